This design comes from an exercise in tuning for small area on the open sky130 flow, not from production work. RTL that was checked went through simulation tests only; none was proved equivalent to the original. Runs are listed by start time; runs that overlapped did not see each other's results, and the first one shown may already differ from the original design. Some runs may be left out. An edit can pass the tests and still lose a function that they never use. No functional check of the RTL was part of runs 1 to 5, 11, 15 and 18 to 20.

### flow/design.v
module gray_converter(
    input [23:0] rgb_in,
    output [7:0] rgb_out 
);
assign rgb_out = (rgb_in[7:0] >> 4) + (rgb_in[15:8] >> 1) + (rgb_in[23:16] >> 2);
endmodule
module line_buffer #(parameter WIDTH = 100, parameter DATA_WIDTH = 24) (
    input clk,
    input rst_n,
    input shift_en,
    input [DATA_WIDTH-1:0] data_in,
    output [DATA_WIDTH-1:0] data_out
);
logic [DATA_WIDTH-1:0] arr [WIDTH-1:0];
always_ff @(posedge clk or negedge rst_n) begin
    if(!rst_n) begin
        for(int i = 0; i < WIDTH; i = i+1) begin
            arr[i] <= {DATA_WIDTH{1'b0}};
        end
    end
    else if (shift_en) begin
        arr[0] <= data_in;
        for(int i = 1; i < WIDTH; i = i+1) begin
            arr[i] <= arr[i-1];
        end 
    end
end
assign data_out = arr[WIDTH-1];
endmodule
module row_fifo_manager #(parameter WIDTH = 100, parameter DATA_WIDTH = 8) (
    input clk,
    input rst_n,
    input shift_en,
    input [DATA_WIDTH-1:0] data_in,
    output [DATA_WIDTH-1:0] row0,
    output [DATA_WIDTH-1:0] row1,
    output [DATA_WIDTH-1:0] row2
);
logic [DATA_WIDTH-1:0] lb1_out;
logic [DATA_WIDTH-1:0] lb2_out;
line_buffer #(.WIDTH(WIDTH+1), .DATA_WIDTH(DATA_WIDTH))lb1 (.clk(clk), .rst_n(rst_n), .shift_en(shift_en),
                .data_in(data_in), .data_out(lb1_out));
line_buffer #(.WIDTH(WIDTH), .DATA_WIDTH(DATA_WIDTH)) lb2 (.clk(clk), .rst_n(rst_n), .shift_en(shift_en),
                .data_in(lb1_out), .data_out(lb2_out));
assign row2 = data_in;
assign row1 = lb1_out;
assign row0 = lb2_out;
endmodule
module pixel_matrix_3x3 #(parameter WIDTH = 100, parameter DATA_WIDTH = 24) (
    input clk,
    input rst_n,
    input shift_en,
    input [DATA_WIDTH-1:0] row0,
    input [DATA_WIDTH-1:0] row1, 
    input [DATA_WIDTH-1:0] row2,
    output logic [DATA_WIDTH-1:0] p11,
    output logic [DATA_WIDTH-1:0] p12,
    output logic [DATA_WIDTH-1:0] p13,
    output logic [DATA_WIDTH-1:0] p21,
    output logic [DATA_WIDTH-1:0] p22,
    output logic [DATA_WIDTH-1:0] p23,
    output logic [DATA_WIDTH-1:0] p31,
    output logic [DATA_WIDTH-1:0] p32,
    output logic [DATA_WIDTH-1:0] p33
);
always_ff @(posedge clk or negedge rst_n) begin
    if(!rst_n) begin
        p11 <= '0;
        p12 <= '0;
        p13 <= '0;
    end
    else if(shift_en) begin
        p11 <= row0;
        p12 <= p11;
        p13 <= p12;
    end
end
always_ff @(posedge clk or negedge rst_n) begin
    if(!rst_n) begin
        p21 <= '0;
        p22 <= '0;
        p23 <= '0;
    end
    else if(shift_en) begin
        p21 <= row1;
        p22 <= p21;
        p23 <= p22;
    end
end
always_ff @(posedge clk or negedge rst_n) begin
    if(!rst_n) begin
        p31 <= '0;
        p32 <= '0;
        p33 <= '0;
    end
    else if(shift_en) begin
        p31 <= row2;
        p32 <= p31;
        p33 <= p32;
    end
end
endmodule
module sobel_kernel #(
    parameter THRESHOLD = 350   
)(
    input  logic clk,
    input  logic rst_n,
    input  logic [7:0] p11, p12, p13,
    input  logic [7:0] p21, p22, p23,
    input  logic [7:0] p31, p32, p33,
    output logic [7:0] out_pixel  
);
    logic signed [10:0] Gx, Gy;
    logic [10:0] abs_gx, abs_gy, sum_final;
    always_ff @(posedge clk or negedge rst_n) begin
        if(!rst_n) begin
            out_pixel <= 8'h0;
            Gx <= '0; Gy <= '0;
            abs_gx <= '0; abs_gy <= '0;
            sum_final <= '0;
        end else begin
            Gx <= (p13 + (p23 << 1) + p33) - (p11 + (p21 << 1) + p31);
            Gy <= (p11 + (p12 << 1) + p13) - (p31 + (p32 << 1) + p33);
            abs_gx <= (Gx < 0) ? -Gx : Gx;
            abs_gy <= (Gy < 0) ? -Gy : Gy;
            sum_final <= abs_gx + abs_gy;
            if (sum_final > THRESHOLD)
                out_pixel <= 8'hFF; 
            else
                out_pixel <= 8'h00; 
        end
    end
endmodule
module image_processor #(parameter WIDTH = 100, parameter DATA_WIDTH = 8) (
    input clk,
    input rst_n,
    input shift_en,
    input [3*DATA_WIDTH-1:0] data_in,
    output logic [3*DATA_WIDTH-1:0] out_pixel
);
logic [DATA_WIDTH-1:0] row_sync0;
logic [DATA_WIDTH-1:0] row_sync1;
logic [DATA_WIDTH-1:0] row_sync2;
logic [DATA_WIDTH-1:0] gray_px;
logic [DATA_WIDTH-1:0] sobel_result;
logic [DATA_WIDTH-1:0] p11, p12, p13, p21, p22, p23, p31, p32, p33;
gray_converter gc(.rgb_in(data_in), .rgb_out(gray_px));
row_fifo_manager #(.WIDTH(100), .DATA_WIDTH(8)) rfm (.clk(clk), .rst_n(rst_n), .shift_en(shift_en),
                      .data_in(gray_px), .row0(row_sync0), .row1(row_sync1), .row2(row_sync2));
pixel_matrix_3x3 #(.WIDTH(100), .DATA_WIDTH(8)) pm3x3 (.clk(clk), .rst_n(rst_n), .shift_en(shift_en), 
                        .row0(row_sync0), .row1(row_sync1), .row2(row_sync2),
                        .p11(p11), .p12(p12), .p13(p13),
                        .p21(p21), .p22(p22), .p23(p23),
                        .p31(p31), .p32(p32), .p33(p33));
sobel_kernel #(.THRESHOLD(350)) kernel (
        .clk, .rst_n,
        .p11, .p12, .p13, .p21, .p22, .p23, .p31, .p32, .p33,
        .out_pixel(sobel_result)
    );
assign out_pixel = {sobel_result, sobel_result, sobel_result};
endmodule
### flow/run.sh
#!/bin/bash
# synth_recipe.tcl (not shown) runs the flow's synth.tcl, then flattens the netlist and writes it again
# the make line also repeats each setting of config.mk as NAME=value (left out here)
make -C /OpenROAD-flow-scripts/flow DESIGN_CONFIG=/design/flow/config.mk WORK_HOME=/design/flow/orfs CLKGATE_MAP_FILE= SYNTH_SCRIPT=/design/flow/synth_recipe.tcl finish
### flow/config.mk
export PLATFORM = sky130hd
export DESIGN_NAME = image_processor
export DESIGN_NICKNAME = image_processor
export VERILOG_FILES = /design/flow/design.v
export SDC_FILE = /design/flow/constraint.sdc
export NUM_CORES = 4
export LEC_CHECK = 0
export CAP_MARGIN = 20
export CORE_MARGIN = 2
export CORE_UTILIZATION = 40
export SLEW_MARGIN = 20
### flow/constraint.sdc
create_clock -name core_clock -period 6.0 [get_ports {clk}]
set_input_delay 1.2000 -clock core_clock [delete_from_list [all_inputs] [get_ports {clk}]]
set_output_delay 1.2000 -clock core_clock [all_outputs]
set_load 0.01 [all_outputs]
==> results of run 1 <==
[synthesized netlist by cell type (3+ instances only)]
cell / n
ha_1: 76
nand2_1: 38
buf_4: 23
nor2b_1: 6
o21ai_1: 16
o31ai_1: 4
o211ai_1: 3
o21a_1: 7
xnor2_1: 51
nor3_1: 9
mux2_2: 1612
a211oi_1: 10
inv_1: 96
a21oi_1: 30
dfrtp_1: 1688
or3_1: 6
clkbuf_1: 12
nand3_1: 8
xor2_1: 22
mux2i_1: 4
o21bai_1: 8
fa_1: 42
o21ai_0: 32
nand2b_1: 8
nor2_1: 30
a21o_1: 13
buf_2: 173
[stage by stage]
step | instance area (um^2) | util, % | hold WS [ps] | worst slack [ps] | instances
final | 74100 | 45.5 | 414 | 1300 | 6416
after global routing | 74100 | 45.5 | 433 | 1100 | 6416
after CTS | 74100 | 45.5 | 417 | 1320 | 6416
after detailed placement | 68500 | 42.0 | 401 | 1350 | 6110
after global placement | 68500 | 42.0 | 410 | 1350 | 6110
after floorplan | 65800 | - | 376 | 1770 | 4056
[layer usage]
metal	vias to the layer above	global-route usage, %	part of all wire [%]
met1	15700	15.6	50
li1	14300	-	-
met3	193	2.34	3.2
met2	261	16.4	44
met5	-	0	0
met4	0	3.89	2.7
[registers in the layout, summed over array words and instances (netlist names)]
register,count
kernel.out_pixel,1
kernel.Gx,11
pm3x3.p31,8
rfm.lb2.arr,776
rfm.lb1.arr,784
pm3x3.p11,8
kernel.abs_gy,11
pm3x3.p23,8
kernel.Gy,11
pm3x3.p22,8
pm3x3.p33,8
pm3x3.p32,8
kernel.abs_gx,11
pm3x3.p12,8
pm3x3.p13,8
kernel.sum_final,11
pm3x3.p21,8
[cell type report]
cell class | count | area (um^2)
Timing Repair Buffer | 87 | 1080
Sequential cell | 1688 | 42200
Tap cell | 2175 | 2720
Fill cell | 14500 | 88800
Clock buffer | 264 | 5050
Multi-Input combinational cell | 2062 | 22100
Inverter | 98 | 368
Clock inverter | 42 | 601
[cell families (layout without fill, tap and decap cells)]
family | Yosys count | in the layout | share of synthesized area [%]
AOI/OAI and AO/OA | 139 | 139 | 1.36
adders and majority gates | 118 | 118 | 2.72
DFF | 1688 | 1688 | 64.2
buffers and inverters | 306 | 491 | 2.21
xor gates and xnor gates | 73 | 73 | 0.972
and+or+nand+nor | 116 | 116 | 0.852
muxes | 1616 | 1616 | 27.7
[worst min path at each step]
stage / start / to / slack (ps) / cells after the start
after global routing: kernel.Gx[0]$_DFF_PN0_ / kernel.abs_gx[0]$_DFF_PN0_ / 430 / 0
after CTS: rst_n / rfm.lb1.arr[45][4]$_DFFE_PN0P_ / 420 / 1
after detailed placement: kernel.Gx[0]$_DFF_PN0_ / kernel.abs_gx[0]$_DFF_PN0_ / 400 / 0
final: kernel.Gx[0]$_DFF_PN0_ / kernel.abs_gx[0]$_DFF_PN0_ / 410 / 0
after floorplan: kernel.Gx[0]$_DFF_PN0_ / kernel.abs_gx[0]$_DFF_PN0_ / 380 / 0
after global placement: kernel.Gy[0]$_DFF_PN0_ / kernel.abs_gy[0]$_DFF_PN0_ / 410 / 0
[worst max-delay path: cells and delay by family, from the launching register on]
| kind | cells | cell delay, ps |
|---|---|---|
| xor+xnor | 1 | 110 |
| buf+inv | 2 | 110 |
| flops | 1 | 410 |
| fa+ha+maj | 5 | 2120 |
| simple gates | 2 | 310 |
| compound gates | 7 | 1600 |
==> run summary, run 1 <==
status complete, no violations; sequential element share of the synthesized area 64.2%; startpoint types register; syn avg cell area 16.2 um^2; crit-path cells ha_1 > fa_1 > a21o_1 > a21oi_1 > o21bai_1 > a211oi_1 > nor2_1 > fa_1 > inv_1 > fa_1 > inv_1 > ha_1 > and4_1 > a2bb2o_1 > a211oi_1 > o21ba_1 > xnor2_1; Slew @ Worst Pin between 900 and 1000 ps; Synth Instances 4056; num rows 148; total gr overflow 0; Slew headroom 37.9%; arrival time at the worst endpoint 5400 ps; largest net degree at the start of global routing 164; post-DR vias/cell 4.74; Post-CTS Resized 0; post-route setup TNS 0 ps; root buf cell clkbuf_16; Synth-to-Final Area Change 12.7%; DRT iter0 DRCs 1290; number of antenna violations at the first check in global routing 0; IO Pins 51; critical path's most frequent cell fa_1; WL per Instance 13.9 um; CTS Hold Bufs 0; Initial Utilization about two fifths; Detailed Place HPWL 51.2 mm; most used cells in the layout excluding fill and tap cells 1688 x dfrtp_1, 1612 x mux2_2, 174 x clkbuf_16; worst-skew pair later-pin latency 780 ps; Critical R2R Launch pm3x3.p11[1]$_DFFE_PN0P_; Core ar. around 160000 um^2; Worst Setup EP kernel.Gy[10]$_DFF_PN0_; slowest CP cell fa_1; Setup crit start pm3x3.p11[1]$_DFFE_PN0P_; ANT cells 0; Yosys reg bits between 1500 and 2000; 1st-pass router iterations 4; critical path's largest stage delay 530 ps; Main synth FF type dfrtp_1; Worst EP required about 6700 ps; CTS Buf Count 174; cell taking the most area after synthesis dfrtp_1; Port-buffer cells 43; MaxCap Viol Count 0; commonest non-fill, non-tap cell in the layout dfrtp_1; critical path type register to register; hold violation count in the final report 0; Synth Cell Area roughly 66000 um^2; clk sink count ~1700; Crit. End Element register; first-pass GRT wire length around 160 mm; flop2flop setup slack around 1300 ps; Clock Skew 38.7 ps; Max Slew Vio Count 0; Yosys cell types 49; GPL Wtd Cong between 0.7 and 0.8; Antenna Nets Post-Route 0; post-synth top area share 64.2%; Nets 4256; DRC Markers 0; Worst Hold Class register to register; RSZ-0062 raised after global routing no; GRT Total Usage 10.9%; vias in the first global route 31700; R2R Path End kernel.Gy[10]$_DFF_PN0_; Vert. Die Dim 409 um; Final Setup Violations 0; Register-to-Register Path Depth 17; Tmin final between 4000 and 5000 ps; CTS tree yes; H-tree Lvls 4; number of synthesized flops with an enable pin 0; Post CTS Setup Buffer Count 0; Chip Width 409 um; Die Area 168000 um^2; Clk pin slew, worst setup/hold paths about 60 ps; worst-path maximum fanout 5; clock buffer depth 3; vias post-DR around 30000; synth warn 6; Syn Nets between 4000 and 5000; Post-synth ARST share 100%; share of cells above drive strength 1 45.2%; Total Wirelength 89.4 mm; top cells by area, synth dfrtp_1 64%, mux2_2 28%, ha_1 1.4%; period utilization 78.4%; Max Clk Rate around 210 MHz
Power of run 1 is not shown: the default activity estimate is doubtful for this run.
==> run 2: changes to the inputs <==
==> flow/design.v (replaced) <==
module gray_converter(
    input [23:0] rgb_in,
    output [7:0] rgb_out 
);
assign rgb_out = (rgb_in[7:0] >> 4) + (rgb_in[15:8] >> 1) + (rgb_in[23:16] >> 2);
endmodule
module line_buffer #(parameter DEPTH = 204, parameter DATA_WIDTH = 8) (
    input clk,
    input shift_en,
    input [DATA_WIDTH-1:0] data_in,
    output logic [DEPTH*DATA_WIDTH-1:0] taps
);
always_ff @(posedge clk) begin
    if (shift_en)
        taps <= {taps[(DEPTH-1)*DATA_WIDTH-1:0], data_in};
end
endmodule
module row_fifo_manager #(parameter WIDTH = 100, parameter DATA_WIDTH = 8) (
    input clk,
    input rst_n,
    input shift_en,
    input [DATA_WIDTH-1:0] data_in,
    output logic [DATA_WIDTH-1:0] p11, p12, p13,
    output logic [DATA_WIDTH-1:0] p21, p22, p23,
    output logic [DATA_WIDTH-1:0] p31, p32, p33
);
localparam DEPTH = 2*WIDTH + 4;
logic [DEPTH*DATA_WIDTH-1:0] taps;
logic [7:0] cnt;
line_buffer #(.DEPTH(DEPTH), .DATA_WIDTH(DATA_WIDTH)) lb (.clk(clk), .shift_en(shift_en),
                .data_in(data_in), .taps(taps));
always_ff @(posedge clk or negedge rst_n) begin
    if (!rst_n)
        cnt <= '0;
    else if (shift_en && cnt != DEPTH)
        cnt <= cnt + 8'd1;
end
function automatic [DATA_WIDTH-1:0] tap(input integer k);
    tap = taps[k*DATA_WIDTH +: DATA_WIDTH] & {DATA_WIDTH{cnt > k}};
endfunction
assign p31 = tap(0);
assign p32 = tap(1);
assign p33 = tap(2);
assign p21 = tap(WIDTH+1);
assign p22 = tap(WIDTH+2);
assign p23 = tap(WIDTH+3);
assign p11 = tap(2*WIDTH+1);
assign p12 = tap(2*WIDTH+2);
assign p13 = tap(2*WIDTH+3);
endmodule
module pixel_matrix_3x3;
endmodule
module sobel_kernel #(
    parameter THRESHOLD = 350
)(
    input  logic clk,
    input  logic rst_n,
    input  logic [7:0] p11, p12, p13,
    input  logic [7:0] p21, p22, p23,
    input  logic [7:0] p31, p32, p33,
    output logic edge_out
);
    logic signed [10:0] Gx, Gy;
    logic [10:0] abs_gx, abs_gy;
    logic [11:0] sum;
    logic e1, e2, e3;
    always_comb begin
        Gx = (p13 + (p23 << 1) + p33) - (p11 + (p21 << 1) + p31);
        Gy = (p11 + (p12 << 1) + p13) - (p31 + (p32 << 1) + p33);
        abs_gx = (Gx < 0) ? -Gx : Gx;
        abs_gy = (Gy < 0) ? -Gy : Gy;
        sum = abs_gx + abs_gy;
    end
    always_ff @(posedge clk or negedge rst_n) begin
        if (!rst_n) begin
            e1 <= 1'b0; e2 <= 1'b0; e3 <= 1'b0; edge_out <= 1'b0;
        end else begin
            e1 <= (sum > THRESHOLD);
            e2 <= e1;
            e3 <= e2;
            edge_out <= e3;
        end
    end
endmodule
module image_processor #(parameter WIDTH = 100, parameter DATA_WIDTH = 8) (
    input clk,
    input rst_n,
    input shift_en,
    input [3*DATA_WIDTH-1:0] data_in,
    output logic [3*DATA_WIDTH-1:0] out_pixel
);
logic [DATA_WIDTH-1:0] gray_px;
logic [DATA_WIDTH-1:0] p11, p12, p13, p21, p22, p23, p31, p32, p33;
logic edge_px;
gray_converter gc(.rgb_in(data_in), .rgb_out(gray_px));
row_fifo_manager #(.WIDTH(100), .DATA_WIDTH(8)) rfm (.clk(clk), .rst_n(rst_n), .shift_en(shift_en),
                      .data_in(gray_px),
                      .p11(p11), .p12(p12), .p13(p13),
                      .p21(p21), .p22(p22), .p23(p23),
                      .p31(p31), .p32(p32), .p33(p33));
sobel_kernel #(.THRESHOLD(350)) kernel (
        .clk, .rst_n,
        .p11, .p12, .p13, .p21, .p22, .p23, .p31, .p32, .p33,
        .edge_out(edge_px)
    );
assign out_pixel = {3*DATA_WIDTH{edge_px}};
endmodule
==> run 2 against run 1 <==
Now fails the layout checks on setup timing. Setup slack worse by 2100 ps. Sequential share of layout area is 20 points higher. Synthesized area fell by 17%. Routed wire length decreased by 18%. Core utilization is 1.9 points higher. Via count decreased by 31%. Clock skew down 12 ps. Fmax down 31%. Clock-buffer cell count shrank 89. Global-route usage shrank 0.49 points. Final cell count fell by 28%.
==> run summary, run 2 <==
Clk pin slew, worst setup/hold paths 60 ps; Post-synth ARST share 0.730%; CTS Buf Count 149; worst-path maximum fanout 5; worst-skew pair later-pin latency 750 ps; Max Clk Rate 146 MHz; flop2flop setup slack -840 ps; MaxCap Viol Count 0; root buf cell clkbuf_16; vias in the first global route 21100; top cells by count, synth 1632 x edfxtp_1, 105 x inv_1, 82 x ha_1, 64 x nand2_1, 49 x xnor2_1; hold violation count in the final report 0; Slew @ Worst Pin 1120 ps; Tmin final 6840 ps; R2R Path End kernel.e1$_DFF_PN0_; Yosys cell types between 60 and 70; Detailed Place HPWL 38.6 mm; number of antenna violations at the first check in global routing 3; 1st-pass router iterations 5; CTS Hold Bufs 0; Port-buffer cells 43; num rows 135; Vert. Die Dim 373 um; Total Wirelength 73.6 mm; H-tree Lvls 4; Slew headroom between 20% and 30%; Nets between 2000 and 3000; Synth Instances 2320; RSZ-0062 raised after global routing yes; Max Slew Vio Count 0; Clock Skew 26.4 ps; number of synthesized flops with an enable pin 1632; Largest register FFs 1632; WL per Instance 16.0 um; Die Area roughly 140000 um^2; post-DR vias/cell roughly 4.6; Critical R2R Launch rfm.cnt[0]$_DFFE_PN0P_; Main synth FF type edfxtp_1; Final Setup Violations 1; share of cells above drive strength 1 between 10% and 20%; cell count after placement 4319; critical path type register to register; Reg with most FFs rfm.lb.taps; post-synth top area share 90.1%; Final Non-Filler Cells 4601; GPL Wtd Cong 0.792; syn avg cell area 23.5 um^2; vias post-DR 21000; DRC Markers 0; synth warn 3; DRT iter0 DRCs between 1500 and 2000; Setup crit start rfm.cnt[0]$_DFFE_PN0P_; top-count cell post-synth edfxtp_1; clock buffer depth 3; status finished with violations; Layout Check Fails setup timing; IO Pins 51; GRT Total Usage about a tenth; commonest non-fill, non-tap cell in the layout edfxtp_1; first-pass GRT wire length about 120 mm; Largest regs rfm.lb.taps (1632), rfm.cnt (8); largest net degree at the start of global routing between 200 and 250; period utilization 114%; Yosys reg bits 1644; clk sink count 1644; most used cells in the layout excluding fill and tap cells 1632 x edfxtp_1, 209 x buf_4, 150 x clkbuf_16; top cells by area, synth edfxtp_1 90%, ha_1 1.9%, fa_1 1.5%; Chip Width between 300 and 400 um; cell taking the most area after synthesis edfxtp_1; Antenna Nets Post-Route 0; ANT cells 0; setup ws final -837 ps; arrival time at the worst endpoint 7490 ps; Synth Cell Area ~54000 um^2; critical path's most frequent cell ha_4; Syn Nets about 2500; Worst EP required 6650 ps; total gr overflow 0; slowest CP cell fa_1; Worst Setup EP kernel.e1$_DFF_PN0_; Core ar. 135000 um^2; Synth-to-Final Area Change 17.8%; sequential element share of the synthesized area 90.6%; Worst Hold Class register to register; Fillers 10900; Register-to-Register Path Depth 31; Initial Utilization 40.2%; Crit. End Element register; critical path's largest stage delay between 500 and 600 ps; CTS tree yes; startpoint types register
==> run 2: cell families after synthesis <==
group	Yosys count	synth area share (%)
buffers and inverters	135	1.11
XOR/XNOR	74	1.20
flip-flops	1644	90.6
AO/OA/AOI/OAI	153	1.89
adder cells (fa/ha/maj)	122	3.36
AND/OR/NAND/NOR	192	1.82
==> run 2: final cells by class <==
| type | instances | area [um^2] | share of cell area, % |
|---|---|---|---|
| Sequential cell | 1644 | 49300 | 76.9 |
| Multi-Input combinational cell | 541 | 5190 | 8.09 |
| Clock buffer | 175 | 3850 | 6.00 |
| Tap cell | 1781 | 2230 | 3.48 |
| Timing Repair Buffer | 265 | 2220 | 3.47 |
| Clock inverter | 90 | 913 | 1.42 |
| Inverter | 105 | 394 | 0.615 |
==> run 2: metal layers <==
layer	wire length [um]	track usage, %
met1	38200	16.2
met2	30500	14.0
met3	3370	2.77
met4	1610	3.94
met5	0	0
==> run 2: repair_timing <==
item / CTS / global route
resized for setup: 16 / 86
gates cloned: 1 / 0
setup endpoints to repair: 1 / 1
pin swaps: 14 / 78
hold endpoints to repair: 0 / 0
buffers inserted: 5 / 12
==> run 2: metrics by stage <==
| stage | util [%] | hold slack (ps) | setup slack (ps) | area (um^2) | TNS, ps |
|---|---|---|---|---|---|
| 2_1_floorplan | - | 331 | -460 | 54700 | -460 |
| 3_3_place_gp | 43.4 | 347 | -1100 | 58700 | -1100 |
| 3_5_place_dp | 43.4 | 337 | -1210 | 58700 | -1210 |
| 4_1_cts | 47.0 | 352 | -956 | 63600 | -956 |
| 5_1_grt | 47.4 | 371 | -1180 | 64100 | -1180 |
| 6_report | 47.4 | 349 | -837 | 64100 | -837 |
==> run 2: critical path: cells and delay by family, from the launching register on <==
kind / cells / cell delay (ps)
AO/OA/AOI/OAI: 10 / 1780
buffers and inverters: 3 / 240
flip-flops: 1 / 420
AND/OR/NAND/NOR: 8 / 1670
adder cells (fa/ha/maj): 7 / 1980
XOR/XNOR: 3 / 670
==> run 2: worst min-delay path by stage <==
stage	depth (start not counted)	end	start	slack, ps
floorplan	0	kernel.e2$_DFF_PN0_	kernel.e1$_DFF_PN0_	330
global placement	0	kernel.e3$_DFF_PN0_	kernel.e2$_DFF_PN0_	350
detailed placement	0	kernel.edge_out$_DFF_PN0_	kernel.e3$_DFF_PN0_	340
CTS	0	kernel.edge_out$_DFF_PN0_	kernel.e3$_DFF_PN0_	350
global route	0	kernel.edge_out$_DFF_PN0_	kernel.e3$_DFF_PN0_	370
finish	0	kernel.edge_out$_DFF_PN0_	kernel.e3$_DFF_PN0_	350
Power of run 2 is not shown: the default activity estimate is doubtful for this run.
==> run 3: changes to the inputs <==
--- a/flow/design.v
+++ b/flow/design.v
@@ -62,12 +62,10 @@
 );
-    logic signed [10:0] Gx, Gy;
-    logic [10:0] abs_gx, abs_gy;
-    logic [11:0] sum;
+    localparam logic [9:0] T = THRESHOLD / 2;
+    logic [9:0] a_pos, a_neg, b_pos, b_neg;
     logic e1, e2, e3;
     always_comb begin
-        Gx = (p13 + (p23 << 1) + p33) - (p11 + (p21 << 1) + p31);
-        Gy = (p11 + (p12 << 1) + p13) - (p31 + (p32 << 1) + p33);
-        abs_gx = (Gx < 0) ? -Gx : Gx;
-        abs_gy = (Gy < 0) ? -Gy : Gy;
-        sum = abs_gx + abs_gy;
+        a_pos = p12 + p13 + p23;
+        a_neg = p21 + p31 + p32;
+        b_pos = p23 + p32 + p33;
+        b_neg = p11 + p12 + p21;
     end
@@ -77,3 +75,4 @@
         end else begin
-            e1 <= (sum > THRESHOLD);
+            e1 <= ({1'b0, a_pos} > a_neg + T) || ({1'b0, a_neg} > a_pos + T) ||
+                  ({1'b0, b_pos} > b_neg + T) || ({1'b0, b_neg} > b_pos + T);
             e2 <= e1;
--- a/flow/config.mk
+++ b/flow/config.mk
@@ -7,5 +7,6 @@
 export LEC_CHECK = 0
-export CAP_MARGIN = 20
+export CAP_MARGIN = 0
 export CORE_MARGIN = 2
 export CORE_UTILIZATION = 40
-export SLEW_MARGIN = 20
+export CTS_BUF_LIST = sky130_fd_sc_hd__clkbuf_4 sky130_fd_sc_hd__clkbuf_8
+export SLEW_MARGIN = 0
==> run 3 against run 2 <==
Now clean on timing, DRC and antenna. Hold slack better by 10 ps. Critical path depth decreased by 1. Highest routed layer unchanged. Routed wire length up 9.0%. Global-route usage rose by 0.80 points.
==> run summary, run 3 <==
H-tree Lvls 5; Synth Instances around 2400; Post-synth ARST share 0.730%; status complete, no violations; share of cells above drive strength 1 19.6%; Hold Crit Depth 0; Register-to-Register Path Depth 30; Final Setup Violations 0; Largest register FFs 1632; Die Area 141000 um^2; DRT iter0 DRCs 1726; Register Area 49300 um^2; Fillers 11200; sequential element share of the synthesized area 89.3%; GRT Total Usage 11.2%; Antenna Nets Post-Route 0; Worst EP required a little under 7000 ps; Initial Utilization 40.2%; Yosys cell types 79; Critical R2R Launch rfm.cnt[1]$_DFFE_PN0P_; Slew headroom 31.9%; 1st-pass router iterations 5; Total Wirelength 80.2 mm; Max Slew Vio Count 0; Syn Nets approximately 2600; worst-path maximum fanout 4; period utilization a little over nine tenths; GPL Wtd Cong 0.801; Synth Cell Area 55200 um^2; number of antenna violations at the first check in global routing 5; vias in the first global route 23000; startpoint types register; IO Pins 51; total gr overflow 0; Yosys reg bits 1644; DRC Markers 0; critical path's largest stage delay 420 ps; top cells by count, synth 1632 x edfxtp_1, 108 x ha_1, 64 x xnor2_1, 60 x inv_1, 45 x a21oi_1; post-DR vias/cell between 4 and 5; worst-skew pair later-pin latency 920 ps; R2R Path End kernel.e1$_DFF_PN0_; Largest regs rfm.lb.taps (1632), rfm.cnt (8); slowest CP cell or4_1; commonest non-fill, non-tap cell in the layout edfxtp_1; setup ws final between 200 and 300 ps; Worst Hold Endpoint kernel.e3$_DFF_PN0_; first-pass GRT wire length 125 mm; top-count cell post-synth edfxtp_1; start point of the worst hold path kernel.e2$_DFF_PN0_; Slew @ Worst Pin 1020 ps; Chip Width 375 um; Nets between 2000 and 3000; critical path's most frequent cell ha_1; Vert. Die Dim 375 um; CTS Buf Count roughly 280; Main synth FF type edfxtp_1; WL per Instance 16.6 um; clk sink count 1644; CTS Hold Bufs 0; Reg with most FFs rfm.lb.taps; pre-CTS setup slack -16.1 ps; Detailed Place HPWL roughly 40 mm; Max Clk Rate 175 MHz; Tmin final 5710 ps; post-synth top area share 88.8%; Synth-to-Final Area Change 15.9%; Multi-input gate area 5560 um^2; clock buffer depth 4; cell taking the most area after synthesis edfxtp_1; Crit. End Element register; MaxCap Viol Count 0; Clk pin slew, worst setup/hold paths ~70 ps; Core ar. 137000 um^2; largest net degree at the start of global routing 190; syn avg cell area 22.7 um^2; flop2flop setup slack roughly 290 ps; Clock Skew slightly above 80 ps; most used cells in the layout excluding fill and tap cells 1632 x edfxtp_1, 287 x clkbuf_8, 124 x buf_4; hold violation count in the final report 0; critical path type register to register; number of synthesized flops with an enable pin 1632; num rows 136; Port-buffer cells 43; top cells by area, synth edfxtp_1 89%, ha_1 2.4%, xnor2_1 1.0%; synth warn 3; vias post-DR roughly 23000; Setup crit start rfm.cnt[1]$_DFFE_PN0P_; root buf cell clkbuf_8; CTS tree yes; Worst Hold Class register to register; arrival time at the worst endpoint 6510 ps
run 3: worst max-delay path by stage:
stage	to	slack (ps)	depth (start not counted)
2_1_floorplan	kernel.e1$_DFF_PN0_	370	28
3_3_place_gp	kernel.e1$_DFF_PN0_	40	27
3_5_place_dp	kernel.e1$_DFF_PN0_	-20	28
4_1_cts	kernel.e1$_DFF_PN0_	40	28
5_1_grt	kernel.e1$_DFF_PN0_	-20	26
6_report	kernel.e1$_DFF_PN0_	290	30
run 3: worst max-delay path, delay by kind of cell (launching register included):
| kind | cells | cell delay, ps |
|---|---|---|
| XOR/XNOR | 2 | 360 |
| buffers and inverters | 4 | 610 |
| flip-flops | 1 | 380 |
| AO/OA/AOI/OAI | 10 | 1770 |
| AND/OR/NAND/NOR | 8 | 1190 |
| multiplexers | 1 | 150 |
| adder cells (fa/ha/maj) | 5 | 1220 |
run 3: logic make-up after synthesis:
family                   count (synthesis)  synth area share (%)
AO/OA/AOI/OAI                          236                  2.95
XOR/XNOR                                96                  1.57
adder cells (fa/ha/maj)                120                  2.83
buffers and inverters                  100                 0.877
flip-flops                            1644                  89.3
multiplexers                             7                 0.152
AND/OR/NAND/NOR                        227                  2.27
run 3: layer usage:
metal | track usage (%) | share of wire [%] | vias to the layer above
li1 | - | - | 10400
met1 | 16.7 | 51 | 11500
met2 | 15.3 | 42 | 458
met3 | 3.00 | 4.2 | 202
met4 | 5.31 | 2.9 | 0
met5 | 0 | 0 | -
run 3: metrics by stage:
step	hold slack (ps)	cells	cell area [um^2]	util, %	TNS [ps]
after CTS	359	4818	63800	46.5	0
after global placement	349	4361	58700	42.8	0
after floorplan	331	2430	55200	-	0
final	359	4820	63900	46.6	0
after global routing	372	4820	63900	46.6	-24.3
after detailed placement	346	4361	58700	42.8	-16.1
run 3: timing repair:
item | CTS | global route
gates resized for setup | 0 | 36
buffers inserted | 0 | 0
endpoints found under the hold margin | 0 | 0
setup endpoints to repair | 0 | 1
run 3: cell type report:
class / instances / area share, %
sequential: 1644 / 77.1
multi-input combinational: 686 / 8.70
clock buffer: 368 / 7.13
tap: 1794 / 3.51
timing repair buffer: 174 / 2.38
clock inverter: 89 / 0.787
inverter: 63 / 0.370
antenna: 2 / 0.00783
Power of run 3 is not shown: the default activity estimate is doubtful for this run.
==> run 4: changes to the inputs <==
--- a/flow/config.mk
+++ b/flow/config.mk
@@ -7,6 +7,5 @@
 export LEC_CHECK = 0
-export CAP_MARGIN = 0
+export CAP_MARGIN = 20
 export CORE_MARGIN = 2
 export CORE_UTILIZATION = 40
-export CTS_BUF_LIST = sky130_fd_sc_hd__clkbuf_4 sky130_fd_sc_hd__clkbuf_8
-export SLEW_MARGIN = 0
+export SLEW_MARGIN = 20
==> run 4 against run 3 <==
Fmax decreased by 0.12%. Die area did not move. Clock skew fell by 54 ps. Non-clock buffer count is 1 higher. First-iteration DRC count up 2.4%. Cell area is 0.14% higher. Global-route usage decreased by 0.30 points. Synthesized area unchanged. Core utilization grew 0.063 points. Register-to-register slack is essentially flat. Synthesized cell count unchanged. Routed wire length shrank 2.7%. Critical path type unchanged.
==> run summary, run 4 <==
Slew @ Worst Pin 1010 ps; top cells by count, synth 1632 x edfxtp_1, 108 x ha_1, 64 x xnor2_1, 60 x inv_1, 45 x a21oi_1; flop2flop setup slack 280 ps; number of synthesized flops with an enable pin between 1500 and 2000; top-count cell post-synth edfxtp_1; CTS Hold Bufs 0; vias post-DR 21800; post-DR vias/cell 4.70; CTS Buf Count 159; WL per Instance 16.8 um; DRT iter0 DRCs approximately 1800; Yosys reg bits between 1500 and 2000; number of antenna violations at the first check in global routing 2; Syn Nets 2574; synth warn 3; Die Area 141000 um^2; H-tree Lvls 4; Detailed Place HPWL 40.8 mm; top cells by area, synth edfxtp_1 89%, ha_1 2.4%, xnor2_1 1.0%; Max Slew Vio Count 0; post-synth top area share 88.8%; vias in the first global route 21800; CTS tree yes; GPL Wtd Cong 0.801; Core ar. about 140000 um^2; largest net degree at the start of global routing 190; sequential element share of the synthesized area 89.3%; Chip Width 375 um; MaxCap Viol Count 0; Final Non-Filler Cells 4646; IO Pins between 50 and 60; Clk pin slew, worst setup/hold paths approximately 60 ps; total gr overflow 0; Post-synth ARST share less than 1%; Worst Hold Class register to register; Max Clk Rate 175 MHz; hold violation count in the final report 0; Nets 2873; Main synth FF type edfxtp_1; share of cells above drive strength 1 between 10 and 15%; Final Setup Violations 0; Total Wirelength a little under 80 mm; final hold slack 360 ps; Largest regs rfm.lb.taps (1632), rfm.cnt (8); Initial Utilization 40.2%; first-pass GRT wire length 122 mm; DRC Markers 0; Clock Skew roughly 27 ps; clock buffer depth 3; Synth Cell Area 55200 um^2; Tmin final 5720 ps; worst-skew pair later-pin latency 760 ps; Worst EP required about 6600 ps; commonest non-fill, non-tap cell in the layout edfxtp_1; startpoint types register; most used cells in the layout excluding fill and tap cells 1632 x edfxtp_1, 160 x clkbuf_16, 124 x buf_4; critical path's largest stage delay 440 ps; clk sink count around 1600; arrival time at the worst endpoint 6350 ps; cell count after placement 4361; root buf cell clkbuf_16; cell taking the most area after synthesis edfxtp_1; syn avg cell area 22.7 um^2; Port-buffer cells 43; period utilization 95.3%; worst-path maximum fanout 9; Slew headroom 32.7%; GRT Total Usage a little over a tenth; slowest CP cell dfrtp_2; 1st-pass router iterations 7; Synth-to-Final Area Change 16.0%; Largest register FFs between 1500 and 2000; Vert. Die Dim approximately 380 um; Antenna Nets Post-Route 0; Fillers 11200; Synth Instances roughly 2400; Yosys cell types 79; Crit. End Element register; num rows 136; Reg with most FFs rfm.lb.taps; status complete, no violations; critical path type register to register; ANT cells 0
[run 4: metrics by stage]
step	cell area, um^2	TNS [ps]	util, %	worst slack, ps
floorplan	55200	0	-	373
global placement	58700	0	42.8	35.4
detailed placement	58700	-16.1	42.8	-16.1
CTS	63800	0	46.5	31.7
global route	64000	-12.9	46.7	-12.9
finish	64000	0	46.7	283
[run 4: timing repair]
item                       4_1_cts  5_1_grt
buffers inserted                 0        1
pin swaps                        0        8
setup endpoints to repair        1        1
resized for setup                2       48
[run 4: logic make-up (layout without fill, tap and decap cells)]
| group | after synthesis | after routing | synth area share, % |
|---|---|---|---|
| and+or+nand+nor | 227 | 227 | 2.27 |
| DFF | 1644 | 1644 | 89.3 |
| AOI/OAI and AO/OA | 236 | 236 | 2.95 |
| xor gates and xnor gates | 96 | 96 | 1.57 |
| muxes | 7 | 7 | 0.152 |
| buffers and inverters | 100 | 522 | 0.877 |
| adders and majority gates | 120 | 120 | 2.83 |
[run 4: layout make-up]
type	instances	area [um^2]	area share (%)
flip-flops and latches	1644	49300	77.0
multi-input cells	686	5600	8.75
repair buffers	175	1530	2.39
clock buffers	204	4200	6.56
clock inverters	80	902	1.41
well taps	1794	2240	3.51
inverters	63	236	0.369
[run 4: final timing paths]
check / depth (start not counted) / to / start
setup / recovery: 29 / kernel.e1$_DFF_PN0_ / rfm.cnt[7]$_DFFE_PN0P_
hold / removal: 0 / kernel.edge_out$_DFF_PN0_ / kernel.e3$_DFF_PN0_
max in group asynchronous: 1 / rfm.cnt[7]$_DFFE_PN0P_ / rst_n
setup reg to reg: 29 / kernel.e1$_DFF_PN0_ / rfm.cnt[7]$_DFFE_PN0P_
min in group asynchronous: 1 / kernel.edge_out$_DFF_PN0_ / rst_n
hold reg to reg: 0 / kernel.edge_out$_DFF_PN0_ / kernel.e3$_DFF_PN0_
[run 4: metal layers]
layer | global-route usage, % | share of wire [%]
met1 | 16.7 | 51
met2 | 15.1 | 42
met3 | 2.90 | 4.1
met4 | 3.71 | 2.2
met5 | 0 | 0
[run 4: worst max-delay path: cells and delay by family (launching register included)]
family	cells	cell delay (ps)
and+or+nand+nor	9	1530
muxes	1	150
xor gates and xnor gates	2	350
DFF	1	440
adders and majority gates	4	990
buffers and inverters	4	590
AOI/OAI and AO/OA	9	1550
Power of run 4 is not shown: the default activity estimate is doubtful for this run.
==> run 5: changes to the inputs <==
--- a/flow/design.v
+++ b/flow/design.v
@@ -6,4 +6,5 @@
 endmodule
-module line_buffer #(parameter DEPTH = 204, parameter DATA_WIDTH = 8) (
+module line_buffer #(parameter DEPTH = 100, parameter DATA_WIDTH = 8, parameter RESET = 0) (
     input clk,
+    input rst_n,
     input shift_en,
@@ -12,5 +13,14 @@
 );
-always_ff @(posedge clk) begin
-    if (shift_en)
-        taps <= {taps[(DEPTH-1)*DATA_WIDTH-1:0], data_in};
+if (RESET) begin : g_rst
+    always_ff @(posedge clk or negedge rst_n) begin
+        if (!rst_n)
+            taps <= '0;
+        else if (shift_en)
+            taps <= {taps[(DEPTH-1)*DATA_WIDTH-1:0], data_in};
+    end
+end else begin : g_norst
+    always_ff @(posedge clk) begin
+        if (shift_en)
+            taps <= {taps[(DEPTH-1)*DATA_WIDTH-1:0], data_in};
+    end
 end
@@ -26,7 +36,8 @@
 );
-localparam DEPTH = 2*WIDTH + 4;
-logic [DEPTH*DATA_WIDTH-1:0] taps;
+localparam N = DATA_WIDTH;
+logic [3*N-1:0] row3, row2, row1;
+logic [(WIDTH-2)*N-1:0] gap1;
+logic [(WIDTH-3)*N-1:0] gap2;
 logic [7:0] cnt;
-line_buffer #(.DEPTH(DEPTH), .DATA_WIDTH(DATA_WIDTH)) lb (.clk(clk), .shift_en(shift_en),
-                .data_in(data_in), .taps(taps));
+logic [N-1:0] to_row2, to_row1;
 always_ff @(posedge clk or negedge rst_n) begin
@@ -34,17 +45,20 @@
         cnt <= '0;
-    else if (shift_en && cnt != DEPTH)
+    else if (shift_en && cnt != 8'(2*WIDTH+1))
         cnt <= cnt + 8'd1;
 end
-function automatic [DATA_WIDTH-1:0] tap(input integer k);
-    tap = taps[k*DATA_WIDTH +: DATA_WIDTH] & {DATA_WIDTH{cnt > k}};
-endfunction
-assign p31 = tap(0);
-assign p32 = tap(1);
-assign p33 = tap(2);
-assign p21 = tap(WIDTH+1);
-assign p22 = tap(WIDTH+2);
-assign p23 = tap(WIDTH+3);
-assign p11 = tap(2*WIDTH+1);
-assign p12 = tap(2*WIDTH+2);
-assign p13 = tap(2*WIDTH+3);
+assign to_row2 = gap1[(WIDTH-2)*N-1 -: N] & {N{cnt > 8'(WIDTH)}};
+assign to_row1 = gap2[(WIDTH-3)*N-1 -: N] & {N{cnt > 8'(2*WIDTH)}};
+line_buffer #(.DEPTH(3), .DATA_WIDTH(N), .RESET(1)) lb_r3 (.clk, .rst_n, .shift_en,
+    .data_in(data_in), .taps(row3));
+line_buffer #(.DEPTH(WIDTH-2), .DATA_WIDTH(N), .RESET(0)) lb_g1 (.clk, .rst_n, .shift_en,
+    .data_in(row3[3*N-1 -: N]), .taps(gap1));
+line_buffer #(.DEPTH(3), .DATA_WIDTH(N), .RESET(1)) lb_r2 (.clk, .rst_n, .shift_en,
+    .data_in(to_row2), .taps(row2));
+line_buffer #(.DEPTH(WIDTH-3), .DATA_WIDTH(N), .RESET(0)) lb_g2 (.clk, .rst_n, .shift_en,
+    .data_in(row2[3*N-1 -: N]), .taps(gap2));
+line_buffer #(.DEPTH(3), .DATA_WIDTH(N), .RESET(1)) lb_r1 (.clk, .rst_n, .shift_en,
+    .data_in(to_row1), .taps(row1));
+assign {p33, p32, p31} = row3;
+assign {p23, p22, p21} = row2;
+assign {p13, p12, p11} = row1;
 endmodule
@@ -62,10 +76,9 @@
 );
-    localparam logic [9:0] T = THRESHOLD / 2;
-    logic [9:0] a_pos, a_neg, b_pos, b_neg;
+    localparam int T = THRESHOLD / 2;
+    logic signed [10:0] d, a, b;
     logic e1, e2, e3;
     always_comb begin
-        a_pos = p12 + p13 + p23;
-        a_neg = p21 + p31 + p32;
-        b_pos = p23 + p32 + p33;
-        b_neg = p11 + p12 + p21;
+        d = $signed({3'b0, p23}) - $signed({3'b0, p21});
+        a = d + $signed({2'b0, {1'b0, p12} + {1'b0, p13}}) - $signed({2'b0, {1'b0, p31} + {1'b0, p32}});
+        b = d + $signed({2'b0, {1'b0, p32} + {1'b0, p33}}) - $signed({2'b0, {1'b0, p11} + {1'b0, p12}});
     end
@@ -75,4 +88,3 @@
         end else begin
-            e1 <= ({1'b0, a_pos} > a_neg + T) || ({1'b0, a_neg} > a_pos + T) ||
-                  ({1'b0, b_pos} > b_neg + T) || ({1'b0, b_neg} > b_pos + T);
+            e1 <= (a > T) || (a < -T) || (b > T) || (b < -T);
             e2 <= e1;
==> run 5 against run 4 <==
Fmax up 32%. Clock-buffer cell count down 12. Register-to-register slack better by 1400 ps. Flip-flop and latch count unchanged. Hold slack better by 3.2 ps. Critical endpoint unchanged. Sequential share of layout area up 3.3 points. Cell area down 4.8%. Final cell count down 7.7%. Setup slack better by 1400 ps.
==> run summary, run 5 <==
Critical R2R Launch rfm.lb_r3.taps[8]$_DFFE_PN0P_; Initial Utilization 40.2%; cell taking the most area after synthesis edfxtp_1; flop2flop setup slack 1680 ps; Most Used Layer, Global Route met1; Worst Hold Endpoint kernel.edge_out$_DFF_PN0_; Register-to-Register Path Depth 18; Reg with most FFs rfm.lb_g1.taps; H-tree Lvls 4; Max Slew Vio Count 0; most used cells in the layout excluding fill and tap cells 1560 x edfxtp_1, 154 x clkbuf_16, 108 x inv_1; Crit. End Element register; Clock Skew around 20 ps; largest net degree at the start of global routing between 200 and 250; Yosys cell types 49; critical path type register to register; worst-skew pair later-pin latency about 750 ps; Slew @ Worst Pin 1020 ps; Largest regs rfm.lb_g1.taps (784), rfm.lb_g2.taps (776); Core ar. 133000 um^2; post-synth top area share 87.7%; grt met2 use approximately an eighth; Hold Crit Depth 0; post-DR vias/cell 4.54; start point of the worst hold path kernel.e3$_DFF_PN0_; syn avg cell area between 20 and 25 um^2; Post-synth ARST share 5.11%; CTS tree yes; Synth-to-Final Area Change 14.1%; total gr overflow 0; arrival time at the worst endpoint 4920 ps; top cells by area, synth edfxtp_1 88%, dfrtp_1 3.9%, ha_1 1.7%; Synth Cell Area 53400 um^2; top-count cell post-synth edfxtp_1; first-pass GRT wire length 106 mm; Tmin final ~4300 ps; met3 Use GR 2.47%; Post CTS Setup Buffer Count 0; Slew headroom 31.7%; WL per Instance 15.5 um; met1 usage 15.1%; sequential element share of the synthesized area 91.6%; top cells by count, synth 1560 x edfxtp_1, 108 x inv_1, 84 x dfrtp_1, 73 x ha_1, 49 x mux2_2; vias post-DR 19500; Chip Width between 300 and 400 um; 1st-pass router iterations 5; Clk pin slew, worst setup/hold paths 60 ps; Yosys reg bits 1644; Antenna Nets Post-Route 0; GPL Wtd Cong ~0.77; num rows about 130; Syn Nets approximately 2300; DRT iter0 DRCs 1860; hold violation count in the final report 0; DRC Markers 0; commonest non-fill, non-tap cell in the layout edfxtp_1; Fillers 10800; share of cells above drive strength 1 a little under an eighth; Max Clk Rate 231 MHz; Final Setup Violations 0; vias in the first global route around 19000; startpoint types register; Vert. Die Dim between 300 and 400 um; period utilization between 70 and 80%; clock buffer depth 3; post-route setup TNS 0 ps; ANT cells 0; Post-CTS Resized 0; synth warn 5; Total Wirelength 66.5 mm; Port-buffer cells 43; MaxCap Viol Count 0; clk sink count roughly 1600; Worst EP required approximately 6600 ps; R2R Path End kernel.e1$_DFF_PN0_; GRT Total Usage 9.72%; root buf cell clkbuf_16; status complete, no violations; number of antenna violations at the first check in global routing 0; Die Area 136000 um^2; Detailed Place HPWL roughly 32 mm; Synth Instances 2217; CTS Hold Bufs 0; IO Pins 51; Main synth FF type edfxtp_1; Worst Hold Class register to register; number of synthesized flops with an enable pin 1560; worst-path maximum fanout 4; Nets roughly 2500; CTS Buf Count 153; RSZ-0062 raised after global routing no; Largest register FFs around 780
## run 5: changes by cell type after synthesis, sizes merged, moves of 28 or more
| cell | change |
|---|---|
| dfrtp | +72 |
| edfxtp | -72 |
| mux2 | +48 |
| inv | +45 |
| ha | -35 |
| xnor2 | -33 |
| and2 | -28 |
| nor2b | -28 |
## run 5: area by class of cell
| class | instances | area, um^2 | share of cell area, % |
|---|---|---|---|
| multi-input combinational | 431 | 3840 | 6.30 |
| inverter | 108 | 405 | 0.665 |
| tap | 1768 | 2210 | 3.63 |
| sequential | 1644 | 48900 | 80.3 |
| clock buffer | 192 | 4000 | 6.56 |
| timing repair buffer | 60 | 677 | 1.11 |
| clock inverter | 87 | 843 | 1.38 |
## run 5: critical path, stage by stage (launching register included)
cell and delay, ps:
dfrtp_1 410, ha_1 240, fa_1 400, a21oi_1 190
nor2_1 60, nor2_1 150, o21bai_1 90, a21oi_1 260
xnor2_1 160, fa_1 550, inv_1 40, ha_1 340
o21a_1 150, a211oi_1 350, o21bai_1 130, a22oi_1 240
nand2_1 90, nor3_1 170, o22ai_1 140
## run 5: metal layers
metal  wire, um  up-vias
met4       1870        0
met1      34500     9987
met5          0        -
met3       2980      134
met2      27200      353
li1           -     8990
## run 5: logic make-up (layout without fill, tap and decap cells)
family,count (synthesis),in the layout,synth area share (%)
muxes,51,51,1.07
DFF,1644,1644,91.6
buffers and inverters,142,447,1.17
AOI/OAI and AO/OA,151,151,1.83
xor gates and xnor gates,50,50,0.848
and+or+nand+nor,78,78,0.675
adders and majority gates,101,101,2.76
## run 5: metrics by stage
stage	std cells	hold WS [ps]	area (um^2)	setup WS, ps	util [%]
finish	4290	364	60900	1680	45.8
global route	4290	379	60900	1310	45.8
CTS	4290	365	60900	1680	45.8
detailed placement	4011	352	56100	1720	42.2
global placement	4011	347	56100	1800	42.2
floorplan	2217	331	53400	2300	-
## run 5: worst max path at each step
stage | slack, ps | startpoint | to | cells after the start
final | 1680 | rfm.lb_r3.taps[8]$_DFFE_PN0P_ | kernel.e1$_DFF_PN0_ | 18
after global routing | 1310 | rfm.lb_r2.taps[16]$_DFFE_PN0P_ | kernel.e1$_DFF_PN0_ | 18
after CTS | 1680 | rfm.lb_r2.taps[16]$_DFFE_PN0P_ | kernel.e1$_DFF_PN0_ | 18
after detailed placement | 1720 | rfm.lb_r2.taps[16]$_DFFE_PN0P_ | kernel.e1$_DFF_PN0_ | 18
after global placement | 1800 | rfm.lb_r2.taps[16]$_DFFE_PN0P_ | kernel.e1$_DFF_PN0_ | 18
after floorplan | 2300 | rfm.lb_r2.taps[16]$_DFFE_PN0P_ | kernel.e1$_DFF_PN0_ | 19
Power of run 5 is not shown: the default activity estimate is doubtful for this run.
==> run 6: changes to the inputs <==
--- a/flow/design.v
+++ b/flow/design.v
@@ -78,7 +78,11 @@
     logic signed [10:0] d, a, b;
+    logic signed [10:0] s12, s13, s21, s23, s11, s31, s32, s33;
     logic e1, e2, e3;
     always_comb begin
-        d = $signed({3'b0, p23}) - $signed({3'b0, p21});
-        a = d + $signed({2'b0, {1'b0, p12} + {1'b0, p13}}) - $signed({2'b0, {1'b0, p31} + {1'b0, p32}});
-        b = d + $signed({2'b0, {1'b0, p32} + {1'b0, p33}}) - $signed({2'b0, {1'b0, p11} + {1'b0, p12}});
+        s11 = {3'b0, p11}; s12 = {3'b0, p12}; s13 = {3'b0, p13};
+        s21 = {3'b0, p21}; s23 = {3'b0, p23};
+        s31 = {3'b0, p31}; s32 = {3'b0, p32}; s33 = {3'b0, p33};
+        d = s23 - s21;
+        a = d + (s12 + s13) - (s31 + s32);
+        b = d + (s32 + s33) - (s11 + s12);
     end
--- a/flow/config.mk
+++ b/flow/config.mk
@@ -10,2 +10,4 @@
 export CORE_UTILIZATION = 40
+export CTS_CLUSTER_DIAMETER = 40
+export CTS_CLUSTER_SIZE = 40
 export SLEW_MARGIN = 20
==> run 6 against run 5 <==
Still clean. Synthesized area about the same. Cell area rose by 1.7%. First-iteration DRC count is 6.8% lower. Critical path type unchanged. Largest cell class unchanged. Highest routed layer unchanged.
==> run summary, run 6 <==
status complete, no violations; Main synth FF type edfxtp_1; Post CTS Setup Buffer Count 0; worst-skew pair later-pin latency around 760 ps; Nets 2533; Worst Setup EP kernel.e1$_DFF_PN0_; vias in the first global route 19700; Worst Hold Class input pin to asynchronous set/reset pin; H-tree Lvls 4; top-count cell post-synth edfxtp_1; Worst EP required 6620 ps; critical path's top delay family compound AO/OA/AOI/OAI gates; 1st-pass router iterations 5; Crit. End Element register; post-route setup TNS 0 ps; sequential element share of the synthesized area 91.6%; period utilization 71.9%; R2R Path End kernel.e1$_DFF_PN0_; vias post-DR 19600; Clock Skew 33.7 ps; GPL Wtd Cong 0.731; most used cells in the layout excluding fill and tap cells 1560 x edfxtp_1, 168 x clkbuf_16, 108 x inv_1; commonest non-fill, non-tap cell in the layout edfxtp_1; CTS Buf Count 162; simple-gate portion of the synthesized area 0.696%; total gr overflow 0; number of synthesized flops with an enable pin roughly 1600; syn avg cell area between 20 and 25 um^2; top cells by count, synth 1560 x edfxtp_1, 108 x inv_1, 84 x dfrtp_1, 73 x ha_1, 49 x mux2_2; clk sink count 1644; flop2flop setup slack 1690 ps; Initial Utilization 40.2%; Synth-to-Final Area Change 16.0%; critical path type register to register; IO Pins between 50 and 60; MaxCap Viol Count 0; number of antenna violations at the first check in global routing 2; Synth Cell Area 53400 um^2; top cells by area, synth edfxtp_1 88%, dfrtp_1 3.9%, ha_1 1.7%; worst-path maximum fanout 4; ANT cells 0; Chip Width 369 um; largest net degree at the start of global routing 200; post-synthesis mux area share 1.07%; Register-to-Register Path Depth 18; post-synth top area share 87.7%; Yosys cell types 50; Fillers ~11000; Slew @ Worst Pin 1100 ps; Slew headroom approximately a quarter; Critical R2R Launch rfm.lb_r2.taps[17]$_DFFE_PN0P_; Total Wirelength 67.0 mm; Detailed Place HPWL 31.4 mm; first-pass GRT wire length 107 mm; RSZ-0062 raised after global routing no; CP Depth 18; share of cells above drive strength 1 14.1%; WL per Instance 15.6 um; Yosys reg bits about 1600; clock buffer depth 3; main combinational cell family by area after synthesis adder cells; Port-buffer cells 43; DRT iter0 DRCs 1733; hold violation count in the final report 0; final core utilization 46.6%; cell taking the most area after synthesis edfxtp_1; num rows 134; synth warn 5; Core ar. about 130000 um^2; Reg with most FFs rfm.lb_g1.taps; CTS tree yes; Vert. Die Dim 369 um; startpoint types register; Synth Instances between 2000 and 2500; Largest regs rfm.lb_g1.taps (784), rfm.lb_g2.taps (776); Tmin final around 4300 ps; Antenna Nets Post-Route 0; WP buf/inv 1; GRT Total Usage 9.79%; DRC Markers 0; Syn Nets 2346; compound-cell area share of the yosys netlist 1.83%; Final Setup Violations 0; crit-path cells ha_1 > nor2b_1 > o21ai_0 > a21oi_1 > o21ai_0 > nand2b_1 > a21o_2 > a21oi_1 > xor2_1 > fa_1 > inv_1 > ha_1 > o21a_1 > o31a_1 > nor2_1 > a2bb2oi_1 > and4_1 > o22ai_1; CTS Hold Bufs 0; slowest CP cell fa_1; arrival time at the worst endpoint 4930 ps; Post-synth ARST share 5.11%; Max Slew Vio Count 0; Clk pin slew, worst setup/hold paths about 80 ps; post-DR vias/cell 4.54; Die Area between 100000 and 150000 um^2; critical path's largest stage delay between 400 and 500 ps; xor and xnor fraction of the mapped netlist area 0.832%; Largest register FFs 784; root buf cell clkbuf_16; Synth Area in Adders 2.76%; Max Clk Rate 232 MHz; Post-CTS Resized 0; Setup crit start rfm.lb_r2.taps[17]$_DFFE_PN0P_
## run 6: metrics by stage
step | cell area (um^2) | hold WS, ps | setup WS (ps) | cells
final | 61900 | 214 | 1690 | 4307
after global routing | 61900 | 156 | 1330 | 4307
after CTS | 61900 | 139 | 1680 | 4307
after detailed placement | 56100 | 336 | 1700 | 4009
after global placement | 56100 | 337 | 1720 | 4009
after floorplan | 53400 | 331 | 2310 | 2218
## run 6: how the worst min path moves through the flow
stage | cells past startpoint | slack [ps] | to | from
4_1_cts | 1 | 140 | kernel.e3$_DFF_PN0_ | rst_n
2_1_floorplan | 0 | 330 | kernel.e2$_DFF_PN0_ | kernel.e1$_DFF_PN0_
6_report | 1 | 210 | kernel.e3$_DFF_PN0_ | rst_n
3_3_place_gp | 0 | 340 | kernel.edge_out$_DFF_PN0_ | kernel.e3$_DFF_PN0_
5_1_grt | 1 | 160 | kernel.edge_out$_DFF_PN0_ | rst_n
3_5_place_dp | 0 | 340 | kernel.edge_out$_DFF_PN0_ | kernel.e3$_DFF_PN0_
## run 6: cells by family after synthesis
group | count (synthesis)
buf+inv | 142
xor+xnor | 49
flops | 1644
simple gates | 80
fa+ha+maj | 101
compound gates | 151
mux | 51
## run 6: final cells by class
| class | instances | area, um^2 | share of cell area [%] |
|---|---|---|---|
| tap | 1768 | 2210 | 3.57 |
| multi-input combinational | 432 | 3840 | 6.20 |
| sequential | 1644 | 48900 | 79.0 |
| clock inverter | 124 | 1600 | 2.59 |
| clock buffer | 174 | 4240 | 6.84 |
| inverter | 108 | 405 | 0.655 |
| timing repair buffer | 57 | 692 | 1.12 |
## run 6: routing by layer
metal | track usage, % | routed length [um] | vias to the layer above
li1 | - | - | 9009
met1 | 15.1 | 34500 | 10100
met2 | 13.0 | 27800 | 286
met3 | 2.84 | 3000 | 145
met4 | 3.88 | 1720 | 0
met5 | 0 | 0 | -
Power of run 6 is not shown: the default activity estimate is doubtful for this run.
==> run 7: changes to the inputs <==
--- a/flow/config.mk
+++ b/flow/config.mk
@@ -10,4 +10,4 @@
 export CORE_UTILIZATION = 40
-export CTS_CLUSTER_DIAMETER = 40
-export CTS_CLUSTER_SIZE = 40
+export CTS_CLUSTER_DIAMETER = 60
+export CTS_CLUSTER_SIZE = 30
 export SLEW_MARGIN = 20
==> run 7 against run 6 <==
Routed wire length down 2.1%. Synthesized cell count is the same. Sequential share of layout area rose by 2.7 points. Register-to-register slack about the same. Fmax fell by 0.26%. Core utilization decreased by 1.5 points. Hold slack better by 56 ps. Cell area shrank 3.3%. Critical path depth is the same. First-iteration DRC count increased by 2.4%. Largest cell class unchanged. Highest routed layer unchanged.
==> run summary, run 7 <==
Total Wirelength about 66 mm; Slew @ Worst Pin 1120 ps; Yosys cell types 50; Final Setup Violations 0; Clk pin slew, worst setup/hold paths 90 ps; hold violation count in the final report 0; CTS tree yes; routed wl met3 approximately 2.2 mm; vias post-DR ~19000; post-route setup TNS 0 ps; Worst EP required 6570 ps; Crit. End Element register; startpoint types register; Synth Instances 2218; top cells by count, synth 1560 x edfxtp_1, 108 x inv_1, 84 x dfrtp_1, 73 x ha_1, 49 x mux2_2; R2R Path End kernel.e1$_DFF_PN0_; Tmin final 4320 ps; Die Area 136000 um^2; CTS Hold Bufs 0; clk sink count between 1500 and 2000; post-route cell area 59900 um^2; Max Slew Vio Count 0; Core ar. 133000 um^2; worst-skew pair later-pin latency 730 ps; Port-buffer cells 43; crit-path cells ha_1 > nor2b_1 > o21ai_0 > a21oi_1 > o21ai_0 > nand2b_1 > a21o_2 > a21oi_1 > xor2_1 > fa_1 > inv_1 > ha_1 > o21a_1 > o31a_1 > nor2_1 > a2bb2oi_1 > and4_1 > o22ai_1; final hold slack 270 ps; Largest register FFs approximately 800; Synth-to-Final Area Change 12.1%; Post CTS Setup Buffer Count 0; Critical R2R Launch rfm.lb_r2.taps[17]$_DFFE_PN0P_; 1st-pass router iterations 5; IO Pins 51; Nets 2472; met1 wire length 34.6 mm; Post-CTS Resized 0; post-DR vias/cell 4.55; num rows between 100 and 150; DRC Markers 0; Highest Signal Layer met4; Reg with most FFs rfm.lb_g1.taps; Largest regs rfm.lb_g1.taps (784), rfm.lb_g2.taps (776); placed inst area 56100 um^2; root buf cell clkbuf_16; arrival time at the worst endpoint slightly below 5000 ps; Antenna Nets Post-Route 0; worst-path maximum fanout 4; DRT iter0 DRCs 1775; GPL Wtd Cong 0.731; first-pass GRT wire length 104 mm; GRT Total Usage a little under a tenth; Detailed Place HPWL 31.4 mm; critical path's largest stage delay 470 ps; Max Clk Rate 231 MHz; Initial Utilization 40.2%; status complete, no violations; Post-synth ARST share 5.11%; Vert. Die Dim 369 um; sequential element share of the synthesized area 91.6%; clock buffer depth 3; cell taking the most area after synthesis edfxtp_1; H-tree Lvls 3; share of cells above drive strength 1 10.7%; Syn Nets 2346; ANT cells 0; MaxCap Viol Count 0; Yosys reg bits 1644; CTS Buf Count 101; period utilization 72.1%; total gr overflow 0; syn avg cell area around 24 um^2; flop2flop setup slack 1680 ps; vias in the first global route 18900; WL per Instance 15.6 um; RSZ-0062 raised after global routing no; routed wire length on met2 27.2 mm; critical path type register to register; Chip Width 369 um; post-synth top area share just under 90%; synth warn 5; Synth Cell Area 53400 um^2; Slew headroom 25.6%; number of antenna violations at the first check in global routing 2; commonest non-fill, non-tap cell in the layout edfxtp_1; largest net degree at the start of global routing 200; Clock Skew around 43 ps; top-count cell post-synth edfxtp_1; top cells by area, synth edfxtp_1 88%, dfrtp_1 3.9%, ha_1 1.7%; slowest CP cell fa_1; number of synthesized flops with an enable pin 1560; Register-to-Register Path Depth 18; Main synth FF type edfxtp_1; Worst Hold Class input pin to asynchronous set/reset pin; most used cells in the layout excluding fill and tap cells 1560 x edfxtp_1, 108 x inv_1, 103 x clkbuf_16
run 7: cell counts after synthesis:
No cell type changed its count.
run 7: critical path, delay by kind of cell, from the launching register on:
kind / cells / cell delay (ps)
compound gates: 9 / 1660
fa+ha+maj: 3 / 1040
simple gates: 4 / 590
flops: 1 / 440
xor+xnor: 1 / 390
buf+inv: 1 / 70
run 7: cell families after synthesis:
logic type               synth area share [%]
adder cells (fa/ha/maj)                  2.76
AO/OA/AOI/OAI                            1.83
AND/OR/NAND/NOR                         0.696
flip-flops                               91.6
XOR/XNOR                                0.832
buffers and inverters                    1.17
multiplexers                             1.07
run 7: worst max-delay path by stage:
stage | end | start
floorplan | kernel.e1$_DFF_PN0_ | rfm.lb_r2.taps[16]$_DFFE_PN0P_
global placement | kernel.e1$_DFF_PN0_ | rfm.lb_r1.taps[8]$_DFFE_PN0P_
detailed placement | kernel.e1$_DFF_PN0_ | rfm.lb_r2.taps[17]$_DFFE_PN0P_
CTS | kernel.e1$_DFF_PN0_ | rfm.lb_r2.taps[17]$_DFFE_PN0P_
global route | kernel.e1$_DFF_PN0_ | rfm.lb_r2.taps[16]$_DFFE_PN0P_
finish | kernel.e1$_DFF_PN0_ | rfm.lb_r2.taps[17]$_DFFE_PN0P_
run 7: cell type report:
type	count	area [um^2]
flip-flops and latches	1644	48900
repair buffers	57	692
fillers	10900	73100
inverters	108	405
clock buffers	105	2580
multi-input cells	432	3840
well taps	1768	2210
clock inverters	85	1200
run 7: routing by layer:
metal	global-route usage, %	up-vias
met5	0	-
met1	15.1	9975
met2	12.7	215
met3	2.09	110
met4	3.15	0
li1	-	8825
run 7: per-stage QoR:
stage / util, % / instances / setup slack [ps]
6_report: 45.0 / 4199 / 1680
5_1_grt: 45.0 / 4199 / 1320
4_1_cts: 45.0 / 4199 / 1640
3_5_place_dp: 42.2 / 4009 / 1700
3_3_place_gp: 42.2 / 4009 / 1720
2_1_floorplan: - / 2218 / 2310
Power of run 7 is not shown: the default activity estimate is doubtful for this run.
==> run 8: changes to the inputs <==
==> flow/flow/run.sh (new file) <==
#!/bin/bash
# Own flow: the standard layout (standard.sh, standard synthesis and
# floorplan/power grid unchanged), with the clock tree built from larger
# sink clusters and without dummy loads, and the ports buffered with the
# smallest buffer. Each step's full log stays in orfs/logs/; make's own
# output goes to standard.log.
set -euo pipefail
cd "$(dirname "$0")/.."
export CTS_ARGS="-sink_clustering_enable -repair_clock_nets -sink_clustering_size ${CTS_SIZE:-30} -sink_clustering_max_diameter ${CTS_DIAM:-60} -dont_use_dummy_load"
export BUFFER_PORTS_ARGS="-buffer_cell sky130_fd_sc_hd__buf_1"
bash standard.sh > standard.log 2>&1
cp -r orfs/logs flow_logs 2>/dev/null || true
==> flow/standard.sh (new file) <==
#!/bin/bash
# synth_recipe.tcl (not shown) runs the flow's synth.tcl, then flattens the netlist and writes it again
# the make line also repeats each setting of config.mk as NAME=value (left out here)
make -C /OpenROAD-flow-scripts/flow DESIGN_CONFIG=/design/flow/config.mk WORK_HOME=/design/flow/orfs CLKGATE_MAP_FILE= SYNTH_SCRIPT=/design/flow/synth_recipe.tcl "${@:-finish}"
--- a/flow/config.mk
+++ b/flow/config.mk
@@ -10,4 +10,2 @@
 export CORE_UTILIZATION = 40
-export CTS_CLUSTER_DIAMETER = 60
-export CTS_CLUSTER_SIZE = 30
 export SLEW_MARGIN = 20
removed: flow/run.sh
==> run 8 against run 7 <==
Clock skew grew 9.8 ps. First-iteration DRC count shrank 4.5%. Synthesized area is the same. Register-to-register slack better by 50 ps. Fmax grew 1.2%. Non-clock buffer count is 18 higher. Final cell count down 1.9%. Via count down 0.62%. Critical path type unchanged. Highest routed layer unchanged.
==> run summary, run 8 <==
WL per Instance ~16 um; hold violation count in the final report 0; slowest CP cell fa_1; clock buffer depth 3; critical path type register to register; Setup crit start rfm.lb_r2.taps[16]$_DFFE_PN0P_; sequential element share of the synthesized area 91.6%; ANT cells 0; CTS Buf Count 94; largest net degree at the start of global routing 157; Crit. End Element register; Post-synth ARST share 5.11%; Main synth FF type edfxtp_1; Worst Hold Class input pin to asynchronous set/reset pin; routed wire length on met2 26.4 mm; post-route setup TNS 0 ps; CTS tree yes; post-synth top area share between 80 and 90%; vias in the first global route 18700; IO Pins 51; Slew @ Worst Pin 989 ps; first-pass GRT wire length 102 mm; number of synthesized flops with an enable pin 1560; Tmin final between 4000 and 5000 ps; CTS Hold Bufs 0; number of antenna violations at the first check in global routing 3; Highest Signal Layer met4; 1st-pass router iterations 5; Slew headroom 34.1%; total gr overflow 0; Port-buffer cells 43; DRC Markers 0; arrival time at the worst endpoint 4780 ps; Initial Utilization 40.2%; Vert. Die Dim 369 um; Yosys reg bits 1644; Total Wirelength 64.0 mm; Reg with most FFs rfm.lb_g1.taps; Post CTS Setup Buffer Count 0; H-tree Lvls 3; Synth Instances approximately 2200; worst-skew pair later-pin latency 670 ps; Yosys cell types 50; syn avg cell area between 20 and 25 um^2; clk sink count 1644; share of cells above drive strength 1 7.99%; Critical R2R Launch rfm.lb_r2.taps[16]$_DFFE_PN0P_; Detailed Place HPWL between 30 and 40 mm; MaxCap Viol Count 0; commonest non-fill, non-tap cell in the layout edfxtp_1; Synth-to-Final Area Change 9.35%; top-count cell post-synth edfxtp_1; GPL Wtd Cong about 0.79; top cells by area, synth edfxtp_1 88%, dfrtp_1 3.9%, ha_1 1.7%; Largest regs rfm.lb_g1.taps (784), rfm.lb_g2.taps (776); Clock Skew 53.1 ps; status complete, no violations; worst-path maximum fanout 8; crit-path cells inv_1 > ha_1 > inv_1 > fa_1 > a21o_1 > a21oi_1 > xor2_1 > fa_1 > inv_1 > ha_1 > o21ai_0 > o21ai_0 > a211oi_1 > o21bai_1 > a22oi_1 > nand2_1 > nor3_1 > o22ai_1; Final Setup Violations 0; critical path's most frequent cell inv_1; Chip Width 369 um; num rows 134; critical path's largest stage delay 490 ps; Max Slew Vio Count 0; top cells by count, synth 1560 x edfxtp_1, 108 x inv_1, 84 x dfrtp_1, 73 x ha_1, 49 x mux2_2; vias post-DR 19000; Post-CTS Resized 0; Max Clk Rate 234 MHz; Synth Cell Area 53400 um^2; Nets approximately 2500; Clk pin slew, worst setup/hold paths 80 ps; synth warn 5; period utilization 71.2%; cell taking the most area after synthesis edfxtp_1; most used cells in the layout excluding fill and tap cells 1560 x edfxtp_1, 108 x inv_1, 94 x clkbuf_16; DRT iter0 DRCs 1695; Largest register FFs approximately 800; startpoint types register; Syn Nets ~2300; met1 wire length ~33 mm; RSZ-0062 raised after global routing no; root buf cell clkbuf_16; GRT Total Usage ~9%; post-DR vias/cell around 4.6; routed wl met3 around 2.7 mm; Core ar. 133000 um^2; Die Area 136000 um^2; Worst EP required 6510 ps; Antenna Nets Post-Route 0
run 8: cell counts after synthesis:
No cell type changed its count.
run 8: layout make-up:
cell class | instances | area, um^2
Clock buffer | 94 | 2350
Fill cell | 11000 | 74500
Inverter | 108 | 405
Multi-Input combinational cell | 432 | 3840
Sequential cell | 1644 | 48900
Tap cell | 1768 | 2210
Timing Repair Buffer | 75 | 651
run 8: per-layer routing:
metal  vias up  track usage (%)
li1       8742                -
met1      9844             14.6
met2       293             12.6
met3       127             2.03
met4         0             3.12
met5         -                0
run 8: worst paths after layout:
path | depth (start not counted) | to | slack [ps]
max in group asynchronous | 2 | rfm.lb_r3.taps[7]$_DFFE_PN0P_ | 4650
min in group core_clock | 0 | kernel.edge_out$_DFF_PN0_ | 360
min reg2reg | 0 | kernel.edge_out$_DFF_PN0_ | 360
max | 18 | kernel.e1$_DFF_PN0_ | 1730
max reg2reg | 18 | kernel.e1$_DFF_PN0_ | 1730
min | 1 | kernel.edge_out$_DFF_PN0_ | 340
run 8: logic make-up after synthesis:
logic type,after synthesis,synth area share (%)
AND/OR/NAND/NOR,80,0.696
multiplexers,51,1.07
flip-flops,1644,91.6
adder cells (fa/ha/maj),101,2.76
buffers and inverters,142,1.17
AO/OA/AOI/OAI,151,1.83
XOR/XNOR,49,0.832
run 8: worst max-delay path: cells and delay by family, from the launching register on:
family	cells	cell delay, ps
compound gates	8	1530
fa+ha+maj	4	1360
xor+xnor	1	420
flops	1	380
simple gates	2	220
buf+inv	3	200
run 8: metrics by stage:
stage	hold slack [ps]	area (um^2)	util [%]	cells	worst slack, ps
after floorplan	331	53400	-	2218	2310
after global placement	341	56100	42.2	4027	1760
after detailed placement	345	56100	42.2	4027	1820
after CTS	268	58400	43.9	4121	1760
after global routing	279	58400	43.9	4121	1350
final	338	58400	43.9	4121	1730
Power of run 8 is not shown: the default activity estimate is doubtful for this run.
==> run 9: changes to the inputs <==
--- a/flow/config.mk
+++ b/flow/config.mk
@@ -9,3 +9,4 @@
 export CORE_MARGIN = 2
-export CORE_UTILIZATION = 40
+export CORE_UTILIZATION = 65
+export PLACE_DENSITY = 0.75
 export SLEW_MARGIN = 20
==> run 9 against run 8 <==
Register-to-register slack hardly changed. Flip-flop and latch count stayed put. Clock-buffer cell count is 7 lower. Still clean. Routed wire length is 8.5% higher. Via count is 0.78% higher. Synthesized cell count stayed put. First-iteration DRC count is 14% higher.
==> run summary, run 9 <==
number of antenna violations at the first check in global routing 1; Worst EP required 6460 ps; Vert. Die Dim 291 um; number of synthesized flops with an enable pin 1560; Yosys cell types 50; num rows 105; post-DR vias/cell 5.63; clock buffer depth 3; MaxCap Viol Count 0; placed inst area 55000 um^2; period utilization 71.2%; most used cells in the layout excluding fill and tap cells 1560 x edfxtp_1, 108 x inv_1, 87 x clkbuf_16; Synth-to-Final Area Change 7.08%; Post CTS Setup Buffer Count 0; CTS tree yes; Max Slew Vio Count 0; Main synth FF type edfxtp_1; DRT iter0 DRCs just under 2000; total gr overflow 0; Max Clk Rate around 230 MHz; arrival time at the worst endpoint 4730 ps; post-route cell area about 57000 um^2; cell taking the most area after synthesis edfxtp_1; ANT cells 0; GRT Total Usage between 10% and 20%; Post-CTS Resized 0; final core utilization a little over two thirds; Initial Utilization 65.4%; Synth Instances 2218; commonest non-fill, non-tap cell in the layout edfxtp_1; Crit. End Element register; Reg with most FFs rfm.lb_g1.taps; status complete, no violations; largest net degree at the start of global routing about 200; RSZ-0062 raised after global routing no; Yosys reg bits 1644; first-pass GRT wire length 107 mm; Clk pin slew, worst setup/hold paths 100 ps; DRC Markers 0; Worst Hold Class register to register; Core ar. 81700 um^2; H-tree Lvls 3; pre-CTS setup slack 1790 ps; Slew headroom between 20% and 30%; vias in the first global route 18900; top cells by count, synth 1560 x edfxtp_1, 108 x inv_1, 84 x dfrtp_1, 73 x ha_1, 49 x mux2_2; 1st-pass router iterations 5; top cells by area, synth edfxtp_1 88%, dfrtp_1 3.9%, ha_1 1.7%; post-route setup TNS 0 ps; root buf cell clkbuf_16; post-synth top area share between 80% and 90%; hold violation count in the final report 0; sequential element share of the synthesized area 91.6%; worst-skew pair later-pin latency 660 ps; Largest register FFs between 700 and 800; CTS Hold Bufs 0; synth warn 5; Clock Skew 85.3 ps; vias post-DR 19200; critical path type register to register; setup ws final 1730 ps; Largest regs rfm.lb_g1.taps (784), rfm.lb_g2.taps (776); Detailed Place HPWL 32.8 mm; top-count cell post-synth edfxtp_1; CTS Buf Count 87; IO Pins 51; Tmin final 4270 ps; worst-path maximum fanout 8; Synth Cell Area 53400 um^2; Slew @ Worst Pin 1140 ps; share of cells above drive strength 1 a little over 7%; clk sink count 1644; syn avg cell area 24.1 um^2; Port-buffer cells 43; Final Setup Violations 0; Post-synth ARST share about 5.1%; Die Area 84500 um^2; startpoint types register; Chip Width 291 um; Nets 2464; WL per Instance 20.4 um; Total Wirelength 69.5 mm; Syn Nets 2346; Antenna Nets Post-Route 0; GPL Wtd Cong 0.801
-- run 9: worst max-delay path, cell delays in order (launching register included) --
cell and delay [ps]:
dfrtp_1 390, inv_1 70, ha_1 160, inv_1 50, fa_1 410, a21o_1 250, a21oi_1 180, xor2_1 400
fa_1 500, inv_1 70, ha_1 300, o21ai_0 160, o21ai_0 160, a211oi_1 330, o21bai_1 120, a22oi_1 210
nand2_1 70, nor3_1 140, o22ai_1 110
-- run 9: routing by layer --
metal	track usage [%]	wire, um	part of all wire [%]
met5	0	0	0
met4	4.04	1370	2.0
met3	2.55	2760	4.0
met2	25.1	32200	46
met1	25.7	33100	48
-- run 9: path summary, 6_finish.rpt --
path                                                 from                        endpoint  slack [ps]  depth (start not counted)
max                        rfm.lb_r2.taps[16]$_DFFE_PN0P_             kernel.e1$_DFF_PN0_        1730                         18
min                          rfm.lb_g1.taps[42]$_DFFE_PP_    rfm.lb_g1.taps[50]$_DFFE_PP_         350                          0
max reg2reg                rfm.lb_r2.taps[16]$_DFFE_PN0P_             kernel.e1$_DFF_PN0_        1730                         18
min reg2reg                  rfm.lb_g1.taps[42]$_DFFE_PP_    rfm.lb_g1.taps[50]$_DFFE_PP_         350                          0
max in group asynchronous                           rst_n  rfm.lb_r1.taps[17]$_DFFE_PN0P_        4630                          2
min in group asynchronous                           rst_n  rfm.lb_r3.taps[23]$_DFFE_PN0P_         680                          2
-- run 9: through the flow --
stage               instances  hold WS (ps)
floorplan                2218           331
global placement         3317           339
detailed placement       3317           343
CTS                      3404           344
global route             3404           352
finish                   3404           346
-- run 9: final cells by class --
class / instances / area [um^2]
multi-input combinational: 432 / 3840
inverter: 108 / 405
tap: 1070 / 1340
clock buffer: 87 / 2180
sequential: 1644 / 48900
timing repair buffer: 63 / 485
fill: 4680 / 24500
-- run 9: cells by family after synthesis --
kind of cell	count (synthesis)	share of synthesized area [%]
fa+ha+maj	101	2.76
flops	1644	91.6
xor+xnor	49	0.832
buf+inv	142	1.17
mux	51	1.07
compound gates	151	1.83
simple gates	80	0.696
Power of run 9 is not shown: the default activity estimate is doubtful for this run.
==> run 10: changes to the inputs <==
--- a/flow/flow/run.sh
+++ b/flow/flow/run.sh
@@ -11,2 +11 @@
 bash standard.sh > standard.log 2>&1
-cp -r orfs/logs flow_logs 2>/dev/null || true
==> run 10 against run 9 <==
Non-clock buffer count unchanged. Setup slack is the same. Still clean. Via count unchanged. Final cell count stayed put. Largest cell class unchanged. Fmax unchanged.
==> run summary, run 10 <==
status complete, no violations; Initial Utilization between 60 and 70%; Post-CTS Resized 0; critical path's largest stage delay 500 ps; R2R Path End kernel.e1$_DFF_PN0_; Yosys cell types 50; post-route cell area 57200 um^2; Post-synth ARST share between 5 and 6%; Synth-to-Final Area Change 7.08%; IO Pins 51; 1st-pass router iterations 5; clk sink count 1644; sequential element share of the synthesized area 91.6%; start point of the worst hold path rfm.lb_g1.taps[42]$_DFFE_PP_; clock buffer depth 3; RSZ-0062 raised after global routing no; first-pass GRT wire length between 100 and 150 mm; Port-buffer cells 43; flop2flop setup slack roughly 1700 ps; Worst Hold Endpoint rfm.lb_g1.taps[50]$_DFFE_PP_; WL per Instance around 20 um; Clk pin slew, worst setup/hold paths 100 ps; Clock Skew roughly 85 ps; Die Area about 84000 um^2; hold violation count in the final report 0; Synth Instances 2218; worst-skew pair later-pin latency 660 ps; top cells by area, synth edfxtp_1 88%, dfrtp_1 3.9%, ha_1 1.7%; GPL Wtd Cong 0.801; Tmin final between 4000 and 5000 ps; ANT cells 0; most used cells in the layout excluding fill and tap cells 1560 x edfxtp_1, 108 x inv_1, 87 x clkbuf_16; number of synthesized flops with an enable pin between 1500 and 2000; num rows 105; Slew headroom 24.2%; vias in the first global route 18900; vias post-DR 19200; startpoint types register; Worst Hold Class register to register; Chip Width roughly 290 um; Vert. Die Dim approximately 290 um; syn avg cell area between 20 and 25 um^2; WP buf/inv 3; CTS tree yes; slowest CP cell fa_1; share of cells above drive strength 1 under 10%; Hold Crit Depth 0; CTS Hold Bufs 0; Yosys reg bits 1644; Max Slew Vio Count 0; Syn Nets 2346; root buf cell clkbuf_16; Post CTS Setup Buffer Count 0; largest net degree at the start of global routing 195; worst-path maximum fanout 8; Synth Cell Area approximately 53000 um^2; GRT Total Usage 16.4%; CTS Buf Count 87; Reg with most FFs rfm.lb_g1.taps; number of antenna violations at the first check in global routing 1; Critical R2R Launch rfm.lb_r2.taps[16]$_DFFE_PN0P_; post-route setup TNS 0 ps; Register-to-Register Path Depth 18; post-DR vias/cell 5.63; period utilization 71.2%; Crit. End Element register; critical path's most frequent cell inv_1; final core utilization between 60% and 70%; arrival time at the worst endpoint 4730 ps; DRC Markers 0; Largest register FFs 784; Core ar. slightly above 80000 um^2; cell taking the most area after synthesis edfxtp_1; Main synth FF type edfxtp_1; synth warn 5; Largest regs rfm.lb_g1.taps (784), rfm.lb_g2.taps (776); critical path's top delay family compound AO/OA/AOI/OAI gates; Total Wirelength 69.5 mm; top-count cell post-synth edfxtp_1; Slew @ Worst Pin 1140 ps; Max Clk Rate around 230 MHz; Final Setup Violations 0; Worst EP required 6460 ps; placed inst area 55000 um^2; critical path type register to register; post-synth top area share just under 90%; Antenna Nets Post-Route 0; Detailed Place HPWL 32.8 mm; MaxCap Viol Count 0; DRT iter0 DRCs about 1900; Nets roughly 2500; top cells by count, synth 1560 x edfxtp_1, 108 x inv_1, 84 x dfrtp_1, 73 x ha_1, 49 x mux2_2; H-tree Lvls 3; crit-path cells inv_1 > ha_1 > inv_1 > fa_1 > a21o_1 > a21oi_1 > xor2_1 > fa_1 > inv_1 > ha_1 > o21ai_0 > o21ai_0 > a211oi_1 > o21bai_1 > a22oi_1 > nand2_1 > nor3_1 > o22ai_1; commonest non-fill, non-tap cell in the layout edfxtp_1; total gr overflow 0
## run 10: cell counts after synthesis
No cell type changed its count.
## run 10: worst reg2reg max path, stage by stage, from the launching register on
cell and delay [ps]:
dfrtp_1 390, inv_1 70, ha_1 160, inv_1 50, fa_1 410, a21o_1 250
a21oi_1 180, xor2_1 400, fa_1 500, inv_1 70, ha_1 300, o21ai_0 160
o21ai_0 160, a211oi_1 330, o21bai_1 120, a22oi_1 210, nand2_1 70, nor3_1 140
o22ai_1 110
## run 10: how the worst max path moves through the flow
stage                                        start                  end  slack [ps]  depth (start not counted)
floorplan           rfm.lb_r2.taps[16]$_DFFE_PN0P_  kernel.e1$_DFF_PN0_        2310                         17
global placement     rfm.lb_r1.taps[8]$_DFFE_PN0P_  kernel.e1$_DFF_PN0_        1830                         19
detailed placement  rfm.lb_r2.taps[16]$_DFFE_PN0P_  kernel.e1$_DFF_PN0_        1790                         18
CTS                 rfm.lb_r2.taps[16]$_DFFE_PN0P_  kernel.e1$_DFF_PN0_        1720                         18
global route         rfm.lb_r2.taps[1]$_DFFE_PN0P_  kernel.e1$_DFF_PN0_        1390                         19
finish              rfm.lb_r2.taps[16]$_DFFE_PN0P_  kernel.e1$_DFF_PN0_        1730                         18
## run 10: layer usage
layer	vias to the layer above	track usage [%]	wire length [um]
met2	392	25.1	32200
met1	9966	25.7	33100
met4	0	4.04	1370
met5	-	0	0
li1	8703	-	-
met3	94	2.55	2760
## run 10: per-stage QoR
step / std cells / setup WS [ps] / hold WS, ps
floorplan: 2218 / 2310 / 331
global placement: 3317 / 1830 / 339
detailed placement: 3317 / 1790 / 343
CTS: 3404 / 1720 / 344
global route: 3404 / 1390 / 352
finish: 3404 / 1730 / 346
## run 10: area by class of cell
| cell class | count | area (um^2) |
|---|---|---|
| sequential | 1644 | 48900 |
| fill | 4680 | 24500 |
| multi-input combinational | 432 | 3840 |
| clock buffer | 87 | 2180 |
| tap | 1070 | 1340 |
| timing repair buffer | 63 | 485 |
| inverter | 108 | 405 |
## run 10: cell families after synthesis
group / after synthesis / synth area share (%)
buf+inv: 142 / 1.17
flops: 1644 / 91.6
xor+xnor: 49 / 0.832
fa+ha+maj: 101 / 2.76
compound gates: 151 / 1.83
simple gates: 80 / 0.696
mux: 51 / 1.07
Power of run 10 is not shown: the default activity estimate is doubtful for this run.
==> run 11: changes to the inputs <==
==> flow/design.v (replaced) <==
module gray_converter(
    input [23:0] rgb_in,
    output [7:0] rgb_out 
);
assign rgb_out = (rgb_in[7:0] >> 4) + (rgb_in[15:8] >> 1) + (rgb_in[23:16] >> 2);
endmodule
module line_buffer #(parameter DEPTH = 204, parameter DATA_WIDTH = 8) (
    input clk,
    input shift_en,
    input [DATA_WIDTH-1:0] data_in,
    output logic [DEPTH*DATA_WIDTH-1:0] taps
);
always_ff @(posedge clk) begin
    if (shift_en)
        taps <= {taps[(DEPTH-1)*DATA_WIDTH-1:0], data_in};
end
endmodule
module row_fifo_manager #(parameter WIDTH = 100, parameter DATA_WIDTH = 8) (
    input clk,
    input rst_n,
    input shift_en,
    input [DATA_WIDTH-1:0] data_in,
    output logic [DATA_WIDTH-1:0] p11, p12, p13,
    output logic [DATA_WIDTH-1:0] p21, p22, p23,
    output logic [DATA_WIDTH-1:0] p31, p32, p33
);
localparam DEPTH = 2*WIDTH + 4;
logic [DEPTH*DATA_WIDTH-1:0] taps;
logic [7:0] cnt;
line_buffer #(.DEPTH(DEPTH), .DATA_WIDTH(DATA_WIDTH)) lb (.clk(clk), .shift_en(shift_en),
                .data_in(data_in), .taps(taps));
always_ff @(posedge clk or negedge rst_n) begin
    if (!rst_n)
        cnt <= '0;
    else if (shift_en && cnt != DEPTH)
        cnt <= cnt + 8'd1;
end
function automatic [DATA_WIDTH-1:0] tap(input integer k);
    tap = taps[k*DATA_WIDTH +: DATA_WIDTH] & {DATA_WIDTH{cnt > k}};
endfunction
assign p31 = tap(0);
assign p32 = tap(1);
assign p33 = tap(2);
assign p21 = tap(WIDTH+1);
assign p22 = tap(WIDTH+2);
assign p23 = tap(WIDTH+3);
assign p11 = tap(2*WIDTH+1);
assign p12 = tap(2*WIDTH+2);
assign p13 = tap(2*WIDTH+3);
endmodule
module pixel_matrix_3x3;
endmodule
module sobel_kernel #(
    parameter THRESHOLD = 350
)(
    input  logic clk,
    input  logic rst_n,
    input  logic [7:0] p11, p12, p13,
    input  logic [7:0] p21, p22, p23,
    input  logic [7:0] p31, p32, p33,
    output logic edge_out
);
    localparam int T = THRESHOLD / 2;
    function automatic [8:0] sub8(input [7:0] u, input [7:0] v);
        logic c;
        c = 1'b1;
        for (int i = 0; i < 8; i++) begin
            sub8[i] = u[i] ^ ~v[i] ^ c;
            c = (u[i] & ~v[i]) | (c & (u[i] ^ ~v[i]));
        end
        sub8[8] = ~c;
    endfunction
    function automatic [10:0] add3(input [8:0] u, input [8:0] v, input [8:0] w, input ci);
        logic [10:0] su, cy, uu, vv, ww;
        logic c;
        uu = {{2{u[8]}}, u}; vv = {{2{v[8]}}, v}; ww = {{2{w[8]}}, w};
        su = uu ^ vv ^ ww;
        cy = {(uu & vv) | (uu & ww) | (vv & ww), ci};
        c = 1'b0;
        for (int i = 0; i < 11; i++) begin
            add3[i] = su[i] ^ cy[i] ^ c;
            c = (su[i] & cy[i]) | (c & (su[i] ^ cy[i]));
        end
    endfunction
    logic [8:0] d, x, y, z;
    logic [10:0] a, b;
    logic big_a, big_b;
    logic e1, e2, e3;
    always_comb begin
        d = sub8(p23, p21);
        x = sub8(p12, p32);
        y = sub8(p13, p31);
        z = sub8(p33, p11);
        a = add3(d, x, y, 1'b0);
        b = add3(d, ~x, z, 1'b1);    
        big_a = a[10] ? (a[9:0] < 10'(1024 - T)) : (a[9:0] > 10'(T));
        big_b = b[10] ? (b[9:0] < 10'(1024 - T)) : (b[9:0] > 10'(T));
    end
    always_ff @(posedge clk or negedge rst_n) begin
        if (!rst_n) begin
            e1 <= 1'b0; e2 <= 1'b0; e3 <= 1'b0; edge_out <= 1'b0;
        end else begin
            e1 <= big_a | big_b;
            e2 <= e1;
            e3 <= e2;
            edge_out <= e3;
        end
    end
endmodule
module image_processor #(parameter WIDTH = 100, parameter DATA_WIDTH = 8) (
    input clk,
    input rst_n,
    input shift_en,
    input [3*DATA_WIDTH-1:0] data_in,
    output logic [3*DATA_WIDTH-1:0] out_pixel
);
logic [DATA_WIDTH-1:0] gray_px;
logic [DATA_WIDTH-1:0] p11, p12, p13, p21, p22, p23, p31, p32, p33;
logic edge_px;
gray_converter gc(.rgb_in(data_in), .rgb_out(gray_px));
row_fifo_manager #(.WIDTH(100), .DATA_WIDTH(8)) rfm (.clk(clk), .rst_n(rst_n), .shift_en(shift_en),
                      .data_in(gray_px),
                      .p11(p11), .p12(p12), .p13(p13),
                      .p21(p21), .p22(p22), .p23(p23),
                      .p31(p31), .p32(p32), .p33(p33));
sobel_kernel #(.THRESHOLD(350)) kernel (
        .clk, .rst_n,
        .p11, .p12, .p13, .p21, .p22, .p23, .p31, .p32, .p33,
        .edge_out(edge_px)
    );
assign out_pixel = {3*DATA_WIDTH{edge_px}};
endmodule
==> run 11 against run 10 <==
The layout now fails its checks (setup timing). Highest routed layer unchanged. Register-to-register slack lost 2100 ps. Via count down 8.4%. Clock-buffer cell count decreased by 5. Sequential share of layout area is 2.1 points higher. Cell area down 1.7%. Core utilization is 0.97 points higher. Fmax is 33% lower. Die area decreased by 2.3%. Setup slack got worse by 2100 ps. Global-route usage up 0.37 points. Clock skew is 21 ps lower.
==> run summary, run 11 <==
arrival time at the worst endpoint 6830 ps; WL per Instance around 22 um; GPL Wtd Cong roughly 0.80; Port-buffer cells 43; clock buffer depth 3; syn avg cell area 26.5 um^2; num rows around 100; DRC Markers 0; critical path's most frequent cell fa_2; CTS Buf Count a little over 80; GRT Total Usage 16.8%; Core ar. 79300 um^2; post-synth top area share 94.0%; Multi-input gate area ~2700 um^2; Die Area 82500 um^2; MaxCap Viol Count 0; CTS tree yes; Synth-to-Final Area Change 7.82%; Synth Instances 1971; status finished with violations; largest net degree at the start of global routing 195; start point of the worst hold path rfm.lb.taps[823]$_DFFE_PP_; Crit. End Element register; total gr overflow 0; sequential element share of the synthesized area 94.5%; first-pass GRT wire length 103 mm; top cells by count, synth 1632 x edfxtp_1, 49 x fa_1, 41 x nand2_1, 35 x inv_1, 30 x xnor2_1; Total Wirelength between 60 and 70 mm; Clock Skew about 65 ps; Reg with most FFs rfm.lb.taps; hold violation count in the final report 0; vias in the first global route 17400; RSZ-0062 raised after global routing yes; Slew @ Worst Pin 1020 ps; slowest CP cell fa_1; top-count cell post-synth edfxtp_1; critical path's largest stage delay 490 ps; cell taking the most area after synthesis edfxtp_1; Syn Nets ~2100; Detailed Place HPWL 32.4 mm; Worst Hold Class register to register; 1st-pass router iterations 5; number of synthesized flops with an enable pin 1632; worst-skew pair later-pin latency 650 ps; startpoint types register; Register Area 49300 um^2; period utilization 106%; root buf cell clkbuf_16; Register-to-Register Path Depth 27; Main synth FF type edfxtp_1; Largest regs rfm.lb.taps (1632), rfm.cnt (8); Worst EP required 6460 ps; most used cells in the layout excluding fill and tap cells 1632 x edfxtp_1, 82 x clkbuf_16, 53 x buf_4; post-DR vias/cell 5.51; Tmin final 6360 ps; Max Clk Rate 157 MHz; number of antenna violations at the first check in global routing 2; Post-synth ARST share 0.730%; clk sink count 1644; vias post-DR between 15000 and 20000; critical path type register to register; share of cells above drive strength 1 8.86%; Largest register FFs 1632; Vert. Die Dim 287 um; final core utilization 71.0%; IO Pins 51; Setup crit start rfm.cnt[0]$_DFFE_PN0P_; CTS Hold Bufs 0; Chip Width 287 um; Clk pin slew, worst setup/hold paths around 90 ps; Layout Check Fails setup timing; H-tree Lvls 3; Slew headroom 31.7%; setup ws final -364 ps; Yosys reg bits roughly 1600; Final Setup Violations 1; Nets 2240; worst-path maximum fanout 3; Hold Crit Depth 0; top cells by area, synth edfxtp_1 94%, fa_1 1.9%, ha_1 0.67%; Critical R2R Launch rfm.cnt[0]$_DFFE_PN0P_; synth warn 3; Yosys cell types 37; commonest non-fill, non-tap cell in the layout edfxtp_1; Max Slew Vio Count 0; Synth Cell Area around 52000 um^2; Antenna Nets Post-Route 0; Initial Utilization 65.8%; DRT iter0 DRCs 1884; Fillers 4427
==> run 11: cell count changes in the layout (fill, tap and decap cells not counted), sizes merged, moves of 28 or more <==
| cell | change |
|---|---|
| ha | -45 |
| dfrtp | -72 |
| mux2 | -49 |
| buf | +44 |
| edfxtp | +72 |
| inv | -73 |
| a21oi | -28 |
| o21ai | -35 |
==> run 11: layer usage <==
| metal | up-vias | GRT usage [%] | share of wire, % |
|---|---|---|---|
| li1 | 7949 | - | - |
| met1 | 9202 | 25.2 | 46 |
| met2 | 288 | 26.7 | 48 |
| met3 | 101 | 2.72 | 3.5 |
| met4 | 0 | 4.23 | 2.0 |
| met5 | - | 0 | 0 |
==> run 11: final timing paths <==
path	to	slack, ps
setup / recovery	kernel.e1$_DFF_PN0_	-360
hold / removal	rfm.lb.taps[831]$_DFFE_PP_	350
setup reg to reg	kernel.e1$_DFF_PN0_	-360
hold reg to reg	rfm.lb.taps[831]$_DFFE_PP_	350
max in group asynchronous	kernel.e1$_DFF_PN0_	4600
min in group asynchronous	kernel.e3$_DFF_PN0_	700
==> run 11: final cells by class <==
cell class | instances | share of cell area [%]
flip-flops and latches | 1644 | 87.7
inverters | 35 | 0.234
multi-input cells | 267 | 4.77
well taps | 1050 | 2.34
repair buffers | 106 | 1.34
diodes | 1 | 0.00445
clock buffers | 82 | 3.65
==> run 11: critical path: cells and delay by family, from the launching register on <==
kind	cells	cell delay, ps
adder cells (fa/ha/maj)	13	4190
AO/OA/AOI/OAI	5	660
AND/OR/NAND/NOR	3	420
XOR/XNOR	1	190
flip-flops	1	420
buffers and inverters	5	320
==> run 11: stage by stage <==
step | area [um^2] | instances | worst slack (ps) | hold slack [ps] | TNS [ps]
finish | 56200 | 3185 | -364 | 351 | -364
global route | 56200 | 3184 | -720 | 341 | -720
CTS | 56200 | 3184 | -382 | 348 | -382
detailed placement | 54100 | 3097 | -644 | 336 | -644
global placement | 54100 | 3097 | -619 | 346 | -619
floorplan | 52200 | 1971 | -446 | 331 | -446
==> run 11: cell families (layout without fill, tap and decap cells) <==
| kind of cell | count (synthesis) | count (layout) | synth area share (%) |
|---|---|---|---|
| other | 0 | 1 | 0 |
| flip-flops | 1644 | 1644 | 94.5 |
| AO/OA/AOI/OAI | 39 | 39 | 0.461 |
| AND/OR/NAND/NOR | 108 | 108 | 1.07 |
| XOR/XNOR | 36 | 36 | 0.633 |
| adder cells (fa/ha/maj) | 84 | 84 | 2.69 |
| buffers and inverters | 60 | 223 | 0.619 |
==> run 11: repair_timing <==
action,4_1_cts,5_1_grt
setup buffers,5,0
gates cloned,0,0
setup endpoints to repair,1,1
pin swaps,17,0
resized for setup,27,0
Power of run 11 is not shown: the default activity estimate is doubtful for this run.
==> run 12: changes to the inputs <==
--- a/flow/design.v
+++ b/flow/design.v
@@ -27,24 +27,32 @@
 localparam DEPTH = 2*WIDTH + 4;
-logic [DEPTH*DATA_WIDTH-1:0] taps;
-logic [7:0] cnt;
-line_buffer #(.DEPTH(DEPTH), .DATA_WIDTH(DATA_WIDTH)) lb (.clk(clk), .shift_en(shift_en),
+localparam N = DATA_WIDTH;
+logic [DEPTH*N-1:0] taps;
+logic [7:0] cnt;             
+logic [2:0] v3, v2, v1;      
+line_buffer #(.DEPTH(DEPTH), .DATA_WIDTH(N)) lb (.clk(clk), .shift_en(shift_en),
                 .data_in(data_in), .taps(taps));
 always_ff @(posedge clk or negedge rst_n) begin
-    if (!rst_n)
+    if (!rst_n) begin
         cnt <= '0;
-    else if (shift_en && cnt != DEPTH)
-        cnt <= cnt + 8'd1;
+        v3 <= '0; v2 <= '0; v1 <= '0;
+    end else if (shift_en) begin
+        if (cnt != 8'(2*WIDTH+1))
+            cnt <= cnt + 8'd1;
+        v3 <= {v3[1:0], 1'b1};
+        v2 <= {v2[1:0], v2[0] | (cnt == 8'(WIDTH+1))};
+        v1 <= {v1[1:0], v1[0] | (cnt == 8'(2*WIDTH+1))};
+    end
 end
-function automatic [DATA_WIDTH-1:0] tap(input integer k);
-    tap = taps[k*DATA_WIDTH +: DATA_WIDTH] & {DATA_WIDTH{cnt > k}};
+function automatic [N-1:0] tap(input integer k, input logic valid);
+    tap = taps[k*N +: N] & {N{valid}};
 endfunction
-assign p31 = tap(0);
-assign p32 = tap(1);
-assign p33 = tap(2);
-assign p21 = tap(WIDTH+1);
-assign p22 = tap(WIDTH+2);
-assign p23 = tap(WIDTH+3);
-assign p11 = tap(2*WIDTH+1);
-assign p12 = tap(2*WIDTH+2);
-assign p13 = tap(2*WIDTH+3);
+assign p31 = tap(0, v3[0]);
+assign p32 = tap(1, v3[1]);
+assign p33 = tap(2, v3[2]);
+assign p21 = tap(WIDTH+1, v2[0]);
+assign p22 = tap(WIDTH+2, v2[1]);
+assign p23 = tap(WIDTH+3, v2[2]);
+assign p11 = tap(2*WIDTH+1, v1[0]);
+assign p12 = tap(2*WIDTH+2, v1[1]);
+assign p13 = tap(2*WIDTH+3, v1[2]);
 endmodule
==> run 12 against run 11 <==
Now clean on timing, DRC and antenna. Die area increased by 0.40%. Critical path depth shrank 7. Core utilization fell by 0.56 points. Register-to-register slack improved by 450 ps. Synthesized area up 0.41%. First-iteration DRC count up 8.2%. Synthesized cell count is 0.36% higher. Hold slack got worse by 4.4 ps. Critical endpoint unchanged. Largest cell class unchanged.
==> run summary, run 12 <==
period utilization 98.6%; Slew @ Worst Pin between 1000 and 1500 ps; top-count cell post-synth edfxtp_1; worst-skew pair later-pin latency 650 ps; crit-path cells nand2_1 > ha_1 > inv_1 > fa_1 > fa_1 > fa_1 > fa_1 > fa_1 > fa_1 > fa_1 > xnor2_1 > xnor2_1 > fa_2 > inv_1 > fa_1 > inv_1 > fa_1 > nand3b_1 > nor2b_1 > a221o_1; startpoint types register; Largest regs rfm.lb.taps (1632), rfm.cnt (8); Worst Hold Class register to register; post-synthesis mux area share 0.129%; Synth Instances 1978; largest net degree at the start of global routing 182; syn avg cell area 26.5 um^2; Detailed Place HPWL 37.9 mm; Max Clk Rate roughly 170 MHz; share of cells above drive strength 1 8.11%; GRT Total Usage between 10% and 20%; Antenna Nets Post-Route 0; Vert. Die Dim about 290 um; WL per Instance 24.5 um; clock buffer depth 3; synth warn 3; Core ar. about 80000 um^2; critical path's top delay family adder cells; Port-buffer cells 43; top cells by count, synth 1632 x edfxtp_1, 49 x fa_1, 38 x nand2_1, 36 x inv_1, 32 x and2_1; num rows around 100; IO Pins 51; Synth-to-Final Area Change 7.75%; first-pass GRT wire length 114 mm; vias in the first global route 17700; critical path's most frequent cell fa_1; most used cells in the layout excluding fill and tap cells 1632 x edfxtp_1, 87 x clkbuf_16, 42 x buf_1, 42 x buf_4, 38 x nand2_1; xor and xnor fraction of the mapped netlist area less than 1%; Clock Skew 78.7 ps; total gr overflow 0; CTS Buf Count 87; DRC Markers 0; Tmin final 5910 ps; GPL Wtd Cong 0.769; Yosys cell types 37; critical path's largest stage delay about 560 ps; WP buf/inv 3; number of synthesized flops with an enable pin 1632; CTS tree yes; MaxCap Viol Count 0; Main synth FF type edfxtp_1; Yosys reg bits between 1500 and 2000; Worst EP required 6450 ps; RSZ-0062 raised after global routing yes; clk sink count approximately 1700; arrival time at the worst endpoint roughly 6400 ps; hold violation count in the final report 0; Nets 2236; critical path type register to register; post-route setup TNS 0 ps; Post-synth ARST share 1.27%; final core utilization 70.4%; Crit. End Element register; commonest non-fill, non-tap cell in the layout edfxtp_1; vias post-DR 18000; slowest CP cell fa_1; DRT iter0 DRCs 2039; H-tree Lvls 3; root buf cell clkbuf_16; Reg with most FFs rfm.lb.taps; compound-cell area share of the yosys netlist 0.409%; Total Wirelength 78.1 mm; Final Setup Violations 0; ANT cells 0; Slew headroom 31.2%; post-synth top area share 93.6%; sequential element share of the synthesized area 94.6%; simple-gate portion of the synthesized area 1.00%; Max Slew Vio Count 0; worst-path maximum fanout 2; Synth Area in Adders 2.63%; Initial Utilization between 60% and 70%; post-DR vias/cell approximately 5.6; top cells by area, synth edfxtp_1 94%, fa_1 1.9%, dfrtp_1 1.0%; cell taking the most area after synthesis edfxtp_1; Syn Nets roughly 2100; placed inst area 54200 um^2; number of antenna violations at the first check in global routing 7; Synth Cell Area 52400 um^2; Clk pin slew, worst setup/hold paths 110 ps; status complete, no violations; 1st-pass router iterations 5; main combinational cell family by area after synthesis adder cells; Largest register FFs 1632; post-route cell area between 50000 and 60000 um^2; Chip Width ~290 um; Die Area 82900 um^2
-- run 12: routing by layer --
layer	GRT usage, %	vias up	share of wire [%]
met5	0	-	0
met3	2.76	107	4.8
met4	4.75	0	2.2
met1	29.5	9450	44
met2	29.5	467	49
li1	-	7952	-
-- run 12: final cells by class --
type | count | area [um^2]
sequential | 1653 | 49500
fill | 4476 | 23700
multi-input combinational | 260 | 2560
clock buffer | 87 | 2180
tap | 1060 | 1330
timing repair buffer | 96 | 701
inverter | 36 | 135
-- run 12: repair_timing --
item,4_1_cts,5_1_grt
buffers inserted,2,1
hold buffers,0,0
gates resized for setup,11,11
setup endpoints to repair,1,1
cloned,0,0
pin swaps,4,11
-- run 12: final timing paths --
check | slack (ps) | start | to | cells after the start
max | 90 | rfm.lb.taps[1624]$_DFFE_PP_ | kernel.e1$_DFF_PN0_ | 20
min | 350 | kernel.e1$_DFF_PN0_ | kernel.e2$_DFF_PN0_ | 0
max reg2reg | 90 | rfm.lb.taps[1624]$_DFFE_PP_ | kernel.e1$_DFF_PN0_ | 20
min reg2reg | 350 | kernel.e1$_DFF_PN0_ | kernel.e2$_DFF_PN0_ | 0
max in group asynchronous | 5080 | rst_n | kernel.e1$_DFF_PN0_ | 2
min in group asynchronous | 520 | rst_n | kernel.edge_out$_DFF_PN0_ | 2
-- run 12: through the flow --
step / instances / worst slack, ps / hold WS, ps
6_report: 3192 / 86.3 / 346
5_1_grt: 3192 / -154 / 369
4_1_cts: 3191 / 8.79 / 356
3_5_place_dp: 3102 / -96.3 / 373
3_3_place_gp: 3102 / -70.8 / 348
2_1_floorplan: 1978 / 86.6 / 331
-- run 12: kinds of logic (layout without fill, tap and decap cells) --
family,count (synthesis),in the layout
muxes,6,6
xor gates and xnor gates,37,37
and+or+nand+nor,102,102
buffers and inverters,65,219
adders and majority gates,82,82
DFF,1653,1653
AOI/OAI and AO/OA,33,33
-- run 12: worst register-to-register path: cells and delay by family, from the launching register on --
kind,cells,cell delay (ps)
xor+xnor,2,310
simple gates,3,420
compound gates,1,350
flops,1,430
buf+inv,3,170
fa+ha+maj,11,4030
Power of run 12 is not shown: the default activity estimate is doubtful for this run.
==> run 13: changes to the inputs <==
==> flow/flow/run.sh (replaced) <==
#!/bin/bash
# Own flow: the standard layout (standard.sh: standard synthesis,
# floorplan, power grid, placement, routing), with the clock tree built
# from small clock buffers on larger sink clusters and without dummy
# loads, and the ports buffered with the smallest buffer. Each step's full
# log stays in orfs/logs/; make's output goes to standard.log.
set -euo pipefail
cd "$(dirname "$0")/.."
export CTS_ARGS="-sink_clustering_enable -repair_clock_nets -dont_use_dummy_load -sink_clustering_size 20 -sink_clustering_max_diameter 42 -buf_list sky130_fd_sc_hd__clkbuf_8"
export BUFFER_PORTS_ARGS="-buffer_cell sky130_fd_sc_hd__buf_1"
bash standard.sh > standard.log 2>&1
--- a/flow/config.mk
+++ b/flow/config.mk
@@ -9,4 +9,4 @@
 export CORE_MARGIN = 2
-export CORE_UTILIZATION = 65
-export PLACE_DENSITY = 0.75
+export CORE_UTILIZATION = 75
+export PLACE_DENSITY = 0.9
 export SLEW_MARGIN = 20
==> run 13 against run 12 <==
Core utilization is 11 points higher. Still clean on timing, DRC and antenna. Clock skew hardly changed. Non-clock buffer count is 9 lower. Register-to-register slack better by 80 ps. Critical endpoint unchanged. Clock-buffer cell count is 51 higher. Critical path depth is 2 higher. Setup slack better by 84 ps.
==> run summary, run 13 <==
Detailed Place HPWL 41.3 mm; synth warn 3; total gr overflow 0; CTS Buf Count 138; commonest non-fill, non-tap cell in the layout edfxtp_1; num rows 96; Initial Utilization roughly three quarters; Post-synth ARST share 1.27%; number of synthesized flops with an enable pin 1632; Total Wirelength 74.1 mm; syn avg cell area between 20 and 30 um^2; Nets 2278; post-DR vias/cell 5.82; DRC Markers 0; share of cells above drive strength 1 a little over a tenth; Synth Area in Adders 2.63%; Crit. End Element register; Slew headroom 25.5%; GPL Wtd Cong 0.769; Final Setup Violations 0; Tmin final between 5000 and 6000 ps; Synth Cell Area 52400 um^2; status complete, no violations; most used cells in the layout excluding fill and tap cells 1632 x edfxtp_1, 138 x clkbuf_8, 42 x buf_1; largest net degree at the start of global routing 209; Max Clk Rate around 170 MHz; Vert. Die Dim 268 um; Reg with most FFs rfm.lb.taps; IO Pins 51; Yosys cell types 37; arrival time at the worst endpoint 6430 ps; first-pass GRT wire length 107 mm; number of antenna violations at the first check in global routing 2; Max Slew Vio Count 0; Yosys reg bits 1653; cell taking the most area after synthesis edfxtp_1; 1st-pass router iterations 6; Clock Skew 78.4 ps; top cells by area, synth edfxtp_1 94%, fa_1 1.9%, dfrtp_1 1.0%; vias in the first global route approximately 18000; CTS Hold Bufs 0; top-count cell post-synth edfxtp_1; Syn Nets 2080; Largest register FFs 1632; crit-path cells and2_4 > ha_1 > inv_1 > fa_2 > fa_2 > fa_2 > fa_2 > fa_2 > fa_2 > inv_2 > fa_2 > buf_6 > xnor2_4 > xnor2_2 > fa_1 > inv_1 > fa_1 > inv_1 > fa_1 > nand3b_1 > nor2b_1 > a221o_1; clock buffer depth 3; simple-gate portion of the synthesized area about 1.0%; critical path type register to register; Slew @ Worst Pin 1120 ps; Worst Hold Class register to register; Port-buffer cells 43; GRT Total Usage 20.9%; critical path's largest stage delay roughly 460 ps; Die Area just over 70000 um^2; main combinational cell family by area after synthesis adder cells; post-synth top area share 93.6%; Final Non-Filler Cells slightly above 3000; CTS tree yes; vias post-DR 18100; hold violation count in the final report 0; worst-skew pair later-pin latency ~800 ps; xor and xnor fraction of the mapped netlist area 0.619%; Synth Instances 1978; Largest regs rfm.lb.taps (1632), rfm.cnt (8); cell count after placement around 3000; critical path's most frequent cell fa_2; startpoint types register; post-route setup TNS 0 ps; period utilization slightly below 100%; sequential element share of the synthesized area 94.6%; top cells by count, synth 1632 x edfxtp_1, 49 x fa_1, 38 x nand2_1, 36 x inv_1, 32 x and2_1; Chip Width 268 um; worst-path maximum fanout 3; post-synthesis mux area share 0.129%; Core ar. 68800 um^2; clk sink count 1653; flop2flop setup slack 170 ps; DRT iter0 DRCs approximately 1800; Antenna Nets Post-Route 0; Synth-to-Final Area Change 6.96%; Main synth FF type edfxtp_1; H-tree Lvls 4; MaxCap Viol Count 0; Clk pin slew, worst setup/hold paths roughly 90 ps; compound-cell area share of the yosys netlist less than 1%; Worst EP required 6600 ps; root buf cell clkbuf_8; WL per Instance 23.9 um; slowest CP cell fa_2
-- run 13: what timing repair did --
item | 4_1_cts | 5_1_grt
setup buffers | 2 | 2
resized for setup | 13 | 27
pin swaps | 5 | 10
endpoints found under the setup margin | 1 | 1
-- run 13: path summary, 6_finish.rpt --
path                                             from                          to  cells after the start
min in group asynchronous                       rst_n         kernel.e2$_DFF_PN0_                      2
min reg2reg                rfm.lb.taps[822]$_DFFE_PP_  rfm.lb.taps[830]$_DFFE_PP_                      0
max                        rfm.lb.taps[808]$_DFFE_PP_         kernel.e1$_DFF_PN0_                     22
min                        rfm.lb.taps[822]$_DFFE_PP_  rfm.lb.taps[830]$_DFFE_PP_                      0
max reg2reg                rfm.lb.taps[808]$_DFFE_PP_         kernel.e1$_DFF_PN0_                     22
max in group asynchronous                       rst_n         kernel.e1$_DFF_PN0_                      2
-- run 13: layer usage --
metal  routed length, um  vias to the layer above  global-route usage [%]
li1                    -                     8018                       -
met1               31600                     9390                    30.1
met2               36600                      519                    33.3
met3                3950                      140                    4.03
met4                1880                        2                    7.29
met5                  12                        -                       0
-- run 13: logic make-up (layout without fill, tap and decap cells) --
group	Yosys count	in the layout
fa+ha+maj	82	82
flops	1653	1653
compound gates	33	33
xor+xnor	37	37
simple gates	102	102
other cells	0	1
buf+inv	65	261
mux	6	6
-- run 13: layout make-up --
cell class | instances | area [um^2]
sequential | 1653 | 49500
fill | 2804 | 12800
multi-input combinational | 260 | 2640
clock buffer | 138 | 1900
tap | 931 | 1160
timing repair buffer | 87 | 649
inverter | 36 | 135
antenna | 1 | 2.50
-- run 13: worst max-delay path: cells and delay by family (launching register included) --
kind / cells / cell delay (ps)
xor gates and xnor gates: 2 / 280
buffers and inverters: 5 / 410
DFF: 1 / 380
adders and majority gates: 11 / 3760
AOI/OAI and AO/OA: 1 / 330
and+or+nand+nor: 3 / 500
-- run 13: stage by stage --
| step | cell area, um^2 | utilization [%] | hold slack (ps) | worst slack [ps] |
|---|---|---|---|---|
| 2_1_floorplan | 52400 | - | 331 | 86.6 |
| 3_3_place_gp | 54000 | 78.4 | 346 | -3.83 |
| 3_5_place_dp | 54000 | 78.4 | 348 | -89.1 |
| 4_1_cts | 55900 | 81.2 | 362 | 2.21 |
| 5_1_grt | 56000 | 81.4 | 378 | -26.8 |
| 6_report | 56000 | 81.4 | 363 | 170 |
Power of run 13 is not shown: the default activity estimate is doubtful for this run.
==> run 14: changes to the inputs <==
==> flow/flow/run.sh (replaced) <==
#!/bin/bash
# Own flow: the standard layout (standard.sh: standard synthesis,
# floorplan, power grid, placement, routing, all unchanged), except that
#  - the clock tree is built from small clock buffers on larger sink
#    clusters and without dummy loads (CTS_ARGS), and
set -uo pipefail
cd "$(dirname "$0")/.."
export BUFFER_PORTS_ARGS="-buffer_cell sky130_fd_sc_hd__buf_1"
base="-sink_clustering_enable -repair_clock_nets -dont_use_dummy_load"
trees=(
  "-sink_clustering_size 20 -sink_clustering_max_diameter 42 -buf_list sky130_fd_sc_hd__clkbuf_8"
  "-sink_clustering_size 20 -sink_clustering_max_diameter 42 -buf_list sky130_fd_sc_hd__clkbuf_8"
  "-sink_clustering_size 30 -sink_clustering_max_diameter 60"
)
RESULTS=$(pwd)/orfs/results/sky130hd/image_processor/base
export RESULTS
n=0
for t in "${trees[@]}"; do
  n=$((n+1))
  export CTS_ARGS="$base $t"
  if [[ $n -gt 1 ]]; then
    bash standard.sh clean_cts clean_route clean_finish > clean_$n.log 2>&1
  fi
  if ! bash standard.sh > standard_$n.log 2>&1; then
    continue
  fi
  openroad -no_init -exit flow/check.tcl > check_$n.log 2>&1 || continue
  slew=$(awk '/^CHECK clk_pin_slew_ps/{print $3}' check_$n.log)
  setup=$(awk '/^CHECK setup_slack/{print $3}' check_$n.log)
  if awk -v s="$slew" -v t="$setup" 'BEGIN{exit !(s != "" && s < 122 && t != "" && t >= 0.06)}'; then
    exit 0
  fi
done
[[ -f out/final.def ]]
==> flow/flow/check.tcl (new file) <==
set P $::env(FLOW_HOME)/platforms/sky130hd
set R $::env(RESULTS)
read_lef $P/lef/sky130_fd_sc_hd.tlef
read_lef $P/lef/sky130_fd_sc_hd_merged.lef
read_liberty $P/lib/sky130_fd_sc_hd__tt_025C_1v80.lib
read_db $R/6_final.odb
read_sdc $R/6_final.sdc
read_spef $R/6_final.spef
set_propagated_clock [all_clocks]
set worst 0
foreach pin [all_registers -clock_pins -edge_triggered] {
  foreach edge {rise fall} {
    foreach analysis {min max} {
      set s [expr {[sta::time_ui_sta [get_property $pin slew_${analysis}_$edge]] * 1e12}]
      if {$s > $worst} { set worst $s }
    }
  }
}
puts "CHECK clk_pin_slew_ps $worst"
puts "CHECK setup_slack [sta::worst_slack -max]"
puts "CHECK hold_slack [sta::worst_slack -min]"
--- a/flow/config.mk
+++ b/flow/config.mk
@@ -7,3 +7,3 @@
 export LEC_CHECK = 0
-export CAP_MARGIN = 20
+export CAP_MARGIN = 0
 export CORE_MARGIN = 2
@@ -11,2 +11,2 @@
 export PLACE_DENSITY = 0.9
-export SLEW_MARGIN = 20
+export SLEW_MARGIN = 0
==> run 14 against run 13 <==
Final cell count stayed put. Highest routed layer unchanged. Sequential share of layout area stayed put. Via count is the same. Synthesized area unchanged. Critical path type unchanged. Flip-flop and latch count stayed put. First-iteration DRC count unchanged. Synthesized cell count unchanged.
==> run summary, run 14 <==
status complete, no violations; Antenna Nets Post-Route 0; worst-path maximum fanout 3; Tmin final ~5800 ps; Vert. Die Dim 268 um; num rows 96; Syn Nets 2080; H-tree Lvls 4; most used cells in the layout excluding fill and tap cells 1632 x edfxtp_1, 138 x clkbuf_8, 42 x buf_1; WL per Instance 23.9 um; Max Clk Rate 172 MHz; Detailed Place HPWL roughly 41 mm; Clk pin slew, worst setup/hold paths 90 ps; Main synth FF type edfxtp_1; Slew @ Worst Pin 1120 ps; CTS Buf Count 138; simple-gate portion of the synthesized area about 1%; Register-to-Register Path Depth 22; clock buffer depth 3; Die Area just over 70000 um^2; critical path type register to register; cell count after placement between 2000 and 3000; Final Non-Filler Cells 3106; number of synthesized flops with an enable pin roughly 1600; Initial Utilization 76.1%; Synth-to-Final Area Change 6.96%; CTS Hold Bufs 0; compound-cell area share of the yosys netlist less than 1%; arrival time at the worst endpoint around 6400 ps; DRT iter0 DRCs 1791; GPL Wtd Cong 0.769; root buf cell clkbuf_8; post-DR vias/cell 5.82; period utilization 97.2%; xor and xnor fraction of the mapped netlist area 0.619%; first-pass GRT wire length ~110 mm; Worst EP required 6600 ps; Yosys cell types 37; Core ar. 68800 um^2; GRT Total Usage 20.9%; largest net degree at the start of global routing 209; Largest register FFs 1632; Total Wirelength 74.1 mm; Hold Crit Depth 0; grt met2 use 33.3%; Port-buffer cells 43; worst-skew pair later-pin latency 800 ps; vias in the first global route 18100; Largest regs rfm.lb.taps (1632), rfm.cnt (8); Chip Width around 270 um; Slew headroom between 20 and 30%; vias post-DR approximately 18000; top cells by count, synth 1632 x edfxtp_1, 49 x fa_1, 38 x nand2_1, 36 x inv_1, 32 x and2_1; Crit. End Element register; met3 Use GR 4.03%; syn avg cell area 26.5 um^2; Nets 2278; startpoint types register; sequential element share of the synthesized area 94.6%; share of cells above drive strength 1 10.6%; Max Slew Vio Count 0; post-route setup TNS 0 ps; clk sink count between 1500 and 2000; total gr overflow 0; post-synth top area share between 90 and 100%; Synth Cell Area 52400 um^2; Most Used Layer, Global Route met2; MaxCap Viol Count 0; cell taking the most area after synthesis edfxtp_1; synth warn 3; DRC Markers 0; Yosys reg bits roughly 1700; Synth Instances a little under 2000; top cells by area, synth edfxtp_1 94%, fa_1 1.9%, dfrtp_1 1.0%; Final Setup Violations 0; CTS tree yes; main combinational cell family by area after synthesis adder cells; Worst Hold Class register to register; hold violation count in the final report 0; post-synthesis mux area share 0.129%; commonest non-fill, non-tap cell in the layout edfxtp_1; met1 usage a little under a third; 1st-pass router iterations 6; IO Pins between 50 and 60; final core utilization 81.4%; top-count cell post-synth edfxtp_1; Synth Area in Adders 2.63%; Clock Skew 78.4 ps; number of antenna violations at the first check in global routing 2; Reg with most FFs rfm.lb.taps; Post-synth ARST share 1.27%
-- run 14: cell counts after synthesis --
Identical to the previous run, type by type.
-- run 14: timing repair --
action	in CTS	in global routing
pin swaps	5	10
setup buffers	2	2
resized for setup	13	27
endpoints found under the setup margin	1	1
-- run 14: layout make-up --
cell class	instances	area, um^2
Antenna cell	1	2.50
Clock buffer	138	1900
Fill cell	2804	12800
Inverter	36	135
Multi-Input combinational cell	260	2640
Sequential cell	1653	49500
Tap cell	931	1160
Timing Repair Buffer	87	649
-- run 14: per-stage QoR --
stage                     setup WS, ps  hold WS, ps  area, um^2
after floorplan                   86.6          331       52400
after global placement           -3.83          346       54000
after detailed placement         -89.1          348       54000
after CTS                         2.21          362       55900
after global routing             -26.8          378       56000
final                              170          363       56000
-- run 14: path summary, 6_finish.rpt --
path | startpoint | slack, ps | end
max | rfm.lb.taps[808]$_DFFE_PP_ | 170 | kernel.e1$_DFF_PN0_
max reg2reg | rfm.lb.taps[808]$_DFFE_PP_ | 170 | kernel.e1$_DFF_PN0_
min in group asynchronous | rst_n | 420 | kernel.e2$_DFF_PN0_
min reg2reg | rfm.lb.taps[822]$_DFFE_PP_ | 360 | rfm.lb.taps[830]$_DFFE_PP_
min | rfm.lb.taps[822]$_DFFE_PP_ | 360 | rfm.lb.taps[830]$_DFFE_PP_
max in group asynchronous | rst_n | 5220 | kernel.e1$_DFF_PN0_
-- run 14: cell families after synthesis --
logic type | Yosys count
compound gates | 33
xor+xnor | 37
buf+inv | 65
flops | 1653
mux | 6
simple gates | 102
fa+ha+maj | 82
-- run 14: metal layers --
layer  up-vias  part of all wire (%)
met5         -                 0.016
met4         2                   2.5
met3       140                   5.3
met2       519                    49
met1      9390                    43
li1       8018                     -
-- run 14: worst max-delay path, stage by stage, from the launching register on --
cell,delay [ps]
edfxtp_1,380
and2_4,160
ha_1,140
inv_1,60
fa_2,370
fa_2,380
fa_2,350
fa_2,350
fa_2,360
fa_2,350
inv_2,70
fa_2,460
buf_6,160
xnor2_4,140
xnor2_2,140
fa_1,410
inv_1,70
fa_1,150
inv_1,50
fa_1,440
nand3b_1,190
nor2b_1,150
a221o_1,330
Power of run 14 is not shown: the default activity estimate is doubtful for this run.
==> run 15: changes to the inputs <==
--- a/flow/design.v
+++ b/flow/design.v
@@ -8,3 +8,4 @@
     input clk,
-    input shift_en,
+    input load,
+    input hold,
     input [DATA_WIDTH-1:0] data_in,
@@ -12,6 +13,6 @@
 );
-always_ff @(posedge clk) begin
-    if (shift_en)
-        taps <= {taps[(DEPTH-1)*DATA_WIDTH-1:0], data_in};
-end
+logic [DEPTH*DATA_WIDTH-1:0] shifted;
+assign shifted = {taps[(DEPTH-1)*DATA_WIDTH-1:0], data_in};
+always_ff @(posedge clk)
+    taps <= (shifted & {DEPTH*DATA_WIDTH{load}}) | (taps & {DEPTH*DATA_WIDTH{hold}});
 endmodule
@@ -31,3 +32,3 @@
 logic [2:0] v3, v2, v1;      
-line_buffer #(.DEPTH(DEPTH), .DATA_WIDTH(N)) lb (.clk(clk), .shift_en(shift_en),
+line_buffer #(.DEPTH(DEPTH), .DATA_WIDTH(N)) lb (.clk(clk), .load(shift_en), .hold(~shift_en),
                 .data_in(data_in), .taps(taps));
--- a/flow/config.mk
+++ b/flow/config.mk
@@ -7,3 +7,3 @@
 export LEC_CHECK = 0
-export CAP_MARGIN = 0
+export CAP_MARGIN = 20
 export CORE_MARGIN = 2
@@ -11,2 +11,3 @@
 export PLACE_DENSITY = 0.9
-export SLEW_MARGIN = 0
+export SLEW_MARGIN = 20
+export SYNTH_HIERARCHICAL = 1
==> run 15 against run 14 <==
The layout now fails its checks (setup timing). Flip-flop and latch count did not move. Fmax fell by 5.6%. First-iteration DRC count increased by 25%. Setup slack got worse by 350 ps. Final cell count increased by 53%. Global-route usage rose by 1.1 points. Clock skew decreased by 13 ps. Synthesized cell count increased by 100%. Via count rose by 65%. Core utilization is 3.9 points lower.
==> run summary, run 15 <==
Max Clk Rate roughly 160 MHz; post-DR vias/cell 6.28; flop2flop setup slack -180 ps; startpoint types register; Total Wirelength slightly above 80 mm; WL per Instance 17.4 um; Die Area 73500 um^2; Setup crit start rfm.v3[1]$_DFFE_PN0P_; H-tree Lvls 3; critical path type register to register; pre-CTS setup slack -285 ps; setup ws final -176 ps; share of cells above drive strength 1 5.11%; root buf cell clkbuf_16; Post CTS Setup Buffer Count 0; start point of the worst hold path kernel.e1$_DFF_PN0_; CTS tree yes; Nets 3903; num rows 97; Synth Cell Area roughly 53000 um^2; Largest regs rfm.lb.taps (1632), rfm.cnt (8); Fillers a little over 4000; vias post-DR 29800; Vert. Die Dim between 200 and 300 um; first-pass GRT wire length 141 mm; clk sink count 1653; Critical R2R Launch rfm.v3[1]$_DFFE_PN0P_; GPL Wtd Cong 0.796; CTS Buf Count 75; Port-buffer cells 43; synth warn 9; Antenna Nets Post-Route 0; Max Slew Vio Count 0; Synth-to-Final Area Change 1.84%; DRC Markers 0; Clock Skew 65.7 ps; Worst EP required 6460 ps; Final Setup Violations 1; total gr overflow 0; Worst Hold Class register to register; Layout Check Fails setup timing; largest net degree at the start of global routing 255; Tmin final between 6000 and 7000 ps; number of antenna violations at the first check in global routing 0; Slew @ Worst Pin about 1100 ps; Reg with most FFs rfm.lb.taps; GRT Total Usage 22.0%; arrival time at the worst endpoint 6640 ps; status finished with violations; placed inst area 52500 um^2; hold violation count in the final report 0; most used cells in the layout excluding fill and tap cells 1633 x a22o_1, 1632 x dfxtp_1, 75 x clkbuf_16; critical path's most frequent cell fa_2; worst-path maximum fanout 9; critical path's largest stage delay 610 ps; Detailed Place HPWL between 40 and 50 mm; Syn Nets 4107; worst-skew pair later-pin latency around 640 ps; IO Pins between 50 and 60; ANT cells 0; post-route cell area 54500 um^2; MaxCap Viol Count 0; Chip Width 271 um; Synth Instances 4006; Initial Utilization 76.1%; cell count after placement 4665; clock buffer depth 3; Slew headroom 25.7%; vias in the first global route 28400; syn avg cell area roughly 13 um^2; crit-path cells buf_4 > and2_1 > inv_1 > fa_2 > ha_4 > xnor2_1 > ha_1 > nand2b_1 > mux2_4 > nand2b_4 > fa_2 > fa_2 > fa_2 > fa_2 > fa_2 > fa_2 > inv_2 > fa_1 > inv_1 > fa_1 > a211o_1 > a22o_1 > a221o_1; DRT iter0 DRCs around 2200; final core utilization 77.5%; 1st-pass router iterations 5; CTS Hold Bufs 0; Final Non-Filler Cells 4740; Clk pin slew, worst setup/hold paths 80 ps; commonest non-fill, non-tap cell in the layout a22o_1; period utilization 103%; RSZ-0062 raised after global routing yes; Crit. End Element register; slowest CP cell fa_2; Largest register FFs 1632; Core ar. 70300 um^2
## run 15: changes by cell type in the layout (fill, tap and decap cells not counted), moves of 4 or more
| cell | delta |
|---|---|
| a22o_1 | +1633 |
| edfxtp_1 | -1632 |
| inv_1 | +30 |
| nand2_1 | -27 |
| buf_12 | +6 |
| clkbuf_16 | +75 |
| and2_1 | +35 |
| nor2_1 | -4 |
| dfxtp_1 | +1632 |
| buf_4 | +17 |
| clkbuf_8 | -138 |
## run 15: final cells by class
| cell class | count | area (um^2) | area share, % |
|---|---|---|---|
| inverters | 67 | 259 | 0.476 |
| well taps | 940 | 1180 | 2.16 |
| repair buffers | 109 | 886 | 1.63 |
| flip-flops and latches | 1653 | 33200 | 60.9 |
| multi-input cells | 1896 | 17100 | 31.3 |
| clock buffers | 75 | 1880 | 3.45 |
## run 15: final timing paths
check | to | depth (start not counted)
max in group asynchronous | rfm.v2[1]$_DFFE_PN0P_ | 2
worst min register to register | kernel.e2$_DFF_PN0_ | 0
worst min-delay path | kernel.e2$_DFF_PN0_ | 0
worst max-delay path | kernel.e1$_DFF_PN0_ | 23
min in group asynchronous | rfm.cnt[2]$_DFFE_PN0P_ | 2
worst max register to register | kernel.e1$_DFF_PN0_ | 23
## run 15: what timing repair did
item / in CTS / in global routing
resized for setup: 10 / 3
setup endpoints to repair: 1 / 1
pin swaps: 4 / 3
## run 15: per-stage QoR
stage,hold WS (ps),TNS [ps]
floorplan,331,-68.1
global placement,335,-245
detailed placement,335,-285
CTS,351,-241
global route,364,-462
finish,349,-176
## run 15: critical path: cells and delay by family (launching register included)
| kind | cells | cell delay (ps) |
|---|---|---|
| adders and majority gates | 11 | 4100 |
| AOI/OAI and AO/OA | 3 | 680 |
| DFF | 1 | 360 |
| buffers and inverters | 4 | 330 |
| and+or+nand+nor | 3 | 280 |
| muxes | 1 | 160 |
| xor gates and xnor gates | 1 | 120 |
## run 15: routing by layer
metal  global-route usage (%)  share of wire, %
met1                     32.5                50
met2                     34.8                47
met3                     2.79               2.2
met4                     4.70               1.8
met5                        0                 0
Power of run 15 is not shown: the default activity estimate is doubtful for this run.
==> run 16: changes to the inputs <==
--- a/flow/design.v
+++ b/flow/design.v
@@ -25,3 +25,4 @@
     output logic [DATA_WIDTH-1:0] p21, p22, p23,
-    output logic [DATA_WIDTH-1:0] p31, p32, p33
+    output logic [DATA_WIDTH-1:0] p31, p32, p33,
+    output logic [2:0] v1, v2, v3    
 );
@@ -31,3 +32,2 @@
 logic [7:0] cnt;             
-logic [2:0] v3, v2, v1;      
 line_buffer #(.DEPTH(DEPTH), .DATA_WIDTH(N)) lb (.clk(clk), .load(shift_en), .hold(~shift_en),
@@ -46,14 +46,11 @@
 end
-function automatic [N-1:0] tap(input integer k, input logic valid);
-    tap = taps[k*N +: N] & {N{valid}};
-endfunction
-assign p31 = tap(0, v3[0]);
-assign p32 = tap(1, v3[1]);
-assign p33 = tap(2, v3[2]);
-assign p21 = tap(WIDTH+1, v2[0]);
-assign p22 = tap(WIDTH+2, v2[1]);
-assign p23 = tap(WIDTH+3, v2[2]);
-assign p11 = tap(2*WIDTH+1, v1[0]);
-assign p12 = tap(2*WIDTH+2, v1[1]);
-assign p13 = tap(2*WIDTH+3, v1[2]);
+assign p31 = taps[0 +: N];
+assign p32 = taps[N +: N];
+assign p33 = taps[2*N +: N];
+assign p21 = taps[(WIDTH+1)*N +: N];
+assign p22 = taps[(WIDTH+2)*N +: N];
+assign p23 = taps[(WIDTH+3)*N +: N];
+assign p11 = taps[(2*WIDTH+1)*N +: N];
+assign p12 = taps[(2*WIDTH+2)*N +: N];
+assign p13 = taps[(2*WIDTH+3)*N +: N];
 endmodule
@@ -69,2 +66,3 @@
     input  logic [7:0] p31, p32, p33,
+    input  logic [2:0] v1, v2, v3,    
     output logic edge_out
@@ -72,37 +70,16 @@
     localparam int T = THRESHOLD / 2;
-    function automatic [8:0] sub8(input [7:0] u, input [7:0] v);
-        logic c;
-        c = 1'b1;
-        for (int i = 0; i < 8; i++) begin
-            sub8[i] = u[i] ^ ~v[i] ^ c;
-            c = (u[i] & ~v[i]) | (c & (u[i] ^ ~v[i]));
-        end
-        sub8[8] = ~c;
-    endfunction
-    function automatic [10:0] add3(input [8:0] u, input [8:0] v, input [8:0] w, input ci);
-        logic [10:0] su, cy, uu, vv, ww;
-        logic c;
-        uu = {{2{u[8]}}, u}; vv = {{2{v[8]}}, v}; ww = {{2{w[8]}}, w};
-        su = uu ^ vv ^ ww;
-        cy = {(uu & vv) | (uu & ww) | (vv & ww), ci};
-        c = 1'b0;
-        for (int i = 0; i < 11; i++) begin
-            add3[i] = su[i] ^ cy[i] ^ c;
-            c = (su[i] & cy[i]) | (c & (su[i] ^ cy[i]));
-        end
-    endfunction
-    logic [8:0] d, x, y, z;
-    logic [10:0] a, b;
-    logic big_a, big_b;
+    localparam int BIAS = 3 * 255;
+    logic [10:0] sa, sb;
     logic e1, e2, e3;
-    always_comb begin
-        d = sub8(p23, p21);
-        x = sub8(p12, p32);
-        y = sub8(p13, p31);
-        z = sub8(p33, p11);
-        a = add3(d, x, y, 1'b0);
-        b = add3(d, ~x, z, 1'b1);    
-        big_a = a[10] ? (a[9:0] < 10'(1024 - T)) : (a[9:0] > 10'(T));
-        big_b = b[10] ? (b[9:0] < 10'(1024 - T)) : (b[9:0] > 10'(T));
-    end
+    logic [7:0] m11, m12, m13, m21, m23, m31, m32, m33;
+    assign m11 = p11 & {8{v1[0]}};
+    assign m12 = p12 & {8{v1[1]}};
+    assign m13 = p13 & {8{v1[2]}};
+    assign m21 = p21 & {8{v2[0]}};
+    assign m23 = p23 & {8{v2[2]}};
+    assign m31 = p31 & {8{v3[0]}};
+    assign m32 = p32 & {8{v3[1]}};
+    assign m33 = p33 & {8{v3[2]}};
+    assign sa = {3'b0, m12} + {3'b0, m13} + {3'b0, m23} + {3'b0, ~m21} + {3'b0, ~m31} + {3'b0, ~m32};
+    assign sb = {3'b0, m23} + {3'b0, m32} + {3'b0, m33} + {3'b0, ~m21} + {3'b0, ~m12} + {3'b0, ~m11};
     always_ff @(posedge clk or negedge rst_n) begin
@@ -111,3 +88,3 @@
         end else begin
-            e1 <= big_a | big_b;
+            e1 <= (sa > 11'(BIAS + T)) | (sa < 11'(BIAS - T)) | (sb > 11'(BIAS + T)) | (sb < 11'(BIAS - T));
             e2 <= e1;
@@ -128,2 +105,3 @@
 logic edge_px;
+logic [2:0] v1, v2, v3;
 gray_converter gc(.rgb_in(data_in), .rgb_out(gray_px));
@@ -133,6 +111,7 @@
                       .p21(p21), .p22(p22), .p23(p23),
-                      .p31(p31), .p32(p32), .p33(p33));
+                      .p31(p31), .p32(p32), .p33(p33),
+                      .v1(v1), .v2(v2), .v3(v3));
 sobel_kernel #(.THRESHOLD(350)) kernel (
         .clk, .rst_n,
-        .p11, .p12, .p13, .p21, .p22, .p23, .p31, .p32, .p33,
+        .p11, .p12, .p13, .p21, .p22, .p23, .p31, .p32, .p33, .v1, .v2, .v3,
         .edge_out(edge_px)
--- a/flow/flow/run.sh
+++ b/flow/flow/run.sh
@@ -11,3 +11,3 @@
   "-sink_clustering_size 20 -sink_clustering_max_diameter 42 -buf_list sky130_fd_sc_hd__clkbuf_8"
-  "-sink_clustering_size 20 -sink_clustering_max_diameter 42 -buf_list sky130_fd_sc_hd__clkbuf_8"
+  "-sink_clustering_size 16 -sink_clustering_max_diameter 40 -buf_list sky130_fd_sc_hd__clkbuf_8"
   "-sink_clustering_size 30 -sink_clustering_max_diameter 60"
@@ -27,2 +27,4 @@
   openroad -no_init -exit flow/check.tcl > check_$n.log 2>&1 || continue
+  cp orfs/reports/sky130hd/image_processor/base/6_finish.rpt finish_$n.rpt 2>/dev/null || true
+  cp orfs/logs/sky130hd/image_processor/base/6_report.log report_$n.log 2>/dev/null || true
   slew=$(awk '/^CHECK clk_pin_slew_ps/{print $3}' check_$n.log)
--- a/flow/config.mk
+++ b/flow/config.mk
@@ -9,4 +9,4 @@
 export CORE_MARGIN = 2
-export CORE_UTILIZATION = 75
-export PLACE_DENSITY = 0.9
+export CORE_UTILIZATION = 65
+export PLACE_DENSITY = 0.75
 export SLEW_MARGIN = 20
==> run 16 against run 15 <==
Largest cell class unchanged. Via count up 0.80%. Global-route usage down 4.2 points. Clock-buffer cell count up 68. Register-to-register slack better by 1700 ps. Critical path depth down 10. Core utilization down 11 points. Final cell count up 4.7%. Critical endpoint unchanged. Now clean on timing, DRC and antenna. First-iteration DRC count down 17%. Routed wire length down 7.8%.
==> run summary, run 16 <==
Vert. Die Dim 292 um; Largest regs rfm.lb.taps (1632), rfm.cnt (8); number of antenna violations at the first check in global routing 2; Core ar. approximately 80000 um^2; vias post-DR around 30000; GRT Total Usage 17.8%; slowest CP cell fa_1; Port-buffer cells 43; critical path type register to register; synth warn 9; Reg with most FFs rfm.lb.taps; sequential element share of the synthesized area between 60% and 70%; syn avg cell area 13.2 um^2; Worst EP required 6660 ps; Nets between 4000 and 5000; most used cells in the layout excluding fill and tap cells 1632 x a22o_1, 1632 x dfxtp_1, 143 x clkbuf_8; first-pass GRT wire length between 100 and 150 mm; Die Area about 85000 um^2; Final Setup Violations 0; RSZ-0062 raised after global routing no; DRT iter0 DRCs 1871; Crit. End Element register; Yosys cell types between 50 and 60; top cells by count, synth 1632 x a22o_1, 1632 x dfxtp_1, 181 x buf_2, 161 x buf_6, 107 x inv_1; Max Clk Rate 221 MHz; GPL Wtd Cong around 0.77; post-synth top area share approximately three fifths; worst-skew pair later-pin latency ~800 ps; Max Slew Vio Count 0; Clk pin slew, worst setup/hold paths 110 ps; Antenna Nets Post-Route 0; critical path's most frequent cell fa_1; period utilization 75.3%; DRC Markers 0; Main synth FF type dfxtp_1; Worst Hold Class register to register; post-route setup TNS 0 ps; crit-path cells and2_1 > fa_1 > inv_1 > fa_1 > fa_1 > ha_1 > fa_1 > a211oi_1 > nor2_1 > o31ai_1 > a22oi_1 > mux2i_1 > nand4_1; Slew headroom 26.6%; Slew @ Worst Pin 1100 ps; number of synthesized flops with an enable pin 0; WL per Instance roughly 15 um; Detailed Place HPWL 40.5 mm; arrival time at the worst endpoint a little over 5000 ps; Fillers 6050; startpoint types register; CTS Hold Bufs 0; Largest register FFs 1632; Yosys reg bits 1653; cell taking the most area after synthesis dfxtp_1; status complete, no violations; hold violation count in the final report 0; 1st-pass router iterations 5; Synth Cell Area 53900 um^2; vias in the first global route between 20000 and 30000; Post-CTS Resized 0; Tmin final 4520 ps; share of cells above drive strength 1 4.57%; post-DR vias/cell 6.05; root buf cell clkbuf_8; Total Wirelength 76.0 mm; largest net degree at the start of global routing 285; num rows 105; Post CTS Setup Buffer Count 0; CTS Buf Count 143; Chip Width 292 um; Synth Instances 4070; H-tree Lvls 4; clk sink count ~1700; Syn Nets 4192; IO Pins 51; Clock Skew 88.2 ps; Post-synth ARST share about 1.3%; CTS tree yes; critical path's largest stage delay 560 ps; MaxCap Viol Count 0; Initial Utilization 65.6%; clock buffer depth 3; total gr overflow 0; Synth-to-Final Area Change 1.48%; worst-path maximum fanout 10; top cells by area, synth dfxtp_1 61%, a22o_1 27%, buf_6 3.4%
## run 16: cell types whose count changed in the layout (fill, tap and decap cells not counted), moves of 33 or more
cell	change
and2_1	-33
buf_4	-38
clkbuf_16	-75
clkbuf_8	+143
fa_1	+41
inv_1	+43
## run 16: worst max-delay path, delay by kind of cell, from the launching register on
| kind | cells | cell delay, ps |
|---|---|---|
| adders and majority gates | 5 | 2260 |
| AOI/OAI and AO/OA | 3 | 920 |
| DFF | 1 | 520 |
| and+or+nand+nor | 3 | 450 |
| muxes | 1 | 180 |
| buffers and inverters | 1 | 50 |
## run 16: metal layers
layer	up-vias	routed length, um	global-route usage [%]
met5	-	0	0
met4	0	1630	6.16
met3	125	1870	2.94
met1	14700	39700	24.8
met2	225	32800	28.1
li1	14900	-	-
## run 16: cell families after synthesis
group	count (synthesis)	synth area share, %
AOI/OAI and AO/OA	1691	27.3
xor gates and xnor gates	18	0.293
adders and majority gates	95	3.11
buffers and inverters	496	6.44
DFF	1653	61.6
muxes	10	0.200
and+or+nand+nor	107	1.06
## run 16: worst paths after layout
kind                                       start                     to  slack, ps  cells after the start
setup reg to reg           rfm.v3[1]$_DFFE_PN0P_    kernel.e1$_DFF_PN0_       1480                     13
hold / removal               kernel.e2$_DFF_PN0_    kernel.e3$_DFF_PN0_        350                      0
max in group asynchronous                  rst_n  rfm.v1[1]$_DFFE_PN0P_       5290                      2
hold reg to reg              kernel.e2$_DFF_PN0_    kernel.e3$_DFF_PN0_        350                      0
setup / recovery           rfm.v3[1]$_DFFE_PN0P_    kernel.e1$_DFF_PN0_       1480                     13
min in group asynchronous                  rst_n    kernel.e1$_DFF_PN0_        370                      2
## run 16: area by class of cell
type	count	area, um^2	area share (%)
Sequential cell	1653	33200	60.7
Multi-Input combinational cell	1921	17200	31.5
Clock buffer	143	1970	3.60
Tap cell	1070	1340	2.45
Timing Repair Buffer	68	548	1.00
Inverter	107	409	0.748
Antenna cell	2	5.00	0.00915
## run 16: Yosys stat by module, one instance, submodules excluded, a selection
module,flops+latches,cells inside
image_processor,0,24
gray_converter,0,39
## run 16: per-stage QoR
| stage | setup WS, ps | cell area [um^2] | utilization [%] | instances | hold WS (ps) |
|---|---|---|---|---|---|
| 6_report | 1480 | 54700 | 66.6 | 4964 | 353 |
| 5_1_grt | 1170 | 54700 | 66.6 | 4964 | 337 |
| 4_1_cts | 1490 | 54700 | 66.6 | 4961 | 286 |
| 3_5_place_dp | 1520 | 52700 | 64.2 | 4818 | 338 |
| 3_3_place_gp | 1560 | 52700 | 64.2 | 4818 | 336 |
| 2_1_floorplan | 2020 | 53900 | - | 4070 | 331 |
Power of run 16 is not shown: the default activity estimate is doubtful for this run.
==> run 17: changes to the inputs <==
--- a/flow/flow/run.sh
+++ b/flow/flow/run.sh
@@ -10,4 +10,4 @@
 trees=(
+  "-sink_clustering_size 20 -sink_clustering_max_diameter 50 -buf_list sky130_fd_sc_hd__clkbuf_8"
   "-sink_clustering_size 20 -sink_clustering_max_diameter 42 -buf_list sky130_fd_sc_hd__clkbuf_8"
-  "-sink_clustering_size 16 -sink_clustering_max_diameter 40 -buf_list sky130_fd_sc_hd__clkbuf_8"
   "-sink_clustering_size 30 -sink_clustering_max_diameter 60"
--- a/flow/config.mk
+++ b/flow/config.mk
@@ -9,4 +9,4 @@
 export CORE_MARGIN = 2
-export CORE_UTILIZATION = 65
-export PLACE_DENSITY = 0.75
+export CORE_UTILIZATION = 75
+export PLACE_DENSITY = 0.9
 export SLEW_MARGIN = 20
==> run 17 against run 16 <==
Global-route usage increased by 3.5 points. Critical path depth is the same. Clock skew grew 33 ps. Register-to-register slack got worse by 20 ps. Sequential share of layout area is 0.72 points higher. Fmax decreased by 0.38%. Critical path type unchanged.
==> run summary, run 17 <==
status complete, no violations; Setup crit start rfm.v3[1]$_DFFE_PN0P_; Final Setup Violations 0; hold violation count in the final report 0; Core ar. 71400 um^2; Vert. Die Dim 272 um; Nets between 3000 and 4000; CTS tree yes; post-synthesis mux area share 0.200%; num rows between 90 and 100; Reg with most FFs rfm.lb.taps; arrival time at the worst endpoint about 5000 ps; DRT iter0 DRCs 2284; Slew headroom between 20 and 30%; xor and xnor fraction of the mapped netlist area 0.293%; Tmin final 4530 ps; Post-synth ARST share 1.27%; cell taking the most area after synthesis dfxtp_1; Critical R2R Launch rfm.v3[1]$_DFFE_PN0P_; clock buffer depth 3; start point of the worst hold path kernel.e3$_DFF_PN0_; root buf cell clkbuf_8; post-route setup TNS 0 ps; first-pass GRT wire length between 100 and 150 mm; Synth-to-Final Area Change 0.299%; WL per Instance 16.7 um; worst-skew pair later-pin latency 760 ps; Slew @ Worst Pin 1070 ps; Clock Skew between 100 and 150 ps; post-DR vias/cell 6.28; IO Pins 51; Yosys cell types between 50 and 60; synth warn 9; CTS Buf Count approximately 110; clk sink count 1653; GRT Total Usage between 20% and 30%; pre-CTS setup slack 1610 ps; period utilization 75.6%; worst-path maximum fanout 10; top cells by area, synth dfxtp_1 61%, a22o_1 27%, buf_6 3.4%; CTS Hold Bufs 0; total gr overflow 0; Clk pin slew, worst setup/hold paths 110 ps; Chip Width 272 um; main combinational cell family by area after synthesis compound AO/OA/AOI/OAI gates; Antenna Nets Post-Route 0; DRC Markers 0; Yosys reg bits around 1700; Synth Area in Adders ~3.1%; Main synth FF type dfxtp_1; vias post-DR around 30000; Post-CTS Resized 0; MaxCap Viol Count 0; top cells by count, synth 1632 x a22o_1, 1632 x dfxtp_1, 181 x buf_2, 161 x buf_6, 107 x inv_1; number of synthesized flops with an enable pin 0; Synth Cell Area 53900 um^2; Largest regs rfm.lb.taps (1632), rfm.cnt (8); Largest register FFs 1632; startpoint types register; largest net degree at the start of global routing 236; final hold slack roughly 340 ps; Worst EP required 6510 ps; RSZ-0062 raised after global routing no; syn avg cell area between 10 and 15 um^2; Syn Nets approximately 4200; Synth Instances 4070; GPL Wtd Cong 0.813; number of antenna violations at the first check in global routing 1; critical path type register to register; Initial Utilization 75.5%; sequential element share of the synthesized area 61.6%; Crit. End Element register; Port-buffer cells 43; Die Area approximately 74000 um^2; share of cells above drive strength 1 3.81%; Detailed Place HPWL 45.9 mm; most used cells in the layout excluding fill and tap cells 1632 x a22o_1, 1632 x dfxtp_1, 106 x inv_1, 106 x clkbuf_8, 65 x fa_1; Worst Hold Class register to register; Total Wirelength 80.5 mm; post-synth top area share 60.6%; vias in the first global route 28700; flop2flop setup slack 1470 ps; 1st-pass router iterations 5; Max Slew Vio Count 0; setup ws final roughly 1500 ps; H-tree Lvls 3; Max Clk Rate 221 MHz; compound-cell area share of the yosys netlist a little over a quarter; simple-gate portion of the synthesized area under 10%; Post CTS Setup Buffer Count 0
==> run 17: cell count changes in the layout (fill, tap and decap cells not counted), sizes merged <==
cell	change
clkbuf	-37
buf	+6
diode	-1
==> run 17: area by class of cell <==
type / count / area, um^2
timing repair buffer: 74 / 573
sequential: 1653 / 33200
fill: 4469 / 17300
clock buffer: 106 / 1460
tap: 950 / 1190
inverter: 107 / 409
antenna: 1 / 2.50
multi-input combinational: 1921 / 17200
==> run 17: path summary, 6_finish.rpt <==
check	cells after the start	to
max	13	kernel.e1$_DFF_PN0_
min reg2reg	0	kernel.edge_out$_DFF_PN0_
max reg2reg	13	kernel.e1$_DFF_PN0_
min	0	kernel.edge_out$_DFF_PN0_
min in group asynchronous	2	rfm.v3[0]$_DFFE_PN0P_
max in group asynchronous	2	rfm.v1[2]$_DFFE_PN0P_
==> run 17: routing by layer <==
layer	up-vias	track usage [%]	wire (um)
li1	14800	-	-
met1	15000	31.2	40000
met2	261	33.6	37100
met3	112	2.97	1900
met4	0	5.42	1500
met5	-	0	0
==> run 17: critical path, cell delays in order (launching register included) <==
cell      delay [ps]
dfrtp_1          530
and2_1           250
fa_1             540
inv_1             60
fa_1             550
fa_1             420
ha_1             240
fa_1             490
a211oi_1         310
nor2_1           110
o31ai_1          350
a22oi_1          150
mux2i_1          170
nand4_1          110
==> run 17: through the flow <==
| stage | util [%] | instances | cell area [um^2] |
|---|---|---|---|
| global placement | 73.7 | 4705 | 52600 |
| detailed placement | 73.7 | 4705 | 52600 |
| finish | 75.7 | 4812 | 54100 |
| floorplan | - | 4070 | 53900 |
| CTS | 75.7 | 4811 | 54100 |
| global route | 75.7 | 4812 | 54100 |
==> run 17: cell families after synthesis <==
family,after synthesis
AOI/OAI and AO/OA,1691
DFF,1653
buffers and inverters,496
and+or+nand+nor,107
adders and majority gates,95
xor gates and xnor gates,18
muxes,10
==> run 17: Yosys stat by module (local to each module, per instance), a selection <==
module | cells | copies in the design | cell area, um^2 | flip-flops and latches
image_processor | 24 | 1 | 180 | 0
gray_converter | 39 | 1 | 362 | 0
Power of run 17 is not shown: the default activity estimate is doubtful for this run.
==> run 18: changes to the inputs <==
--- a/flow/design.v
+++ b/flow/design.v
@@ -4,3 +4,24 @@
 );
-assign rgb_out = (rgb_in[7:0] >> 4) + (rgb_in[15:8] >> 1) + (rgb_in[23:16] >> 2);
+wire [3:0] b = rgb_in[7:4];
+wire [6:0] g = rgb_in[15:9];
+wire [5:0] r = rgb_in[23:18];
+function automatic [1:0] fa(input x, input y, input z);    
+    fa = {(x & y) | (x & z) | (y & z), x ^ y ^ z};
+endfunction
+function automatic [1:0] ha(input x, input y);
+    ha = {x & y, x ^ y};
+endfunction
+wire [1:0] f0 = fa(b[0], g[0], r[0]);
+wire [1:0] f1 = fa(b[1], g[1], r[1]);
+wire [1:0] f2 = fa(b[2], g[2], r[2]);
+wire [1:0] f3 = fa(b[3], g[3], r[3]);
+wire [1:0] f4 = fa(g[4], r[4], f3[1]);
+wire [1:0] h1 = ha(f1[0], f0[1]);
+wire [1:0] a2 = fa(f2[0], f1[1], h1[1]);
+wire [1:0] a3 = fa(f3[0], f2[1], a2[1]);
+wire [1:0] h4 = ha(f4[0], a3[1]);
+wire [1:0] f5 = fa(g[5], r[5], f4[1]);
+wire [1:0] h5 = ha(f5[0], h4[1]);
+wire [1:0] a6 = fa(g[6], f5[1], h5[1]);
+assign rgb_out = {a6[1], a6[0], h5[0], h4[0], a3[0], a2[0], h1[0], f0[0]};
 endmodule
==> run 18 against run 17 <==
Hold slack got worse by 9.5 ps. Critical path type unchanged. Via count decreased by 0.12%. Critical endpoint unchanged. Non-clock buffer count rose by 2.
==> run summary, run 18 <==
status complete, no violations; Max Slew Vio Count 0; Detailed Place HPWL 48.9 mm; GRT Total Usage 22.3%; routed wl met3 2.06 mm; post-DR vias/cell 6.27; Clock Skew around 120 ps; Fillers about 4400; Post-synth ARST share 1.27%; final hold slack 334 ps; routed wire length on met2 39.6 mm; Worst EP required 6610 ps; WL per Instance 17.6 um; startpoint types register; syn avg cell area 13.2 um^2; Vert. Die Dim 272 um; Crit. End Element register; met1 wire length roughly 40 mm; Critical R2R Launch rfm.v3[1]$_DFFE_PN0P_; R2R Path End kernel.e1$_DFF_PN0_; final core utilization between 70% and 80%; Syn Nets 4187; Yosys cell types 50; Worst Hold Class register to register; Yosys reg bits 1653; top cells by area, synth dfxtp_1 61%, a22o_1 27%, buf_6 3.4%; Initial Utilization 75.6%; Max Clk Rate 227 MHz; Port-buffer cells 43; worst-skew pair later-pin latency 760 ps; GPL Wtd Cong 0.797; cell taking the most area after synthesis dfxtp_1; Slew @ Worst Pin 1060 ps; Chip Width 272 um; Core ar. 71200 um^2; period utilization 73.4%; Post-CTS Resized 0; critical path's most frequent cell fa_1; Main synth FF type dfxtp_1; post-synthesis mux area share 0.200%; slowest CP cell fa_1; Reg with most FFs rfm.lb.taps; Slew headroom 29.6%; Worst Setup EP kernel.e1$_DFF_PN0_; hold violation count in the final report 0; Clk pin slew, worst setup/hold paths 110 ps; Largest register FFs 1632; crit-path cells and2_1 > fa_1 > inv_1 > fa_1 > fa_1 > ha_1 > fa_1 > a211oi_1 > nor2_1 > o31ai_1 > a22oi_1 > mux2i_1 > nand4_1; xor and xnor fraction of the mapped netlist area 0.244%; total gr overflow 0; Synth Area in Adders 3.15%; Synth Instances around 4100; Tmin final 4400 ps; CTS Buf Count 107; MaxCap Viol Count 0; critical path type register to register; root buf cell clkbuf_8; CTS tree yes; Total Wirelength 84.8 mm; Synth Cell Area around 54000 um^2; Register-to-Register Path Depth 13; most used cells in the layout excluding fill and tap cells 1632 x a22o_1, 1632 x dfxtp_1, 120 x inv_1; H-tree Lvls 3; clock buffer depth 3; post-synth top area share approximately three fifths; vias post-DR between 30000 and 40000; post-route cell area 54100 um^2; vias in the first global route 29000; 1st-pass router iterations 5; DRT iter0 DRCs 2268; synth warn 10; Final Setup Violations 0; compound-cell area share of the yosys netlist 27.2%; num rows 98; Die Area roughly 74000 um^2; simple-gate portion of the synthesized area 1.02%; Largest regs rfm.lb.taps (1632), rfm.cnt (8); Register Area between 30000 and 40000 um^2; CTS Hold Bufs 0; Synth-to-Final Area Change 0.483%; worst-path maximum fanout 10; Antenna Nets Post-Route 0; Nets 3983; Setup crit start rfm.v3[1]$_DFFE_PN0P_; arrival time at the worst endpoint approximately 5000 ps; largest net degree at the start of global routing 242; DRC Markers 0; Post CTS Setup Buffer Count 0; Multi-input gate area 17100 um^2; first-pass GRT wire length 142 mm; post-route setup TNS 0 ps; number of synthesized flops with an enable pin 0; sequential element share of the synthesized area 61.7%; main combinational cell family by area after synthesis compound AO/OA/AOI/OAI gates; critical path's largest stage delay between 500 and 600 ps; number of antenna violations at the first check in global routing 1; flop2flop setup slack 1600 ps; placed inst area about 53000 um^2; share of cells above drive strength 1 3.81%; top cells by count, synth 1632 x a22o_1, 1632 x dfxtp_1, 181 x buf_2, 161 x buf_6, 121 x inv_1; clk sink count 1653; IO Pins 51; Highest Signal Layer met4; RSZ-0062 raised after global routing no
[run 18: changes by cell type after synthesis, sizes merged, moves of 3 or more]
cell / previous run / this run
ha: 30 / 25
xnor2: 11 / 8
a21oi: 13 / 10
fa: 65 / 69
inv: 107 / 121
o21ai: 9 / 6
[run 18: cell type report]
type	instances	area share, %
antenna	1	0.00463
clock buffer	107	2.72
inverter	121	0.853
multi-input combinational	1903	31.6
sequential	1653	61.4
tap	950	2.20
timing repair buffer	76	1.22
[run 18: logic make-up (layout without fill, tap and decap cells)]
family	count (synthesis)	in the layout
compound gates	1680	1680
xor+xnor	15	15
fa+ha+maj	94	94
buf+inv	510	304
flops	1653	1653
mux	10	10
other cells	0	1
simple gates	104	104
[run 18: stage by stage]
step | setup slack (ps) | cells
2_1_floorplan | 2020 | 4066
3_3_place_gp | 1650 | 4702
3_5_place_dp | 1620 | 4702
4_1_cts | 1590 | 4809
5_1_grt | 1290 | 4811
6_report | 1600 | 4811
[run 18: worst max-delay path: cells and delay by family (launching register included)]
| family | cells | cell delay, ps |
|---|---|---|
| DFF | 1 | 510 |
| and+or+nand+nor | 3 | 490 |
| muxes | 1 | 160 |
| buffers and inverters | 1 | 60 |
| adders and majority gates | 5 | 2260 |
| AOI/OAI and AO/OA | 3 | 810 |
[run 18: Yosys stat by module, one instance, submodules excluded, excerpt]
| module | times used | area [um^2] | flip-flops and latches | cells inside |
|---|---|---|---|---|
| gray_converter | 1 | 304 | 0 | 35 |
| image_processor | 1 | 180 | 0 | 24 |
[run 18: routing by layer]
metal	track usage, %	up-vias
met5	0	-
li1	-	14800
met1	31.9	14900
met3	3.16	142
met4	6.32	0
met2	35.7	288
[run 18: worst min-delay path by stage]
stage / from / to / slack [ps] / cells after the start
global placement: kernel.e2$_DFF_PN0_ / kernel.e3$_DFF_PN0_ / 340 / 0
floorplan: kernel.e1$_DFF_PN0_ / kernel.e2$_DFF_PN0_ / 330 / 0
detailed placement: kernel.e2$_DFF_PN0_ / kernel.e3$_DFF_PN0_ / 340 / 0
CTS: kernel.e2$_DFF_PN0_ / kernel.e3$_DFF_PN0_ / 340 / 0
finish: kernel.e2$_DFF_PN0_ / kernel.e3$_DFF_PN0_ / 330 / 0
global route: kernel.e2$_DFF_PN0_ / kernel.e3$_DFF_PN0_ / 350 / 0
Power of run 18 is not shown: the default activity estimate is doubtful for this run.
==> run 19: changes to the inputs <==
--- a/flow/config.mk
+++ b/flow/config.mk
@@ -9,4 +9,4 @@
 export CORE_MARGIN = 2
-export CORE_UTILIZATION = 75
-export PLACE_DENSITY = 0.9
+export CORE_UTILIZATION = 80
+export PLACE_DENSITY = 0.95
 export SLEW_MARGIN = 20
==> run 19 against run 18 <==
Core utilization increased by 5.2 points. Clock skew decreased by 27 ps. Register-to-register slack got worse by 40 ps. Final cell count decreased by 1.2%. Fmax decreased by 0.89%. Critical path type unchanged. Critical endpoint unchanged.
==> run summary, run 19 <==
status complete, no violations; Chip Width 263 um; xor and xnor fraction of the mapped netlist area 0.244%; RSZ-0062 raised after global routing no; arrival time at the worst endpoint 5040 ps; Post-synth ARST share 1.27%; worst-path maximum fanout 10; top cells by count, synth 1632 x a22o_1, 1632 x dfxtp_1, 181 x buf_2, 161 x buf_6, 121 x inv_1; Post-CTS Resized 0; Crit. End Element register; startpoint types register; syn avg cell area 13.2 um^2; post-route setup TNS 0 ps; Total Wirelength 94.1 mm; number of synthesized flops with an enable pin 0; Core ar. around 67000 um^2; top cells by area, synth dfxtp_1 61%, a22o_1 27%, buf_6 3.4%; simple-gate portion of the synthesized area about 1.0%; GPL Wtd Cong 0.851; CTS Buf Count 131; Max Clk Rate 225 MHz; 1st-pass router iterations 5; Nets 4004; largest net degree at the start of global routing 239; main combinational cell family by area after synthesis compound AO/OA/AOI/OAI gates; period utilization 74.1%; Synth-to-Final Area Change 0.792%; DRC Markers 0; Die Area 69400 um^2; Tmin final 4440 ps; Yosys reg bits 1653; Reg with most FFs rfm.lb.taps; most used cells in the layout excluding fill and tap cells 1632 x a22o_1, 1632 x dfxtp_1, 131 x clkbuf_8; Syn Nets 4187; Hold Crit Depth 0; H-tree Lvls 4; Vert. Die Dim 263 um; Initial Utilization 80.5%; total gr overflow 0; WL per Instance 19.8 um; critical path type register to register; vias in the first global route 30900; MaxCap Viol Count 0; post-synthesis mux area share 0.200%; DRT iter0 DRCs 2464; cell taking the most area after synthesis dfxtp_1; Critical R2R Launch rfm.v3[1]$_DFFE_PN0P_; num rows 95; sequential element share of the synthesized area 61.7%; Antenna Nets Post-Route 0; root buf cell clkbuf_8; Max Slew Vio Count 0; Worst Hold Class register to register; Register-to-Register Path Depth 13; clk sink count 1653; Largest regs rfm.lb.taps (1632), rfm.cnt (8); Worst EP required approximately 6600 ps; synth warn 10; Yosys cell types 50; first-pass GRT wire length between 150 and 200 mm; Largest register FFs between 1500 and 2000; number of antenna violations at the first check in global routing 1; Main synth FF type dfxtp_1; post-DR vias/cell 6.62; clock buffer depth 3; Detailed Place HPWL between 40 and 50 mm; Synth Area in Adders 3.15%; Post CTS Setup Buffer Count 0; worst-skew pair later-pin latency 810 ps; GRT Total Usage a little over a quarter; post-synth top area share 60.7%; IO Pins 51; Synth Instances 4066; start point of the worst hold path kernel.e1$_DFF_PN0_; CTS tree yes; share of cells above drive strength 1 under 10%; vias post-DR roughly 31000; Final Setup Violations 0; Clock Skew 95.5 ps; Slew headroom 29.2%; hold violation count in the final report 0; CTS Hold Bufs 0; Clk pin slew, worst setup/hold paths 110 ps; compound-cell area share of the yosys netlist 27.2%; Port-buffer cells 43; Synth Cell Area around 54000 um^2; Slew @ Worst Pin between 1000 and 1500 ps; Setup crit start rfm.v3[1]$_DFFE_PN0P_
run 19: changes by cell type in the layout (fill, tap and decap cells not counted), sizes merged:
cell    change
clkbuf     +24
buf         -3
run 19: critical path, stage by stage, from the launching register on:
cell and delay (ps):
dfrtp_1 510, and2_1 260, fa_1 550, inv_1 50, fa_1 550, fa_1 410, ha_1 240, fa_1 490
a211oi_1 300, nor2_1 120, o31ai_1 370, a22oi_1 150, mux2i_1 160, nand4_1 110
run 19: path summary, 6_finish.rpt:
check	to	slack, ps
worst min-delay path	kernel.e2$_DFF_PN0_	350
worst min register to register	kernel.e2$_DFF_PN0_	350
max in group asynchronous	kernel.edge_out$_DFF_PN0_	5310
worst max register to register	kernel.e1$_DFF_PN0_	1560
worst max-delay path	kernel.e1$_DFF_PN0_	1560
min in group asynchronous	rfm.v2[1]$_DFFE_PN0P_	390
run 19: layer usage:
layer	GRT usage [%]	up-vias	share of wire, %	routed length, um
li1	-	14900	-	-
met1	35.4	15800	44	41800
met2	44.5	621	50	46900
met3	4.03	223	3.2	2990
met4	9.62	0	2.6	2450
met5	0	-	0	0
run 19: area by class of cell:
class | instances | area [um^2]
Inverter | 121 | 462
Antenna cell | 1 | 2.50
Fill cell | 3396 | 12700
Clock buffer | 131 | 1800
Sequential cell | 1653 | 33200
Multi-Input combinational cell | 1903 | 17100
Timing Repair Buffer | 73 | 591
Tap cell | 873 | 1090
run 19: kinds of logic (layout without fill, tap and decap cells):
| logic type | after synthesis | count (layout) |
|---|---|---|
| adders and majority gates | 94 | 94 |
| other | 0 | 1 |
| DFF | 1653 | 1653 |
| and+or+nand+nor | 104 | 104 |
| buffers and inverters | 510 | 325 |
| xor gates and xnor gates | 15 | 15 |
| AOI/OAI and AO/OA | 1680 | 1680 |
| muxes | 10 | 10 |
run 19: per-stage QoR:
stage	hold WS, ps	instance area [um^2]	std cells	worst slack (ps)	utilization, %
6_report	348	54300	4755	1560	81.1
5_1_grt	367	54300	4755	1240	81.1
4_1_cts	346	54300	4754	1580	81.1
3_5_place_dp	335	52500	4623	1600	78.4
3_3_place_gp	332	52500	4623	1560	78.4
2_1_floorplan	331	53800	4066	2020	-
run 19: modules after synthesis, one instance, submodules excluded, excerpt:
module | copies in the design | cells inside
image_processor | 1 | 24
gray_converter | 1 | 35
Power of run 19 is not shown: the default activity estimate is doubtful for this run.
==> run 20: changes to the inputs <==
--- a/flow/design.v
+++ b/flow/design.v
@@ -4,24 +4,3 @@
 );
-wire [3:0] b = rgb_in[7:4];
-wire [6:0] g = rgb_in[15:9];
-wire [5:0] r = rgb_in[23:18];
-function automatic [1:0] fa(input x, input y, input z);    
-    fa = {(x & y) | (x & z) | (y & z), x ^ y ^ z};
-endfunction
-function automatic [1:0] ha(input x, input y);
-    ha = {x & y, x ^ y};
-endfunction
-wire [1:0] f0 = fa(b[0], g[0], r[0]);
-wire [1:0] f1 = fa(b[1], g[1], r[1]);
-wire [1:0] f2 = fa(b[2], g[2], r[2]);
-wire [1:0] f3 = fa(b[3], g[3], r[3]);
-wire [1:0] f4 = fa(g[4], r[4], f3[1]);
-wire [1:0] h1 = ha(f1[0], f0[1]);
-wire [1:0] a2 = fa(f2[0], f1[1], h1[1]);
-wire [1:0] a3 = fa(f3[0], f2[1], a2[1]);
-wire [1:0] h4 = ha(f4[0], a3[1]);
-wire [1:0] f5 = fa(g[5], r[5], f4[1]);
-wire [1:0] h5 = ha(f5[0], h4[1]);
-wire [1:0] a6 = fa(g[6], f5[1], h5[1]);
-assign rgb_out = {a6[1], a6[0], h5[0], h4[0], a3[0], a2[0], h1[0], f0[0]};
+assign rgb_out = (rgb_in[7:0] >> 4) + (rgb_in[15:8] >> 1) + (rgb_in[23:16] >> 2);
 endmodule
@@ -103,4 +82,17 @@
     assign m33 = p33 & {8{v3[2]}};
-    assign sa = {3'b0, m12} + {3'b0, m13} + {3'b0, m23} + {3'b0, ~m21} + {3'b0, ~m31} + {3'b0, ~m32};
-    assign sb = {3'b0, m23} + {3'b0, m32} + {3'b0, m33} + {3'b0, ~m21} + {3'b0, ~m12} + {3'b0, ~m11};
+    function automatic [10:0] sum6(input [7:0] u1, input [7:0] u2, input [7:0] u3,
+                                   input [7:0] w1, input [7:0] w2, input [7:0] w3);
+        logic [10:0] v1, v2, v3, v4, s2, c2, s3, c3;
+        v1 = {3'b0, u1 ^ u2 ^ u3};
+        v3 = {2'b0, (u1 & u2) | (u1 & u3) | (u2 & u3), 1'b0};
+        v2 = {3'b0, ~(w1 ^ w2 ^ w3)};
+        v4 = {2'b0, ~((w1 & w2) | (w1 & w3) | (w2 & w3)), 1'b0};
+        s2 = v1 ^ v2 ^ v3;
+        c2 = {(v1[9:0] & v2[9:0]) | (v1[9:0] & v3[9:0]) | (v2[9:0] & v3[9:0]), 1'b0};
+        s3 = s2 ^ c2 ^ v4;
+        c3 = {(s2[9:0] & c2[9:0]) | (s2[9:0] & v4[9:0]) | (c2[9:0] & v4[9:0]), 1'b0};
+        sum6 = s3 + c3;
+    endfunction
+    assign sa = sum6(m12, m13, m23, m21, m31, m32);
+    assign sb = sum6(m23, m32, m33, m21, m12, m11);
     always_ff @(posedge clk or negedge rst_n) begin
--- a/flow/config.mk
+++ b/flow/config.mk
@@ -9,4 +9,4 @@
 export CORE_MARGIN = 2
-export CORE_UTILIZATION = 80
-export PLACE_DENSITY = 0.95
+export CORE_UTILIZATION = 75
+export PLACE_DENSITY = 0.9
 export SLEW_MARGIN = 20
==> run 20 against run 19 <==
Via count fell by 4.3%. Global-route usage fell by 5.1 points. Non-clock buffer count rose by 1. Setup slack got worse by 24 ps. Clock skew fell by 26 ps. Flip-flop and latch count did not move. Sequential share of layout area rose by 0.18 points. Largest cell class unchanged. Cell area fell by 0.29%.
==> run summary, run 20 <==
GRT Total Usage 21.5%; grt met2 use 33.5%; post-synth top area share 60.7%; Post CTS Setup Buffer Count 0; share of cells above drive strength 1 4.23%; R2R Path End kernel.e1$_DFF_PN0_; Detailed Place HPWL 46.0 mm; status complete, no violations; Main synth FF type dfxtp_1; CTS tree yes; CTS Buf Count 110; Slew @ Worst Pin 1080 ps; total gr overflow 0; root buf cell clkbuf_8; CTS Hold Bufs 0; RSZ-0062 raised after global routing no; Yosys reg bits approximately 1700; top cells by count, synth 1632 x a22o_1, 1632 x dfxtp_1, 181 x buf_2, 161 x buf_6, 78 x inv_1; Synth Cell Area around 54000 um^2; Reg with most FFs rfm.lb.taps; 1st-pass router iterations 5; Register-to-Register Path Depth 14; synth warn 9; period utilization 74.5%; Clk pin slew, worst setup/hold paths 100 ps; critical path type register to register; Critical R2R Launch rfm.v3[1]$_DFFE_PN0P_; top cells by area, synth dfxtp_1 61%, a22o_1 27%, buf_6 3.4%; Largest register FFs approximately 1600; Crit. End Element register; Worst EP required 6600 ps; Antenna Nets Post-Route 0; Post-synth ARST share 1.27%; Syn Nets 4178; Tmin final 4470 ps; Worst Hold Class register to register; clock buffer depth 3; first-pass GRT wire length 139 mm; Max Slew Vio Count 0; arrival time at the worst endpoint 5070 ps; Synth Instances slightly above 4000; DRT iter0 DRCs 2072; Core ar. 71200 um^2; Hold Crit Depth 0; number of synthesized flops with an enable pin 0; vias in the first global route between 20000 and 30000; WL per Instance 16.8 um; MaxCap Viol Count 0; Port-buffer cells 43; post-DR vias/cell between 6 and 7; vias post-DR 30100; Chip Width 272 um; sequential element share of the synthesized area 61.6%; startpoint types register; post-route setup TNS 0 ps; hold violation count in the final report 0; Yosys cell types 56; met1 usage between 30% and 40%; Post-CTS Resized 0; flop2flop setup slack 1530 ps; IO Pins just over 50; DRC Markers 0; number of antenna violations at the first check in global routing 1; Nets a little under 4000; Worst Hold Endpoint kernel.e3$_DFF_PN0_; Die Area 74000 um^2; cell taking the most area after synthesis dfxtp_1; met3 Use GR 2.76%; num rows 98; Slew headroom 28.1%; Total Wirelength ~81 mm; Initial Utilization 75.6%; start point of the worst hold path kernel.e2$_DFF_PN0_; Max Clk Rate 224 MHz; GPL Wtd Cong just under 0.8; syn avg cell area 13.3 um^2; clk sink count 1653; Synth-to-Final Area Change 0.451%; largest net degree at the start of global routing around 270; Most Used Layer, Global Route met2; Vert. Die Dim around 270 um; Final Setup Violations 0; worst-skew pair later-pin latency 750 ps; worst-path maximum fanout 10; most used cells in the layout excluding fill and tap cells 1632 x a22o_1, 1632 x dfxtp_1, 110 x clkbuf_8; Clock Skew 69.4 ps; Largest regs rfm.lb.taps (1632), rfm.cnt (8); H-tree Lvls 3
-- run 20: cell count changes in the layout (fill, tap and decap cells not counted), sizes merged, moves of 4 or more --
cell	delta
maj3	+7
and2	-23
clkbuf	-21
nand3	-4
nand2	+24
fa	-9
xnor2	+17
a21oi	-4
inv	-44
nor2	+9
o21ai	+7
o211ai	+4
o21a	+4
-- run 20: area by class of cell --
type	instances	area, um^2
antenna	1	2.50
clock buffer	110	1510
fill	4448	17100
inverter	78	305
multi-input combinational	1942	17300
sequential	1653	33200
tap	950	1190
timing repair buffer	74	602
-- run 20: Yosys stat by module, one instance, submodules excluded, excerpt --
module           copies in the design  cells inside
image_processor                     1            24
gray_converter                      1            39
-- run 20: per-layer routing --
| metal | routed length, um | vias up |
|---|---|---|
| li1 | - | 14900 |
| met1 | 40600 | 14900 |
| met2 | 36800 | 275 |
| met3 | 2100 | 96 |
| met4 | 1390 | 0 |
| met5 | 0 | - |
-- run 20: through the flow --
| step | std cells | area [um^2] | hold slack [ps] | setup WS [ps] | util (%) |
|---|---|---|---|---|---|
| after detailed placement | 4697 | 52600 | 346 | 1530 | 73.8 |
| after floorplan | 4064 | 53900 | 331 | 1820 | - |
| final | 4808 | 54100 | 369 | 1530 | 76.0 |
| after global routing | 4808 | 54100 | 379 | 1240 | 76.0 |
| after CTS | 4807 | 54100 | 360 | 1520 | 75.9 |
| after global placement | 4697 | 52600 | 333 | 1530 | 73.8 |
-- run 20: worst max-delay path by stage --
stage / cells after the start / to / startpoint / slack, ps
CTS: 14 / kernel.e1$_DFF_PN0_ / rfm.v3[1]$_DFFE_PN0P_ / 1520
detailed placement: 14 / kernel.e1$_DFF_PN0_ / rfm.v3[1]$_DFFE_PN0P_ / 1530
floorplan: 15 / kernel.e1$_DFF_PN0_ / rfm.v1[0]$_DFFE_PN0P_ / 1820
global placement: 14 / kernel.e1$_DFF_PN0_ / rfm.v2[0]$_DFFE_PN0P_ / 1530
finish: 14 / kernel.e1$_DFF_PN0_ / rfm.v3[1]$_DFFE_PN0P_ / 1530
global route: 14 / kernel.e1$_DFF_PN0_ / rfm.v3[1]$_DFFE_PN0P_ / 1240
-- run 20: kinds of logic (layout without fill, tap and decap cells) --
group	Yosys count	after routing	share of synthesized area (%)
AOI/OAI and AO/OA	1691	1691	27.4
xor gates and xnor gates	30	30	0.488
adders and majority gates	94	94	2.99
buffers and inverters	469	262	6.26
DFF	1653	1653	61.6
muxes	7	7	0.144
other	0	1	0
and+or+nand+nor	120	120	1.11
-- run 20: worst max-delay path, cell delays in order (launching register included) --
cell and delay [ps]:
dfrtp_1 540, nand2_1 230, fa_1 580, inv_1 50
fa_1 470, fa_1 490, inv_1 40, ha_1 210
fa_1 480, a211oi_2 330, nor2_1 130, o21a_1 180
o311a_1 300, a2111oi_2 200, nand4_1 120
Power of run 20 is not shown: the default activity estimate is doubtful for this run.

==> what the ideal ports hide <==
In the flow no input, the clock included, has a driving cell. The finished layouts below were timed again as built, in two steps.
Step 1 assumes that a clkbuf_16 drives the clock port and a buf_2 every other input.
Step 2 times the ports against the registers' clock, not the clock port: input delays grow and output delays shrink by t, the midpoint of the rising clock arrivals with the driver on.
a / b / c = ideal ports / drivers / drivers and shift; a / b = the first two.
| run | t (ns) | setup slack, ns | hold WS [ns] | worst slew at a driven data input, ns | pins driven straight from the clock port |
|---|---|---|---|---|---|
| run 1 | 0.836 | 1.297 / 1.297 / 1.297 | 0.414 / 0.414 / 0.414 | 0.08 | 1 |
| run 2 | 0.805 | -0.837 / -0.837 / -0.837 | 0.349 / 0.349 / 0.349 | 0.11 | 1 |
| run 3 | 0.955 | 0.290 / 0.290 / 0.290 | 0.359 / 0.359 / 0.359 | 0.08 | 1 |
| run 4 | 0.817 | 0.283 / 0.283 / 0.283 | 0.360 / 0.360 / 0.360 | 0.08 | 1 |
| run 5 | 0.815 | 1.680 / 1.680 / 1.680 | 0.364 / 0.364 / 0.364 | 0.14 | 1 |
| run 6 | 0.815 | 1.687 / 1.687 / 1.687 | 0.214 / 0.172 / 0.360 | 0.08 | 1 |
| run 7 | 0.774 | 1.676 / 1.676 / 1.676 | 0.270 / 0.229 / 0.358 | 0.08 | 1 |
| run 8 | 0.719 | 1.727 / 1.727 / 1.727 | 0.338 / 0.295 / 0.363 | 0.07 | 1 |
| run 9 | 0.681 | 1.730 / 1.730 / 1.730 | 0.346 / 0.346 / 0.346 | 0.03 | 1 |
| run 10 | 0.681 | 1.730 / 1.730 / 1.730 | 0.346 / 0.346 / 0.346 | 0.03 | 1 |
| run 11 | 0.691 | -0.364 / -0.364 / -0.364 | 0.351 / 0.351 / 0.351 | 0.05 | 1 |
| run 12 | 0.682 | 0.086 / 0.086 / 0.086 | 0.346 / 0.346 / 0.346 | 0.08 | 1 |
| run 13 | 0.819 | 0.170 / 0.170 / 0.170 | 0.363 / 0.363 / 0.363 | 0.04 | 1 |
| run 14 | 0.819 | 0.170 / 0.170 / 0.170 | 0.363 / 0.363 / 0.363 | 0.04 | 1 |
| run 15 | 0.682 | -0.176 / -0.176 / -0.176 | 0.349 / 0.349 / 0.349 | 0.03 | 1 |
| run 16 | 0.831 | 1.484 / 1.484 / 1.484 | 0.353 / 0.336 / 0.353 | 0.10 | 1 |
| run 17 | 0.758 | 1.467 / 1.467 / 1.467 | 0.344 / 0.344 / 0.344 | 0.04 | 1 |
| run 18 | 0.769 | 1.596 / 1.596 / 1.596 | 0.334 / 0.334 / 0.334 | 0.04 | 1 |
| run 19 | 0.825 | 1.556 / 1.556 / 1.556 | 0.348 / 0.348 / 0.348 | 0.05 | 1 |
| run 20 | 0.756 | 1.532 / 1.532 / 1.532 | 0.369 / 0.369 / 0.369 | 0.03 | 1 |
